This design comes from an exercise in tuning for a short achievable clock period and few clock cycles per item on the open sky130 flow, not from production work. Where RTL was checked, it was by simulation tests only, not by an equivalence proof against the original. The runs stand in the order in which they began. Some may have run side by side, so a run need not build on the results above it, and the first need not be the original design. Not every run is shown, and edits may drop behaviour that the tests do not exercise. Function not checked in runs 2, 6 and 7: the RTL went through the layout flow alone. Power is estimated from default activity; no workload was simulated.

--- config.mk ---
export PLATFORM = sky130hd
export DESIGN_NAME = top_RISCV
export DESIGN_NICKNAME = top_RISCV
export VERILOG_FILES = /design/flow/design.v
export SDC_FILE = /design/flow/constraint.sdc
export NUM_CORES = 8
export LEC_CHECK = 0
export CAP_MARGIN = 20
export CORE_MARGIN = 2
export CORE_UTILIZATION = 40
export SETUP_SLACK_MARGIN = 5
export SLEW_MARGIN = 20
--- constraint.sdc ---
create_clock -name core_clock -period 10.0 [get_ports {clk}]
set_input_delay 2.0000 -clock core_clock [delete_from_list [all_inputs] [get_ports {clk}]]
set_output_delay 2.0000 -clock core_clock [all_outputs]
set_load 0.01 [all_outputs]
--- run.sh ---
#!/bin/bash
# synth_recipe.tcl (not shown) runs the flow's synth.tcl, then flattens the netlist and writes it again
# the make line also repeats each setting of config.mk as NAME=value (left out here)
make -C /OpenROAD-flow-scripts/flow DESIGN_CONFIG=/design/flow/config.mk WORK_HOME=/design/flow/orfs CLKGATE_MAP_FILE= SYNTH_SCRIPT=/design/flow/synth_recipe.tcl finish
--- design.v ---
module adder (
    input wire [31:0] in1,
    input wire [31:0] in2,
    output wire [31:0] out
);
assign out = in1 + in2;
endmodule
module mux2x1 #(parameter n = 32)(
    input wire sel,
    input wire [n-1:0] in0, in1,
    output reg [n-1:0] out
);
always @* begin
    out = (sel) ? in1 : in0;
end
endmodule
module mux3x1 #(parameter n = 32)(
    input wire [1:0] sel,
    input wire [n-1:0] in0, in1, in2,
    output reg [n-1:0] out
);
always @* begin
    case (sel)
        2'b10: out = in2;
        2'b01: out = in1;
        default: out = in0;
    endcase
end
endmodule
module flip_flop #(parameter n = 32) (
    input wire clk,
    input wire rst,
    input wire [n-1:0] d,
    output reg [n-1:0] q
);
always @(posedge clk or posedge rst) begin
    if (rst) begin
        q <= 'b0;
    end
    else begin
        q <= d; 
    end
end
endmodule
module Sign_ext (
    input wire [31:7] in,
    input wire [1:0] opcode,
    output reg [31:0] out
);
always @* begin
    case(opcode)
        2'b00: out = {{20{in[31]}}, in[31:20]};  
        2'b01: out = {{20{in[31]}}, in[31:25], in[11:7]};  
        2'b10: out = {{20{in[31]}}, in[7], in[30:25], in[11:8], 1'b0};  
        2'b11: out = {{12{in[31]}}, in[19:12], in[20], in[30:21], 1'b0};  
        default: out = 32'h00000000;  
    endcase
end
endmodule
module Reg_file (
    input wire clk,
    input wire rst,
    input wire [4:0] Addr1,
    input wire [4:0] Addr2,
    input wire [4:0] Addr3,
    input wire [31:0] wd3,
    input wire we3,
    output reg [31:0] rd1,
    output reg [31:0] rd2
);
reg [31:0] temp [0:31];
integer i;
always @(posedge clk or posedge rst) begin
    if (rst) begin
        for (i = 0; i < 32; i = i + 1) begin
            temp[i] <= 32'h0;
        end
    end
    else begin
        if (we3) begin
            temp[Addr3] <= wd3;
        end
    end
end
always @* begin
    rd1 = (Addr1 == 5'b0) ? 32'h0 : temp[Addr1];
    rd2 = (Addr2 == 5'b0) ? 32'h0 : temp[Addr2];
end
endmodule
module Alu (
    input wire [1:0] ALUctrl,
    input wire [31:0] A, B,
    output reg [31:0] ALUout,
    output wire zero
);
assign zero = (ALUout == 32'b0) ? 1'b1 : 1'b0;
always @(*)
begin
    case(ALUctrl)
        2'b00: ALUout = A + B;
        2'b01: ALUout = A - B;
        2'b10: ALUout = A & B;
        2'b11: ALUout = A | B;
        default: ALUout = 32'b0;
    endcase
end
endmodule
module Alu_decoder (
    input wire [1:0] ALUop,
    input wire [2:0] funct3,
    input wire        funct7_5,
    input wire        op_5,
    output reg [1:0] ALUctrl
);
always @(*)
begin
    case(ALUop)
        2'b00:  
            ALUctrl = 2'b00;
        2'b01:  
            ALUctrl = 2'b01;
        2'b10:  
            case(funct3)
                3'b000: 
                    if ({op_5, funct7_5} == 3'b11)
                        ALUctrl = 2'b01;  
                    else
                        ALUctrl = 2'b00;  
                3'b111: 
                    ALUctrl = 2'b10;  
                3'b110: 
                    ALUctrl = 2'b11;  
                default: 
                    ALUctrl = 2'b00;
            endcase
        default: 
            ALUctrl = 2'b00; 
    endcase
end
endmodule
module main_decoder (
    input wire [6:0] op,
    output reg jump,
    output reg jalr,
    output reg branch,
    output reg [1:0] immsrc,
    output reg ALUsrc,
    output reg [1:0] ALUop,
    output reg [1:0] resultsrc,
    output reg regwr,
    output reg memwr
);
reg [2:0] instr_type;
always @* begin
    instr_type[2] = (op[6] == 1'b1 && op[5:3] == 3'b000) ? 1 : 0;  
    instr_type[1] = (op == 7'b1100011) ? 1 : 0;  
    instr_type[0] = (op == 7'b1101111) ? 1 : 0;  
end
always@(*)
begin
  case(op)
    7'b0000011 :  
    begin
      regwr     = 1'b1  ;
      immsrc    = 2'b00 ;
      ALUsrc    = 1'b1  ;
      memwr     = 1'b0  ;
      resultsrc = 2'b01 ;
      branch    = 1'b0  ; 
      ALUop     = 2'b00 ;
      jump      = 1'b0  ;
      jalr      = 1'b0  ;
    end
    7'b0100011 :  
    begin
      regwr     = 1'b0  ;
      immsrc    = 2'b01 ;
      ALUsrc    = 1'b1  ;
      memwr     = 1'b1  ;
      resultsrc = 2'b00 ;
      branch    = 1'b0  ; 
      ALUop     = 2'b00 ;
      jump      = 1'b0  ;
      jalr      = 1'b0  ;
    end
    7'b0110011 :  
    begin
      regwr     = 1'b1  ;
      immsrc    = 2'b00 ;
      ALUsrc    = 1'b0  ;
      memwr     = 1'b0  ;
      resultsrc = 2'b00 ;
      branch    = 1'b0  ; 
      ALUop     = 2'b10 ;
      jump      = 1'b0  ;
      jalr      = 1'b0  ;
    end
    7'b1100011 :  
    begin
      regwr     = 1'b0  ;
      immsrc    = 2'b10 ;
      ALUsrc    = 1'b0  ;
      memwr     = 1'b0  ;
      resultsrc = 2'b00 ;
      branch    = 1'b1  ; 
      ALUop     = 2'b01 ;
      jump      = 1'b0  ;
      jalr      = 1'b0  ;
    end
    7'b0010011 :  
    begin
      regwr     = 1'b1  ;
      immsrc    = 2'b00 ;
      ALUsrc    = 1'b1  ;
      memwr     = 1'b0  ;
      resultsrc = 2'b00 ;
      branch    = 1'b0  ; 
      ALUop     = 2'b10 ;
      jump      = 1'b0  ;
      jalr      = 1'b0  ;
    end
    7'b1101111 :  
    begin
      regwr     = 1'b1  ;
      immsrc    = 2'b11 ;
      ALUsrc    = 1'b0  ;
      memwr     = 1'b0  ;
      resultsrc = 2'b10 ;
      branch    = 1'b0  ; 
      ALUop     = 2'b00 ;
      jump      = 1'b1  ;
      jalr      = 1'b0  ;
    end
    7'b1100111 :  
    begin
      regwr     = 1'b1  ;
      immsrc    = 2'b00 ;
      ALUsrc    = 1'b1  ;
      memwr     = 1'b0  ;
      resultsrc = 2'b10 ;
      branch    = 1'b0  ; 
      ALUop     = 2'b00 ;
      jump      = 1'b0  ;
      jalr      = 1'b1  ;
    end
    default : 
    begin
      regwr     = 1'b0  ;
      immsrc    = 2'b00 ;
      ALUsrc    = 1'b0  ;
      memwr     = 1'b0  ;
      resultsrc = 2'b00 ;
      branch    = 1'b0  ; 
      ALUop     = 2'b00 ;
      jump      = 1'b0  ;
      jalr      = 1'b0  ;
    end
  endcase
end
endmodule
module control_unit(
    input wire [6:0] op,
    input wire [2:0] funct3,
    input wire funct7_5,
    input wire zero,
    output wire [1:0] PCsrc,
    output wire [1:0] immsrc,
    output wire ALUsrc,
    output wire [1:0] ALUctrl,
    output wire [1:0] resultsrc,
    output wire regwr,
    output wire memwr
);
wire [1:0] ALUop;
wire jump;
wire jalr;
wire branch;
wire zero_new;
assign zero_new = (funct3[0] && op == 7'b1100011) ? !zero : zero;
assign PCsrc = {jalr, ((zero_new & branch) | jump)};
main_decoder u_md (
    .op(op),
    .jump(jump),
    .jalr(jalr),
    .branch(branch),
    .immsrc(immsrc),
    .ALUsrc(ALUsrc),
    .ALUop(ALUop), 
    .resultsrc(resultsrc),
    .regwr(regwr),
    .memwr(memwr)
);
Alu_decoder u_ad (
    .ALUop(ALUop),
    .funct3(funct3),
    .funct7_5(funct7_5),
    .op_5(op[5]),
    .ALUctrl(ALUctrl)
);
endmodule
module datapath (
    input wire clk,
    input wire rst,
    input wire [31:0] instr,
    input wire [31:0] read_data,
    input wire [1:0] PCsrc,
    input wire [1:0] immsrc,
    input wire ALUsrc,
    input wire [1:0] ALUctrl,
    input wire [1:0] resultsrc,
    input wire regwr,
    output wire [31:0] PC,
    output wire zero,
    output wire [31:0] ALUout,
    output wire [31:0] write_data
);
wire [31:0] PCnext, PCplus4, PCtarget;
wire [31:0] result;
wire [31:0] SrcA, SrcB;
wire [31:0] immext;
flip_flop #(32) u_ff(
    .clk(clk),
    .rst(rst),
    .d(PCnext), 
    .q(PC)
);
mux3x1 #(32) u_pcmux (
    .sel(PCsrc),
    .in0(PCplus4),
    .in1(PCtarget),
    .in2({ALUout[31:1], 1'b0}),
    .out(PCnext)
);
Reg_file u_regf (
    .clk(clk),
    .rst(rst),
    .Addr1(instr[19:15]),
    .Addr2(instr[24:20]),
    .Addr3(instr[11:7]),
    .wd3(result), 
    .we3(regwr),
    .rd1(SrcA), 
    .rd2(write_data)
);
Sign_ext u_signext(
    .in(instr[31:7]),
    .opcode(immsrc),
    .out(immext)
);
mux2x1 #(32) u_alumux (
    .sel(ALUsrc),
    .in0(write_data),
    .in1(immext),
    .out(SrcB)
);
adder u_adderplus4 (
    .in1(PC), 
    .in2(32'd4),
    .out(PCplus4)
);
adder u_addertarget (
    .in1(PC), 
    .in2(immext),
    .out(PCtarget)
);
Alu u_ALU (
    .ALUctrl(ALUctrl),
    .A(SrcA),
    .B(SrcB),
    .ALUout(ALUout),
    .zero(zero)
);
mux3x1 #(32) u_resultmux (
    .sel(resultsrc),
    .in0(ALUout),
    .in1(read_data),
    .in2(PCplus4),
    .out(result)
);
endmodule
module top_RISCV #(
    parameter n = 10,
    parameter m = 32
)(
    input wire clk,
    input wire rst,
    output wire [n-1:0] addr,
    output wire [m-1:0] write_data,
    output wire memwr,
    input wire [31:0] read_data,
    output wire [31:0] PC,
    input wire [31:0] instr
);
wire [1:0] PCsrc;
wire [1:0] immsrc;
wire ALUsrc;
wire [1:0] ALUctrl;
wire [1:0] resultsrc;
wire regwr;
wire zero;
wire [31:0] ALUout;
datapath u_dp (
    .clk(clk),
    .rst(rst),
    .instr(instr),
    .read_data(read_data),
    .PC(PC),
    .PCsrc(PCsrc),
    .immsrc(immsrc),
    .ALUsrc(ALUsrc),
    .ALUctrl(ALUctrl),
    .resultsrc(resultsrc),
    .regwr(regwr),
    .zero(zero),
    .ALUout(ALUout),
    .write_data(write_data)
);
control_unit u_cu (
    .op(instr[6:0]),
    .funct3(instr[14:12]),
    .funct7_5(instr[30]),
    .zero(zero),
    .PCsrc(PCsrc),
    .immsrc(immsrc),
    .ALUsrc(ALUsrc),
    .ALUctrl(ALUctrl),
    .resultsrc(resultsrc),
    .regwr(regwr),
    .memwr(memwr)
);
assign addr = ALUout[9:0];
endmodule
==> summary.md, run 1 <==
| Metric | Value |
|---|---|
| First-pass GRT wire length | 515000 um |
| Slowest stage delay, CP | 0.56 ns |
| Hold Crit Depth | 2 |
| Status | no timing/DRC/antenna violations |
| Post-synth EDFFs | 0 |
| NumNets Final | 7549 |
| Req. time, crit path | 10.69 ns |
| Post-synthesis sequential area ratio | 0.453 |
| Syn Inst Count | 6677 |
| Iteration-0 DRC Markers | 12900 |
| Ports | 141 |
| Setup CP Type | input port to flip-flop |
| Setup crit end kind | flip-flop |
| Routed Wire Length | 390000 um |
| Total of max-cap violations | 0 |
| Initial antenna violation count | 35 |
| Post-synthesis cell type count | 91 |
| Commonest cells after routing, fill and taps aside | nand2_1 (1168), dfrtp_1 (1024), buf_4 (566), a22oi_1 (510), o21ai_2 (452) |
| Skew-Pair Late Insertion Delay | 0.83 ns |
| Worst path arrival time | 9.23 ns |
| Slew Viols, Final | 0 |
| Avg Inst Size Synth | 8.48 um2 |
| # DRC | 0 |
| Share of cells above drive strength 1 | 0.316 |
| Worst R2R Path Depth | 31 |
| Top FF cell, synth | dfrtp_1 |
| Routed len/inst | 41.4 um |
| Vias in the first global route | 61200 |
| P per Cell Area | 178 mW/mm2 |
| Final period util | 0.854 |
| Post-route cell area | 0.0815 mm2 |
| Final setup vio count | 0 |
| Synth Area in Compound Gates | 0.248 |
| Die area | 0.145 mm2 |
| Commonest non-fill, non-tap cell in the layout | nand2_1 |
| Reg clk slew, reported paths | 0.06 ns |
| CTS H-tree lvls | 3 |
| Bufs on Longest Clock Path | 3 |
| IO buf count | 140 |
| Core ar. | 0.141 mm2 |
| Synth Area in Adders | 0.0200 |
| R2R setup slack | 2.55 ns |
| Grt ovf | 0 |
| Crit path time final | 8.54 ns |
| Main combinational cell family by area after synthesis | compound AO/OA/AOI/OAI gates |
| Die height | 380 um |
| Final core utilization | 0.578 |
| Vias | 67900 |
| Drt pass-1 iters | 14 |
| Clock Tree Root | clkbuf_16 |
| Leakage | 36.2 nW |
| RSZ-0062 raised after global routing | yes |
| Seq cells post-synth | 1024 |
| Mux contribution to synthesized area | 0.00676 |
| Worst setup SP type | input port |
| Die width | 380 um |
| Row cnt | 138 |
| Crit-path slowest cell | or4bb_4 |
| Placement Cell Area | 0.0635 mm2 |
| Initial Util | 0.401 |
| CTS tree | built |
| Total CTS buffers | 116 |
| Sink Count | 1024 |
| Post-DR vias/cell | 7.19 |
| FFs w/ async S/R, synth | 1.00 |
| Synth warn | 9 |
| Post-DP HPWL | 240000 um |
| Synth Cell Area | 0.0566 mm2 |
| Area grow syn2layout | 44.1% |
| Critical Path Sink | u_dp.u_ff.q[15] |
| Reg2reg end | u_dp.u_ff.q[15] |
| Highest clock rate | 0.117 GHz |
| Hold Vio Cnt, Final | 0 |
| Syn Nets | 6817 |
| Synth Area in XOR/XNOR | 0.0168 |
| Min-Delay Path Class | flip-flop to flip-flop |
| Post-layout power | 14.5 mW |
| Peak VDD IR | 0.204 mV |
| Largest net degree at the start of global routing | 167 |
| Slew HR | 0.116 |
| Final Wtd Congestion | 1.07 |
| Simple-gate share of the synthesized area | 0.209 |
| Measured slew at the worst slew-check pin | 1.33 ns |
| Reg2reg start | u_dp.u_regf.temp[23][5] |
| Worst setup startpoint | instr[20] |
| Critical path's most frequent cell | buf_6 |
| Post-Route Setup TNS | 0 ns |
| GRT Util Overall | 0.511 |
| Crit-path max FO | 20 |
| Clk_skew | 0.101 ns |
| Antenna Nets Post-Route | 0 |
-- logic make-up after synthesis --
group,count (synthesis)
simple gates,2513
compound gates,2225
flops,1024
buf+inv,678
xor+xnor,108
fa+ha+maj,93
mux,36
-- cell usage after synthesis, drive strengths merged, types with 9 or more instances --
cell type | number | area share
nand4 | 172 | 0.019
dfrtp | 1024 | 0.45
a22o | 33 | 0.0051
or2 | 10 | 0.0011
nand2 | 1218 | 0.081
a22oi | 526 | 0.070
nor2b | 23 | 0.0025
maj3 | 19 | 0.0034
nand3 | 376 | 0.033
and3b | 11 | 0.0017
nor3b | 14 | 0.0019
clkbuf | 547 | 0.036
o21a | 10 | 0.0013
a222oi | 30 | 0.0053
and2 | 24 | 0.0027
nor4 | 54 | 0.0062
a2111oi | 60 | 0.0093
mux2i | 18 | 0.0032
o21ai | 1089 | 0.098
a31oi | 22 | 0.0024
nor4bb | 9 | 0.0016
a21oi | 199 | 0.018
mux2 | 18 | 0.0036
and4 | 17 | 0.0026
a21boi | 9 | 0.0012
nand2b | 24 | 0.0027
nand4b | 13 | 0.0020
o211ai | 9 | 0.0013
ha | 72 | 0.016
and3 | 227 | 0.025
a221oi | 56 | 0.0087
a211oi | 16 | 0.0022
xor2 | 40 | 0.0063
xnor2 | 68 | 0.011
buf | 61 | 0.0058
nand3b | 14 | 0.0019
inv | 70 | 0.0046
nor2 | 215 | 0.014
o2111ai | 15 | 0.0023
a221o | 12 | 0.0021
nor3 | 60 | 0.0053
a21o | 51 | 0.0069
-- registers in the layout, summed over array words and instances, names as in the netlist --
signal and count:
u_dp.u_regf.temp 992, u_dp.u_ff.q 32
-- through the flow --
step / hold slack, ns / std cells / setup slack [ns]
floorplan: 0.455 / 6677 / -6.11
global placement: 0.482 / 8629 / -0.183
detailed placement: 0.486 / 8632 / 0.0459
CTS: 0.500 / 9212 / 1.85
global route: 0.524 / 9406 / 1.28
finish: 0.503 / 9433 / 1.46
-- area by class of cell --
type                       count  area [um2]
tap                         1890        2360
fill                       12400       59500
sequential                  1024       25600
clock inverter                54         823
timing repair buffer        1217       14800
multi-input combinational   4980       34100
inverter                      70         285
antenna                       34        85.1
clock buffer                 164        3410
-- critical path: cells and delay by family --
| family | cells | cell delay [ns] |
|---|---|---|
| buffers and inverters | 7 | 1.17 |
| AND/OR/NAND/NOR | 10 | 2.23 |
| XOR/XNOR | 2 | 0.36 |
| adder cells (fa/ha/maj) | 2 | 0.62 |
| AO/OA/AOI/OAI | 13 | 2.77 |
-- metal layers --
layer	track usage	wire length (um)
met1	0.628	137000
met5	0.00364	779
met2	0.680	149000
met3	0.246	63400
met4	0.398	40100
-- where the power goes --
group	switching, mW	leakage [nW]	internal (mW)	total [mW]
logic	2.82	20.0	2.21	5.02
clock network	2.02	2.05	2.77	4.79
registers	0.311	14.2	4.35	4.66
total	5.15	36.2	9.33	14.5
-- how the worst min path moves through the flow --
| stage | from | endpoint | slack, ns |
|---|---|---|---|
| after CTS | u_dp.u_regf.temp[30][19] | u_dp.u_regf.temp[30][19] | 0.50 |
| after global routing | u_dp.u_regf.temp[10][31] | u_dp.u_regf.temp[10][31] | 0.52 |
| after detailed placement | u_dp.u_regf.temp[25][20] | u_dp.u_regf.temp[25][20] | 0.49 |
| final | u_dp.u_regf.temp[10][21] | u_dp.u_regf.temp[10][21] | 0.50 |
| after global placement | u_dp.u_regf.temp[1][22] | u_dp.u_regf.temp[1][22] | 0.48 |
| after floorplan | u_dp.u_regf.temp[30][4] | u_dp.u_regf.temp[30][4] | 0.46 |
-- repair_timing --
| item | CTS | global route |
|---|---|---|
| pin swaps | 337 | 339 |
| setup endpoints to repair | 1067 | 1038 |
| endpoints found under the hold margin | 0 | 0 |
| resized for setup | 1415 | 1048 |
| buffers inserted | 294 | 148 |
| gates cloned | 68 | 38 |
| hold buffers | 0 | 0 |
Testbench counts, summed over its fixed seeds: cycles 21,394, instrs 21,298.
==> inputs of run 2 (changes only) <==
==> design.v (replaced) <==
module adder #(parameter N = 32) (
    input  wire [N-1:0] a,
    input  wire [N-1:0] b,
    input  wire         ci,
    output wire [N-1:0] s
);
localparam L = (N > 1) ? $clog2(N) : 1;
wire [N-1:0] p = a ^ b;
wire [N-1:0] g = {a[N-1:1] & b[N-1:1], (a[0] & b[0]) | (p[0] & ci)};
genvar k;
generate
    for (k = 0; k < L; k = k + 1) begin : g_lvl
        wire [N-1:0] gi, pi, go, po;
        if (k == 0) begin : g_first
            assign gi = g;
            assign pi = p;
        end else begin : g_next
            assign gi = g_lvl[k-1].go;
            assign pi = g_lvl[k-1].po;
        end
        assign go = gi | (pi & {gi[N-1-(1<<k):0], {(1<<k){1'b0}}});
        assign po = pi & {pi[N-1-(1<<k):0], {(1<<k){1'b0}}};
    end
endgenerate
wire [N-1:0] c = {g_lvl[L-1].go[N-2:0], ci};
assign s = p ^ c;
endmodule
module rfread (
    input  wire [4:0]       sel,
    input  wire [31*32-1:0] regs,
    output wire [31:0]      q
);
wire [32*32-1:0] all = {regs, 32'd0};
assign q = all[sel*32 +: 32];
endmodule
module eqcmp #(parameter N = 32) (
    input  wire [N-1:0] a,
    input  wire [N-1:0] b,
    output wire         eq
);
assign eq = ~|(a ^ b);
endmodule
module addz #(parameter N = 32) (
    input  wire [N-1:0] a,
    input  wire [N-1:0] b,
    output wire         z
);
assign z = ~|((a ^ b) ^ {a[N-2:0] | b[N-2:0], 1'b0});
endmodule
module top_RISCV #(
    parameter n = 10,
    parameter m = 32
)(
    input wire clk,
    input wire rst,
    output wire [n-1:0] addr,
    output wire [m-1:0] write_data,
    output wire memwr,
    input wire [31:0] read_data,
    output wire [31:0] PC,
    input wire [31:0] instr
);
localparam [6:0] OP_R = 7'b0110011, OP_I = 7'b0010011, OP_L = 7'b0000011,
                 OP_S = 7'b0100011, OP_B = 7'b1100011, OP_J = 7'b1101111,
                 OP_JR = 7'b1100111;
reg  [7:0]  fidx;            
reg  [7:0]  pc_o;            
reg  [31:0] pc_x;            
reg         v_e;
reg  [31:0] a_e, b_e, sd_e, imm_e;
reg         fa_e, fb_e, fs_e;        
reg         wa_e, wb_e, ws_e;        
reg  [4:0]  rd_e;
reg         wen_e, sub_e, and_e, or_e, br_e, bne_e, jal_e, jalr_e, lw_e, sw_e, link_e, alu_e, add_e;
reg  [7:0]  pred_e;
reg  [31:0] npc;             
reg  [31:0] res_m;
reg  [4:0]  rd_m;
reg         wen_m, ld_m;
reg  [31:0] wb_w;            
reg  [9:0]  addr_r;
reg  [31:0] wdata_r;
reg         memwr_r;
reg  [7:0]  ras;             
reg  [31:0] rf [1:31];
assign PC         = {pc_x[31:10], pc_o, pc_x[1:0]};
assign addr       = addr_r;
assign write_data = wdata_r;
assign memwr      = memwr_r;
wire [31:0] mval = ld_m ? read_data : res_m;
wire [31:0] A  = fa_e ? res_m : wa_e ? wb_w : a_e;
wire [31:0] B  = fb_e ? res_m : wb_e ? wb_w : b_e;
wire [31:0] SD = fs_e ? mval  : ws_e ? wb_w : sd_e;
wire [31:0] sum, tgt;
wire [29:0] link_hi;
adder #(32) u_sum  (.a(A), .b(sub_e ? ~B : B), .ci(sub_e), .s(sum));
adder #(32) u_tgt  (.a(npc), .b(imm_e), .ci(1'b0), .s(tgt));
adder #(30) u_link (.a(npc[31:2]), .b(30'd0), .ci(1'b1), .s(link_hi));
wire [31:0] link = {link_hi, npc[1:0]};
wire [31:0] alu = and_e ? (A & B) : or_e ? (A | B) : sum;
wire [31:0] res_e = link_e ? link : alu;
wire eq;
eqcmp #(32) u_eq (.a(A), .b(B), .eq(eq));
wire taken = br_e & (eq ^ bne_e);
wire okT, okN, okR;
eqcmp #(8) u_okt (.a(tgt[9:2]),  .b(pred_e), .eq(okT));
eqcmp #(8) u_okn (.a(link[9:2]), .b(pred_e), .eq(okN));
eqcmp #(8) u_okr (.a(sum[9:2]),  .b(pred_e), .eq(okR));
wire misT = ~okT;
wire misN = ~okN;
wire misR = ~okR;
wire e_mis = v_e & (jalr_e ? misR : (jal_e | taken) ? misT : misN);
wire [31:0] e_next = jalr_e ? {sum[31:1], 1'b0} : (jal_e | taken) ? tgt : link;
wire [7:0]  e_idx  = jalr_e ? sum[9:2] : (jal_e | taken) ? tgt[9:2] : link[9:2];
wire        e_mis_t = v_e & (jalr_e ? misR : misT);    
wire        e_mis_n = v_e & (jalr_e ? misR : misN);    
wire add_z;
addz #(32) u_addz (.a(A), .b(B), .z(add_z));
wire ezero = sub_e ? eq : and_e ? ~|(A & B) : or_e ? ~|(A | B) : add_z;
wire [6:0] op  = instr[6:0];
wire [2:0] f3  = instr[14:12];
wire [4:0] rs1 = instr[19:15];
wire [4:0] rs2 = instr[24:20];
wire [4:0] rd  = instr[11:7];
wire is_r    = (op == OP_R);
wire is_i    = (op == OP_I);
wire is_lw   = (op == OP_L);
wire is_sw   = (op == OP_S);
wire is_br   = (op == OP_B);
wire is_jal  = (op == OP_J);
wire is_jalr = (op == OP_JR);
wire wen_d    = (is_r | is_i | is_lw | is_jal | is_jalr) & (rd != 5'd0);
wire useimm_d = is_i | is_lw | is_sw | is_jalr;
wire use1_d   = is_r | is_i | is_lw | is_sw | is_br | is_jalr;
wire use2_d   = is_r | is_br;
wire [31:0] imm_i = {{20{instr[31]}}, instr[31:20]};
wire [31:0] imm_s = {{20{instr[31]}}, instr[31:25], instr[11:7]};
wire [31:0] imm_b = {{20{instr[31]}}, instr[7], instr[30:25], instr[11:8], 1'b0};
wire [31:0] imm_j = {{12{instr[31]}}, instr[19:12], instr[20], instr[30:21], 1'b0};
wire [31*32-1:0] rfv;
wire [31:0] rf1, rf2;
rfread u_rf1 (.sel(rs1), .regs(rfv), .q(rf1));
rfread u_rf2 (.sel(rs2), .regs(rfv), .q(rf2));
wire e1 = v_e & wen_e & (rd_e == rs1);
wire e2 = v_e & wen_e & (rd_e == rs2);
wire m1 = wen_m & (rd_m == rs1);
wire m2 = wen_m & (rd_m == rs2);
wire stall = lw_e & ((e1 & use1_d) | (e2 & use2_d));
wire [7:0] seq   = fidx + 8'd1;
wire       h_d   = f3[0] ^ (rs1 == rs2);
wire       e_alu = v_e & alu_e & wen_e;
wire       br_ex = e_alu & (((rs2 == 5'd0) & (rd_e == rs1)) | ((rs1 == 5'd0) & (rd_e == rs2)));
wire       br_pt = br_ex ? (ezero ^ f3[0]) : h_d;
wire [9:0] jr_e, jr_m;
adder #(10) u_jre (.a(sum[9:0]), .b(imm_i[9:0]), .ci(1'b0), .s(jr_e));
adder #(10) u_jrm (.a(res_m[9:0]), .b(imm_i[9:0]), .ci(1'b0), .s(jr_m));
wire [7:0] jr_pt = e1 ? ((e_alu & add_e) ? jr_e[9:2] : seq) :
                   m1 ? (ld_m ? seq : jr_m[9:2]) :
                   (rs1 == 5'd1) ? ras : seq;
wire [7:0] jal_t, br_t;
adder #(8) u_jal (.a(fidx), .b(imm_j[9:2]), .ci(1'b0), .s(jal_t));
adder #(8) u_br  (.a(fidx), .b(imm_b[9:2]), .ci(1'b0), .s(br_t));
wire [7:0] f_t = is_jal ? jal_t : is_br ? br_t : is_jalr ? jr_pt : seq;
wire [7:0] f_n = is_jal ? jal_t : is_jalr ? jr_pt : seq;
wire [7:0] f_next = br_pt ? f_t : f_n;
wire [7:0] e_side   = e_mis ? e_idx : fidx;
wire [7:0] idx_next = (e_mis | stall) ? e_side : f_next;
always @(posedge clk or posedge rst) begin
    if (rst)
        fidx <= 8'd0;
    else
        fidx <= idx_next;
end
always @(posedge clk) begin
    if (rst)
        pc_o <= 8'd0;
    else
        pc_o <= idx_next;
end
always @(posedge clk) begin
    if (rst)
        pc_x <= 32'd0;
    else if (v_e)
        pc_x <= e_next;
end
always @(posedge clk or posedge rst) begin
    if (rst)
        v_e <= 1'b0;
    else
        v_e <= ~e_mis & ~stall;
end
always @(posedge clk) begin
    a_e    <= rf1;
    fa_e   <= e1;
    wa_e   <= ~e1 & m1;
    b_e    <= useimm_d ? (is_sw ? imm_s : imm_i) : rf2;
    fb_e   <= ~useimm_d & e2;
    wb_e   <= ~useimm_d & ~e2 & m2;
    sd_e   <= rf2;
    fs_e   <= e2;
    ws_e   <= ~e2 & m2;
    imm_e  <= is_jal ? imm_j : imm_b;
    rd_e   <= rd;
    wen_e  <= wen_d;
    sub_e  <= is_r & (f3 == 3'b000) & instr[30];
    and_e  <= (is_r | is_i) & (f3 == 3'b111);
    or_e   <= (is_r | is_i) & (f3 == 3'b110);
    add_e  <= ~(is_r & instr[30]) & (f3 == 3'b000);
    br_e   <= is_br;
    bne_e  <= f3[0];
    jal_e  <= is_jal;
    jalr_e <= is_jalr;
    lw_e   <= is_lw;
    sw_e   <= is_sw;
    link_e <= is_jal | is_jalr;
    alu_e  <= is_r | is_i;
    pred_e <= f_next;
end
always @(posedge clk or posedge rst) begin
    if (rst) begin
        npc     <= 32'd0;
        wen_m   <= 1'b0;
        memwr_r <= 1'b0;
    end else begin
        if (v_e)
            npc <= e_next;
        wen_m   <= v_e & wen_e;
        memwr_r <= v_e & sw_e;
    end
end
always @(posedge clk) begin
    res_m   <= res_e;
    rd_m    <= rd_e;
    ld_m    <= lw_e;
    addr_r  <= sum[9:0];
    wdata_r <= SD;
    wb_w    <= mval;
end
always @(posedge clk or posedge rst) begin
    if (rst)
        ras <= 8'd0;
    else if (v_e & link_e & (rd_e == 5'd1))
        ras <= link[9:2];
end
genvar gi;
generate
    for (gi = 1; gi < 32; gi = gi + 1) begin : g_rf
        always @(posedge clk or posedge rst) begin
            if (rst)
                rf[gi] <= 32'd0;
            else if (wen_m && rd_m == gi)
                rf[gi] <= mval;
        end
        assign rfv[(gi-1)*32 +: 32] = rf[gi];
    end
endgenerate
endmodule
==> flow/run.sh (new file) <==
#!/bin/bash
# Layout flow: the standard ORFS flow (standard.sh) with three changes:
#  - synthesis maps the logic with abc using flow/abc_fast.script, which maps
#    every path for delay (the standard script recovers area on paths abc
#    thinks are short, which is most of the paths from the input ports);
#  - no full/half adder cells (ADDER_MAP_FILE empty): the adders, written as
#    prefix adders in the RTL, go to abc as plain logic;
#  - repair_timing aims at a tighter setup margin than the 5 ns that the
#    settings list allows, so it keeps working down to a ~3.5 ns period.
# Registers, constraints, floorplan, CTS and routing are standard.sh's.
# make's full output goes to flow_make.log here; ORFS keeps each step's log
# under orfs/logs/.
set -euo pipefail
WD=$(pwd)
MARGIN=${FLOW_SETUP_MARGIN:-6.5}
cat > flow_synth.tcl <<EOS
proc abc {args} {
  set i [lsearch -exact \$args -script]
  if {\$i >= 0} { lset args [expr {\$i + 1}] $WD/flow/abc_fast.script }
  yosys abc {*}\$args
}
source $WD/synth_recipe.tcl
EOS
grep -q 'SYNTH_SCRIPT=[^ ]*synth_recipe.tcl' standard.sh
grep -q '"${@:-finish}"' standard.sh
sed -e "s|SYNTH_SCRIPT=[^ ]*synth_recipe.tcl|SYNTH_SCRIPT=$WD/flow_synth.tcl|" \
    -e "s|\"\${@:-finish}\"|SETUP_SLACK_MARGIN=${MARGIN} ADDER_MAP_FILE= \"\${@:-finish}\"|" \
    standard.sh > flow_standard.sh
grep -q "SETUP_SLACK_MARGIN=${MARGIN} ADDER_MAP_FILE=" flow_standard.sh
grep -q "SYNTH_SCRIPT=$WD/flow_synth.tcl" flow_standard.sh
bash flow_standard.sh "$@" > flow_make.log 2>&1
==> flow/abc_fast.script (new file) <==
strash
dch -f
map -D 10
buffer -c
topo
stime -c
upsize -c
dnsize -c
==> standard.sh (new file) <==
#!/bin/bash
# synth_recipe.tcl (not shown) runs the flow's synth.tcl, then flattens the netlist and writes it again
# the make line also repeats each setting of config.mk as NAME=value (left out here)
make -C /OpenROAD-flow-scripts/flow DESIGN_CONFIG=/design/flow/config.mk WORK_HOME=/design/flow/orfs CLKGATE_MAP_FILE= SYNTH_SCRIPT=/design/flow/synth_recipe.tcl "${@:-finish}"
removed: run.sh
==> run 2 against run 1 <==
Net effect:
- still clean on timing, DRC and antenna
- sequential share of layout area rose by 4.4 points
- via count rose by 19%
- cell count rose by 29%
- sequential power rose by 41%
- worst setup slack improved by 4.6 ns
- register-to-register slack improved by 3.5 ns
- die area rose by 27%
- clock power rose by 21%
- non-clock buffer count fell by 532
- power rose by 23%
- global-route usage fell by 11 points
==> summary.md, run 2 <==
| Metric | Value |
|---|---|
| Status | no timing/DRC/antenna violations |
| Reg2reg start | wa_e |
| GRT Util Overall | 0.404 (-0.108) |
| Clk_skew | 0.0703 ns (-0.0310 ns) |
| Avg Inst Size Synth | 7.53 um2 (-11%) |
| Most flop-heavy register | rf |
| Psw | 6.91 mW (+34%) |
| Leakage | 40.6 nW (+12%) |
| Bufs on Longest Clock Path | 3 (unchanged) |
| Max reg flops | 992 (unchanged) |
| Post-synth EDFFs | 0 (unchanged) |
| Core ar. | 0.179 mm2 (+27%) |
| Req. time, crit path | 10.67 ns (-0.02 ns) |
| Slew Viols, Final | 0 (unchanged) |
| Clock network power share | 0.326 (-0.005) |
| Area grow syn2layout | 23.9% |
| DP Cell Count | 11500 (+33%) |
| Synth cell count leaders | o21ai_0 (2027), nand2_1 (1915), dfrtp_1 (1043) |
| Worst-path cell chain | bufbuf_16 > nand2_1 > nand3_1 > nand4_1 > nand2_1 > nand4_1 > nor4_4 > nand3_4 > a21boi_4 > o21ai_4 > and2_4 > clkinv_8 > o21ai_4 > a21oi_4 > nand2_4 > nand2_2 > o21bai_4 > a21oi_2 |
| Post-synthesis sequential area ratio | 0.444 (-0.00914) |
| Die width | 428 um (+13%) |
| Synth warn | 2 (-7) |
| Slew HR | 0.129 (+0.0125) |
| Worst hold slack | 0.350 ns (-0.152 ns) |
| Hold path startpoint | lw_e |
| RSZ-0062 raised after global routing | yes |
| Ports | 141 (unchanged) |
| IO buf count | 140 (unchanged) |
| Crit path time final | 3.94 ns (-4.60 ns) |
| Share of cells above drive strength 1 | 0.153 (-0.163) |
| Hold Vio Cnt, Final | 0 (unchanged) |
| Total CTS buffers | 152 (+31%) |
| Die area | 0.183 mm2 (+27%) |
| Antenna Nets Post-Route | 0 (unchanged) |
| Grt ovf | 0 (unchanged) |
| Post-DR vias/cell | 6.63 (-7.9%) |
| Clock Tree Root | clkbuf_16 |
| Post-synthesis cell type count | 84 (-7.7%) |
| CTS H-tree lvls | 4 (+1) |
| Crit-path slowest cell | nor4_4 |
| Final Wtd Congestion | 1.00 (-6.1%) |
| Post-synth top area share | 0.362 (-0.0903) |
| Sw Share | 0.390 (+0.0342) |
| Commonest cells after routing, fill and taps aside | o21ai_0 (1917), nand2_1 (1793), dfrtp_1 (1042), nor2_1 (657), a21oi_1 (547) |
| Routed Wire Length | 393000 um (+0.80%) |
| Non-Filler Instances | 12200 (+29%) |
| P per Cell Area | 199 mW/mm2 (+12%) |
| Setup crit end kind | flip-flop |
| NumNets Final | 9714 (+29%) |
| Drt pass-1 iters | 10 (-4) |
| Count leader, synth | o21ai_0 |
| CTS tree | built |
| Row cnt | 155 (+12%) |
| Sink Count | 1335 (+30%) |
| Post-DP HPWL | 214000 um (-11%) |
| Cell taking the most area after synthesis | dfrtp_1 |
| First-pass GRT wire length | 541000 um (+5.2%) |
| Vias in the first global route | 73400 (+20%) |
| Min-Delay Path Class | flip-flop to flip-flop |
| Reg clk slew, reported paths | 0.06 ns (about the same) |
| Top FF cell, synth | dfrtp_1 |
| Buffers & Inverters on Critical Path | 2 (-5) |
| P_int | 10.8 mW (+16%) |
| Flop pwr share | 0.369 (+0.047) |
| Syn Nets | 9636 (+41%) |
| Combinational share of power | 0.304 (-0.043) |
| Crit-path max FO | 14 (-30%) |
| Slowest stage delay, CP | 0.49 ns (-0.07 ns) |
| Commonest non-fill, non-tap cell in the layout | o21ai_0 |
| Seq cells post-synth | 1335 (+30%) |
| Initial Util | 0.403 (+0.00197) |
| Vias | 80600 (+19%) |
| Worst setup SP type | flip-flop |
| Syn Inst Count | 9570 (+43%) |
| Initial antenna violation count | 28 (-20%) |
| Routed len/inst | 32.4 um (-22%) |
| Worst path arrival time | 4.61 ns (-4.62 ns) |
| Total of max-cap violations | 0 (unchanged) |
| Skew-Pair Late Insertion Delay | 0.86 ns (+0.03 ns) |
| Iteration-0 DRC Markers | 14300 (+11%) |
| FFs w/ async S/R, synth | 0.781 (-0.219) |
| Die height | 428 um (+13%) |
| Measured slew at the worst slew-check pin | 1.29 ns (-0.0324 ns) |
| Synth Cell Area | 0.0720 mm2 (+27%) |
| Peak VDD IR | 0.118 mV (-42%) |
| Largest net degree at the start of global routing | 104 (-38%) |
| Highest clock rate | 0.254 GHz (+120%) |
| Final period util | 0.394 (-0.460) |
| Crit path max-delay family | simple AND/OR/NAND/NOR gates |
| Worst setup startpoint | wa_e |
| Setup CP Type | flip-flop to flip-flop |
| # DRC | 0 (unchanged) |
| Top cells by area, synth | dfrtp_1 (36%), o21ai_0 (14%), nand2_1 (10%) |
| Final setup vio count | 0 (unchanged) |
-- run 2: cell families after synthesis --
family                 share of synthesized area
AND/OR/NAND/NOR                            0.187
XOR/XNOR                                  0.0152
AO/OA/AOI/OAI                              0.282
buffers and inverters                     0.0728
flip-flops                                 0.444
-- run 2: timing repair --
action                      CTS  global route
pin swaps                   109           183
hold buffers                  0             0
setup endpoints to repair  1135           671
resized for setup           703           403
buffers inserted            167           130
cloned                       60            28
-- run 2: layout make-up --
| type | instances | area (um2) |
|---|---|---|
| fillers | 17000 | 89400 |
| multi-input cells | 6881 | 38200 |
| flip-flops and latches | 1335 | 32000 |
| repair buffers | 685 | 8500 |
| clock buffers | 238 | 4480 |
| well taps | 2355 | 2950 |
| inverters | 586 | 2440 |
| clock inverters | 45 | 583 |
| repair inverters | 7 | 67.6 |
| diodes | 21 | 52.6 |
-- run 2: metal layers --
metal | track usage | share of wire | up-vias
li1 | - | - | 33400
met1 | 0.521 | 0.37 | 38800
met2 | 0.569 | 0.41 | 6724
met3 | 0.141 | 0.15 | 1663
met4 | 0.267 | 0.078 | 14
met5 | 0 | 0.00059 | -
-- run 2: worst paths after layout --
path | end | slack, ns | cells after the start
setup / recovery | pc_o[4] | 6.06 | 18
hold / removal | ld_m | 0.35 | 0
setup reg to reg | pc_o[4] | 6.06 | 18
hold reg to reg | ld_m | 0.35 | 0
max in group asynchronous | rf[15][17] | 6.74 | 6
min in group asynchronous | ras[6] | 1.91 | 4
-- run 2: power by group through the flow --
stage                     Clock [mW]  Sequential [mW]  Combinational, mW
after floorplan                    0             6.36               2.71
after global placement             0             6.59               4.39
after detailed placement           0             6.59               4.39
after CTS                       5.79             6.50               4.80
after global routing            6.01             6.58               5.66
final                           5.79             6.56               5.40
-- run 2: stage by stage --
stage | setup slack, ns | TNS (ns) | utilization | instance area, um2 | power [mW]
floorplan | -6.66 | -6950.41 | - | 72000 | 9.06
global placement | 4.09 | 0 | 0.421 | 75200 | 11.0
detailed placement | 4.07 | 0 | 0.421 | 75300 | 11.0
CTS | 6.23 | 0 | 0.480 | 85800 | 17.1
global route | 6.03 | 0 | 0.499 | 89200 | 18.2
finish | 6.06 | 0 | 0.500 | 89200 | 17.7
==> inputs of run 3 (changes only) <==
--- a/design.v
+++ b/design.v
@@ -6,3 +6,3 @@
 );
-localparam L = (N > 1) ? $clog2(N) : 1;
+localparam L = (N > 32) ? 6 : (N > 16) ? 5 : (N > 8) ? 4 : (N > 4) ? 3 : (N > 2) ? 2 : 1;
 wire [N-1:0] p = a ^ b;
@@ -49,2 +49,26 @@
 endmodule
+module aluz (
+    input  wire [31:0] a,
+    input  wire [31:0] b,
+    input  wire        sub,
+    input  wire        andop,
+    input  wire        orop,
+    output wire        z
+);
+wire za, ze;
+addz  #(32) u_za (.a(a), .b(b), .z(za));
+eqcmp #(32) u_ze (.a(a), .b(b), .eq(ze));
+assign z = sub ? ze : andop ? ~|(a & b) : orop ? ~|(a | b) : za;
+endmodule
+module idxchk (
+    input  wire [9:0] a,
+    input  wire [9:0] b,
+    input  wire [7:0] k,
+    output wire       ok
+);
+wire [9:2] r  = a[9:2] ^ b[9:2] ^ k;
+wire       c2 = (a[1] & b[1]) | ((a[1] ^ b[1]) & a[0] & b[0]);
+wire [9:3] rk = ~(r[9:3] ^ ((a[8:2] & b[8:2]) | ((a[8:2] | b[8:2]) & r[8:2])));
+assign ok = (r[2] == c2) & (&rk);
+endmodule
 module top_RISCV #(
@@ -72,3 +96,5 @@
 reg         wa_e, wb_e, ws_e;        
+reg         q_ab, q_mb, q_wb, q_am, q_aw, q_mw, q_same;   
 reg  [4:0]  rd_e;
+reg         nbf_e;                   
 reg         wen_e, sub_e, and_e, or_e, br_e, bne_e, jal_e, jalr_e, lw_e, sw_e, link_e, alu_e, add_e;
@@ -101,4 +127,11 @@
 wire [31:0] res_e = link_e ? link : alu;
-wire eq;
-eqcmp #(32) u_eq (.a(A), .b(B), .eq(eq));
+wire eq_ab, eq_mb, eq_wb, eq_am, eq_aw, eq_mw;
+eqcmp #(32) u_eqab (.a(a_e),   .b(b_e),   .eq(eq_ab));
+eqcmp #(32) u_eqmb (.a(res_m), .b(b_e),   .eq(eq_mb));
+eqcmp #(32) u_eqwb (.a(wb_w),  .b(b_e),   .eq(eq_wb));
+eqcmp #(32) u_eqam (.a(a_e),   .b(res_m), .eq(eq_am));
+eqcmp #(32) u_eqaw (.a(a_e),   .b(wb_w),  .eq(eq_aw));
+eqcmp #(32) u_eqmw (.a(res_m), .b(wb_w),  .eq(eq_mw));
+wire eq = (q_ab & eq_ab) | (q_mb & eq_mb) | (q_wb & eq_wb) |
+          (q_am & eq_am) | (q_aw & eq_aw) | (q_mw & eq_mw) | q_same;
 wire taken = br_e & (eq ^ bne_e);
@@ -107,3 +140,7 @@
 eqcmp #(8) u_okn (.a(link[9:2]), .b(pred_e), .eq(okN));
-eqcmp #(8) u_okr (.a(sum[9:2]),  .b(pred_e), .eq(okR));
+wire okR_a, okR_m, okR_w;
+idxchk u_okra (.a(a_e[9:0]),   .b(b_e[9:0]), .k(pred_e), .ok(okR_a));
+idxchk u_okrm (.a(res_m[9:0]), .b(b_e[9:0]), .k(pred_e), .ok(okR_m));
+idxchk u_okrw (.a(wb_w[9:0]),  .b(b_e[9:0]), .k(pred_e), .ok(okR_w));
+assign okR = fa_e ? okR_m : wa_e ? okR_w : okR_a;
 wire misT = ~okT;
@@ -114,7 +151,7 @@
 wire [7:0]  e_idx  = jalr_e ? sum[9:2] : (jal_e | taken) ? tgt[9:2] : link[9:2];
-wire        e_mis_t = v_e & (jalr_e ? misR : misT);    
-wire        e_mis_n = v_e & (jalr_e ? misR : misN);    
-wire add_z;
-addz #(32) u_addz (.a(A), .b(B), .z(add_z));
-wire ezero = sub_e ? eq : and_e ? ~|(A & B) : or_e ? ~|(A | B) : add_z;
+wire z_a, z_m, z_w;
+aluz u_za (.a(a_e),   .b(b_e), .sub(sub_e), .andop(and_e), .orop(or_e), .z(z_a));
+aluz u_zm (.a(res_m), .b(b_e), .sub(sub_e), .andop(and_e), .orop(or_e), .z(z_m));
+aluz u_zw (.a(wb_w),  .b(b_e), .sub(sub_e), .andop(and_e), .orop(or_e), .z(z_w));
+wire ezero = fa_e ? z_m : wa_e ? z_w : z_a;
 wire [6:0] op  = instr[6:0];
@@ -124,9 +161,9 @@
 wire [4:0] rd  = instr[11:7];
-wire is_r    = (op == OP_R);
-wire is_i    = (op == OP_I);
-wire is_lw   = (op == OP_L);
-wire is_sw   = (op == OP_S);
-wire is_br   = (op == OP_B);
-wire is_jal  = (op == OP_J);
-wire is_jalr = (op == OP_JR);
+wire is_r    =  op[5] &  op[4];
+wire is_i    = ~op[5] &  op[4];
+wire is_lw   = ~op[5] & ~op[4];
+wire is_sw   = ~op[6] &  op[5] & ~op[4];
+wire is_br   =  op[6] & ~op[2];
+wire is_jal  =  op[3];
+wire is_jalr =  op[2] & ~op[3];
 wire wen_d    = (is_r | is_i | is_lw | is_jal | is_jalr) & (rd != 5'd0);
@@ -150,11 +187,14 @@
 wire       h_d   = f3[0] ^ (rs1 == rs2);
-wire       e_alu = v_e & alu_e & wen_e;
+wire       e_alu = v_e & alu_e & wen_e & nbf_e;
 wire       br_ex = e_alu & (((rs2 == 5'd0) & (rd_e == rs1)) | ((rs1 == 5'd0) & (rd_e == rs2)));
 wire       br_pt = br_ex ? (ezero ^ f3[0]) : h_d;
-wire [9:0] jr_e, jr_m;
-adder #(10) u_jre (.a(sum[9:0]), .b(imm_i[9:0]), .ci(1'b0), .s(jr_e));
+wire [9:0] jp_a, jp_m, jp_w, jr_a, jr_mm, jr_w, jr_e, jr_m;
+adder #(10) u_jpa (.a(a_e[9:0]),   .b(b_e[9:0]), .ci(1'b0), .s(jp_a));
+adder #(10) u_jpm (.a(res_m[9:0]), .b(b_e[9:0]), .ci(1'b0), .s(jp_m));
+adder #(10) u_jpw (.a(wb_w[9:0]),  .b(b_e[9:0]), .ci(1'b0), .s(jp_w));
+adder #(10) u_jra (.a(jp_a), .b(imm_i[9:0]), .ci(1'b0), .s(jr_a));
+adder #(10) u_jrx (.a(jp_m), .b(imm_i[9:0]), .ci(1'b0), .s(jr_mm));
+adder #(10) u_jrw (.a(jp_w), .b(imm_i[9:0]), .ci(1'b0), .s(jr_w));
+assign jr_e = fa_e ? jr_mm : wa_e ? jr_w : jr_a;
 adder #(10) u_jrm (.a(res_m[9:0]), .b(imm_i[9:0]), .ci(1'b0), .s(jr_m));
-wire [7:0] jr_pt = e1 ? ((e_alu & add_e) ? jr_e[9:2] : seq) :
-                   m1 ? (ld_m ? seq : jr_m[9:2]) :
-                   (rs1 == 5'd1) ? ras : seq;
 wire [7:0] jal_t, br_t;
@@ -162,7 +202,17 @@
 adder #(8) u_br  (.a(fidx), .b(imm_b[9:2]), .ci(1'b0), .s(br_t));
-wire [7:0] f_t = is_jal ? jal_t : is_br ? br_t : is_jalr ? jr_pt : seq;
-wire [7:0] f_n = is_jal ? jal_t : is_jalr ? jr_pt : seq;
-wire [7:0] f_next = br_pt ? f_t : f_n;
-wire [7:0] e_side   = e_mis ? e_idx : fidx;
-wire [7:0] idx_next = (e_mis | stall) ? e_side : f_next;
+wire nf    = ~e_mis & ~stall;            
+wire j_e   = e1 & e_alu & add_e;
+wire j_m   = ~e1 & m1 & ~ld_m;
+wire j_r   = ~e1 & ~m1 & (rs1 == 5'd1);
+wire s_jal = nf & is_jal;
+wire s_br  = nf & is_br & br_pt;
+wire s_jre = nf & is_jalr & j_e;
+wire s_jrm = nf & is_jalr & j_m;
+wire s_ras = nf & is_jalr & j_r;
+wire s_seq = nf & ~is_jal & ~(is_br & br_pt) & ~(is_jalr & (j_e | j_m | j_r));
+wire s_hld = ~e_mis & stall;
+wire [7:0] idx_next = ({8{e_mis}} & e_idx)     | ({8{s_hld}} & fidx) |
+                      ({8{s_jal}} & jal_t)     | ({8{s_br}}  & br_t) |
+                      ({8{s_jre}} & jr_e[9:2]) | ({8{s_jrm}} & jr_m[9:2]) |
+                      ({8{s_ras}} & ras)       | ({8{s_seq}} & seq);
 always @(posedge clk or posedge rst) begin
@@ -192,2 +242,9 @@
 always @(posedge clk) begin
+    q_ab   <= ~e1 & ~m1 & ~(~useimm_d & (e2 | m2));
+    q_mb   <=  e1 & ~(~useimm_d & (e2 | m2));
+    q_wb   <= ~e1 &  m1 & ~(~useimm_d & (e2 | m2));
+    q_am   <= ~e1 & ~m1 & ~useimm_d & e2;
+    q_aw   <= ~e1 & ~m1 & ~useimm_d & ~e2 & m2;
+    q_mw   <= (e1 & ~useimm_d & ~e2 & m2) | (~e1 & m1 & ~useimm_d & e2);
+    q_same <= (e1 & ~useimm_d & e2) | (~e1 & m1 & ~useimm_d & ~e2 & m2);
     a_e    <= rf1;
@@ -197,2 +254,3 @@
     fb_e   <= ~useimm_d & e2;
+    nbf_e  <= useimm_d | (~e2 & ~m2);
     wb_e   <= ~useimm_d & ~e2 & m2;
@@ -216,3 +274,3 @@
     alu_e  <= is_r | is_i;
-    pred_e <= f_next;
+    pred_e <= idx_next;
 end
==> flow/run.sh (replaced) <==
#!/bin/bash
# Layout flow: the standard ORFS flow (standard.sh) with these changes:
#  - synthesis maps the logic with abc using flow/abc_fast.script, which maps
#    every path for delay (the standard script recovers area on paths abc
#    thinks are short, which is most of the paths from the input ports),
#    without the slow 4-high-stack gates listed in flow/abc_dont_use.txt;
#  - no full/half adder cells (ADDER_MAP_FILE empty): the adders, written as
#    prefix adders in the RTL, go to abc as plain logic;
#  - repair_timing aims at a tighter setup margin than the 5 ns that the
#    settings list allows, so it keeps working down to a ~3.5 ns period;
#  - the port buffers are buf_4 cells (buffer_ports otherwise picks a
#    clock-delay buffer, which repair may only swap for other delay cells).
# Registers, constraints, floorplan, CTS and routing are standard.sh's.
# make's full output goes to flow_make.log here; ORFS keeps each step's log
# under orfs/logs/.
set -euo pipefail
WD=$(pwd)
MARGIN=${FLOW_SETUP_MARGIN:-6.5}
sed "s|@WD@|$WD|g" flow/synth_wrap.tcl > flow_synth.tcl
grep -q 'SYNTH_SCRIPT=[^ ]*synth_recipe.tcl' standard.sh
grep -q '"${@:-finish}"' standard.sh
sed -e "s|SYNTH_SCRIPT=[^ ]*synth_recipe.tcl|SYNTH_SCRIPT=$WD/flow_synth.tcl|" \
    -e "s|\"\${@:-finish}\"|SETUP_SLACK_MARGIN=${MARGIN} ADDER_MAP_FILE= BUFFER_PORTS_ARGS=\"-buffer_cell sky130_fd_sc_hd__buf_4\" \"\${@:-finish}\"|" \
    standard.sh > flow_standard.sh
grep -q "SETUP_SLACK_MARGIN=${MARGIN} ADDER_MAP_FILE=" flow_standard.sh
grep -q "SYNTH_SCRIPT=$WD/flow_synth.tcl" flow_standard.sh
bash flow_standard.sh "$@" > flow_make.log 2>&1
==> flow/abc_dont_use.txt (new file) <==
sky130_fd_sc_hd__a2111o_1
sky130_fd_sc_hd__a2111o_2
sky130_fd_sc_hd__a2111o_4
sky130_fd_sc_hd__a2111oi_0
sky130_fd_sc_hd__a2111oi_1
sky130_fd_sc_hd__a2111oi_2
sky130_fd_sc_hd__a2111oi_4
sky130_fd_sc_hd__a41o_1
sky130_fd_sc_hd__a41o_2
sky130_fd_sc_hd__a41o_4
sky130_fd_sc_hd__a41oi_1
sky130_fd_sc_hd__a41oi_2
sky130_fd_sc_hd__a41oi_4
sky130_fd_sc_hd__nor4_1
sky130_fd_sc_hd__nor4_2
sky130_fd_sc_hd__nor4_4
sky130_fd_sc_hd__nor4b_1
sky130_fd_sc_hd__nor4b_2
sky130_fd_sc_hd__nor4b_4
sky130_fd_sc_hd__nor4bb_1
sky130_fd_sc_hd__nor4bb_2
sky130_fd_sc_hd__nor4bb_4
sky130_fd_sc_hd__o2111a_1
sky130_fd_sc_hd__o2111a_2
sky130_fd_sc_hd__o2111a_4
sky130_fd_sc_hd__o2111ai_1
sky130_fd_sc_hd__o2111ai_2
sky130_fd_sc_hd__o2111ai_4
sky130_fd_sc_hd__o41a_1
sky130_fd_sc_hd__o41a_2
sky130_fd_sc_hd__o41a_4
sky130_fd_sc_hd__o41ai_1
sky130_fd_sc_hd__o41ai_2
sky130_fd_sc_hd__o41ai_4
sky130_fd_sc_hd__or4_1
sky130_fd_sc_hd__or4_2
sky130_fd_sc_hd__or4_4
sky130_fd_sc_hd__or4b_1
sky130_fd_sc_hd__or4b_2
sky130_fd_sc_hd__or4b_4
sky130_fd_sc_hd__or4bb_1
sky130_fd_sc_hd__or4bb_2
sky130_fd_sc_hd__or4bb_4
==> flow/synth_wrap.tcl (new file) <==
# Synthesis wrapper: synth_recipe.tcl (the standard synthesis) with its abc
# call given flow/abc_fast.script and the cells in flow/abc_dont_use.txt
# kept out of the mapping. @WD@ is replaced by the work folder.
proc abc {args} {
  set i [lsearch -exact $args -script]
  if {$i >= 0} { lset args [expr {$i + 1}] @WD@/flow/abc_fast.script }
  set f [open @WD@/flow/abc_dont_use.txt]
  foreach c [split [string trim [read $f]]] {
    if {$c ne ""} { lappend args -dont_use $c }
  }
  close $f
  yosys abc {*}$args
}
source @WD@/synth_recipe.tcl
==> run 3 against run 2 <==
Net effect:
- clock power grew 9.7%
- global-route usage grew 4.4 points
- hold slack gained 0.029 ns
- cell count grew 14%
- sequential share of layout area shrank 2.1 points
- utilization shrank 1.8 points
- register-to-register slack gained 0.18 ns
- via count grew 13%
- critical path depth shrank 3
- still clean on timing, DRC and antenna
- design area grew 7.6%
- non-clock buffer count shrank 78
- largest power group is now combinational logic
- critical endpoint is now fidx[3]
- worst setup slack gained 0.16 ns
==> summary.md, run 3 <==
| Metric | Value |
|---|---|
| Min-Delay Path Class | flip-flop to flip-flop |
| Die width | 452 um (+5.4%) |
| Syn Nets | 11200 (+17%) |
| Commonest non-fill, non-tap cell in the layout | nand2_1 |
| Post-synth top area share | 0.326 (-0.0367) |
| Commonest cells after routing, fill and taps aside | nand2_1 (2163), o21ai_0 (2019), dfrtp_1 (1041), nor2_1 (857), inv_1 (612) |
| Initial antenna violation count | 28 (unchanged) |
| Ports | 141 (unchanged) |
| Synth Cell Area | 0.0801 mm2 (+11%) |
| Slowest stage delay, CP | 0.33 ns (-0.16 ns) |
| GRT Max-Usage Layer | met2 |
| Top cells by area, synth | dfrtp_1 (33%), o21ai_0 (13%), nand2_1 (11%) |
| Leakage | 42.4 nW (+4.3%) |
| Total of max-cap violations | 0 (unchanged) |
| Final Wtd Congestion | 1.12 (+11%) |
| Worst R2R Path Depth | 16 (-2) |
| Slew Viols, Final | 0 (unchanged) |
| First-pass GRT wire length | 651000 um (+20%) |
| Post-synth EDFFs | 0 (unchanged) |
| Req. time, crit path | 10.72 ns (+0.05 ns) |
| Post-Route Setup TNS | 0 ns (unchanged) |
| Cell taking the most area after synthesis | dfrtp_1 |
| Crit-path max FO | 25 (+11) |
| Met1 usage | 0.527 (+0.00607) |
| Syn Inst Count | 11200 (+17%) |
| IO buf count | 138 (-1.4%) |
| Count leader, synth | nand2_1 |
| R2R setup slack | 6.24 ns (+0.18 ns) |
| Crit-path slowest cell | a21oi_4 |
| Routed len/inst | 34.3 um (+5.8%) |
| Hold path startpoint | lw_e |
| Reg clk slew, reported paths | 0.06 ns (about the same) |
| Initial Util | 0.402 (-0.00142) |
| NumNets Final | 11100 (+15%) |
| Final-layout fill cell count | 19800 (+17%) |
| Bufs on Longest Clock Path | 3 (unchanged) |
| CTS H-tree lvls | 4 (unchanged) |
| FFs w/ async S/R, synth | 0.777 (-0.00465) |
| Post-layout power | 29.1 mW (+64%) |
| Antenna Nets Post-Route | 0 (unchanged) |
| Worst setup startpoint | instr[20] |
| Measured slew at the worst slew-check pin | 1.27 ns (-0.0184 ns) |
| Clock Tree Root | clkbuf_16 |
| Post-DR vias/cell | 6.57 (-0.94%) |
| Stages on worst setup path | 15 (-3) |
| Reg2reg start | wb_w[30] |
| RSZ-0062 raised after global routing | yes |
| Seq cells post-synth | 1343 (+0.60%) |
| Post-synthesis sequential area ratio | 0.401 (-0.0429) |
| Worst setup SP type | input port |
| Iteration-0 DRC Markers | 13800 (-3.4%) |
| M2 GR Usage | 0.687 (+0.117) |
| Final setup vio count | 0 (unchanged) |
| Buffers & Inverters on Critical Path | 6 (+4) |
| Synth warn | 2 (unchanged) |
| Most flop-heavy register | rf |
| Synth cell count leaders | nand2_1 (2259), o21ai_0 (2089), dfrtp_1 (1043) |
| Hold Vio Cnt, Final | 0 (unchanged) |
| Setup CP Type | input port to flip-flop |
| Worst-path cell chain | buf_16 > buf_16 > nor2_4 > buf_12 > nand4_1 > a21oi_4 > buf_6 > buf_6 > nand2_4 > a31oi_4 > o21bai_4 > buf_12 > nand4_1 > nand4_1 > or2_1 |
| Critical path's most frequent cell | nand4_1 |
| Total CTS buffers | 160 (+5.3%) |
| Setup crit end kind | flip-flop |
| Skew-Pair Late Insertion Delay | 0.88 ns (+0.02 ns) |
| Hold Buf Count CTS | 0 (unchanged) |
| Crit path max-delay family | buffers and inverters |
| Post-DP HPWL | 293000 um (+37%) |
| Area grow syn2layout | 19.8% |
| Die area | 0.204 mm2 (+11%) |
| Clk_skew | 0.0608 ns (-0.00957 ns) |
| GR Layer Usage met3 | 0.113 (-0.0273) |
| Share of cells above drive strength 1 | 0.144 (-0.00910) |
| Critical Path Sink | fidx[3] |
| Max reg flops | 992 (unchanged) |
| Status | no timing/DRC/antenna violations |
| Post-route cell area | 0.0960 mm2 (+7.6%) |
| Core ar. | 0.199 mm2 (+12%) |
| Die height | 452 um (+5.4%) |
| Top FF cell, synth | dfrtp_1 |
| GRT Util Overall | 0.448 (+0.0440) |
| Row cnt | 164 (+5.8%) |
| CTS tree | built |
| Largest net degree at the start of global routing | 161 (+55%) |
| Peak VDD IR | 0.184 mV (+56%) |
| Drt pass-1 iters | 9 (-1) |
| Worst path arrival time | 4.50 ns (-0.11 ns) |
| Final period util | 0.378 (-0.0160) |
| Vias | 91100 (+13%) |
| Slew HR | 0.150 (+0.0214) |
| Grt ovf | 0 (unchanged) |
| Routed Wire Length | 475000 um (+21%) |
| Avg Inst Size Synth | 7.18 um2 (-4.6%) |
| # DRC | 0 (unchanged) |
| P per Cell Area | 303 mW/mm2 (+52%) |
| Sink Count | 1343 (+0.60%) |
| Vias in the first global route | 84600 (+15%) |
| Reg2reg end | pred_e[0] |
| Post-synthesis cell type count | 74 (-12%) |
| Placement Cell Area | 0.0833 mm2 (+11%) |
| Highest clock rate | 0.264 GHz (+4.2%) |
| Crit path time final | 3.78 ns (-0.160 ns) |
[run 3: final cells by class]
type                            count  area [um2]  area share
Tap cell                         2656        3320      0.0346
Antenna cell                       22        55.1    0.000573
Clock buffer                      229        4700      0.0489
Sequential cell                  1343       32400       0.337
Timing Repair inverter              2        17.5    0.000182
Inverter                          723        3110      0.0323
Timing Repair Buffer              607        6900      0.0719
Multi-Input combinational cell   8228       44600       0.465
Clock inverter                     66         952     0.00992
[run 3: worst min-delay path by stage]
stage	endpoint	slack [ns]	depth (start not counted)
6_report	ld_m	0.38	0
5_1_grt	ld_m	0.38	0
4_1_cts	ld_m	0.36	0
3_5_place_dp	ld_m	0.34	0
3_3_place_gp	ld_m	0.33	0
2_1_floorplan	ld_m	0.33	0
[run 3: logic make-up after synthesis]
kind of cell / synth area share
simple gates: 0.224
compound gates: 0.275
buf+inv: 0.0777
flops: 0.401
xor+xnor: 0.0229
mux: 0.000140
[run 3: routing by layer]
metal | share of wire | wire length, um
met5 | 0.00015 | 71
met4 | 0.10 | 49500
met3 | 0.11 | 52700
met2 | 0.43 | 205000
met1 | 0.35 | 168000
[run 3: repair_timing]
action	CTS	global route
endpoints found under the setup margin	290	142
pin swaps	87	63
gates cloned	39	10
setup buffers	150	83
gates resized for setup	661	285
[run 3: power by group]
group          internal [mW]  leakage, nW  total (mW)  switching [mW]
registers               7.95         14.3        10.3            2.37
clock network           3.71         2.76        6.35            2.64
logic                   4.08         25.4        12.4            8.32
total                   15.7         42.4        29.1            13.3
[run 3: worst reg2reg max path, cell delays in order (launching register included)]
cell     delay [ns]
dfxtp_2        0.46
nor2_4         0.38
nand4_1        0.57
nor2_1         0.29
nand3_1        0.14
o22ai_1        0.25
nand2_1        0.14
nand2_4        0.17
nand3_2        0.16
nand3_1        0.14
nand2_2        0.13
nand3_2        0.11
nand3_4        0.12
buf_4          0.18
nand4_1        0.06
nand3_1        0.10
or2_1          0.24
[run 3: stage by stage]
step                      std cells  worst slack [ns]   util  hold WS [ns]
final                         13900              6.22  0.481         0.379
after CTS                     13800              6.39  0.471         0.356
after floorplan               11200              5.42      -         0.331
after detailed placement      13300              4.06  0.417         0.335
after global routing          13900              6.14  0.481         0.381
after global placement        13300              4.10  0.417         0.332
Testbench counts for the RTL of run 3, summed over its fixed seeds: cycles 22,015, instrs 21,298.
==> inputs of run 4 (changes only) <==
--- a/design.v
+++ b/design.v
@@ -100,3 +100,2 @@
 reg         wen_e, sub_e, and_e, or_e, br_e, bne_e, jal_e, jalr_e, lw_e, sw_e, link_e, alu_e, add_e;
-reg  [7:0]  pred_e;
 reg  [31:0] npc;             
@@ -136,10 +135,14 @@
           (q_am & eq_am) | (q_aw & eq_aw) | (q_mw & eq_mw) | q_same;
+wire tk = jal_e | (br_e & ((q_ab & (eq_ab ^ bne_e)) | (q_mb & (eq_mb ^ bne_e)) |
+                           (q_wb & (eq_wb ^ bne_e)) | (q_am & (eq_am ^ bne_e)) |
+                           (q_aw & (eq_aw ^ bne_e)) | (q_mw & (eq_mw ^ bne_e)) |
+                           (q_same & ~bne_e)));
 wire taken = br_e & (eq ^ bne_e);
 wire okT, okN, okR;
-eqcmp #(8) u_okt (.a(tgt[9:2]),  .b(pred_e), .eq(okT));
-eqcmp #(8) u_okn (.a(link[9:2]), .b(pred_e), .eq(okN));
+idxchk u_okt (.a(npc[9:0]), .b(imm_e[9:0]), .k(fidx), .ok(okT));
+eqcmp #(8) u_okn (.a(link[9:2]), .b(fidx), .eq(okN));
 wire okR_a, okR_m, okR_w;
-idxchk u_okra (.a(a_e[9:0]),   .b(b_e[9:0]), .k(pred_e), .ok(okR_a));
-idxchk u_okrm (.a(res_m[9:0]), .b(b_e[9:0]), .k(pred_e), .ok(okR_m));
-idxchk u_okrw (.a(wb_w[9:0]),  .b(b_e[9:0]), .k(pred_e), .ok(okR_w));
+idxchk u_okra (.a(a_e[9:0]),   .b(b_e[9:0]), .k(fidx), .ok(okR_a));
+idxchk u_okrm (.a(res_m[9:0]), .b(b_e[9:0]), .k(fidx), .ok(okR_m));
+idxchk u_okrw (.a(wb_w[9:0]),  .b(b_e[9:0]), .k(fidx), .ok(okR_w));
 assign okR = fa_e ? okR_m : wa_e ? okR_w : okR_a;
@@ -148,5 +151,13 @@
 wire misR = ~okR;
-wire e_mis = v_e & (jalr_e ? misR : (jal_e | taken) ? misT : misN);
-wire [31:0] e_next = jalr_e ? {sum[31:1], 1'b0} : (jal_e | taken) ? tgt : link;
-wire [7:0]  e_idx  = jalr_e ? sum[9:2] : (jal_e | taken) ? tgt[9:2] : link[9:2];
+wire mT = v_e & ~jalr_e & misT;
+wire mN = v_e & ~jalr_e & misN;
+wire mR = v_e &  jalr_e & misR;
+wire e_mis = mR | (tk ? mT : mN);
+wire [31:0] e_next = jalr_e ? {sum[31:1], 1'b0} : tk ? tgt : link;
+wire [9:0] jp_a, jp_m, jp_w;
+adder #(10) u_jpa (.a(a_e[9:0]),   .b(b_e[9:0]), .ci(1'b0), .s(jp_a));
+adder #(10) u_jpm (.a(res_m[9:0]), .b(b_e[9:0]), .ci(1'b0), .s(jp_m));
+adder #(10) u_jpw (.a(wb_w[9:0]),  .b(b_e[9:0]), .ci(1'b0), .s(jp_w));
+wire [7:0]  jt_idx = fa_e ? jp_m[9:2] : wa_e ? jp_w[9:2] : jp_a[9:2];
+wire [7:0]  e_idx  = jalr_e ? jt_idx : tk ? tgt[9:2] : link[9:2];
 wire z_a, z_m, z_w;
@@ -170,3 +181,2 @@
 wire useimm_d = is_i | is_lw | is_sw | is_jalr;
-wire use1_d   = is_r | is_i | is_lw | is_sw | is_br | is_jalr;
 wire use2_d   = is_r | is_br;
@@ -184,3 +194,3 @@
 wire m2 = wen_m & (rd_m == rs2);
-wire stall = lw_e & ((e1 & use1_d) | (e2 & use2_d));
+wire stall = lw_e & ((e1 & ~is_jal) | (e2 & use2_d));
 wire [7:0] seq   = fidx + 8'd1;
@@ -190,6 +200,3 @@
 wire       br_pt = br_ex ? (ezero ^ f3[0]) : h_d;
-wire [9:0] jp_a, jp_m, jp_w, jr_a, jr_mm, jr_w, jr_e, jr_m;
-adder #(10) u_jpa (.a(a_e[9:0]),   .b(b_e[9:0]), .ci(1'b0), .s(jp_a));
-adder #(10) u_jpm (.a(res_m[9:0]), .b(b_e[9:0]), .ci(1'b0), .s(jp_m));
-adder #(10) u_jpw (.a(wb_w[9:0]),  .b(b_e[9:0]), .ci(1'b0), .s(jp_w));
+wire [9:0] jr_a, jr_mm, jr_w, jr_e;
 adder #(10) u_jra (.a(jp_a), .b(imm_i[9:0]), .ci(1'b0), .s(jr_a));
@@ -198,3 +205,2 @@
 assign jr_e = fa_e ? jr_mm : wa_e ? jr_w : jr_a;
-adder #(10) u_jrm (.a(res_m[9:0]), .b(imm_i[9:0]), .ci(1'b0), .s(jr_m));
 wire [7:0] jal_t, br_t;
@@ -202,17 +208,13 @@
 adder #(8) u_br  (.a(fidx), .b(imm_b[9:2]), .ci(1'b0), .s(br_t));
-wire nf    = ~e_mis & ~stall;            
 wire j_e   = e1 & e_alu & add_e;
-wire j_m   = ~e1 & m1 & ~ld_m;
-wire j_r   = ~e1 & ~m1 & (rs1 == 5'd1);
-wire s_jal = nf & is_jal;
-wire s_br  = nf & is_br & br_pt;
-wire s_jre = nf & is_jalr & j_e;
-wire s_jrm = nf & is_jalr & j_m;
-wire s_ras = nf & is_jalr & j_r;
-wire s_seq = nf & ~is_jal & ~(is_br & br_pt) & ~(is_jalr & (j_e | j_m | j_r));
-wire s_hld = ~e_mis & stall;
-wire [7:0] idx_next = ({8{e_mis}} & e_idx)     | ({8{s_hld}} & fidx) |
-                      ({8{s_jal}} & jal_t)     | ({8{s_br}}  & br_t) |
-                      ({8{s_jre}} & jr_e[9:2]) | ({8{s_jrm}} & jr_m[9:2]) |
-                      ({8{s_ras}} & ras)       | ({8{s_seq}} & seq);
+wire j_r   = ~j_e & (rs1 == 5'd1);
+wire s_jal = is_jal;
+wire s_br  = is_br & br_pt;
+wire s_jre = is_jalr & j_e;
+wire s_ras = is_jalr & j_r;
+wire s_seq = ~(s_jal | s_br | s_jre | s_ras);
+wire [7:0] g_idx    = ({8{s_jal}} & jal_t)     | ({8{s_br}}  & br_t) |
+                      ({8{s_jre}} & jr_e[9:2]) | ({8{s_ras}} & ras)  |
+                      ({8{s_seq}} & seq);
+wire [7:0] idx_next = e_mis ? e_idx : stall ? fidx : g_idx;
 always @(posedge clk or posedge rst) begin
@@ -274,3 +276,2 @@
     alu_e  <= is_r | is_i;
-    pred_e <= idx_next;
 end
--- a/flow/run.sh
+++ b/flow/run.sh
@@ -17,3 +17,3 @@
 WD=$(pwd)
-MARGIN=${FLOW_SETUP_MARGIN:-6.5}
+MARGIN=${FLOW_SETUP_MARGIN:-6.8}
 sed "s|@WD@|$WD|g" flow/synth_wrap.tcl > flow_synth.tcl
--- a/config.mk
+++ b/config.mk
@@ -9,3 +9,3 @@
 export CORE_MARGIN = 2
-export CORE_UTILIZATION = 40
+export CORE_UTILIZATION = 65
 export SETUP_SLACK_MARGIN = 5
==> run 4 against run 3 <==
Net effect:
- the flow now stops in global routing
- synthesized area rose by 0.11%
- synthesized cell count increased by 1.1%
==> summary.md, run 4 <==
| Metric | Value |
|---|---|
| Status | aborted with a tool error |
| Last stage reached | global routing |
| Halt Reason | [ERROR GRT-0232] Routing congestion too high. Check the congestion heatmap in the GUI. |
| Seq cells post-synth | 1335 (-0.60%) |
| Clock Tree Root | clkbuf_16 |
| DP Cell Count | 12300 (-7.5%) |
| Synth warn | 2 (unchanged) |
| Syn Inst Count | 11300 (+1.1%) |
| CTS H-tree lvls | 4 (unchanged) |
| Total CTS buffers | 143 (-11%) |
| Synth Cell Area | 0.0802 mm2 (+0.11%) |
| Bufs on Longest Clock Path | 3 (unchanged) |
| Pre-CTS setup slack | 4.36 ns (+0.296 ns) |
| Avg Inst Size Synth | 7.11 um2 (-0.96%) |
| Count leader, synth | nand2_1 |
| Syn Nets | 11300 (+1.1%) |
| Top FF cell, synth | dfrtp_1 |
| Final Wtd Congestion | 1.12 (-0.13%) |
| Synth cell count leaders | nand2_1 (2312), o21ai_0 (2216), nor2_1 (1339) |
| GRT Util Overall | 0.732 |
| Ports | 141 (unchanged) |
| Largest net degree at the start of global routing | 200 |
| Post-DP HPWL | 225000 um (-23%) |
| Top cells by area, synth | dfrtp_1 (33%), o21ai_0 (14%), nand2_1 (11%) |
| Sink Count | 1335 (-0.60%) |
| Cell taking the most area after synthesis | dfrtp_1 |
| Post-synthesis sequential area ratio | 0.398 (-0.00242) |
| Die width | 355 um (-21%) |
| Row cnt | 128 (-22%) |
| Initial Util | 0.657 (+0.255) |
| Die height | 355 um (-21%) |
| IO buf count | 138 (unchanged) |
| Grt ovf | 2 |
| Hold Buf Count CTS | 0 (unchanged) |
| Post-synthesis cell type count | 76 (+2.7%) |
| FFs w/ async S/R, synth | 0.781 (+0.00465) |
| Post-synth EDFFs | 0 (unchanged) |
| Post-synth top area share | 0.325 (-0.000345) |
[run 4: changes by cell type after synthesis, moves of 21 or more]
cell,change
a22oi_1,-81
buf_1,-21
clkbuf_1,+41
a21oi_1,-212
o211ai_1,+115
o22ai_1,+117
nand4_1,-88
o21ai_0,+127
nand2_1,+53
inv_1,-131
nor2_1,+408
nand3_1,-193
a221oi_1,-107
xor2_1,+70
[run 4: worst max-delay path by stage]
stage                          from      end  slack (ns)  cells after the start
after floorplan                 rst  fidx[0]       -6.66                      3
after detailed placement  instr[15]   a_e[2]        4.36                      9
after global placement    instr[15]   a_e[2]        4.36                      9
after CTS                 instr[21]  pc_o[6]        6.43                     16
[run 4: routing by layer]
metal	GRT overflow	GRT usage
met1	0	0.757
met2	1	0.897
met3	0	0.557
met4	1	0.692
met5	0	0.344
[run 4: kinds of logic after synthesis]
kind of cell | synth area share
simple gates | 0.228
flops | 0.398
compound gates | 0.274
buf+inv | 0.0739
xor+xnor | 0.0265
[run 4: per-stage QoR]
stage               hold slack, ns  cell area, um2  power, mW  setup TNS, ns
floorplan                    0.331           80200       16.2       -6950.41
global placement             0.333           81300       19.4              0
detailed placement           0.335           81300       19.9              0
CTS                          0.361           91900       26.2              0
[run 4: power by group through the flow]
stage | Clock [mW] | Sequential, mW | Combinational [mW]
floorplan | 0 | 9.30 | 6.92
global placement | 0 | 9.95 | 9.40
detailed placement | 0 | 10.1 | 9.75
CTS | 5.54 | 10.2 | 10.5
[run 4: repair_timing]
item                                    4_1_cts
gates cloned                                 68
setup buffers                               125
endpoints found under the setup margin      919
pin swaps                                    83
resized for setup                           805
Testbench counts for the RTL of run 4, summed over its fixed seeds: cycles 22,015, instrs 21,298.
==> inputs of run 5 (changes only) <==
--- a/flow/run.sh
+++ b/flow/run.sh
@@ -17,3 +17,3 @@
 WD=$(pwd)
-MARGIN=${FLOW_SETUP_MARGIN:-6.8}
+MARGIN=${FLOW_SETUP_MARGIN:-6.5}
 sed "s|@WD@|$WD|g" flow/synth_wrap.tcl > flow_synth.tcl
--- a/config.mk
+++ b/config.mk
@@ -9,3 +9,3 @@
 export CORE_MARGIN = 2
-export CORE_UTILIZATION = 65
+export CORE_UTILIZATION = 40
 export SETUP_SLACK_MARGIN = 5
==> run 5 against run 4 <==
Net effect:
- now clean on timing, DRC and antenna
- synthesized area unchanged
- synthesized cell count stayed put
==> summary.md, run 5 <==
| Metric | Value |
|---|---|
| Seq cells post-synth | 1335 (unchanged) |
| Reg clk slew, reported paths | 0.06 ns |
| Synth warn | 2 (unchanged) |
| R2R setup slack | 6.47 ns |
| Slowest stage delay, CP | 0.28 ns |
| Skew-Pair Late Insertion Delay | 0.86 ns |
| Req. time, crit path | 10.71 ns |
| Grt ovf | 0 |
| P per Cell Area | 290 mW/mm2 |
| Stages on worst setup path | 16 |
| Bufs on Longest Clock Path | 3 (unchanged) |
| Routed len/inst | 29.9 um |
| Commonest non-fill, non-tap cell in the layout | nand2_1 |
| Clock Tree Root | clkbuf_16 |
| Measured slew at the worst slew-check pin | 1.26 ns |
| Synth Area in Adders | 0 (unchanged) |
| Combinational share of power | 0.394 |
| Most flop-heavy register | rf |
| Top cells by area, synth | dfrtp_1 (33%), o21ai_0 (14%), nand2_1 (11%) |
| Reg2reg start | res_m[5] |
| Synth Area in Compound Gates | 0.274 (unchanged) |
| Min-Delay Path Class | flip-flop to flip-flop |
| FFs w/ async S/R, synth | 0.781 (unchanged) |
| Drt pass-1 iters | 9 |
| Synth Cell Area | 0.0802 mm2 (unchanged) |
| Final setup vio count | 0 |
| Psw | 11.9 mW |
| Commonest cells after routing, fill and taps aside | nand2_1 (2261), o21ai_0 (2156), nor2_1 (1303), dfrtp_1 (1040), inv_1 (537) |
| Mux contribution to synthesized area | 0 (unchanged) |
| Hold Vio Cnt, Final | 0 |
| Setup crit end kind | flip-flop |
| Final-layout fill cell count | 19900 |
| Worst path arrival time | 4.38 ns |
| Count leader, synth | nand2_1 |
| Final core utilization | 0.465 |
| Worst R2R Path Depth | 16 |
| Slew HR | 0.163 |
| CTS tree | built |
| Worst setup startpoint | instr[20] |
| Critical Path Sink | pc_o[3] |
| First-pass GRT wire length | 584000 um |
| Syn Nets | 11300 (unchanged) |
| Die height | 452 um (+27%) |
| Sink Count | 1335 (unchanged) |
| Crit path time final | 3.67 ns |
| RSZ-0062 raised after global routing | yes |
| Post-synth top area share | 0.325 (unchanged) |
| Status | no timing/DRC/antenna violations |
| Share of cells above drive strength 1 | 0.114 |
| Main combinational cell family by area after synthesis | compound AO/OA/AOI/OAI gates |
| Worst-path cell chain | buf_16 > clkinv_16 > buf_16 > nor3_4 > o21a_1 > nand4_1 > a31oi_4 > a21oi_2 > o21ai_2 > o311ai_4 > nand3_2 > nand2_1 > a31oi_1 > nand2_1 > nand2_2 > a21oi_1 |
| Antenna Nets Post-Route | 0 |
| CTS H-tree lvls | 4 (unchanged) |
| Die area | 0.204 mm2 |
| Initial antenna violation count | 17 |
| Crit path max-delay family | compound AO/OA/AOI/OAI gates |
| IO buf count | 138 (unchanged) |
| Total CTS buffers | 155 (+8.4%) |
| Die width | 452 um (+27%) |
| Buffers & Inverters on Critical Path | 3 |
| Leakage | 41.0 nW |
| Row cnt | 164 (+28%) |
| Core ar. | 0.199 mm2 |
| Initial Util | 0.402 (-0.254) |
| Area grow syn2layout | 15.5% |
| Ports | 141 (unchanged) |
| Post-synthesis sequential area ratio | 0.398 (unchanged) |
| Sw Share | 0.445 |
| Post-synthesis cell type count | 76 (unchanged) |
| Clock network power share | 0.223 |
| Vias | 88900 |
| Iteration-0 DRC Markers | 13400 |
| Total of max-cap violations | 0 |
| Crit-path slowest cell | nor3_4 |
| Post-layout power | 26.8 mW |
| P_int | 14.9 mW |
| Worst setup SP type | input port |
| Post-route cell area | 0.0927 mm2 |
| Post-synth EDFFs | 0 (unchanged) |
| Crit-path max FO | 8 |
| Avg Inst Size Synth | 7.11 um2 (unchanged) |
| Largest net degree at the start of global routing | 170 |
| Post-DR vias/cell | 6.44 |
| Synth Area in XOR/XNOR | 0.0265 (unchanged) |
| Routed Wire Length | 413000 um |
| # DRC | 0 |
| Simple-gate share of the synthesized area | 0.228 (unchanged) |
| Vias in the first global route | 81800 |
| Top FF cell, synth | dfrtp_1 |
| Clk_skew | 0.0490 ns |
| Final period util | 0.367 |
| Reg2reg end | pc_o[6] |
| Synth cell count leaders | nand2_1 (2312), o21ai_0 (2216), nor2_1 (1339) |
| Syn Inst Count | 11300 (unchanged) |
| Flop pwr share | 0.383 |
| Cell taking the most area after synthesis | dfrtp_1 |
| Post-DP HPWL | 249000 um (+11%) |
| Highest clock rate | 0.273 GHz |
| Slew Viols, Final | 0 |
| GRT Util Overall | 0.388 |
| NumNets Final | 11100 |
| Setup CP Type | input port to flip-flop |
| Max reg flops | 992 |
| Placement Cell Area | 0.0829 mm2 (+2.0%) |
| Peak VDD IR | 0.193 mV |
| Final Wtd Congestion | 1.03 (-7.6%) |
[run 5: cell counts after synthesis]
Identical to the previous run, type by type.
[run 5: power by group through the flow]
stage	Sequential [mW]	Combinational (mW)	Clock, mW
2_1_floorplan	9.30	6.92	0
3_3_place_gp	10.1	9.65	0
3_5_place_dp	10.1	9.80	0
4_1_cts	10.1	10.1	6.03
5_1_grt	10.5	11.6	6.25
6_report	10.3	10.6	5.99
[run 5: timing repair]
action                                  4_1_cts  5_1_grt
gates cloned                                 41       10
endpoints found under the setup margin      216      500
hold buffers                                  0        0
resized for setup                           393      221
pin swaps                                    46       64
setup buffers                                58       49
[run 5: metal layers]
metal / share of wire / track usage / up-vias
li1: - / - / 38400
met1: 0.38 / 0.497 / 42900
met2: 0.43 / 0.575 / 6215
met3: 0.12 / 0.0935 / 1394
met4: 0.079 / 0.272 / 8
met5: 0.00011 / 0 / -
[run 5: worst min-delay path by stage]
| stage | from | to | slack (ns) | cells past startpoint |
|---|---|---|---|---|
| detailed placement | lw_e | ld_m | 0.34 | 0 |
| global route | lw_e | ld_m | 0.39 | 0 |
| floorplan | lw_e | ld_m | 0.33 | 0 |
| finish | lw_e | ld_m | 0.38 | 0 |
| CTS | lw_e | ld_m | 0.36 | 0 |
| global placement | lw_e | ld_m | 0.33 | 0 |
[run 5: final cells by class]
cell class	count	area (um2)	share of cell area
diodes	16	40.0	0.000432
clock buffers	239	4670	0.0504
clock inverters	46	602	0.00649
inverters	604	2450	0.0264
multi-input cells	8461	44200	0.477
flip-flops and latches	1335	32100	0.346
well taps	2656	3320	0.0358
repair buffers	449	5240	0.0565
repair inverters	9	81.3	0.000877
[run 5: cell families (layout without fill, tap and decap cells)]
group | after synthesis | in the layout
flops | 1335 | 1335
simple gates | 4454 | 4459
buf+inv | 1491 | 1347
compound gates | 3785 | 3785
xor+xnor | 217 | 217
other cells | 0 | 16
[run 5: through the flow]
step	hold slack, ns	cells	TNS [ns]	worst slack (ns)
after global routing	0.386	13800	0	6.31
after detailed placement	0.340	13400	0	4.00
after CTS	0.359	13700	0	6.43
after floorplan	0.331	11300	-6950.41	-6.66
after global placement	0.332	13400	0	4.04
final	0.380	13800	0	6.33
==> inputs of run 6 (changes only) <==
--- a/design.v
+++ b/design.v
@@ -90,4 +90,2 @@
 reg  [7:0]  fidx;            
-reg  [7:0]  pc_o;            
-reg  [31:0] pc_x;            
 reg         v_e;
@@ -110,3 +108,3 @@
 reg  [31:0] rf [1:31];
-assign PC         = {pc_x[31:10], pc_o, pc_x[1:0]};
+assign PC         = {npc[31:10], fidx, npc[1:0]};
 assign addr       = addr_r;
@@ -225,14 +223,2 @@
 end
-always @(posedge clk) begin
-    if (rst)
-        pc_o <= 8'd0;
-    else
-        pc_o <= idx_next;
-end
-always @(posedge clk) begin
-    if (rst)
-        pc_x <= 32'd0;
-    else if (v_e)
-        pc_x <= e_next;
-end
 always @(posedge clk or posedge rst) begin
==> run 6 against run 5 <==
Net effect:
- still clean on timing, DRC and antenna
- hold slack improved by 0.0015 ns
- critical path depth is the same
- count of clock-buffer cells in the layout fell by 3
- first-iteration DRC count is 12% lower
- register-to-register slack worse by 0.30 ns
- power decreased by 3.3%
- clock skew down 0.0086 ns
- utilization is 0.44 points lower
- die area shrank 0.77%
- routed wire length shrank 3.0%
- design area is 1.8% lower
==> summary.md, run 6 <==
| Metric | Value |
|---|---|
| Status | no timing/DRC/antenna violations |
| Syn Nets | 11300 (-0.70%) |
| CTS H-tree lvls | 4 (unchanged) |
| Commonest non-fill, non-tap cell in the layout | nand2_1 |
| Synth Area in Compound Gates | 0.273 (-0.000589) |
| Slew Viols, Final | 0 (unchanged) |
| IO buf count | 137 (-0.72%) |
| Highest clock rate | 0.261 GHz (-4.4%) |
| Commonest cells after routing, fill and taps aside | nand2_1 (2265), o21ai_0 (2192), nor2_1 (1270), dfrtp_1 (1017), inv_1 (511) |
| Max reg flops | 992 (unchanged) |
| Synth cell count leaders | nand2_1 (2308), o21ai_0 (2248), nor2_1 (1289) |
| Routed Wire Length | 400000 um (-3.0%) |
| Worst hold slack | 0.382 ns (+0.00148 ns) |
| Synth Area in Adders | 0.000126 (+0.000126) |
| Routed len/inst | 29.3 um (-1.8%) |
| Initial antenna violation count | 27 (+10) |
| Vias | 86200 (-3.0%) |
| Simple-gate share of the synthesized area | 0.233 (+0.00498) |
| P per Cell Area | 285 mW/mm2 (-1.5%) |
| Post-synthesis sequential area ratio | 0.393 (-0.00524) |
| Bufs on Longest Clock Path | 3 (unchanged) |
| Slew HR | 0.0952 (-0.0678) |
| Sink Count | 1302 (-2.5%) |
| Die height | 450 um (-0.39%) |
| Post-synth top area share | 0.328 (+0.00224) |
| Largest net degree at the start of global routing | 167 (-1.8%) |
| R2R setup slack | 6.17 ns (-0.30 ns) |
| Post-synth EDFFs | 0 (unchanged) |
| Slowest stage delay, CP | 0.55 ns (+0.27 ns) |
| Skew-Pair Late Insertion Delay | 0.85 ns (about the same) |
| Leakage | 40.1 nW (-2.1%) |
| RSZ-0062 raised after global routing | yes |
| Clk_skew | 0.0404 ns (-0.00859 ns) |
| Vias in the first global route | 80700 (-1.3%) |
| Crit path time final | 3.83 ns (+0.168 ns) |
| Grt ovf | 0 (unchanged) |
| Critical path's most frequent cell | nand2_1 |
| First-pass GRT wire length | 568000 um (-2.6%) |
| Final Wtd Congestion | 1.04 (+0.58%) |
| Syn Inst Count | 11200 (-0.70%) |
| Synth Cell Area | 0.0796 mm2 (-0.78%) |
| Setup crit end kind | flip-flop |
| Cell taking the most area after synthesis | dfrtp_1 |
| Reg clk slew, reported paths | 0.06 ns (about the same) |
| Buffers & Inverters on Critical Path | 2 (-1) |
| Measured slew at the worst slew-check pin | 1.35 ns (+0.0926 ns) |
| CTS tree | built |
| Area grow syn2layout | 14.3% |
| Post-DP HPWL | 249000 um (-0.11%) |
| Clock Tree Root | clkbuf_16 |
| Synth warn | 2 (unchanged) |
| Crit-path slowest cell | dfxtp_1 |
| Main combinational cell family by area after synthesis | compound AO/OA/AOI/OAI gates |
| Die area | 0.203 mm2 (-0.77%) |
| FFs w/ async S/R, synth | 0.800 (+0.0190) |
| Final-layout fill cell count | 19800 (-0.77%) |
| Top cells by area, synth | dfrtp_1 (33%), o21ai_0 (14%), nand2_1 (11%) |
| GRT Util Overall | 0.378 (-0.0102) |
| Hold Vio Cnt, Final | 0 (unchanged) |
| Worst path arrival time | 4.56 ns (+0.18 ns) |
| Most flop-heavy register | rf |
| Total CTS buffers | 152 (-1.9%) |
| Initial Util | 0.403 (+0.000562) |
| Die width | 450 um (-0.39%) |
| Drt pass-1 iters | 10 (+1) |
| Post-layout power | 26.0 mW (-3.3%) |
| Worst-path cell chain | inv_1 > nand2_1 > nand2_1 > nand2_1 > nand4_1 > nor2_1 > nand4_1 > o21ai_0 > a31oi_1 > o221ai_2 > nand2_2 > a31oi_4 > buf_6 > a211oi_2 > o21ai_1 > nand2_1 |
| NumNets Final | 10900 (-1.5%) |
| Final setup vio count | 0 (unchanged) |
| Setup CP Type | flip-flop to flip-flop |
| Synth Area in XOR/XNOR | 0.0241 (-0.00237) |
| Worst setup SP type | flip-flop |
| Final period util | 0.383 (+0.0168) |
| Row cnt | 163 (-0.61%) |
| Iteration-0 DRC Markers | 11800 (-12%) |
| Post-synthesis cell type count | 90 (+18%) |
| Antenna Nets Post-Route | 0 (unchanged) |
| Count leader, synth | nand2_1 |
| Total of max-cap violations | 0 (unchanged) |
| Core ar. | 0.198 mm2 (-0.92%) |
| Post-DR vias/cell | 6.32 (-1.8%) |
| Min-Delay Path Class | flip-flop to flip-flop |
| # DRC | 0 (unchanged) |
| Avg Inst Size Synth | 7.11 um2 (about the same) |
| Seq cells post-synth | 1302 (-2.5%) |
| Crit-path max FO | 7 (-1) |
| Req. time, crit path | 10.73 ns (+0.02 ns) |
| Ports | 141 (unchanged) |
| Peak VDD IR | 0.214 mV (+11%) |
| Share of cells above drive strength 1 | 0.114 (-0.000351) |
| Crit path max-delay family | compound AO/OA/AOI/OAI gates |
| Mux contribution to synthesized area | 0.000424 (+0.000424) |
| Top FF cell, synth | dfrtp_1 |
[run 6: what timing repair did]
action,4_1_cts,5_1_grt
cloned,17,14
resized for setup,370,212
setup endpoints to repair,213,694
hold buffers,0,0
setup buffers,58,29
pin swaps,40,43
[run 6: worst paths after layout]
path	depth (start not counted)	to	from
max in group asynchronous	4	rf[14][0]	rst
max	16	fidx[4]	b_e[30]
min in group asynchronous	2	rf[26][28]	rst
min reg2reg	0	ld_m	lw_e
max reg2reg	16	fidx[4]	b_e[30]
min	0	ld_m	lw_e
[run 6: routing by layer]
| metal | wire [um] | up-vias | GRT usage |
|---|---|---|---|
| li1 | - | 38000 | - |
| met1 | 147000 | 41300 | 0.460 |
| met2 | 178000 | 5526 | 0.590 |
| met3 | 40100 | 1437 | 0.0788 |
| met4 | 34900 | 14 | 0.281 |
| met5 | 86 | - | 0 |
[run 6: logic make-up after synthesis]
group | count (synthesis)
buffers and inverters | 1523
muxes | 3
xor gates and xnor gates | 197
DFF | 1302
AOI/OAI and AO/OA | 3731
and+or+nand+nor | 4445
other | 1
adders and majority gates | 1
[run 6: worst register-to-register path, stage by stage, from the launching register on]
cell,delay (ns)
dfxtp_1,0.55
inv_1,0.22
nand2_1,0.22
nand2_1,0.24
nand2_1,0.12
nand4_1,0.09
nor2_1,0.19
nand4_1,0.29
o21ai_0,0.28
a31oi_1,0.18
o221ai_2,0.43
nand2_2,0.14
a31oi_4,0.28
buf_6,0.18
a211oi_2,0.06
o21ai_1,0.19
nand2_1,0.07
[run 6: metrics by stage]
step           std cells  utilization  setup slack (ns)  instance area, um2  TNS (ns)
2_1_floorplan      11200            -             -6.37               79800  -6633.07
3_3_place_gp       13200        0.415              3.99               82100         0
3_5_place_dp       13200        0.415              3.97               82100         0
4_1_cts            13600        0.453              6.33               89600         0
5_1_grt            13600        0.460              6.16               91000         0
6_report           13600        0.460              6.17               91000         0
[run 6: area by class of cell]
class	instances	area [um2]	area share
inverter	610	2420	0.0266
clock inverter	42	447	0.00491
antenna	33	82.6	0.000908
clock buffer	236	4560	0.0502
sequential	1302	31500	0.346
multi-input combinational	8379	44000	0.483
timing repair buffer	403	4710	0.0517
tap	2640	3300	0.0363
timing repair inverter	3	25.0	0.000275
[run 6: power by group]
group / switching (mW) / total (mW) / leakage [nW] / internal, mW
Combinational: 6.79 / 10.3 / 23.6 / 3.51
Sequential: 2.28 / 9.95 / 14.0 / 7.68
Clock: 2.47 / 5.71 / 2.46 / 3.24
Total: 11.5 / 26.0 / 40.1 / 14.4
==> inputs of run 7 (changes only) <==
--- a/design.v
+++ b/design.v
@@ -90,2 +90,4 @@
 reg  [7:0]  fidx;            
+reg  [7:0]  pc_o;            
+reg  [31:0] pc_x;            
 reg         v_e;
@@ -108,3 +110,3 @@
 reg  [31:0] rf [1:31];
-assign PC         = {npc[31:10], fidx, npc[1:0]};
+assign PC         = {pc_x[31:10], pc_o, pc_x[1:0]};
 assign addr       = addr_r;
@@ -196,3 +198,3 @@
 wire       e_alu = v_e & alu_e & wen_e & nbf_e;
-wire       br_ex = e_alu & (((rs2 == 5'd0) & (rd_e == rs1)) | ((rs1 == 5'd0) & (rd_e == rs2)));
+wire       br_ex = e_alu & (rs2 == 5'd0) & (rd_e == rs1);
 wire       br_pt = br_ex ? (ezero ^ f3[0]) : h_d;
@@ -223,2 +225,14 @@
 end
+always @(posedge clk) begin
+    if (rst)
+        pc_o <= 8'd0;
+    else
+        pc_o <= idx_next;
+end
+always @(posedge clk) begin
+    if (rst)
+        pc_x <= 32'd0;
+    else if (v_e)
+        pc_x <= e_next;
+end
 always @(posedge clk or posedge rst) begin
==> run 7 against run 6 <==
Net effect:
- first-iteration DRC count increased by 14%
- register-to-register slack gained 0.05 ns
- global-route usage up 1.1 points
- hold slack hardly changed
- largest cell class unchanged
- highest routed layer unchanged
==> summary.md, run 7 <==
| Metric | Value |
|---|---|
| Top cells by area, synth | dfrtp_1 (32%), o21ai_0 (14%), nand2_1 (10%) |
| Count leader, synth | o21ai_0 |
| RSZ-0062 raised after global routing | yes |
| Peak VDD IR | 0.189 mV (-12%) |
| NumNets Final | 11200 (+2.9%) |
| Final setup vio count | 0 (unchanged) |
| Post-synth EDFFs | 0 (unchanged) |
| Iteration-0 DRC Markers | 13400 (+14%) |
| Simple-gate share of the synthesized area | 0.222 (-0.0107) |
| Highest clock rate | 0.264 GHz (+1.3%) |
| Post-DP HPWL | 259000 um (+4.2%) |
| P per Cell Area | 294 mW/mm2 (+3.1%) |
| Vias | 89700 (+4.0%) |
| Crit path time final | 3.79 ns (-0.0474 ns) |
| Setup CP Type | flip-flop to flip-flop |
| Mux contribution to synthesized area | 0 (-0.000424) |
| Routed Wire Length | 418000 um (+4.4%) |
| Placement Cell Area | 0.0837 mm2 (+1.9%) |
| R2R setup slack | 6.21 ns (+0.05 ns) |
| Post-synthesis cell type count | 86 (-4.4%) |
| Die area | 0.206 mm2 (+1.7%) |
| Synth warn | 2 (unchanged) |
| Req. time, crit path | 10.76 ns (+0.03 ns) |
| Top FF cell, synth | dfrtp_1 |
| Worst setup SP type | flip-flop |
| Drt pass-1 iters | 9 (-1) |
| Antenna Nets Post-Route | 0 (unchanged) |
| Largest net degree at the start of global routing | 187 (+12%) |
| Clk_skew | 0.0635 ns (+0.0231 ns) |
| CTS tree | built |
| Post-synth top area share | 0.322 (-0.00525) |
| Grt ovf | 0 (unchanged) |
| Total of max-cap violations | 0 (unchanged) |
| Synth Area in Adders | 0 (-0.000126) |
| Reg2reg end | pc_o[5] |
| Reg clk slew, reported paths | 0.06 ns (about the same) |
| Synth cell count leaders | o21ai_0 (2338), nand2_1 (2257), nor2_1 (1463) |
| Reg2reg start | res_m[17] |
| Cell taking the most area after synthesis | dfrtp_1 |
| Final Wtd Congestion | 1.05 (+1.8%) |
| Commonest cells after routing, fill and taps aside | o21ai_0 (2267), nand2_1 (2204), nor2_1 (1410), dfrtp_1 (1042), inv_1 (578) |
| Initial Util | 0.401 (-0.00132) |
| Syn Nets | 11600 (+2.6%) |
| Bufs on Longest Clock Path | 3 (unchanged) |
| Worst R2R Path Depth | 18 (+2) |
| Die height | 454 um (+0.85%) |
| Crit-path max FO | 8 (+1) |
| Hold Vio Cnt, Final | 0 (unchanged) |
| Worst hold slack | 0.382 ns (+0.000144 ns) |
| Row cnt | 165 (+1.2%) |
| Synth Cell Area | 0.0810 mm2 (+1.7%) |
| Slew Viols, Final | 0 (unchanged) |
| Total CTS buffers | 158 (+3.9%) |
| Ports | 141 (unchanged) |
| Hold Crit Depth | 0 (unchanged) |
| Hold Buf Count CTS | 0 (unchanged) |
| Worst path arrival time | 4.54 ns (-0.02 ns) |
| Slew HR | 0.152 (+0.0569) |
| First-pass GRT wire length | 587000 um (+3.2%) |
| IO buf count | 138 (+0.73%) |
| Routed len/inst | 29.9 um (+1.9%) |
| Post-synthesis sequential area ratio | 0.394 (+0.00155) |
| Post-DR vias/cell | 6.41 (+1.5%) |
| Initial antenna violation count | 18 (-33%) |
| # DRC | 0 (unchanged) |
| Hold EP | ld_m |
| Post-route cell area | 0.0935 mm2 (+2.7%) |
| Main combinational cell family by area after synthesis | compound AO/OA/AOI/OAI gates |
| Share of cells above drive strength 1 | 0.116 (+0.00194) |
| Final period util | 0.379 (-0.00474) |
| FFs w/ async S/R, synth | 0.781 (-0.0190) |
| Setup crit end kind | flip-flop |
| Vias in the first global route | 82400 (+2.1%) |
| Status | no timing/DRC/antenna violations |
| Synth Area in XOR/XNOR | 0.0252 (+0.00112) |
| Area grow syn2layout | 15.4% |
| Syn Inst Count | 11500 (+2.6%) |
| Commonest non-fill, non-tap cell in the layout | o21ai_0 |
| Hold path startpoint | lw_e |
| Skew-Pair Late Insertion Delay | 0.86 ns (about the same) |
| CTS H-tree lvls | 4 (unchanged) |
| Measured slew at the worst slew-check pin | 1.26 ns (-0.0896 ns) |
| Clock Tree Root | clkbuf_16 |
| Sink Count | 1335 (+2.5%) |
| Avg Inst Size Synth | 7.04 um2 (-0.89%) |
| Synth Area in Compound Gates | 0.283 (+0.0100) |
| Most flop-heavy register | rf |
| Leakage | 41.1 nW (+2.5%) |
| Seq cells post-synth | 1335 (+2.5%) |
| Core ar. | 0.202 mm2 (+2.1%) |
| Max reg flops | 992 (unchanged) |
| GRT Util Overall | 0.389 (+0.0110) |
| Min-Delay Path Class | flip-flop to flip-flop |
| Die width | 454 um (+0.85%) |
run 7: changes by cell type after synthesis, sizes merged, moves of 38 or more:
cell / previous run / this run
a221oi: 105 / 42
buf: 188 / 140
nand3: 405 / 283
o22ai: 118 / 246
clkbuf: 725 / 773
a21oi: 366 / 473
nor2: 1326 / 1487
nand2: 2342 / 2288
o21ai: 2339 / 2442
a22oi: 114 / 64
o211ai: 219 / 257
run 7: cell type report:
cell class / instances / area (um2)
flip-flops and latches: 1335 / 32100
repair buffers: 414 / 4860
multi-input cells: 8618 / 45200
inverters: 639 / 2540
fillers: 20200 / 108000
clock buffers: 234 / 4660
repair inverters: 6 / 75.1
diodes: 10 / 25.0
clock inverters: 55 / 687
well taps: 2672 / 3340
run 7: worst max-delay path by stage:
stage | slack [ns] | from | cells after the start | to
CTS | 6.46 | instr[20] | 13 | pc_o[2]
detailed placement | 4.43 | instr[23] | 17 | pc_o[5]
finish | 6.21 | res_m[17] | 18 | pc_o[5]
global route | 6.26 | b_e[28] | 16 | pc_o[0]
global placement | 4.42 | instr[23] | 17 | pc_o[5]
floorplan | -6.63 | rst | 3 | fidx[0]
run 7: what timing repair did:
item,4_1_cts,5_1_grt
pin swaps,44,77
setup endpoints to repair,476,414
gates resized for setup,358,328
setup buffers,50,29
gates cloned,35,11
run 7: stage by stage:
step	std cells	worst slack, ns	util	power [mW]	setup TNS [ns]
after floorplan	11500	-6.63	-	16.4	-6915.17
after global placement	13600	4.42	0.415	20.1	0
after detailed placement	13600	4.43	0.415	20.4	0
after CTS	13900	6.46	0.455	26.8	0
after global routing	14000	6.26	0.463	29.0	0
final	14000	6.21	0.464	27.5	0
run 7: report_power, final:
part	switching (mW)	internal (mW)	total (mW)
combinational	7.54	3.77	11.3
sequential	2.31	7.85	10.2
clock	2.52	3.52	6.04
total	12.4	15.1	27.5
run 7: cell families after synthesis:
family,count (synthesis)
buffers and inverters,1552
DFF,1335
AOI/OAI and AO/OA,3992
xor gates and xnor gates,208
and+or+nand+nor,4412
run 7: per-layer routing:
metal  share of wire  GRT usage  up-vias
li1                -          -    38900
met3            0.11     0.0772     1278
met1            0.40      0.521    43300
met2            0.43      0.583     6078
met5         0.00041          0        -
met4           0.067      0.224       12
run 7: critical path: stages, from the launching register on:
cell,delay [ns]
dfxtp_4,0.36
clkinvlp_4,0.20
nand2_2,0.10
nand4_1,0.17
nor3_4,0.31
nand4_1,0.44
nor2_4,0.37
a21boi_1,0.10
o21ai_1,0.10
nand4_1,0.16
o21ai_4,0.19
buf_12,0.15
buf_4,0.13
nand2_4,0.14
nand2_2,0.13
nand2_1,0.10
a21oi_4,0.21
o21ai_1,0.11
a21oi_1,0.20
==> inputs of run 8 (changes only) <==
--- a/design.v
+++ b/design.v
@@ -91,3 +91,3 @@
 reg  [7:0]  pc_o;            
-reg  [31:0] pc_x;            
+reg  [31:0] pc_xn;           
 reg         v_e;
@@ -110,3 +110,3 @@
 reg  [31:0] rf [1:31];
-assign PC         = {pc_x[31:10], pc_o, pc_x[1:0]};
+assign PC         = {~pc_xn[31:10], pc_o, ~pc_xn[1:0]};
 assign addr       = addr_r;
@@ -231,7 +231,7 @@
 end
-always @(posedge clk) begin
+always @(posedge clk or posedge rst) begin
     if (rst)
-        pc_x <= 32'd0;
+        pc_xn <= 32'hffffffff;
     else if (v_e)
-        pc_x <= e_next;
+        pc_xn <= ~e_next;
 end
==> run 8 against run 7 <==
Net effect:
- sequential power about the same
- via count decreased by 1.0%
- still clean
- register-to-register slack improved by 0.25 ns
- design area about the same
- clock power decreased by 1%
- hold slack improved by 0.020 ns
- synthesized cell count decreased by 0.34%
==> summary.md, run 8 <==
| Metric | Value |
|---|---|
| Status | no timing/DRC/antenna violations |
| Syn Inst Count | 11500 (-0.34%) |
| Largest net degree at the start of global routing | 184 (-1.6%) |
| Worst setup SP type | input port |
| Routed Wire Length | 410000 um (-2.0%) |
| Die area | 0.206 mm2 (about the same) |
| Vias | 88700 (-1.0%) |
| Seq cells post-synth | 1335 (unchanged) |
| Setup crit end kind | flip-flop |
| Final period util | 0.363 (-0.0160) |
| P per Cell Area | 287 mW/mm2 (-2.5%) |
| Cell taking the most area after synthesis | dfrtp_1 |
| Final Wtd Congestion | 1.02 (-3.5%) |
| Max reg flops | 992 (unchanged) |
| CTS H-tree lvls | 4 (unchanged) |
| Post-route cell area | 0.0934 mm2 (about the same) |
| Commonest cells after routing, fill and taps aside | o21ai_0 (2322), nand2_1 (2123), nor2_1 (1447), dfrtp_1 (1042), inv_1 (567) |
| Vias in the first global route | 81400 (-1.2%) |
| Antenna Nets Post-Route | 0 (unchanged) |
| Clock Tree Root | clkbuf_16 |
| Most flop-heavy register | rf |
| Die height | 454 um (about the same) |
| Top cells by area, synth | dfrtp_1 (32%), o21ai_0 (15%), nand2_1 (10%) |
| NumNets Final | 11300 (+0.15%) |
| Worst path arrival time | 4.38 ns (-0.16 ns) |
| Reg clk slew, reported paths | 0.07 ns (about the same) |
| RSZ-0062 raised after global routing | yes |
| DP Cell Count | 13500 (-0.13%) |
| CTS tree | built |
| Sw Share | 0.442 (-0.00736) |
| Psw | 11.9 mW (-4.1%) |
| Core ar. | 0.202 mm2 (unchanged) |
| Final-layout fill cell count | 20200 (-0.17%) |
| Sink Count | 1335 (unchanged) |
| Share of cells above drive strength 1 | 0.124 (+0.00826) |
| Hold Crit Depth | 0 (unchanged) |
| Min-Delay Path Class | flip-flop to flip-flop |
| Post-synth EDFFs | 0 (unchanged) |
| Non-Filler Instances | 14000 (+0.26%) |
| Peak VDD IR | 0.189 mV (+0.18%) |
| Routed len/inst | 29.2 um (-2.2%) |
| Area grow syn2layout | 15.4% (about the same) |
| Post-synthesis sequential area ratio | 0.396 (+0.00185) |
| Post-DR vias/cell | 6.33 (-1.3%) |
| Die width | 454 um (about the same) |
| Slew HR | 0.187 (+0.0347) |
| GRT Util Overall | 0.378 (-0.0114) |
| Post-synthesis cell type count | 83 (-3.5%) |
| Row cnt | 165 (unchanged) |
| Measured slew at the worst slew-check pin | 1.22 ns (-0.0387 ns) |
| Combinational share of power | 0.396 (-0.015) |
| Grt ovf | 0 (unchanged) |
| Total CTS buffers | 157 (-0.63%) |
| # DRC | 0 (unchanged) |
| Initial Util | 0.401 (about the same) |
| Flop pwr share | 0.381 (+0.012) |
| Clk_skew | 0.0444 ns (-0.0190 ns) |
| Drt pass-1 iters | 7 (-2) |
| Total of max-cap violations | 0 (unchanged) |
| P_int | 15.0 mW (-1.2%) |
| First-pass GRT wire length | 573000 um (-2.4%) |
| Bufs on Longest Clock Path | 3 (unchanged) |
| Syn Nets | 11500 (-0.34%) |
| Post-synth top area share | 0.322 (about the same) |
| Iteration-0 DRC Markers | 13400 (+0.38%) |
| Highest clock rate | 0.276 GHz (+4.4%) |
| Slew Viols, Final | 0 (unchanged) |
| Skew-Pair Late Insertion Delay | 0.86 ns (about the same) |
| Synth warn | 2 (unchanged) |
| Placement Cell Area | 0.0837 mm2 (about the same) |
| Leakage | 41.4 nW (+0.83%) |
| Hold Vio Cnt, Final | 0 (unchanged) |
| Post-DP HPWL | 252000 um (-2.9%) |
| Synth cell count leaders | o21ai_0 (2381), nand2_1 (2180), nor2_1 (1485) |
| Worst R2R Path Depth | 13 (-5) |
| Initial antenna violation count | 22 (+4) |
| Setup CP Type | input port to flip-flop |
| Avg Inst Size Synth | 7.07 um2 (+0.34%) |
| Clock network power share | 0.223 (+0.003) |
| Req. time, crit path | 10.75 ns (about the same) |
| Top FF cell, synth | dfrtp_1 |
| FFs w/ async S/R, synth | 0.799 (+0.0180) |
| Crit-path max FO | 61 (+53) |
| Final core utilization | 0.463 (about the same) |
| Commonest non-fill, non-tap cell in the layout | o21ai_0 |
| Ports | 141 (unchanged) |
| Count leader, synth | o21ai_0 |
| Final setup vio count | 0 (unchanged) |
| Synth Cell Area | 0.0810 mm2 (about the same) |
| Crit path time final | 3.63 ns (-0.160 ns) |
| IO buf count | 138 (unchanged) |
## run 8: cell types whose count changed in the layout (fill, tap and decap cells not counted), moves of 27 or more
cell | previous run | this run
dfxtp_1 | 196 | 167
nand2_1 | 2204 | 2123
nor2_1 | 1410 | 1447
a21oi_1 | 404 | 377
a32oi_1 | 62 | 30
nand3_1 | 258 | 293
o21ai_0 | 2267 | 2322
## run 8: critical path: stages
cell and delay [ns]:
buf_16 0.16, inv_16 0.19, buf_16 0.31, buf_8 0.30
o21ai_0 0.12, o22ai_1 0.14, nor2_1 0.06, o21ai_0 0.35
nor2_1 0.12, a31oi_2 0.29, nand2_1 0.10, nand2_1 0.08
## run 8: path summary, 6_finish.rpt
path	from	endpoint	slack [ns]
worst max-delay path	instr[20]	b_e[21]	6.37
worst min-delay path	lw_e	ld_m	0.40
worst max register to register	res_m[8]	pc_o[5]	6.46
worst min register to register	lw_e	ld_m	0.40
max in group asynchronous	rst	rf[14][19]	6.70
min in group asynchronous	rst	fidx[1]	1.26
## run 8: logic make-up after synthesis
family	share of synthesized area
and+or+nand+nor	0.226
AOI/OAI and AO/OA	0.277
buffers and inverters	0.0756
DFF	0.396
xor gates and xnor gates	0.0244
adders and majority gates	0.000139
## run 8: final cells by class
cell class | instances | area [um2] | share of cell area
flip-flops and latches | 1335 | 32300 | 0.346
clock buffers | 237 | 4730 | 0.0507
clock inverters | 55 | 606 | 0.00648
repair inverters | 6 | 52.6 | 0.000562
multi-input cells | 8582 | 44400 | 0.476
repair buffers | 452 | 5290 | 0.0566
inverters | 655 | 2630 | 0.0281
well taps | 2672 | 3340 | 0.0358
diodes | 25 | 62.6 | 0.000669
## run 8: timing repair
item                       CTS  global route
pin swaps                   35            58
setup buffers               69            44
setup endpoints to repair  237           355
hold buffers                 0             0
gates resized for setup    381           249
gates cloned                30            15
## run 8: through the flow
step	power [mW]	hold WS [ns]	setup TNS [ns]	setup WS [ns]
floorplan	16.2	0.331	-7205.14	-6.85
global placement	19.7	0.362	0	4.14
detailed placement	19.9	0.358	0	4.13
CTS	26.3	0.402	0	6.40
global route	28.4	0.410	0	6.36
finish	26.8	0.402	0	6.37
## run 8: power groups by stage
stage          Clock (mW)  Sequential (mW)  Combinational, mW
2_1_floorplan           0             9.30               6.89
3_3_place_gp            0             10.0               9.73
3_5_place_dp            0             10.1               9.86
4_1_cts              6.02             10.1               10.2
5_1_grt              6.24             10.5               11.7
6_report             5.97             10.2               10.6
## run 8: per-layer routing
layer | share of wire | GRT usage | up-vias | routed length (um)
met3 | 0.11 | 0.0685 | 1212 | 44600
met1 | 0.39 | 0.507 | 42800 | 161000
met5 | 0.00026 | 0 | - | 106
met2 | 0.43 | 0.567 | 5933 | 177000
li1 | - | - | 38800 | -
met4 | 0.066 | 0.224 | 16 | 27200
Testbench counts for the RTL of run 8, summed over its fixed seeds: cycles 22,016, instrs 21,298.
==> inputs of run 9 (changes only) <==
--- a/flow/run.sh
+++ b/flow/run.sh
@@ -17,3 +17,3 @@
 WD=$(pwd)
-MARGIN=${FLOW_SETUP_MARGIN:-6.5}
+MARGIN=${FLOW_SETUP_MARGIN:-6.8}
 sed "s|@WD@|$WD|g" flow/synth_wrap.tcl > flow_synth.tcl
==> run 9 against run 8 <==
Net effect:
- routed wire length grew 8.2%
- largest power group unchanged
- global-route usage is 2.3 points higher
- critical endpoint is now PC[13]
- first-iteration DRC count rose by 8.0%
- still clean
- critical path type is now flip-flop to output port
==> summary.md, run 9 <==
| Metric | Value |
|---|---|
| Status | no timing/DRC/antenna violations |
| Largest net degree at the start of global routing | 184 (unchanged) |
| Total of max-cap violations | 0 (unchanged) |
| Post-synth EDFFs | 0 (unchanged) |
| Worst hold slack | 0.403 ns (+0.00109 ns) |
| Routed len/inst | 31.0 um (+6.2%) |
| Post-synth top area share | 0.322 (unchanged) |
| Leakage | 44.2 nW (+6.6%) |
| Register Area | 0.0324 mm2 (+0.48%) |
| Cell taking the most area after synthesis | dfrtp_1 |
| Clock Tree Root | clkbuf_16 |
| Clk_skew | 0.0848 ns (+0.0404 ns) |
| Crit-path max FO | 2 (-97%) |
| RSZ-0062 raised after global routing | yes |
| Avg Inst Size Synth | 7.07 um2 (unchanged) |
| Routed Wire Length | 444000 um (+8.2%) |
| Post-synthesis cell type count | 83 (unchanged) |
| Initial Util | 0.401 (unchanged) |
| R2R setup slack | 6.48 ns (+0.02 ns) |
| Slew HR | 0.166 (-0.0210) |
| Synth Cell Area | 0.0810 mm2 (unchanged) |
| Setup crit end kind | output port |
| Crit path time final | 3.54 ns (-0.0818 ns) |
| P per Cell Area | 278 mW/mm2 (-3.1%) |
| Hold Crit Depth | 0 (unchanged) |
| Post-DP HPWL | 252000 um (unchanged) |
| Skew-Pair Late Insertion Delay | 0.89 ns (+0.03 ns) |
| Commonest cells after routing, fill and taps aside | o21ai_0 (2239), nand2_1 (2044), nor2_1 (1383), dfrtp_1 (1041), inv_1 (550) |
| NumNets Final | 11500 (+2.3%) |
| CTS tree | built |
| First-pass GRT wire length | 602000 um (+5.1%) |
| Area of the multi-input gates | 0.0468 mm2 (+5.3%) |
| Synth warn | 2 (unchanged) |
| Req. time, crit path | 8.00 ns (-2.75 ns) |
| Reg2reg start | wb_w[19] |
| Worst setup SP type | flip-flop |
| Bufs on Longest Clock Path | 3 (unchanged) |
| GRT Util Overall | 0.400 (+0.0229) |
| Antenna Nets Post-Route | 0 (unchanged) |
| Commonest non-fill, non-tap cell in the layout | o21ai_0 |
| Final setup vio count | 0 (unchanged) |
| Most flop-heavy register | rf |
| CTS H-tree lvls | 4 (unchanged) |
| Crit path max-delay family | flip-flops |
| Core ar. | 0.202 mm2 (unchanged) |
| Count leader, synth | o21ai_0 |
| Die area | 0.206 mm2 (unchanged) |
| FFs w/ async S/R, synth | 0.799 (unchanged) |
| Seq cells post-synth | 1335 (unchanged) |
| Highest clock rate | 0.282 GHz (+2.3%) |
| Syn Nets | 11500 (unchanged) |
| Post-synthesis sequential area ratio | 0.396 (unchanged) |
| Min-Delay Path Class | flip-flop to flip-flop |
| Post-DR vias/cell | 6.44 (+1.7%) |
| Iteration-0 DRC Markers | 14500 (+8.0%) |
| Worst-path cell chain | inv_2 > buf_6 |
| Sink Count | 1335 (unchanged) |
| Slowest stage delay, CP | 0.52 ns (+0.17 ns) |
| Peak VDD IR | 0.190 mV (+0.67%) |
| Hold Buf Count CTS | 0 (unchanged) |
| Worst path arrival time | 1.54 ns (-2.84 ns) |
| Syn Inst Count | 11500 (unchanged) |
| Buffers & Inverters on Critical Path | 2 (-2) |
| Final-layout fill cell count | 19500 (-3.3%) |
| Total CTS buffers | 157 (unchanged) |
| Initial antenna violation count | 28 (+27%) |
| Synth cell count leaders | o21ai_0 (2381), nand2_1 (2180), nor2_1 (1485) |
| Measured slew at the worst slew-check pin | 1.24 ns (+0.0184 ns) |
| Area grow syn2layout | 24.0% |
| Ports | 141 (unchanged) |
| Setup CP Type | flip-flop to output port |
| Vias in the first global route | 83800 (+3.0%) |
| Vias | 92000 (+3.7%) |
| Final Wtd Congestion | 1.02 (unchanged) |
| Hold path startpoint | lw_e |
| Max reg flops | 992 (unchanged) |
| Top cells by area, synth | dfrtp_1 (32%), o21ai_0 (15%), nand2_1 (10%) |
| Crit-path slowest cell | dfstp_2 |
| # DRC | 0 (unchanged) |
| Die height | 454 um (unchanged) |
| Final core utilization | 0.498 (+0.0344) |
| Die width | 454 um (unchanged) |
| Reg clk slew, reported paths | 0.07 ns (about the same) |
| Grt ovf | 0 (unchanged) |
| Drt pass-1 iters | 11 (+4) |
| Share of cells above drive strength 1 | 0.182 (+0.0582) |
| Top FF cell, synth | dfrtp_1 |
| IO buf count | 138 (unchanged) |
| Reg2reg end | npc[21] |
| Hold Vio Cnt, Final | 0 (unchanged) |
| Worst R2R Path Depth | 18 (+5) |
| Final period util | 0.354 (-0.00818) |
| Hold EP | ld_m |
| Row cnt | 165 (unchanged) |
| Slew Viols, Final | 0 (unchanged) |
[run 9: area by class of cell]
| cell class | count | area share |
|---|---|---|
| antenna | 35 | 0.000872 |
| inverter | 655 | 0.0266 |
| multi-input combinational | 8587 | 0.466 |
| clock inverter | 55 | 0.00603 |
| timing repair buffer | 705 | 0.0952 |
| sequential | 1335 | 0.323 |
| clock buffer | 237 | 0.0471 |
| tap | 2672 | 0.0333 |
| timing repair inverter | 11 | 0.00126 |
[run 9: worst reg2reg max path: stages (launching register included)]
cell,delay (ns)
dfxtp_4,0.38
buf_6,0.13
nand2_2,0.04
nand4_1,0.16
nor3_4,0.26
nand4_1,0.45
nor2_4,0.32
a21boi_2,0.08
o21ai_1,0.09
nand3_1,0.13
o21ai_4,0.27
buf_6,0.14
buf_6,0.09
buf_8,0.12
nand2_8,0.12
nand3b_1,0.22
o211ai_1,0.14
nand2_1,0.14
o21ai_1,0.07
[run 9: layer usage]
layer	track usage	share of wire	wire, um
met3	0.0890	0.12	54900
met4	0.261	0.078	34400
met2	0.595	0.42	187000
met5	0.000933	0.00028	124
met1	0.523	0.38	168000
[run 9: worst max path at each step]
| stage | startpoint | cells past startpoint | end |
|---|---|---|---|
| 2_1_floorplan | rst | 2 | fidx[0] |
| 3_3_place_gp | instr[15] | 14 | pc_o[7] |
| 3_5_place_dp | instr[15] | 13 | pc_o[0] |
| 4_1_cts | pc_xn[13] | 2 | PC[13] |
| 5_1_grt | instr[21] | 15 | pc_o[7] |
| 6_report | pc_xn[13] | 2 | PC[13] |
[run 9: repair_timing]
action	4_1_cts	5_1_grt
pin swaps	119	252
resized for setup	963	588
setup endpoints to repair	689	522
buffers inserted	168	127
gates cloned	70	57
[run 9: cell families after synthesis]
kind of cell / Yosys count / synth area share
adder cells (fa/ha/maj): 1 / 0.000139
buffers and inverters: 1545 / 0.0756
AO/OA/AOI/OAI: 3917 / 0.277
AND/OR/NAND/NOR: 4458 / 0.226
flip-flops: 1335 / 0.396
XOR/XNOR: 204 / 0.0244
[run 9: power breakdown]
| part | switching (mW) | leakage, nW | internal (mW) |
|---|---|---|---|
| Sequential | 2.38 | 14.4 | 7.93 |
| Combinational | 7.50 | 27.1 | 4.12 |
| Clock | 2.59 | 2.63 | 3.42 |
| Total | 12.5 | 44.2 | 15.5 |
[run 9: stage by stage]
stage	cells	total power, mW	area, um2	setup slack, ns	setup TNS (ns)
2_1_floorplan	11500	16.2	81000	-6.85	-7205.14
3_3_place_gp	13500	19.7	83700	4.14	0
3_5_place_dp	13500	19.9	83700	4.13	0
4_1_cts	14100	26.8	95600	6.41	0
5_1_grt	14300	29.4	100000	6.40	0
6_report	14300	27.9	100000	6.46	0
==> inputs of run 10 (changes only) <==
--- a/flow/run.sh
+++ b/flow/run.sh
@@ -17,3 +17,3 @@
 WD=$(pwd)
-MARGIN=${FLOW_SETUP_MARGIN:-6.8}
+MARGIN=${FLOW_SETUP_MARGIN:-7.0}
 sed "s|@WD@|$WD|g" flow/synth_wrap.tcl > flow_synth.tcl
==> run 10 against run 9 <==
Net effect:
- register-to-register slack worse by 0.05 ns
- largest cell class unchanged
- non-clock buffer count is 395 higher
- routed wire length is 9.4% higher
- still clean on timing, DRC and antenna
- largest power group unchanged
- synthesized cell count stayed put
==> summary.md, run 10 <==
| Metric | Value |
|---|---|
| Status | no timing/DRC/antenna violations |
| Seq cells post-synth | 1335 (unchanged) |
| Final setup vio count | 0 (unchanged) |
| Slew HR | 0.144 (-0.0218) |
| Hold EP | ld_m |
| Top FF cell, synth | dfrtp_1 |
| CTS tree | built |
| Max reg flops | 992 (unchanged) |
| Crit path time final | 3.57 ns (+0.0276 ns) |
| Skew-Pair Late Insertion Delay | 0.89 ns (about the same) |
| Commonest non-fill, non-tap cell in the layout | o21ai_0 |
| Synth Area in XOR/XNOR | 0.0244 (unchanged) |
| Total of max-cap violations | 0 (unchanged) |
| Initial antenna violation count | 35 (+25%) |
| Worst setup SP type | flip-flop |
| Reg2reg end | fidx[3] |
| Worst-path cell chain | inv_2 > buf_6 |
| Crit-path slowest cell | dfstp_2 |
| Routed len/inst | 33.0 um (+6.3%) |
| Buffers & Inverters on Critical Path | 2 (unchanged) |
| Final core utilization | 0.541 (+0.0436) |
| Grt ovf | 0 (unchanged) |
| Post-DP HPWL | 252000 um (unchanged) |
| Vias in the first global route | 87800 (+4.7%) |
| Synth cell count leaders | o21ai_0 (2381), nand2_1 (2180), nor2_1 (1485) |
| Non-Filler Instances | 14700 (+2.9%) |
| Most flop-heavy register | rf |
| Slowest stage delay, CP | 0.53 ns (about the same) |
| # DRC | 0 (unchanged) |
| FFs w/ async S/R, synth | 0.799 (unchanged) |
| Share of cells above drive strength 1 | 0.241 (+0.0593) |
| Worst path arrival time | 1.57 ns (+0.03 ns) |
| Routed Wire Length | 485000 um (+9.4%) |
| Min-Delay Path Class | flip-flop to flip-flop |
| Synth Area in Compound Gates | 0.277 (unchanged) |
| Initial Util | 0.401 (unchanged) |
| Clock Tree Root | clkbuf_16 |
| Syn Inst Count | 11500 (unchanged) |
| GRT Util Overall | 0.433 (+0.0326) |
| Setup crit end kind | output port |
| Core ar. | 0.202 mm2 (unchanged) |
| Post-DR vias/cell | 6.62 (+2.8%) |
| DP Cell Count | 13500 (unchanged) |
| Reg2reg start | a_e[16] |
| Final period util | 0.357 (+0.00276) |
| Leakage | 47.8 nW (+8.3%) |
| Total CTS buffers | 157 (unchanged) |
| Slew Viols, Final | 0 (unchanged) |
| Count leader, synth | o21ai_0 |
| Largest net degree at the start of global routing | 152 (-17%) |
| Hold Vio Cnt, Final | 0 (unchanged) |
| Peak VDD IR | 0.200 mV (+5.1%) |
| Final Wtd Congestion | 1.02 (unchanged) |
| NumNets Final | 11900 (+3.4%) |
| Row cnt | 165 (unchanged) |
| Syn Nets | 11500 (unchanged) |
| Clk_skew | 0.0557 ns (-0.0291 ns) |
| Die width | 454 um (unchanged) |
| Post-route cell area | 0.109 mm2 (+8.8%) |
| Vias | 97300 (+5.8%) |
| Reg clk slew, reported paths | 0.07 ns (about the same) |
| Cell taking the most area after synthesis | dfrtp_1 |
| Top cells by area, synth | dfrtp_1 (32%), o21ai_0 (15%), nand2_1 (10%) |
| Post-synthesis sequential area ratio | 0.396 (unchanged) |
| Pre-CTS setup slack | 4.13 ns (unchanged) |
| Simple-gate share of the synthesized area | 0.226 (unchanged) |
| Bufs on Longest Clock Path | 3 (unchanged) |
| Worst setup margin | 6.43 ns (-0.0276 ns) |
| Mux contribution to synthesized area | 0 (unchanged) |
| Crit-path max FO | 2 (unchanged) |
| Req. time, crit path | 8.00 ns (about the same) |
| IO buf count | 138 (unchanged) |
| First-pass GRT wire length | 645000 um (+7.1%) |
| Sink Count | 1335 (unchanged) |
| Main combinational cell family by area after synthesis | compound AO/OA/AOI/OAI gates |
| Post-synth EDFFs | 0 (unchanged) |
| R2R setup slack | 6.43 ns (-0.05 ns) |
| Hold path startpoint | lw_e |
| RSZ-0062 raised after global routing | yes |
| Worst R2R Path Depth | 15 (-3) |
| Synth warn | 2 (unchanged) |
| Post-synthesis cell type count | 83 (unchanged) |
| Antenna Nets Post-Route | 0 (unchanged) |
| Drt pass-1 iters | 17 (+6) |
| Highest clock rate | 0.280 GHz (-0.77%) |
| Hold Buf Count CTS | 0 (unchanged) |
| Worst hold slack | 0.399 ns (-0.00431 ns) |
| Avg Inst Size Synth | 7.07 um2 (unchanged) |
| Ports | 141 (unchanged) |
| Iteration-0 DRC Markers | 16600 (+14%) |
| Die area | 0.206 mm2 (unchanged) |
| Synth Cell Area | 0.0810 mm2 (unchanged) |
| Setup CP Type | flip-flop to output port |
| Measured slew at the worst slew-check pin | 1.28 ns (+0.0373 ns) |
| Commonest cells after routing, fill and taps aside | o21ai_0 (2027), nand2_1 (1993), nor2_1 (1305), dfrtp_1 (1041), inv_1 (532) |
| Area grow syn2layout | 34.8% |
| P per Cell Area | 268 mW/mm2 (-3.6%) |
| CTS H-tree lvls | 4 (unchanged) |
| Crit path max-delay family | flip-flops |
| Hold Crit Depth | 0 (unchanged) |
| Die height | 454 um (unchanged) |
| Placement Cell Area | 0.0837 mm2 (unchanged) |
| Synth Area in Adders | 0.000139 (unchanged) |
| Post-synth top area share | 0.322 (unchanged) |
-- run 10: cell counts after synthesis --
Identical to the previous run, type by type.
-- run 10: repair_timing --
item	in CTS	in global routing
setup endpoints to repair	912	885
buffers inserted	393	207
pin swaps	428	492
cloned	152	69
gates resized for setup	1733	902
-- run 10: power breakdown --
part / switching (mW) / internal (mW)
clock: 2.62 / 3.42
sequential: 2.49 / 7.93
combinational: 8.11 / 4.71
-- run 10: per-stage QoR --
step	total power [mW]	setup TNS, ns
after global placement	19.7	0
after global routing	30.6	0
final	29.3	0
after floorplan	16.2	-7205.14
after detailed placement	19.9	0
after CTS	27.6	0
-- run 10: worst max-delay path by stage --
stage / cells past startpoint / startpoint / end
final: 2 / pc_xn[15] / PC[15]
after global routing: 2 / pc_xn[12] / PC[12]
after CTS: 2 / pc_xn[13] / PC[13]
after detailed placement: 13 / instr[15] / pc_o[0]
after global placement: 14 / instr[15] / pc_o[7]
after floorplan: 2 / rst / fidx[0]
-- run 10: cell type report --
cell class,count,area (um2)
inverter,655,2690
tap,2672,3340
clock inverter,55,606
multi-input combinational,8589,49500
fill,18400,92500
antenna,52,130
clock buffer,237,4730
timing repair inverter,11,158
timing repair buffer,1100,15600
sequential,1335,32500
-- run 10: logic make-up after synthesis --
group,after synthesis
AO/OA/AOI/OAI,3917
buffers and inverters,1545
AND/OR/NAND/NOR,4458
XOR/XNOR,204
adder cells (fa/ha/maj),1
flip-flops,1335
-- run 10: layer usage --
metal  part of all wire  vias to the layer above  GRT usage
met4              0.097                       39      0.314
li1                   -                    40300          -
met2               0.40                     8025      0.623
met5             0.0015                        -          0
met3               0.14                     2498      0.133
met1               0.36                    46400      0.547
==> inputs of run 11 (changes only) <==
--- a/flow/run.sh
+++ b/flow/run.sh
@@ -10,3 +10,3 @@
 #    settings list allows, so it keeps working down to a ~3.5 ns period;
-#  - the port buffers are buf_4 cells (buffer_ports otherwise picks a
+#  - the port buffers are buf_8 cells (buffer_ports otherwise picks a
 #    clock-delay buffer, which repair may only swap for other delay cells).
@@ -17,3 +17,3 @@
 WD=$(pwd)
-MARGIN=${FLOW_SETUP_MARGIN:-7.0}
+MARGIN=${FLOW_SETUP_MARGIN:-6.8}
 sed "s|@WD@|$WD|g" flow/synth_wrap.tcl > flow_synth.tcl
@@ -22,3 +22,3 @@
 sed -e "s|SYNTH_SCRIPT=[^ ]*synth_recipe.tcl|SYNTH_SCRIPT=$WD/flow_synth.tcl|" \
-    -e "s|\"\${@:-finish}\"|SETUP_SLACK_MARGIN=${MARGIN} ADDER_MAP_FILE= BUFFER_PORTS_ARGS=\"-buffer_cell sky130_fd_sc_hd__buf_4\" \"\${@:-finish}\"|" \
+    -e "s|\"\${@:-finish}\"|SETUP_SLACK_MARGIN=${MARGIN} ADDER_MAP_FILE= BUFFER_PORTS_ARGS=\"-buffer_cell sky130_fd_sc_hd__buf_8\" \"\${@:-finish}\"|" \
     standard.sh > flow_standard.sh
==> run 11 against run 10 <==
Net effect:
- still clean on timing, DRC and antenna
- design area is 6.9% lower
- sequential share of layout area is 2.1 points higher
- register-to-register slack better by 0.02 ns
- fmax hardly changed
- largest cell class unchanged
- die area stayed put
- clock skew is 0.0085 ns lower
- highest routed layer unchanged
- hold slack worse by 0.024 ns
- cell count is 2.5% lower
- utilization is 3.7 points lower
- clock power is 1% lower
- global-route usage is 3.4 points lower
- sequential power hardly changed
==> summary.md, run 11 <==
| Metric | Value |
|---|---|
| Syn Inst Count | 11500 (unchanged) |
| Synth Area in XOR/XNOR | 0.0244 (unchanged) |
| Antenna Nets Post-Route | 0 (unchanged) |
| Synth cell count leaders | o21ai_0 (2381), nand2_1 (2180), nor2_1 (1485) |
| FFs w/ async S/R, synth | 0.799 (unchanged) |
| Leakage | 44.6 nW (-6.7%) |
| Clk_skew | 0.0473 ns (-0.00846 ns) |
| Iteration-0 DRC Markers | 15300 (-8.1%) |
| Area grow syn2layout | 25.5% |
| Row cnt | 165 (unchanged) |
| Post-synth EDFFs | 0 (unchanged) |
| Post-synthesis sequential area ratio | 0.396 (unchanged) |
| Cell taking the most area after synthesis | dfrtp_1 |
| Mux contribution to synthesized area | 0 (unchanged) |
| Final period util | 0.357 (about the same) |
| Crit path time final | 3.57 ns (-0.00356 ns) |
| Buffers & Inverters on Critical Path | 2 (unchanged) |
| Vias | 92700 (-4.8%) |
| Synth Area in Adders | 0.000139 (unchanged) |
| Die height | 454 um (unchanged) |
| Post-layout power | 28.1 mW (-4.0%) |
| Clock network power share | 0.212 (+0.006) |
| Vias in the first global route | 83000 (-5.5%) |
| Post-synth top area share | 0.322 (unchanged) |
| NumNets Final | 11600 (-3.0%) |
| Crit-path slowest cell | dfstp_2 |
| Slew HR | 0.128 (-0.0160) |
| Grt ovf | 0 (unchanged) |
| Post-DR vias/cell | 6.46 (-2.3%) |
| Largest net degree at the start of global routing | 151 (-0.66%) |
| Measured slew at the worst slew-check pin | 1.30 ns (+0.0238 ns) |
| Post-DP HPWL | 255000 um (+1.2%) |
| Worst-path cell chain | inv_4 > buf_8 |
| Total CTS buffers | 156 (-0.64%) |
| Top FF cell, synth | dfrtp_1 |
| Initial antenna violation count | 40 (+14%) |
| Die width | 454 um (unchanged) |
| DP Cell Count | 13500 (+0.030%) |
| Setup crit end kind | output port |
| Setup CP Type | flip-flop to output port |
| CTS tree | built |
| Crit-path max FO | 2 (unchanged) |
| IO buf count | 138 (unchanged) |
| # DRC | 0 (unchanged) |
| Ports | 141 (unchanged) |
| Flop pwr share | 0.368 (+0.012) |
| First-pass GRT wire length | 600000 um (-6.9%) |
| Count leader, synth | o21ai_0 |
| Synth warn | 2 (unchanged) |
| Post-synthesis cell type count | 83 (unchanged) |
| P_int | 15.6 mW (-2.8%) |
| P per Cell Area | 277 mW/mm2 (+3.1%) |
| Highest clock rate | 0.280 GHz (about the same) |
| Slowest stage delay, CP | 0.55 ns (+0.02 ns) |
| Psw | 12.5 mW (-5.4%) |
| CTS H-tree lvls | 4 (unchanged) |
| Hold Vio Cnt, Final | 0 (unchanged) |
| Non-Filler Instances | 14300 (-2.5%) |
| Combinational share of power | 0.420 (-0.018) |
| Simple-gate share of the synthesized area | 0.226 (unchanged) |
| Min-Delay Path Class | flip-flop to flip-flop |
| Commonest cells after routing, fill and taps aside | o21ai_0 (2132), nand2_1 (2065), nor2_1 (1375), dfrtp_1 (1040), inv_1 (556) |
| GRT Util Overall | 0.399 (-0.0337) |
| Bufs on Longest Clock Path | 3 (unchanged) |
| Pre-CTS setup slack | 4.37 ns (+0.236 ns) |
| Avg Inst Size Synth | 7.07 um2 (unchanged) |
| Sink Count | 1335 (unchanged) |
| Status | no timing/DRC/antenna violations |
| Clock Tree Root | clkbuf_16 |
| Share of cells above drive strength 1 | 0.184 (-0.0573) |
| Synth Area in Compound Gates | 0.277 (unchanged) |
| Final setup vio count | 0 (unchanged) |
| Die area | 0.206 mm2 (unchanged) |
| Syn Nets | 11500 (unchanged) |
| Worst setup SP type | flip-flop |
| Peak VDD IR | 0.210 mV (+5.0%) |
| Crit path max-delay family | flip-flops |
| Worst hold slack | 0.374 ns (-0.0244 ns) |
| RSZ-0062 raised after global routing | yes |
| Skew-Pair Late Insertion Delay | 0.86 ns (-0.03 ns) |
| Total of max-cap violations | 0 (unchanged) |
| Top cells by area, synth | dfrtp_1 (32%), o21ai_0 (15%), nand2_1 (10%) |
| Req. time, crit path | 8.00 ns (about the same) |
| Reg clk slew, reported paths | 0.06 ns (about the same) |
| Seq cells post-synth | 1335 (unchanged) |
| Most flop-heavy register | rf |
| Worst setup margin | 6.43 ns (+0.00356 ns) |
| Worst path arrival time | 1.57 ns (about the same) |
| Final Wtd Congestion | 1.03 (+1.2%) |
| Drt pass-1 iters | 10 (-7) |
| Initial Util | 0.401 (unchanged) |
| Core ar. | 0.202 mm2 (unchanged) |
| Hold Buf Count CTS | 0 (unchanged) |
| Routed Wire Length | 450000 um (-7.4%) |
| Synth Cell Area | 0.0810 mm2 (unchanged) |
| Main combinational cell family by area after synthesis | compound AO/OA/AOI/OAI gates |
| Routed len/inst | 31.4 um (-5.0%) |
| Slew Viols, Final | 0 (unchanged) |
| Max reg flops | 992 (unchanged) |
| Commonest non-fill, non-tap cell in the layout | o21ai_0 |
| Sw Share | 0.445 (-0.00663) |
==> run 11: path summary, 6_finish.rpt <==
check / start / endpoint / slack, ns / cells past startpoint
setup / recovery: pc_xn[18] / PC[18] / 6.43 / 2
hold / removal: lw_e / ld_m / 0.37 / 0
setup reg to reg: wb_w[22] / pc_o[3] / 6.45 / 18
hold reg to reg: lw_e / ld_m / 0.37 / 0
max in group asynchronous: rst / rf[6][9] / 6.97 / 4
min in group asynchronous: rst / rf[17][0] / 1.26 / 2
==> run 11: per-layer routing <==
| layer | vias up | track usage | share of wire |
|---|---|---|---|
| met5 | - | 0 | 0.00056 |
| met4 | 24 | 0.261 | 0.080 |
| met3 | 1725 | 0.0926 | 0.13 |
| met2 | 6996 | 0.590 | 0.42 |
| met1 | 44400 | 0.522 | 0.37 |
| li1 | 39500 | - | - |
==> run 11: worst register-to-register path, stage by stage, from the launching register on <==
cell and delay [ns]:
dfxtp_2 0.45, inv_1 0.14, nand2_1 0.08, nand4_1 0.11, nor3_2 0.20, nand4_1 0.43, nor2_4 0.26, buf_12 0.15
a21boi_2 0.05, o21ai_1 0.08, nand3_1 0.14, o21ai_4 0.28, buf_6 0.18, nand2_8 0.09, buf_12 0.20, o211ai_1 0.32
nand2_1 0.16, nand2_2 0.10, a21oi_2 0.05
==> run 11: final cells by class <==
| class | count | area [um2] |
|---|---|---|
| Fill cell | 19300 | 100000 |
| Multi-Input combinational cell | 8584 | 46900 |
| Sequential cell | 1335 | 32400 |
| Timing Repair Buffer | 752 | 11000 |
| Clock buffer | 231 | 4530 |
| Tap cell | 2672 | 3340 |
| Inverter | 655 | 2660 |
| Clock inverter | 56 | 677 |
| Antenna cell | 42 | 105 |
| Timing Repair inverter | 9 | 81.3 |
==> run 11: logic make-up (layout without fill, tap and decap cells) <==
logic type,count (synthesis),in the layout
other,0,42
AOI/OAI and AO/OA,3917,3917
DFF,1335,1335
and+or+nand+nor,4458,4462
xor gates and xnor gates,204,204
adders and majority gates,1,1
buffers and inverters,1545,1703
==> run 11: metrics by stage <==
stage | utilization | instance area (um2) | setup TNS [ns]
floorplan | - | 81000 | -7205.14
global placement | 0.420 | 84700 | 0
detailed placement | 0.420 | 84700 | 0
CTS | 0.475 | 95900 | 0
global route | 0.504 | 102000 | 0
finish | 0.504 | 102000 | 0
==> run 11: repair_timing <==
action,4_1_cts,5_1_grt
endpoints found under the setup margin,510,705
gates resized for setup,839,753
gates cloned,62,76
buffers inserted,148,173
pin swaps,146,305
==> run 11: power by group through the flow <==
stage               clock (mW)  sequential (mW)  combinational, mW
floorplan                    0             9.30               6.89
global placement             0             10.0               9.86
detailed placement           0             10.1               10.0
CTS                       5.98             10.1               10.8
global route              6.19             10.6               12.8
finish                    5.95             10.4               11.8
==> inputs of run 12 (changes only) <==
--- a/flow/run.sh
+++ b/flow/run.sh
@@ -10,3 +10,3 @@
 #    settings list allows, so it keeps working down to a ~3.5 ns period;
-#  - the port buffers are buf_8 cells (buffer_ports otherwise picks a
+#  - the port buffers are buf_4 cells (buffer_ports otherwise picks a
 #    clock-delay buffer, which repair may only swap for other delay cells).
@@ -22,3 +22,3 @@
 sed -e "s|SYNTH_SCRIPT=[^ ]*synth_recipe.tcl|SYNTH_SCRIPT=$WD/flow_synth.tcl|" \
-    -e "s|\"\${@:-finish}\"|SETUP_SLACK_MARGIN=${MARGIN} ADDER_MAP_FILE= BUFFER_PORTS_ARGS=\"-buffer_cell sky130_fd_sc_hd__buf_8\" \"\${@:-finish}\"|" \
+    -e "s|\"\${@:-finish}\"|SETUP_SLACK_MARGIN=${MARGIN} ADDER_MAP_FILE= BUFFER_PORTS_ARGS=\"-buffer_cell sky130_fd_sc_hd__buf_4\" \"\${@:-finish}\"|" \
     standard.sh > flow_standard.sh
--- a/config.mk
+++ b/config.mk
@@ -9,3 +9,3 @@
 export CORE_MARGIN = 2
-export CORE_UTILIZATION = 40
+export CORE_UTILIZATION = 45
 export SETUP_SLACK_MARGIN = 5
==> run 12 against run 11 <==
Net effect:
- first-iteration DRC count fell by 4.3%
- global-route usage is 3.9 points higher
- critical path type is now flip-flop to flip-flop
- count of clock-buffer cells in the layout is 9 higher
- cell count fell by 3.2%
- clock skew decreased by 0.0023 ns
- sequential share of layout area increased by 1.1 points
==> summary.md, run 12 <==
| Metric | Value |
|---|---|
| Row cnt | 155 (-6.1%) |
| Skew-Pair Late Insertion Delay | 0.87 ns (about the same) |
| First-pass GRT wire length | 592000 um (-1.4%) |
| Area grow syn2layout | 21.1% |
| Vias in the first global route | 82700 (-0.33%) |
| # DRC | 0 (unchanged) |
| Synth warn | 2 (unchanged) |
| Avg Inst Size Synth | 7.07 um2 (unchanged) |
| Seq cells post-synth | 1335 (unchanged) |
| Slew Viols, Final | 0 (unchanged) |
| Worst setup SP type | flip-flop |
| Commonest non-fill, non-tap cell in the layout | o21ai_0 |
| Drt pass-1 iters | 10 (unchanged) |
| Largest net degree at the start of global routing | 154 (+2.0%) |
| Final setup vio count | 0 (unchanged) |
| Synth Cell Area | 0.0810 mm2 (unchanged) |
| Setup crit end kind | flip-flop |
| Flop pwr share | 0.373 (+0.005) |
| Peak VDD IR | 0.197 mV (-5.9%) |
| Syn Nets | 11500 (unchanged) |
| P per Cell Area | 281 mW/mm2 (+1.7%) |
| Hold Vio Cnt, Final | 0 (unchanged) |
| Cell taking the most area after synthesis | dfrtp_1 |
| Post-synthesis sequential area ratio | 0.396 (unchanged) |
| Antenna Nets Post-Route | 0 (unchanged) |
| Sink Count | 1335 (unchanged) |
| Final Wtd Congestion | 1.03 (+0.41%) |
| Worst setup margin | 6.14 ns (-0.295 ns) |
| Crit-path max FO | 6 (+4) |
| Post-DR vias/cell | 6.58 (+1.9%) |
| Post-layout power | 27.6 mW (-1.9%) |
| Worst-path cell chain | xor2_1 > nor3_4 > nand4_1 > nor2_2 > a21boi_1 > o21ai_1 > nand4_1 > o21ai_4 > buf_12 > nand2_8 > o211ai_4 > nand2_4 > buf_12 > buf_8 > nand2_4 > a21oi_1 |
| Post-DP HPWL | 257000 um (+0.95%) |
| Iteration-0 DRC Markers | 14600 (-4.3%) |
| Crit path time final | 3.86 ns (+0.295 ns) |
| Top FF cell, synth | dfrtp_1 |
| Core ar. | 0.179 mm2 (-11%) |
| Bufs on Longest Clock Path | 3 (unchanged) |
| Setup CP Type | flip-flop to flip-flop |
| Count leader, synth | o21ai_0 |
| Die height | 428 um (-5.7%) |
| P_int | 15.3 mW (-1.6%) |
| NumNets Final | 11400 (-1.1%) |
| Status | no timing/DRC/antenna violations |
| Clock Tree Root | clkbuf_16 |
| Measured slew at the worst slew-check pin | 1.31 ns (+0.0145 ns) |
| Clk_skew | 0.0450 ns (-0.00226 ns) |
| FFs w/ async S/R, synth | 0.799 (unchanged) |
| Min-Delay Path Class | flip-flop to flip-flop |
| Total CTS buffers | 155 (-0.64%) |
| Vias | 91400 (-1.4%) |
| Post-Route Setup TNS | 0 ns (unchanged) |
| Post-synth top area share | 0.322 (unchanged) |
| Worst path arrival time | 4.58 ns (+3.01 ns) |
| Commonest cells after routing, fill and taps aside | o21ai_0 (2267), nand2_1 (2073), nor2_1 (1414), dfrtp_1 (1042), inv_1 (557) |
| Crit-path slowest cell | dfxtp_2 |
| Non-Filler Instances | 13900 (-3.2%) |
| Highest clock rate | 0.259 GHz (-7.6%) |
| Slew HR | 0.124 (-0.00385) |
| DP Cell Count | 13200 (-2.3%) |
| Die area | 0.183 mm2 (-11%) |
| Pre-CTS setup slack | 4.11 ns (-0.254 ns) |
| Most flop-heavy register | rf |
| Combinational share of power | 0.411 (-0.009) |
| Routed Wire Length | 433000 um (-3.7%) |
| Share of cells above drive strength 1 | 0.159 (-0.0252) |
| Initial antenna violation count | 32 (-20%) |
| CTS H-tree lvls | 4 (unchanged) |
| Req. time, crit path | 10.71 ns (+2.71 ns) |
| Reg clk slew, reported paths | 0.06 ns (about the same) |
| Routed len/inst | 31.2 um (-0.52%) |
| Ports | 141 (unchanged) |
| Die width | 428 um (-5.7%) |
| IO buf count | 138 (unchanged) |
| Clock network power share | 0.216 (+0.004) |
| Total of max-cap violations | 0 (unchanged) |
| Psw | 12.2 mW (-2.3%) |
| Hold Buf Count CTS | 0 (unchanged) |
| Slowest stage delay, CP | 0.54 ns (about the same) |
| Syn Inst Count | 11500 (unchanged) |
| Post-synthesis cell type count | 83 (unchanged) |
| Initial Util | 0.453 (+0.0519) |
| Final-layout fill cell count | 16800 (-13%) |
| Final period util | 0.386 (+0.0295) |
| Post-synth EDFFs | 0 (unchanged) |
| CTS tree | built |
| Sw Share | 0.443 (-0.00179) |
| Grt ovf | 0 (unchanged) |
| Synth cell count leaders | o21ai_0 (2381), nand2_1 (2180), nor2_1 (1485) |
| GRT Util Overall | 0.438 (+0.0389) |
| Leakage | 43.5 nW (-2.6%) |
| Top cells by area, synth | dfrtp_1 (32%), o21ai_0 (15%), nand2_1 (10%) |
| Max reg flops | 992 (unchanged) |
| RSZ-0062 raised after global routing | yes |
==> run 12: critical path: cells and delay by family, from the launching register on <==
| kind | cells | cell delay [ns] |
|---|---|---|
| AO/OA/AOI/OAI | 5 | 0.82 |
| XOR/XNOR | 1 | 0.17 |
| buffers and inverters | 3 | 0.43 |
| flip-flops | 1 | 0.54 |
| AND/OR/NAND/NOR | 7 | 1.72 |
==> run 12: metrics by stage <==
step / utilization / hold slack [ns] / cell area, um2
3_3_place_gp: 0.466 / 0.342 / 83200
4_1_cts: 0.529 / 0.366 / 94400
3_5_place_dp: 0.466 / 0.346 / 83300
6_report: 0.549 / 0.367 / 98000
2_1_floorplan: - / 0.331 / 81000
5_1_grt: 0.549 / 0.374 / 98000
==> run 12: cells by family (layout without fill, tap and decap cells) <==
| family | after synthesis | after routing | synth area share |
|---|---|---|---|
| fa+ha+maj | 1 | 1 | 0.000139 |
| simple gates | 4458 | 4461 | 0.226 |
| xor+xnor | 204 | 204 | 0.0244 |
| flops | 1335 | 1335 | 0.396 |
| compound gates | 3917 | 3917 | 0.277 |
| other cells | 0 | 21 | 0 |
| buf+inv | 1545 | 1582 | 0.0756 |
==> run 12: worst paths after layout <==
kind | startpoint | slack [ns] | end | depth (start not counted)
max | a_e[17] | 6.14 | pc_o[3] | 16
min | lw_e | 0.37 | ld_m | 0
max reg2reg | a_e[17] | 6.14 | pc_o[3] | 16
min reg2reg | lw_e | 0.37 | ld_m | 0
max in group asynchronous | rst | 6.95 | rf[1][10] | 4
min in group asynchronous | rst | 1.29 | rf[14][26] | 2
==> run 12: layout make-up <==
cell class | count | area (um2) | share of cell area
Multi-Input combinational cell | 8583 | 46000 | 0.470
Sequential cell | 1335 | 32400 | 0.330
Timing Repair Buffer | 628 | 8590 | 0.0877
Clock buffer | 240 | 4650 | 0.0474
Tap cell | 2355 | 2950 | 0.0301
Inverter | 655 | 2670 | 0.0272
Clock inverter | 51 | 649 | 0.00662
Timing Repair inverter | 8 | 80.1 | 0.000817
Antenna cell | 21 | 52.6 | 0.000536
==> run 12: power groups by stage <==
stage / sequential [mW] / combinational [mW] / clock, mW
global route: 10.5 / 12.4 / 6.20
floorplan: 9.30 / 6.89 / 0
global placement: 10.0 / 9.61 / 0
finish: 10.3 / 11.3 / 5.96
CTS: 10.1 / 10.6 / 5.98
detailed placement: 10.1 / 9.76 / 0
==> run 12: timing repair <==
item                                    in CTS  in global routing
cloned                                      56                 46
endpoints found under the hold margin        0                  0
gates resized for setup                    893                384
pin swaps                                  144                153
buffers inserted                           125                111
endpoints found under the setup margin     517                761
==> run 12: per-layer routing <==
metal / GRT usage / share of wire / vias to the layer above
li1: - / - / 39200
met1: 0.574 / 0.38 / 43700
met2: 0.647 / 0.42 / 6853
met3: 0.100 / 0.13 / 1588
met4: 0.293 / 0.077 / 16
met5: 0 / 0.00023 / -
==> inputs of run 13 (changes only) <==
--- a/config.mk
+++ b/config.mk
@@ -9,3 +9,4 @@
 export CORE_MARGIN = 2
-export CORE_UTILIZATION = 45
+export CORE_UTILIZATION = 40
+export GPL_ROUTABILITY_DRIVEN = 0
 export SETUP_SLACK_MARGIN = 5
==> run 13 against run 12 <==
Net effect:
- worst setup slack improved by 0.23 ns
- routed wire length decreased by 5.1%
- synthesized cell count did not move
- clock power rose by 3%
==> summary.md, run 13 <==
| Metric | Value |
|---|---|
| Status | no timing/DRC/antenna violations |
| Sink Count | 1335 (unchanged) |
| Critical path's most frequent cell | nand2_4 |
| IO buf count | 138 (unchanged) |
| Skew-Pair Late Insertion Delay | 0.87 ns (about the same) |
| Buffers & Inverters on Critical Path | 4 (+1) |
| Min-Delay Path Class | flip-flop to flip-flop |
| Synth Cell Area | 0.0810 mm2 (unchanged) |
| Share of cells above drive strength 1 | 0.170 (+0.0109) |
| Total of max-cap violations | 0 (unchanged) |
| Commonest non-fill, non-tap cell in the layout | o21ai_0 |
| Hold Buf Count CTS | 0 (unchanged) |
| Post-DR vias/cell | 6.50 (-1.2%) |
| Die width | 454 um (+6.0%) |
| Total CTS buffers | 153 (-1.3%) |
| Syn Inst Count | 11500 (unchanged) |
| Slowest stage delay, CP | 0.42 ns (-0.12 ns) |
| Grt ovf | 0 (unchanged) |
| Crit-path slowest cell | nand4_1 |
| Count leader, synth | o21ai_0 |
| Post-synth EDFFs | 0 (unchanged) |
| CTS H-tree lvls | 4 (unchanged) |
| Crit-path max FO | 10 (+4) |
| Cell taking the most area after synthesis | dfrtp_1 |
| Worst setup SP type | flip-flop |
| Setup CP Type | flip-flop to flip-flop |
| First-pass GRT wire length | 563000 um (-4.8%) |
| Iteration-0 DRC Markers | 16700 (+14%) |
| Area grow syn2layout | 23.0% |
| Area of the multi-input gates | 0.0464 mm2 (+0.79%) |
| GRT Util Overall | 0.367 (-0.0714) |
| Final setup vio count | 0 (unchanged) |
| Register Area | 0.0324 mm2 (+0.15%) |
| Slew Viols, Final | 0 (unchanged) |
| Worst setup margin | 6.37 ns (+0.229 ns) |
| Vias | 92500 (+1.2%) |
| Row cnt | 165 (+6.5%) |
| Final period util | 0.363 (-0.0229) |
| Peak VDD IR | 0.218 mV (+10%) |
| CTS tree | built |
| Hold EP | ld_m |
| R2R setup slack | 6.37 ns (+0.23 ns) |
| Reg clk slew, reported paths | 0.06 ns (about the same) |
| Post-Route Setup TNS | 0 ns (unchanged) |
| Core ar. | 0.202 mm2 (+13%) |
| Worst path arrival time | 4.34 ns (-0.24 ns) |
| Drt pass-1 iters | 13 (+3) |
| RSZ-0062 raised after global routing | yes |
| Initial antenna violation count | 27 (-16%) |
| Pre-CTS setup slack | 4.22 ns (+0.105 ns) |
| Top FF cell, synth | dfrtp_1 |
| Synth warn | 2 (unchanged) |
| Die area | 0.206 mm2 (+12%) |
| Post-synthesis cell type count | 83 (unchanged) |
| Post-DP HPWL | 225000 um (-12%) |
| Clk_skew | 0.0660 ns (+0.0210 ns) |
| Highest clock rate | 0.275 GHz (+6.3%) |
| Reg2reg end | pc_o[7] |
| Die height | 454 um (+6.0%) |
| Hold Vio Cnt, Final | 0 (unchanged) |
| Avg Inst Size Synth | 7.07 um2 (unchanged) |
| Final-layout fill cell count | 19100 (+14%) |
| Post-synth top area share | 0.322 (unchanged) |
| Post-synthesis sequential area ratio | 0.396 (unchanged) |
| Worst hold slack | 0.383 ns (+0.0159 ns) |
| Slew HR | 0.114 (-0.0101) |
| Worst R2R Path Depth | 18 (+2) |
| Seq cells post-synth | 1335 (unchanged) |
| Hold path startpoint | lw_e |
| Top cells by area, synth | dfrtp_1 (32%), o21ai_0 (15%), nand2_1 (10%) |
| Routed len/inst | 28.9 um (-7.4%) |
| P per Cell Area | 278 mW/mm2 (-1.1%) |
| Syn Nets | 11500 (unchanged) |
| FFs w/ async S/R, synth | 0.799 (unchanged) |
| NumNets Final | 11500 (+0.22%) |
| Leakage | 43.8 nW (+0.75%) |
| Req. time, crit path | 10.71 ns (about the same) |
| Largest net degree at the start of global routing | 149 (-3.2%) |
| Routed Wire Length | 411000 um (-5.1%) |
| Antenna Nets Post-Route | 0 (unchanged) |
| Vias in the first global route | 83500 (+1.0%) |
| Max reg flops | 992 (unchanged) |
| Clock Tree Root | clkbuf_16 |
| Measured slew at the worst slew-check pin | 1.32 ns (+0.00627 ns) |
| Initial Util | 0.401 (-0.0519) |
| Setup crit end kind | flip-flop |
| Worst-path cell chain | inv_2 > nand2_2 > nand2_4 > nand4_1 > nor2_1 > nand4_1 > buf_4 > xor2_1 > nand2_1 > nand3_2 > o21ai_4 > buf_6 > nand2_8 > o211ai_4 > nand2_4 > buf_12 > nand2_4 > a21oi_2 |
| Reg2reg start | b_e[6] |
| Hold Crit Depth | 0 (unchanged) |
| Synth cell count leaders | o21ai_0 (2381), nand2_1 (2180), nor2_1 (1485) |
| Bufs on Longest Clock Path | 3 (unchanged) |
| Crit path max-delay family | simple AND/OR/NAND/NOR gates |
| Most flop-heavy register | rf |
| Ports | 141 (unchanged) |
| Crit path time final | 3.63 ns (-0.229 ns) |
| # DRC | 0 (unchanged) |
| Worst setup startpoint | b_e[6] |
| Commonest cells after routing, fill and taps aside | o21ai_0 (2146), nand2_1 (2092), nor2_1 (1380), dfrtp_1 (1041), inv_1 (557) |
[run 13: cell counts after synthesis]
Identical to the previous run, type by type.
[run 13: final cells by class]
type,count,share of cell area
Antenna cell,31,0.000779
Inverter,655,0.0268
Tap cell,2672,0.0336
Clock inverter,50,0.00777
Timing Repair Buffer,650,0.0923
Timing Repair inverter,11,0.00136
Sequential cell,1335,0.325
Multi-Input combinational cell,8585,0.466
Clock buffer,234,0.0465
[run 13: where the power goes]
part | internal (mW) | switching, mW | total (mW)
clock network | 3.59 | 2.51 | 6.11
registers | 7.92 | 2.40 | 10.3
logic | 4.06 | 7.22 | 11.3
total | 15.6 | 12.1 | 27.7
[run 13: how the worst max path moves through the flow]
| stage | endpoint | slack (ns) | cells past startpoint |
|---|---|---|---|
| 5_1_grt | pc_o[1] | 6.38 | 18 |
| 3_5_place_dp | b_e[26] | 4.22 | 10 |
| 2_1_floorplan | fidx[0] | -6.85 | 2 |
| 6_report | pc_o[7] | 6.37 | 18 |
| 3_3_place_gp | pc_o[3] | 4.18 | 17 |
| 4_1_cts | PC[0] | 6.40 | 2 |
[run 13: kinds of logic after synthesis]
| group | count (synthesis) | synth area share |
|---|---|---|
| AND/OR/NAND/NOR | 4458 | 0.226 |
| AO/OA/AOI/OAI | 3917 | 0.277 |
| buffers and inverters | 1545 | 0.0756 |
| flip-flops | 1335 | 0.396 |
| XOR/XNOR | 204 | 0.0244 |
| adder cells (fa/ha/maj) | 1 | 0.000139 |
[run 13: per-stage QoR]
stage	instance area [um2]	instances	utilization	power (mW)
3_3_place_gp	83500	13500	0.414	19.3
3_5_place_dp	83500	13500	0.414	19.5
5_1_grt	99600	14200	0.494	29.1
2_1_floorplan	81000	11500	-	16.2
6_report	99600	14200	0.494	27.7
4_1_cts	94800	14000	0.470	26.4
[run 13: timing repair]
action                     in CTS  in global routing
setup buffers                 142                111
cloned                         70                 60
setup endpoints to repair    1032                680
pin swaps                     117                276
gates resized for setup       815                717
[run 13: worst register-to-register path, delay by kind of cell, from the launching register on]
| family | cells | cell delay (ns) |
|---|---|---|
| XOR/XNOR | 1 | 0.15 |
| AND/OR/NAND/NOR | 10 | 1.58 |
| AO/OA/AOI/OAI | 3 | 0.64 |
| buffers and inverters | 4 | 0.72 |
| flip-flops | 1 | 0.40 |
[run 13: layer usage]
metal  up-vias  share of wire  GRT usage
li1      39300              -          -
met1     43600           0.35      0.457
met2      7623           0.41      0.534
met3      2018           0.15      0.114
met4        20          0.090      0.266
met5         -        0.00035    0.00163
==> inputs of run 14 (changes only) <==
--- a/flow/run.sh
+++ b/flow/run.sh
@@ -5,3 +5,4 @@
 #    thinks are short, which is most of the paths from the input ports),
-#    without the slow 4-high-stack gates listed in flow/abc_dont_use.txt;
+#    without the slow 4-high-stack gates and the weakest (_0, _1) sizes
+#    listed in flow/abc_dont_use.txt;
 #  - no full/half adder cells (ADDER_MAP_FILE empty): the adders, written as
--- a/flow/abc_dont_use.txt
+++ b/flow/abc_dont_use.txt
@@ -7,2 +7,22 @@
 sky130_fd_sc_hd__a2111oi_4
+sky130_fd_sc_hd__a211o_1
+sky130_fd_sc_hd__a211oi_1
+sky130_fd_sc_hd__a21bo_1
+sky130_fd_sc_hd__a21boi_0
+sky130_fd_sc_hd__a21boi_1
+sky130_fd_sc_hd__a21o_1
+sky130_fd_sc_hd__a21oi_1
+sky130_fd_sc_hd__a221o_1
+sky130_fd_sc_hd__a221oi_1
+sky130_fd_sc_hd__a222oi_1
+sky130_fd_sc_hd__a22o_1
+sky130_fd_sc_hd__a22oi_1
+sky130_fd_sc_hd__a2bb2o_1
+sky130_fd_sc_hd__a2bb2oi_1
+sky130_fd_sc_hd__a311o_1
+sky130_fd_sc_hd__a311oi_1
+sky130_fd_sc_hd__a31o_1
+sky130_fd_sc_hd__a31oi_1
+sky130_fd_sc_hd__a32o_1
+sky130_fd_sc_hd__a32oi_1
 sky130_fd_sc_hd__a41o_1
@@ -13,2 +33,31 @@
 sky130_fd_sc_hd__a41oi_4
+sky130_fd_sc_hd__and2_0
+sky130_fd_sc_hd__and2_1
+sky130_fd_sc_hd__and2b_1
+sky130_fd_sc_hd__and3_1
+sky130_fd_sc_hd__and3b_1
+sky130_fd_sc_hd__and4_1
+sky130_fd_sc_hd__and4b_1
+sky130_fd_sc_hd__and4bb_1
+sky130_fd_sc_hd__fa_1
+sky130_fd_sc_hd__fah_1
+sky130_fd_sc_hd__fahcin_1
+sky130_fd_sc_hd__fahcon_1
+sky130_fd_sc_hd__ha_1
+sky130_fd_sc_hd__inv_1
+sky130_fd_sc_hd__maj3_1
+sky130_fd_sc_hd__mux2_1
+sky130_fd_sc_hd__mux2i_1
+sky130_fd_sc_hd__mux4_1
+sky130_fd_sc_hd__nand2_1
+sky130_fd_sc_hd__nand2b_1
+sky130_fd_sc_hd__nand3_1
+sky130_fd_sc_hd__nand3b_1
+sky130_fd_sc_hd__nand4_1
+sky130_fd_sc_hd__nand4b_1
+sky130_fd_sc_hd__nand4bb_1
+sky130_fd_sc_hd__nor2_1
+sky130_fd_sc_hd__nor2b_1
+sky130_fd_sc_hd__nor3_1
+sky130_fd_sc_hd__nor3b_1
 sky130_fd_sc_hd__nor4_1
@@ -28,2 +77,22 @@
 sky130_fd_sc_hd__o2111ai_4
+sky130_fd_sc_hd__o211a_1
+sky130_fd_sc_hd__o211ai_1
+sky130_fd_sc_hd__o21a_1
+sky130_fd_sc_hd__o21ai_0
+sky130_fd_sc_hd__o21ai_1
+sky130_fd_sc_hd__o21ba_1
+sky130_fd_sc_hd__o21bai_1
+sky130_fd_sc_hd__o221a_1
+sky130_fd_sc_hd__o221ai_1
+sky130_fd_sc_hd__o22a_1
+sky130_fd_sc_hd__o22ai_1
+sky130_fd_sc_hd__o2bb2a_1
+sky130_fd_sc_hd__o2bb2ai_1
+sky130_fd_sc_hd__o311a_1
+sky130_fd_sc_hd__o311ai_0
+sky130_fd_sc_hd__o311ai_1
+sky130_fd_sc_hd__o31a_1
+sky130_fd_sc_hd__o31ai_1
+sky130_fd_sc_hd__o32a_1
+sky130_fd_sc_hd__o32ai_1
 sky130_fd_sc_hd__o41a_1
@@ -34,2 +103,7 @@
 sky130_fd_sc_hd__o41ai_4
+sky130_fd_sc_hd__or2_0
+sky130_fd_sc_hd__or2_1
+sky130_fd_sc_hd__or2b_1
+sky130_fd_sc_hd__or3_1
+sky130_fd_sc_hd__or3b_1
 sky130_fd_sc_hd__or4_1
@@ -43 +117,6 @@
 sky130_fd_sc_hd__or4bb_4
+sky130_fd_sc_hd__sdlclkp_1
+sky130_fd_sc_hd__xnor2_1
+sky130_fd_sc_hd__xnor3_1
+sky130_fd_sc_hd__xor2_1
+sky130_fd_sc_hd__xor3_1
--- a/config.mk
+++ b/config.mk
@@ -10,3 +10,2 @@
 export CORE_UTILIZATION = 40
-export GPL_ROUTABILITY_DRIVEN = 0
 export SETUP_SLACK_MARGIN = 5
==> run 14 against run 13 <==
Net effect:
- combinational power rose by 44%
- utilization fell by 0.30 points
- global-route usage fell by 2.3 points
- critical path depth fell by 1
- clock skew rose by 0.0074 ns
- sequential power barely moved
- synthesized area rose by 24%
- non-clock buffer count rose by 153
- routed wire length rose by 12%
- worst setup slack got worse by 0.034 ns
- first-iteration DRC count fell by 46%
- largest cell class unchanged
==> summary.md, run 14 <==
| Metric | Value |
|---|---|
| Status | no timing/DRC/antenna violations |
| Top FF cell, synth | dfrtp_1 |
| Worst hold slack | 0.414 ns (+0.0316 ns) |
| Commonest non-fill, non-tap cell in the layout | mux2_2 |
| Drt pass-1 iters | 5 (-8) |
| Reg2reg start | b_e[4] |
| Simple-gate share of the synthesized area | 0.185 (-0.0412) |
| Setup CP Type | input port to flip-flop |
| Final Wtd Congestion | 0.996 |
| Post-layout power | 33.1 mW (+19%) |
| RSZ-0062 raised after global routing | yes |
| Post-Route Setup TNS | 0 ns (unchanged) |
| Die width | 505 um (+11%) |
| Seq cells post-synth | 1335 (unchanged) |
| Clock Tree Root | clkbuf_16 |
| Skew-Pair Late Insertion Delay | 0.89 ns (+0.02 ns) |
| Post-synth top area share | 0.260 (-0.0622) |
| Commonest cells after routing, fill and taps aside | mux2_2 (2053), dfrtp_1 (1037), nand2_2 (876), nor2_2 (420), buf_4 (373) |
| Crit-path max FO | 7 (-3) |
| Total of max-cap violations | 0 (unchanged) |
| Reg clk slew, reported paths | 0.06 ns (about the same) |
| Final period util | 0.367 (+0.00341) |
| Core ar. | 0.249 mm2 (+24%) |
| Row cnt | 183 (+11%) |
| Final setup vio count | 0 (unchanged) |
| Mux contribution to synthesized area | 0.242 (+0.242) |
| Cell taking the most area after synthesis | dfrtp_1 |
| Initial antenna violation count | 45 (+67%) |
| Post-synth EDFFs | 0 (unchanged) |
| Max reg flops | 992 (unchanged) |
| Routed len/inst | 35.9 um (+24%) |
| Die height | 505 um (+11%) |
| Hold path startpoint | rd_e[3] |
| Vias in the first global route | 80900 (-3.1%) |
| Iteration-0 DRC Markers | 8951 (-46%) |
| Most flop-heavy register | rf |
| Worst setup startpoint | instr[20] |
| Clk_skew | 0.0734 ns (+0.00741 ns) |
| Syn Inst Count | 9080 (-21%) |
| Slew HR | 0.196 (+0.0822) |
| FFs w/ async S/R, synth | 0.799 (unchanged) |
| Leakage | 51.7 nW (+18%) |
| Peak VDD IR | 0.204 mV (-6.3%) |
| Synth warn | 2 (unchanged) |
| GRT Util Overall | 0.344 (-0.0225) |
| Setup crit end kind | flip-flop |
| CTS H-tree lvls | 4 (unchanged) |
| Measured slew at the worst slew-check pin | 1.21 ns (-0.114 ns) |
| Sink Count | 1335 (unchanged) |
| Slew Viols, Final | 0 (unchanged) |
| CTS tree | built |
| Syn Nets | 9146 (-21%) |
| Vias | 82300 (-11%) |
| Die area | 0.255 mm2 (+24%) |
| Worst setup SP type | input port |
| Ports | 141 (unchanged) |
| Avg Inst Size Synth | 11.1 um2 (+56%) |
| First-pass GRT wire length | 632000 um (+12%) |
| Area grow syn2layout | 21.9% |
| Total CTS buffers | 160 (+4.6%) |
| Hold Vio Cnt, Final | 0 (unchanged) |
| P per Cell Area | 270 mW/mm2 (-2.8%) |
| Post-synthesis sequential area ratio | 0.320 (-0.0765) |
| Top cells by area, synth | dfrtp_1 (26%), mux2_2 (24%), nand2_2 (5.8%) |
| Grt ovf | 0 (unchanged) |
| # DRC | 0 (unchanged) |
| Count leader, synth | mux2_2 |
| Synth Area in Adders | 0.000337 (+0.000198) |
| Req. time, crit path | 10.70 ns (about the same) |
| Routed Wire Length | 459000 um (+12%) |
| Post-DP HPWL | 262000 um (+16%) |
| Min-Delay Path Class | flip-flop to flip-flop |
| Antenna Nets Post-Route | 0 (unchanged) |
| Synth Area in Compound Gates | 0.183 (-0.0941) |
| Post-DR vias/cell | 6.44 (-0.93%) |
| NumNets Final | 9342 (-18%) |
| Initial Util | 0.403 (+0.00128) |
| Placement Cell Area | 0.104 mm2 (+24%) |
| IO buf count | 138 (unchanged) |
| Share of cells above drive strength 1 | 0.865 (+0.695) |
| Synth Area in XOR/XNOR | 0.0213 (-0.00312) |
| Synth Cell Area | 0.100 mm2 (+24%) |
| Largest net degree at the start of global routing | 139 (-6.7%) |
| Main combinational cell family by area after synthesis | multiplexers |
| Synth cell count leaders | mux2_2 (2150), dfrtp_1 (1043), nand2_2 (936) |
| Highest clock rate | 0.273 GHz (-0.93%) |
| Bufs on Longest Clock Path | 3 (unchanged) |
| Post-route cell area | 0.122 mm2 (+23%) |
| Crit path time final | 3.67 ns (+0.0341 ns) |
| Worst path arrival time | 4.36 ns (+0.02 ns) |
| Post-synthesis cell type count | 93 (+12%) |
[run 14: cell types whose count changed in the layout (fill, tap and decap cells not counted), sizes merged, moves of 217 or more]
cell,before,now
mux2,0,2151
o211ai,251,34
o21a,14,305
or2,13,329
inv,648,260
nor2,1533,498
o22ai,254,4
a21oi,433,128
a221o,0,292
nand2,2229,943
o21ai,2461,184
[run 14: metal layers]
metal / routed length, um / part of all wire / vias to the layer above / GRT usage
met5: 166 / 0.00036 / - / 0
met4: 32100 / 0.070 / 24 / 0.198
met3: 50100 / 0.11 / 1432 / 0.0943
met2: 191000 / 0.42 / 4930 / 0.503
met1: 185000 / 0.40 / 42300 / 0.455
li1: - / - / 33600 / -
[run 14: layout make-up]
type	instances	area, um2
Timing Repair Buffer	803	11600
Timing Repair inverter	9	111
Antenna cell	27	67.6
Multi-Input combinational cell	6591	66200
Clock buffer	228	4610
Clock inverter	72	1190
Fill cell	22000	127000
Tap cell	3330	4170
Inverter	376	1790
Sequential cell	1335	32500
[run 14: critical path: stages]
cell and delay, ns:
buf_16 0.11, buf_12 0.16, buf_12 0.13, clkinv_16 0.08, or2_4 0.23, o211a_4 0.14
o211a_4 0.14, nand3_4 0.07, inv_4 0.05, a22o_4 0.26, nand2_8 0.09, clkinv_8 0.07
a311o_2 0.36, a21oi_2 0.13, nand2_2 0.09, o21bai_4 0.16, a21oi_2 0.07
[run 14: cell families (layout without fill, tap and decap cells)]
group                    count (synthesis)  count (layout)
adder cells (fa/ha/maj)                  3               3
XOR/XNOR                               120             120
flip-flops                            1335            1335
other                                    0              27
buffers and inverters                 1156            1488
AO/OA/AOI/OAI                         1806            1806
AND/OR/NAND/NOR                       2503            2505
multiplexers                          2157            2157
[run 14: repair_timing]
item	in CTS	in global routing
pin swaps	117	174
setup endpoints to repair	785	889
hold endpoints to repair	0	0
cloned	128	21
buffers inserted	276	124
hold buffers	0	0
gates resized for setup	991	289
[run 14: stage by stage]
stage,cells,setup WS [ns],utilization
floorplan,9080,4.83,-
global placement,11900,3.78,0.416
detailed placement,11900,3.81,0.416
CTS,12600,6.34,0.478
global route,12800,6.29,0.491
finish,12800,6.33,0.491
[run 14: report_power, final]
part	internal, mW	leakage (nW)	switching (mW)
Sequential	7.80	16.0	2.51
Combinational	7.83	33.0	8.46
Clock	3.80	2.82	2.68
Total	19.4	51.7	13.6
[run 14: final timing paths]
| path | slack [ns] | cells after the start | end |
|---|---|---|---|
| max in group asynchronous | 6.92 | 4 | rf[23][17] |
| max reg2reg | 6.67 | 18 | pc_o[3] |
| min | 0.41 | 0 | rd_m[3] |
| min reg2reg | 0.41 | 0 | rd_m[3] |
| min in group asynchronous | 1.14 | 2 | npc[6] |
| max | 6.33 | 17 | pc_o[5] |
==> inputs of run 15 (changes only) <==
--- a/flow/run.sh
+++ b/flow/run.sh
@@ -5,4 +5,3 @@
 #    thinks are short, which is most of the paths from the input ports),
-#    without the slow 4-high-stack gates and the weakest (_0, _1) sizes
-#    listed in flow/abc_dont_use.txt;
+#    without the slow 4-high-stack gates listed in flow/abc_dont_use.txt;
 #  - no full/half adder cells (ADDER_MAP_FILE empty): the adders, written as
@@ -18,3 +17,3 @@
 WD=$(pwd)
-MARGIN=${FLOW_SETUP_MARGIN:-6.8}
+MARGIN=${FLOW_SETUP_MARGIN:-6.7}
 sed "s|@WD@|$WD|g" flow/synth_wrap.tcl > flow_synth.tcl
==> flow/abc_dont_use.txt (replaced) <==
sky130_fd_sc_hd__a2111o_1
sky130_fd_sc_hd__a2111o_2
sky130_fd_sc_hd__a2111o_4
sky130_fd_sc_hd__a2111oi_0
sky130_fd_sc_hd__a2111oi_1
sky130_fd_sc_hd__a2111oi_2
sky130_fd_sc_hd__a2111oi_4
sky130_fd_sc_hd__a41o_1
sky130_fd_sc_hd__a41o_2
sky130_fd_sc_hd__a41o_4
sky130_fd_sc_hd__a41oi_1
sky130_fd_sc_hd__a41oi_2
sky130_fd_sc_hd__a41oi_4
sky130_fd_sc_hd__nor4_1
sky130_fd_sc_hd__nor4_2
sky130_fd_sc_hd__nor4_4
sky130_fd_sc_hd__nor4b_1
sky130_fd_sc_hd__nor4b_2
sky130_fd_sc_hd__nor4b_4
sky130_fd_sc_hd__nor4bb_1
sky130_fd_sc_hd__nor4bb_2
sky130_fd_sc_hd__nor4bb_4
sky130_fd_sc_hd__o2111a_1
sky130_fd_sc_hd__o2111a_2
sky130_fd_sc_hd__o2111a_4
sky130_fd_sc_hd__o2111ai_1
sky130_fd_sc_hd__o2111ai_2
sky130_fd_sc_hd__o2111ai_4
sky130_fd_sc_hd__o41a_1
sky130_fd_sc_hd__o41a_2
sky130_fd_sc_hd__o41a_4
sky130_fd_sc_hd__o41ai_1
sky130_fd_sc_hd__o41ai_2
sky130_fd_sc_hd__o41ai_4
sky130_fd_sc_hd__or4_1
sky130_fd_sc_hd__or4_2
sky130_fd_sc_hd__or4_4
sky130_fd_sc_hd__or4b_1
sky130_fd_sc_hd__or4b_2
sky130_fd_sc_hd__or4b_4
sky130_fd_sc_hd__or4bb_1
sky130_fd_sc_hd__or4bb_2
sky130_fd_sc_hd__or4bb_4
==> run 15 against run 14 <==
Net effect:
- first-iteration DRC count rose by 52%
- count of clock-buffer cells in the layout rose by 9
- still clean on timing, DRC and antenna
- die area fell by 19%
- highest routed layer unchanged
- critical path depth did not move
==> summary.md, run 15 <==
| Metric | Value |
|---|---|
| Clock Tree Root | clkbuf_16 |
| # DRC | 0 (unchanged) |
| Die width | 454 um (-10%) |
| Status | no timing/DRC/antenna violations |
| Drt pass-1 iters | 9 (+4) |
| Share of cells above drive strength 1 | 0.160 (-0.705) |
| Bufs on Longest Clock Path | 3 (unchanged) |
| Commonest cells after routing, fill and taps aside | o21ai_0 (2289), nand2_1 (2055), nor2_1 (1403), dfrtp_1 (1041), inv_1 (559) |
| Syn Nets | 11500 (+26%) |
| Highest clock rate | 0.280 GHz (+2.6%) |
| Slew HR | 0.149 (-0.0468) |
| Worst R2R Path Depth | 17 (-1) |
| Min-Delay Path Class | flip-flop to flip-flop |
| FFs w/ async S/R, synth | 0.799 (unchanged) |
| Crit path time final | 3.58 ns (-0.0919 ns) |
| Req. time, crit path | 10.71 ns (about the same) |
| Post-synthesis cell type count | 83 (-11%) |
| Vias | 90300 (+9.7%) |
| Routed Wire Length | 429000 um (-6.5%) |
| Post-Route Setup TNS | 0 ns (unchanged) |
| Final setup vio count | 0 (unchanged) |
| Seq cells post-synth | 1335 (unchanged) |
| Commonest non-fill, non-tap cell in the layout | o21ai_0 |
| Synth Cell Area | 0.0810 mm2 (-19%) |
| Reg clk slew, reported paths | 0.07 ns (about the same) |
| Syn Inst Count | 11500 (+26%) |
| Final period util | 0.358 (-0.00920) |
| Final-layout fill cell count | 19800 (-10%) |
| P_int | 15.3 mW (-21%) |
| Top FF cell, synth | dfrtp_1 |
| Vias in the first global route | 82700 (+2.3%) |
| Post-synthesis sequential area ratio | 0.396 (+0.0765) |
| Largest net degree at the start of global routing | 184 (+32%) |
| Routed len/inst | 30.3 um (-16%) |
| Critical Path Sink | fidx[3] |
| Psw | 12.2 mW (-10%) |
| Register Area | 0.0324 mm2 (-0.36%) |
| Antenna Nets Post-Route | 0 (unchanged) |
| Avg Inst Size Synth | 7.07 um2 (-36%) |
| Crit-path max FO | 8 (+1) |
| Post-DR vias/cell | 6.38 (-0.99%) |
| Initial antenna violation count | 18 (-60%) |
| Grt ovf | 0 (unchanged) |
| Worst setup SP type | flip-flop |
| GRT Util Overall | 0.390 (+0.0461) |
| Sink Count | 1335 (unchanged) |
| RSZ-0062 raised after global routing | yes |
| Top cells by area, synth | dfrtp_1 (32%), o21ai_0 (15%), nand2_1 (10%) |
| Initial Util | 0.401 (-0.00128) |
| Setup CP Type | flip-flop to flip-flop |
| Peak VDD IR | 0.192 mV (-5.9%) |
| Reg2reg start | wb_w[18] |
| Total of max-cap violations | 0 (unchanged) |
| Clk_skew | 0.0467 ns (-0.0267 ns) |
| Setup crit end kind | flip-flop |
| Worst path arrival time | 4.29 ns (-0.07 ns) |
| P per Cell Area | 282 mW/mm2 (+4.3%) |
| Area of the multi-input gates | 0.0460 mm2 (-31%) |
| Worst setup startpoint | wb_w[18] |
| Row cnt | 165 (-9.8%) |
| Clock network power share | 0.218 (+0.022) |
| Sw Share | 0.445 (+0.0322) |
| Count leader, synth | o21ai_0 |
| Post-DP HPWL | 252000 um (-4.1%) |
| CTS tree | built |
| Cell taking the most area after synthesis | dfrtp_1 |
| Leakage | 42.9 nW (-17%) |
| First-pass GRT wire length | 589000 um (-6.7%) |
| Final core utilization | 0.483 (-0.00790) |
| Area grow syn2layout | 20.3% |
| Synth warn | 2 (unchanged) |
| CTS H-tree lvls | 4 (unchanged) |
| Post-synth top area share | 0.322 (+0.0622) |
| Reg2reg end | fidx[3] |
| Core ar. | 0.202 mm2 (-19%) |
| Die height | 454 um (-10%) |
| NumNets Final | 11400 (+22%) |
| Die area | 0.206 mm2 (-19%) |
| IO buf count | 138 (unchanged) |
| Final Wtd Congestion | 1.02 (+2.2%) |
| Iteration-0 DRC Markers | 13600 (+52%) |
| Post-synth EDFFs | 0 (unchanged) |
| Ports | 141 (unchanged) |
| Hold Buf Count CTS | 0 (unchanged) |
| Synth cell count leaders | o21ai_0 (2381), nand2_1 (2180), nor2_1 (1485) |
| Max reg flops | 992 (unchanged) |
| Combinational share of power | 0.408 (-0.085) |
| Hold Vio Cnt, Final | 0 (unchanged) |
| Skew-Pair Late Insertion Delay | 0.87 ns (-0.02 ns) |
| R2R setup slack | 6.42 ns (-0.25 ns) |
| Measured slew at the worst slew-check pin | 1.28 ns (+0.0702 ns) |
| Total CTS buffers | 157 (-1.9%) |
| Most flop-heavy register | rf |
| Slew Viols, Final | 0 (unchanged) |
| Flop pwr share | 0.374 (+0.062) |
-- run 15: changes by cell type after synthesis, moves of 314 or more --
cell      before   now
nor2_2       487    42
nand2_1        0  2180
nand3_1        0   329
nand2_2      936    44
a21oi_1        0   418
clkbuf_1     444   758
o21ai_0        0  2381
inv_1          0   612
nor2_1         0  1485
mux2_2      2150     0
-- run 15: cells by family (layout without fill, tap and decap cells) --
family | after synthesis | count (layout) | share of synthesized area
adder cells (fa/ha/maj) | 1 | 1 | 0.000139
AO/OA/AOI/OAI | 3917 | 3917 | 0.277
flip-flops | 1335 | 1335 | 0.396
XOR/XNOR | 204 | 204 | 0.0244
other | 0 | 31 | 0
AND/OR/NAND/NOR | 4458 | 4463 | 0.226
buffers and inverters | 1545 | 1528 | 0.0756
-- run 15: worst min-delay path by stage --
| stage | from | to | slack (ns) | cells past startpoint |
|---|---|---|---|---|
| 2_1_floorplan | lw_e | ld_m | 0.33 | 0 |
| 3_3_place_gp | lw_e | ld_m | 0.36 | 0 |
| 3_5_place_dp | lw_e | ld_m | 0.36 | 0 |
| 4_1_cts | lw_e | ld_m | 0.40 | 0 |
| 5_1_grt | lw_e | ld_m | 0.42 | 0 |
| 6_report | lw_e | ld_m | 0.40 | 0 |
-- run 15: worst max-delay path, cell delays in order, from the launching register on --
cell and delay, ns:
dfxtp_4 0.37, buf_4 0.14, nand2_1 0.07, nand4_1 0.14, nor3_4 0.27, nand4_1 0.47
nor2_4 0.32, a21boi_2 0.07, o21ai_1 0.08, nand3_1 0.13, o21ai_4 0.27, buf_6 0.15
buf_6 0.11, nand2_8 0.09, o211ai_1 0.39, nand2_1 0.15, nand2_1 0.13, nand2_1 0.07
-- run 15: layout make-up --
type                            instances  share of cell area
Timing Repair Buffer                  572              0.0771
Antenna cell                           31            0.000796
Timing Repair inverter                  9            0.000938
Tap cell                             2672              0.0343
Sequential cell                      1335               0.333
Clock buffer                          237              0.0486
Inverter                              655              0.0273
Clock inverter                         55             0.00622
Multi-Input combinational cell       8585               0.472
-- run 15: repair_timing --
action                                  4_1_cts  5_1_grt
setup buffers                               112       85
endpoints found under the setup margin      362      462
pin swaps                                    80      142
gates resized for setup                     717      535
gates cloned                                 52       35
-- run 15: stage by stage --
| stage | total power, mW | worst slack, ns | std cells | area [um2] | hold slack, ns |
|---|---|---|---|---|---|
| 2_1_floorplan | 16.2 | -6.85 | 11500 | 81000 | 0.331 |
| 3_3_place_gp | 19.7 | 4.14 | 13500 | 83700 | 0.362 |
| 3_5_place_dp | 19.9 | 4.13 | 13500 | 83700 | 0.358 |
| 4_1_cts | 26.6 | 6.41 | 14000 | 93800 | 0.404 |
| 5_1_grt | 29.0 | 6.41 | 14100 | 97400 | 0.415 |
| 6_report | 27.5 | 6.42 | 14200 | 97400 | 0.399 |
-- run 15: power by group through the flow --
| stage | combinational, mW | clock (mW) | sequential [mW] |
|---|---|---|---|
| floorplan | 6.89 | 0 | 9.30 |
| global placement | 9.73 | 0 | 10.0 |
| detailed placement | 9.86 | 0 | 10.1 |
| CTS | 10.4 | 6.02 | 10.1 |
| global route | 12.2 | 6.24 | 10.5 |
| finish | 11.2 | 6.00 | 10.3 |
-- run 15: layer usage --
layer	global-route usage	vias up	part of all wire
li1	-	39100	-
met1	0.516	43600	0.39
met2	0.583	6157	0.43
met3	0.0799	1391	0.11
met4	0.244	6	0.072
met5	0	-	0.000072
==> inputs of run 16 (changes only) <==
--- a/flow/run.sh
+++ b/flow/run.sh
@@ -17,3 +17,3 @@
 WD=$(pwd)
-MARGIN=${FLOW_SETUP_MARGIN:-6.7}
+MARGIN=${FLOW_SETUP_MARGIN:-6.8}
 sed "s|@WD@|$WD|g" flow/synth_wrap.tcl > flow_synth.tcl
==> flow/abc_fast.script (replaced) <==
strash
dch
map -D 10
buffer -c
topo
stime -c
upsize -c
dnsize -c
==> run 16 against run 15 <==
Net effect:
- via count rose by 1.3%
- global-route usage rose by 0.82 points
- hold slack got worse by 0.041 ns
==> summary.md, run 16 <==
| Metric | Value |
|---|---|
| Status | no timing/DRC/antenna violations |
| Synth warn | 2 (unchanged) |
| Final Wtd Congestion | 0.990 (-2.7%) |
| Commonest cells after routing, fill and taps aside | nand2_1 (2323), o21ai_0 (2069), nor2_1 (1182), dfrtp_1 (1042), a21oi_1 (573) |
| FFs w/ async S/R, synth | 0.799 (unchanged) |
| Grt ovf | 0 (unchanged) |
| Slew Viols, Final | 0 (unchanged) |
| Post-DP HPWL | 253000 um (+0.47%) |
| Hold Buf Count CTS | 0 (unchanged) |
| Post-layout power | 27.6 mW (+0.32%) |
| Max reg flops | 992 (unchanged) |
| Final setup vio count | 0 (unchanged) |
| Slew HR | 0.173 (+0.0235) |
| Top FF cell, synth | dfrtp_1 |
| Post-synth EDFFs | 0 (unchanged) |
| Cell taking the most area after synthesis | dfrtp_1 |
| Initial antenna violation count | 25 (+7) |
| First-pass GRT wire length | 597000 um (+1.3%) |
| Die area | 0.205 mm2 (-0.65%) |
| Reg clk slew, reported paths | 0.06 ns (about the same) |
| Hold Vio Cnt, Final | 0 (unchanged) |
| Post-synthesis sequential area ratio | 0.399 (+0.00261) |
| Clock Tree Root | clkbuf_16 |
| Total of max-cap violations | 0 (unchanged) |
| Setup CP Type | flip-flop to output port |
| Synth cell count leaders | nand2_1 (2443), o21ai_0 (2210), nor2_1 (1259) |
| Met1 wire length | 164000 um (-1.4%) |
| Worst path arrival time | 1.58 ns (-2.71 ns) |
| Clk_skew | 0.0824 ns (+0.0357 ns) |
| Post-DR vias/cell | 6.43 (+0.83%) |
| Buffers & Inverters on Critical Path | 2 (-1) |
| GRT Util Overall | 0.399 (+0.00819) |
| Crit-path slowest cell | dfstp_2 |
| Max layer used | met5 |
| Avg Inst Size Synth | 7.04 um2 (-0.38%) |
| Top cells by area, synth | dfrtp_1 (32%), o21ai_0 (14%), nand2_1 (11%) |
| Vias | 91400 (+1.3%) |
| Largest net degree at the start of global routing | 139 (-24%) |
| Worst setup SP type | flip-flop |
| Crit-path max FO | 2 (-6) |
| Met2 routed WL | 184000 um (+0.37%) |
| Row cnt | 164 (-0.61%) |
| Area grow syn2layout | 23.5% |
| Highest clock rate | 0.279 GHz (-0.13%) |
| Final period util | 0.358 (+0.000460) |
| Worst hold slack | 0.358 ns (-0.0415 ns) |
| NumNets Final | 11500 (+0.81%) |
| DP Cell Count | 13500 (-0.30%) |
| Die height | 452 um (-0.32%) |
| IO buf count | 138 (unchanged) |
| Final-layout fill cell count | 19500 (-1.5%) |
| Post-synth top area share | 0.324 (+0.00212) |
| Final core utilization | 0.497 (+0.0140) |
| Skew-Pair Late Insertion Delay | 0.90 ns (+0.03 ns) |
| Syn Nets | 11500 (-0.28%) |
| Commonest non-fill, non-tap cell in the layout | nand2_1 |
| P per Cell Area | 278 mW/mm2 (-1.6%) |
| Slowest stage delay, CP | 0.58 ns (+0.11 ns) |
| CTS H-tree lvls | 4 (unchanged) |
| Routed len/inst | 30.8 um (+1.7%) |
| Worst-path cell chain | inv_2 > buf_6 |
| Bufs on Longest Clock Path | 3 (unchanged) |
| Antenna Nets Post-Route | 0 (unchanged) |
| Crit path time final | 3.58 ns (+0.00460 ns) |
| RSZ-0062 raised after global routing | yes |
| Setup crit end kind | output port |
| Req. time, crit path | 8.00 ns (-2.71 ns) |
| Sink Count | 1335 (unchanged) |
| Ports | 141 (unchanged) |
| Most flop-heavy register | rf |
| Crit path max-delay family | flip-flops |
| Count leader, synth | nand2_1 |
| Die width | 452 um (-0.32%) |
| Post-synthesis cell type count | 80 (-3.6%) |
| Seq cells post-synth | 1335 (unchanged) |
| Core ar. | 0.200 mm2 (-0.91%) |
| Iteration-0 DRC Markers | 14400 (+5.7%) |
| CTS tree | built |
| Vias in the first global route | 83200 (+0.55%) |
| Leakage | 44.1 nW (+2.8%) |
| Total CTS buffers | 155 (-1.3%) |
| Syn Inst Count | 11400 (-0.28%) |
| Min-Delay Path Class | flip-flop to flip-flop |
| Detail Route met3 WL | 55900 um (+15%) |
| Routed Wire Length | 438000 um (+2.1%) |
| Synth Cell Area | 0.0805 mm2 (-0.65%) |
| Initial Util | 0.403 (+0.00104) |
| # DRC | 0 (unchanged) |
| Measured slew at the worst slew-check pin | 1.24 ns (-0.0352 ns) |
| Peak VDD IR | 0.196 mV (+1.8%) |
| Non-Filler Instances | 14200 (+0.42%) |
| Drt pass-1 iters | 10 (+1) |
| Share of cells above drive strength 1 | 0.170 (+0.0102) |
run 16: cell types whose count changed in the layout (fill, tap and decap cells not counted), moves of 34 or more:
cell / before / now
o22ai_1: 251 / 175
nand3_1: 271 / 320
nand2_1: 2055 / 2323
buf_4: 302 / 371
o221ai_1: 173 / 139
o21ai_2: 86 / 125
o211ai_1: 233 / 76
nor2_1: 1403 / 1182
o21ai_0: 2289 / 2069
a21oi_1: 353 / 573
a22oi_1: 40 / 116
run 16: cells by family (layout without fill, tap and decap cells):
family | count (synthesis) | count (layout) | share of synthesized area
DFF | 1335 | 1335 | 0.399
other | 0 | 14 | 0
xor gates and xnor gates | 196 | 196 | 0.0238
AOI/OAI and AO/OA | 3902 | 3903 | 0.276
buffers and inverters | 1520 | 1627 | 0.0745
and+or+nand+nor | 4475 | 4480 | 0.227
run 16: final timing paths:
path	slack [ns]	cells after the start	to	start
worst max-delay path	6.42	2	PC[1]	pc_xn[1]
min in group asynchronous	1.33	2	rf[27][5]	rst
worst min-delay path	0.36	0	ld_m	lw_e
worst min register to register	0.36	0	ld_m	lw_e
max in group asynchronous	7.25	4	rf[6][23]	rst
worst max register to register	6.51	18	npc[28]	wb_w[31]
run 16: layout make-up:
| type | count | area, um2 | area share |
|---|---|---|---|
| well taps | 2656 | 3320 | 0.0335 |
| repair buffers | 704 | 9340 | 0.0941 |
| clock buffers | 238 | 4600 | 0.0463 |
| multi-input cells | 8579 | 46000 | 0.463 |
| flip-flops and latches | 1335 | 32400 | 0.326 |
| inverters | 623 | 2570 | 0.0258 |
| diodes | 14 | 35.0 | 0.000353 |
| repair inverters | 9 | 76.3 | 0.000768 |
| clock inverters | 53 | 937 | 0.00943 |
run 16: metrics by stage:
stage	setup WS, ns	TNS [ns]	area [um2]
floorplan	-6.88	-7237.95	80500
global placement	4.17	0	83200
detailed placement	4.18	0	83200
CTS	6.38	0	94900
global route	6.39	0	99300
finish	6.42	0	99300
run 16: power breakdown:
part / switching, mW / internal, mW / total [mW]
Combinational: 7.12 / 3.97 / 11.1
Clock: 2.63 / 3.56 / 6.20
Sequential: 2.42 / 7.87 / 10.3
Total: 12.2 / 15.4 / 27.6
run 16: what timing repair did:
item                                    CTS  global route
setup buffers                           157           144
endpoints found under the setup margin  985           733
cloned                                   61            45
gates resized for setup                 943           559
pin swaps                               114           160
run 16: per-layer routing:
layer  up-vias  GRT usage
met3      1550      0.105
met4        14      0.257
met1     43900      0.513
li1      39200          -
met5         -          0
met2      6704      0.591
==> inputs of run 17 (changes only) <==
--- a/design.v
+++ b/design.v
@@ -200,7 +200,5 @@
 wire       br_pt = br_ex ? (ezero ^ f3[0]) : h_d;
-wire [9:0] jr_a, jr_mm, jr_w, jr_e;
-adder #(10) u_jra (.a(jp_a), .b(imm_i[9:0]), .ci(1'b0), .s(jr_a));
-adder #(10) u_jrx (.a(jp_m), .b(imm_i[9:0]), .ci(1'b0), .s(jr_mm));
-adder #(10) u_jrw (.a(jp_w), .b(imm_i[9:0]), .ci(1'b0), .s(jr_w));
-assign jr_e = fa_e ? jr_mm : wa_e ? jr_w : jr_a;
+wire [9:0] jp_s = fa_e ? jp_m : wa_e ? jp_w : jp_a;
+wire [9:0] jr_e;
+adder #(10) u_jre (.a(jp_s), .b(imm_i[9:0]), .ci(1'b0), .s(jr_e));
 wire [7:0] jal_t, br_t;
==> flow/abc_fast.script (replaced) <==
strash
dch -f
map -D 10
buffer -c
topo
stime -c
upsize -c
dnsize -c
==> run 17 against run 16 <==
Net effect:
- critical path type unchanged
- clock power decreased by 3.5%
- count of clock-buffer cells in the layout rose by 3
- clock skew is 0.039 ns lower
- register-to-register slack hardly changed
- global-route usage down 2.2 points
- highest routed layer unchanged
- flip-flop and latch count unchanged
- non-clock buffer count decreased by 112
- critical endpoint is now PC[0]
- via count down 4.1%
- still clean on timing, DRC and antenna
- worst setup slack better by 0.018 ns
- hold slack worse by 0.016 ns
==> summary.md, run 17 <==
| Metric | Value |
|---|---|
| Status | no timing/DRC/antenna violations |
| Min-Delay Path Class | flip-flop to flip-flop |
| Ports | 141 (unchanged) |
| Critical Path Sink | PC[0] |
| Setup crit end kind | output port |
| Commonest non-fill, non-tap cell in the layout | nand2_1 |
| CTS tree | built |
| Worst path arrival time | 1.56 ns (-0.02 ns) |
| Final core utilization | 0.491 (-0.00605) |
| Post-synthesis sequential area ratio | 0.410 (+0.0109) |
| CTS H-tree lvls | 4 (unchanged) |
| Worst setup startpoint | pc_xn[0] |
| Cell taking the most area after synthesis | dfrtp_1 |
| Leakage | 41.8 nW (-5.3%) |
| NumNets Final | 10900 (-5.0%) |
| Die width | 446 um (-1.3%) |
| Worst setup SP type | flip-flop |
| Die area | 0.199 mm2 (-2.6%) |
| Antenna Nets Post-Route | 0 (unchanged) |
| Routed len/inst | 29.8 um (-3.5%) |
| Slowest stage delay, CP | 0.53 ns (-0.05 ns) |
| Clk_skew | 0.0429 ns (-0.0394 ns) |
| GRT Util Overall | 0.377 (-0.0218) |
| Placement Cell Area | 0.0808 mm2 (-2.9%) |
| Most flop-heavy register | rf |
| Final setup vio count | 0 (unchanged) |
| Initial Util | 0.402 (-0.000515) |
| Core ar. | 0.195 mm2 (-2.5%) |
| Avg Inst Size Synth | 7.18 um2 (+2.0%) |
| Highest clock rate | 0.281 GHz (+0.50%) |
| Top FF cell, synth | dfrtp_1 |
| Syn Inst Count | 10900 (-4.6%) |
| Slew HR | 0.189 (+0.0160) |
| Post-synth top area share | 0.333 (+0.00887) |
| FFs w/ async S/R, synth | 0.799 (unchanged) |
| Die height | 446 um (-1.3%) |
| Slew Viols, Final | 0 (unchanged) |
| Top cells by area, synth | dfrtp_1 (33%), o21ai_0 (14%), nand2_1 (11%) |
| Syn Nets | 11000 (-4.5%) |
| Clock Tree Root | clkbuf_16 |
| Post-synth EDFFs | 0 (unchanged) |
| # DRC | 0 (unchanged) |
| Crit-path max FO | 2 (unchanged) |
| Post-Route Setup TNS | 0 ns (unchanged) |
| Area grow syn2layout | 22.1% |
| Grt ovf | 0 (unchanged) |
| Reg2reg start | a_e[17] |
| Synth warn | 2 (unchanged) |
| Reg2reg end | pc_o[6] |
| R2R setup slack | 6.51 ns (about the same) |
| Peak VDD IR | 0.179 mV (-8.6%) |
| Iteration-0 DRC Markers | 15200 (+5.2%) |
| Reg clk slew, reported paths | 0.06 ns (about the same) |
| Final period util | 0.356 (-0.00177) |
| Routed Wire Length | 405000 um (-7.6%) |
| Total CTS buffers | 155 (unchanged) |
| Share of cells above drive strength 1 | 0.162 (-0.00810) |
| Worst R2R Path Depth | 18 (unchanged) |
| Sink Count | 1335 (unchanged) |
| Total of max-cap violations | 0 (unchanged) |
| Bufs on Longest Clock Path | 3 (unchanged) |
| Hold Vio Cnt, Final | 0 (unchanged) |
| Post-route cell area | 0.0956 mm2 (-3.7%) |
| First-pass GRT wire length | 553000 um (-7.3%) |
| Final Wtd Congestion | 1.08 (+8.7%) |
| Max reg flops | 992 (unchanged) |
| Setup CP Type | flip-flop to output port |
| Post-DP HPWL | 233000 um (-7.8%) |
| P per Cell Area | 281 mW/mm2 (+1.1%) |
| Synth Cell Area | 0.0783 mm2 (-2.7%) |
| Worst-path cell chain | inv_2 > buf_6 |
| Post-DR vias/cell | 6.44 (+0.21%) |
| Hold Buf Count CTS | 0 (unchanged) |
| Non-Filler Instances | 13600 (-4.3%) |
| Post-synthesis cell type count | 77 (-3.8%) |
| Commonest cells after routing, fill and taps aside | nand2_1 (2154), o21ai_0 (2097), nor2_1 (1158), dfrtp_1 (1039), inv_1 (520) |
| Largest net degree at the start of global routing | 165 (+19%) |
| DP Cell Count | 13000 (-3.9%) |
| Row cnt | 162 (-1.2%) |
| Crit path time final | 3.56 ns (-0.0177 ns) |
| RSZ-0062 raised after global routing | yes |
| IO buf count | 138 (unchanged) |
| Vias | 87700 (-4.1%) |
| Vias in the first global route | 80100 (-3.7%) |
| Synth cell count leaders | nand2_1 (2239), o21ai_0 (2187), nor2_1 (1231) |
| Drt pass-1 iters | 11 (+1) |
| Seq cells post-synth | 1335 (unchanged) |
| Crit-path slowest cell | dfstp_2 |
| Initial antenna violation count | 24 (-4.0%) |
| Measured slew at the worst slew-check pin | 1.22 ns (-0.0240 ns) |
| Count leader, synth | nand2_1 |
| Skew-Pair Late Insertion Delay | 0.86 ns (-0.04 ns) |
| Req. time, crit path | 8.00 ns (about the same) |
==> run 17: cell types whose count changed after synthesis, moves of 23 or more <==
cell / before / now
a21oi_1: 641 / 432
a221oi_1: 34 / 77
a22oi_1: 152 / 121
a32oi_1: 30 / 89
buf_2: 84 / 32
nand2_1: 2443 / 2239
nand3_1: 362 / 307
nand4_1: 204 / 167
nor2_1: 1259 / 1231
o211ai_1: 76 / 226
o21ai_0: 2210 / 2187
o311ai_0: 55 / 3
==> run 17: cell families (layout without fill, tap and decap cells) <==
group	count (synthesis)	count (layout)	share of synthesized area
buffers and inverters	1465	1514	0.0735
AND/OR/NAND/NOR	4175	4184	0.218
flip-flops	1335	1335	0.410
AO/OA/AOI/OAI	3752	3752	0.278
other	0	17	0
XOR/XNOR	179	179	0.0203
==> run 17: per-stage QoR <==
stage                     power [mW]  worst slack, ns  hold WS (ns)
final                           26.8             6.44         0.342
after global routing            28.3             6.42         0.353
after CTS                       25.6             6.42         0.340
after detailed placement        19.0             4.23         0.332
after global placement          18.7             4.24         0.331
after floorplan                 15.7            -6.85         0.325
==> run 17: area by class of cell <==
cell class	instances	area, um2
Fill cell	18700	99200
Timing Repair Buffer	592	8100
Timing Repair inverter	9	71.3
Antenna cell	17	42.5
Clock inverter	46	646
Inverter	626	2550
Sequential cell	1335	32400
Tap cell	2624	3280
Clock buffer	241	4650
Multi-Input combinational cell	8115	43800
==> run 17: worst min path at each step <==
stage	startpoint	to	slack [ns]	cells past startpoint
after floorplan	lw_e	ld_m	0.32	0
after global placement	lw_e	ld_m	0.33	0
after detailed placement	lw_e	ld_m	0.33	0
after CTS	lw_e	ld_m	0.34	0
after global routing	lw_e	ld_m	0.35	0
final	lw_e	ld_m	0.34	0
==> run 17: routing by layer <==
layer / vias to the layer above / part of all wire / GRT usage
met5: - / 0.00033 / 0
met4: 6 / 0.081 / 0.269
met3: 1578 / 0.13 / 0.0915
met2: 6682 / 0.42 / 0.558
met1: 41900 / 0.37 / 0.480
li1: 37500 / - / -
==> run 17: timing repair <==
item / CTS / global route
setup endpoints to repair: 671 / 767
gates cloned: 46 / 47
gates resized for setup: 780 / 573
pin swaps: 68 / 216
buffers inserted: 113 / 117
hold endpoints to repair: 0 / 0
==> run 17: critical path: cells and delay by family, from the launching register on <==
| family | cells | cell delay (ns) |
|---|---|---|
| DFF | 1 | 0.53 |
| buffers and inverters | 2 | 0.18 |
==> run 17: power breakdown <==
group	internal [mW]	switching, mW
registers	7.94	2.32
logic	3.76	6.84
clock network	3.49	2.49
total	15.2	11.6
Testbench counts for the RTL of run 17, summed over its fixed seeds: cycles 22,016, instrs 21,298.
==> inputs of run 18 (changes only) <==
--- a/flow/run.sh
+++ b/flow/run.sh
@@ -17,3 +17,3 @@
 WD=$(pwd)
-MARGIN=${FLOW_SETUP_MARGIN:-6.8}
+MARGIN=${FLOW_SETUP_MARGIN:-6.7}
 sed "s|@WD@|$WD|g" flow/synth_wrap.tcl > flow_synth.tcl
==> run 18 against run 17 <==
Net effect:
- still clean
- fmax up 0.90%
- flip-flop and latch count did not move
- sequential power barely moved
- first-iteration DRC count is 11% lower
- critical path type unchanged
==> summary.md, run 18 <==
| Metric | Value |
|---|---|
| Core ar. | 0.195 mm2 (unchanged) |
| Post-layout power | 26.4 mW (-1.6%) |
| Post-route cell area | 0.0931 mm2 (-2.6%) |
| Worst path arrival time | 1.53 ns (-0.03 ns) |
| CTS H-tree lvls | 4 (unchanged) |
| Die width | 446 um (unchanged) |
| Reg2reg start | a_e[11] |
| Crit path time final | 3.53 ns (-0.0317 ns) |
| R2R setup slack | 6.49 ns (-0.02 ns) |
| Vias in the first global route | 79200 (-1.1%) |
| P per Cell Area | 284 mW/mm2 (+1.1%) |
| CTS tree | built |
| GRT Util Overall | 0.370 (-0.00704) |
| Post-synth EDFFs | 0 (unchanged) |
| IO buf count | 138 (unchanged) |
| Vias | 86200 (-1.7%) |
| Hold path startpoint | lw_e |
| Worst R2R Path Depth | 18 (unchanged) |
| Crit-path max FO | 2 (unchanged) |
| Die area | 0.199 mm2 (unchanged) |
| Synth warn | 2 (unchanged) |
| FFs w/ async S/R, synth | 0.799 (unchanged) |
| Ports | 141 (unchanged) |
| Most flop-heavy register | rf |
| RSZ-0062 raised after global routing | yes |
| Antenna Nets Post-Route | 0 (unchanged) |
| Setup crit end kind | output port |
| Total CTS buffers | 155 (unchanged) |
| Reg clk slew, reported paths | 0.06 ns (about the same) |
| Top FF cell, synth | dfrtp_1 |
| Initial antenna violation count | 12 (-50%) |
| Initial Util | 0.402 (unchanged) |
| Synth Cell Area | 0.0783 mm2 (unchanged) |
| Crit path max-delay family | flip-flops |
| Routed Wire Length | 392000 um (-3.2%) |
| Hold Crit Depth | 0 (unchanged) |
| Hold Vio Cnt, Final | 0 (unchanged) |
| # DRC | 0 (unchanged) |
| Worst hold slack | 0.340 ns (-0.00131 ns) |
| Bufs on Longest Clock Path | 3 (unchanged) |
| Setup CP Type | flip-flop to output port |
| Share of cells above drive strength 1 | 0.142 (-0.0202) |
| Highest clock rate | 0.283 GHz (+0.90%) |
| Final setup vio count | 0 (unchanged) |
| Status | no timing/DRC/antenna violations |
| Top cells by area, synth | dfrtp_1 (33%), o21ai_0 (14%), nand2_1 (11%) |
| Non-Filler Instances | 13500 (-0.72%) |
| Post-synthesis cell type count | 77 (unchanged) |
| Max reg flops | 992 (unchanged) |
| Area of the multi-input gates | 0.0429 mm2 (-2.1%) |
| Grt ovf | 0 (unchanged) |
| Slowest stage delay, CP | 0.52 ns (about the same) |
| Final-layout fill cell count | 19000 (+1.5%) |
| Area grow syn2layout | 18.9% |
| First-pass GRT wire length | 544000 um (-1.7%) |
| Iteration-0 DRC Markers | 13500 (-11%) |
| Row cnt | 162 (unchanged) |
| Clock Tree Root | clkbuf_16 |
| Skew-Pair Late Insertion Delay | 0.85 ns (about the same) |
| Worst setup margin | 6.47 ns (+0.0317 ns) |
| Final Wtd Congestion | 1.08 (unchanged) |
| Worst-path cell chain | inv_2 > buf_6 |
| Commonest non-fill, non-tap cell in the layout | nand2_1 |
| Post-Route Setup TNS | 0 ns (unchanged) |
| Routed len/inst | 29.0 um (-2.5%) |
| Post-synthesis sequential area ratio | 0.410 (unchanged) |
| Drt pass-1 iters | 8 (-3) |
| Buffers & Inverters on Critical Path | 2 (unchanged) |
| Pre-CTS setup slack | 4.23 ns (unchanged) |
| Post-DP HPWL | 233000 um (unchanged) |
| Measured slew at the worst slew-check pin | 1.27 ns (+0.0580 ns) |
| Post-DR vias/cell | 6.38 (-0.95%) |
| Reg2reg end | npc[30] |
| Placement Cell Area | 0.0808 mm2 (unchanged) |
| Synth cell count leaders | nand2_1 (2239), o21ai_0 (2187), nor2_1 (1231) |
| Sink Count | 1335 (unchanged) |
| Hold EP | ld_m |
| Peak VDD IR | 0.174 mV (-2.5%) |
| NumNets Final | 10800 (-0.84%) |
| Avg Inst Size Synth | 7.18 um2 (unchanged) |
| Syn Nets | 11000 (unchanged) |
| Cell taking the most area after synthesis | dfrtp_1 |
| Total of max-cap violations | 0 (unchanged) |
| Worst setup SP type | flip-flop |
| Largest net degree at the start of global routing | 165 (unchanged) |
| Post-synth top area share | 0.333 (unchanged) |
| Count leader, synth | nand2_1 |
| Syn Inst Count | 10900 (unchanged) |
| Slew Viols, Final | 0 (unchanged) |
| Req. time, crit path | 8.00 ns (about the same) |
| Clk_skew | 0.0434 ns (+0.000518 ns) |
| DP Cell Count | 13000 (unchanged) |
| Seq cells post-synth | 1335 (unchanged) |
| Min-Delay Path Class | flip-flop to flip-flop |
| Leakage | 40.8 nW (-2.3%) |
| Die height | 446 um (unchanged) |
| Register Area | 0.0324 mm2 (about the same) |
| Crit-path slowest cell | dfstp_2 |
| Final period util | 0.353 (-0.00317) |
| Commonest cells after routing, fill and taps aside | nand2_1 (2181), o21ai_0 (2129), nor2_1 (1172), dfrtp_1 (1039), inv_1 (532) |
| Slew HR | 0.150 (-0.0387) |
| Final core utilization | 0.478 (-0.0129) |
-- run 18: layer usage --
layer / GRT usage / up-vias / wire [um]
li1: - / 37300 / -
met5: 0 / - / 238
met1: 0.471 / 41300 / 146000
met4: 0.257 / 14 / 31700
met3: 0.0892 / 1480 / 46400
met2: 0.552 / 6132 / 167000
-- run 18: worst max-delay path by stage --
stage                         start      end  depth (start not counted)
after floorplan                 rst  fidx[0]                          2
after global placement    instr[20]  b_e[25]                         13
after detailed placement  instr[20]  b_e[25]                         13
after CTS                  pc_xn[0]    PC[0]                          2
after global routing      pc_xn[18]   PC[18]                          2
final                      pc_xn[0]    PC[0]                          2
-- run 18: cell type report --
type,instances,share of cell area
antenna,11,0.000296
timing repair inverter,6,0.000564
clock inverter,46,0.00693
timing repair buffer,503,0.0705
sequential,1335,0.348
clock buffer,241,0.0499
multi-input combinational,8115,0.461
inverter,626,0.0272
tap,2624,0.0353
-- run 18: what timing repair did --
item | in CTS | in global routing
buffers inserted | 87 | 84
cloned | 34 | 26
pin swaps | 49 | 123
endpoints found under the setup margin | 431 | 579
hold buffers | 0 | 0
gates resized for setup | 632 | 423
-- run 18: kinds of logic (layout without fill, tap and decap cells) --
family	count (synthesis)	in the layout	synth area share
other	0	11	0
xor gates and xnor gates	179	179	0.0203
DFF	1335	1335	0.410
and+or+nand+nor	4175	4184	0.218
buffers and inverters	1465	1422	0.0735
AOI/OAI and AO/OA	3752	3752	0.278
-- run 18: power by group --
| group | switching [mW] | total (mW) | internal [mW] |
|---|---|---|---|
| combinational | 6.61 | 10.2 | 3.61 |
| clock | 2.47 | 5.97 | 3.49 |
| sequential | 2.30 | 10.2 | 7.93 |
==> inputs of run 19 (changes only) <==
--- a/flow/run.sh
+++ b/flow/run.sh
@@ -17,3 +17,3 @@
 WD=$(pwd)
-MARGIN=${FLOW_SETUP_MARGIN:-6.7}
+MARGIN=${FLOW_SETUP_MARGIN:-6.8}
 sed "s|@WD@|$WD|g" flow/synth_wrap.tcl > flow_synth.tcl
--- a/config.mk
+++ b/config.mk
@@ -9,3 +9,3 @@
 export CORE_MARGIN = 2
-export CORE_UTILIZATION = 40
+export CORE_UTILIZATION = 35
 export SETUP_SLACK_MARGIN = 5
==> run 19 against run 18 <==
Net effect:
- via count is 2.1% higher
- register-to-register slack improved by 0.03 ns
- flip-flop and latch count stayed put
- hold slack gained 0.011 ns
- power is 1.8% higher
- combinational power up 6%
- routed wire length rose by 8.4%
- cell count rose by 3.3%
- design area is 3.6% higher
- die area increased by 14%
==> summary.md, run 19 <==
| Metric | Value |
|---|---|
| Largest net degree at the start of global routing | 178 (+7.9%) |
| Die width | 477 um (+6.8%) |
| Post-synthesis sequential area ratio | 0.410 (unchanged) |
| Synth Area in Adders | 0 (unchanged) |
| Max reg flops | 992 (unchanged) |
| Cell taking the most area after synthesis | dfrtp_1 |
| Clock Tree Root | clkbuf_16 |
| Seq cells post-synth | 1335 (unchanged) |
| CTS H-tree lvls | 4 (unchanged) |
| Syn Inst Count | 10900 (unchanged) |
| Req. time, crit path | 8.00 ns (about the same) |
| Slew HR | 0.142 (-0.00809) |
| Clk_skew | 0.0646 ns (+0.0211 ns) |
| Most flop-heavy register | rf |
| Measured slew at the worst slew-check pin | 1.29 ns (+0.0121 ns) |
| Post-synth top area share | 0.333 (unchanged) |
| Peak VDD IR | 0.207 mV (+19%) |
| Vias in the first global route | 81300 (+2.6%) |
| GRT Util Overall | 0.342 (-0.0281) |
| Pre-CTS setup slack | 3.87 ns (-0.363 ns) |
| Reg2reg end | npc[25] |
| Setup crit end kind | output port |
| Post-DR vias/cell | 6.31 (-1.1%) |
| P per Cell Area | 279 mW/mm2 (-1.8%) |
| Final setup vio count | 0 (unchanged) |
| Post-synth EDFFs | 0 (unchanged) |
| FFs w/ async S/R, synth | 0.799 (unchanged) |
| Commonest non-fill, non-tap cell in the layout | nand2_1 |
| Final-layout fill cell count | 22200 (+16%) |
| CTS tree | built |
| First-pass GRT wire length | 576000 um (+5.8%) |
| Drt pass-1 iters | 9 (+1) |
| Setup CP Type | flip-flop to output port |
| Mux contribution to synthesized area | 0 (unchanged) |
| Iteration-0 DRC Markers | 12900 (-4.8%) |
| Synth Cell Area | 0.0783 mm2 (unchanged) |
| R2R setup slack | 6.52 ns (+0.03 ns) |
| Routed len/inst | 30.4 um (+4.9%) |
| NumNets Final | 10900 (+0.91%) |
| Routed Wire Length | 425000 um (+8.4%) |
| Core ar. | 0.222 mm2 (+14%) |
| Worst R2R Path Depth | 19 (+1) |
| Min-Delay Path Class | flip-flop to flip-flop |
| IO buf count | 138 (unchanged) |
| Bufs on Longest Clock Path | 3 (unchanged) |
| Die area | 0.228 mm2 (+14%) |
| Post-DP HPWL | 242000 um (+3.8%) |
| Simple-gate share of the synthesized area | 0.218 (unchanged) |
| Critical Path Sink | PC[0] |
| Final core utilization | 0.434 (-0.0442) |
| Worst path arrival time | 1.55 ns (+0.02 ns) |
| Synth warn | 2 (unchanged) |
| Synth cell count leaders | nand2_1 (2239), o21ai_0 (2187), nor2_1 (1231) |
| Syn Nets | 11000 (unchanged) |
| Count leader, synth | nand2_1 |
| Total of max-cap violations | 0 (unchanged) |
| Slew Viols, Final | 0 (unchanged) |
| Synth Area in XOR/XNOR | 0.0203 (unchanged) |
| Avg Inst Size Synth | 7.18 um2 (unchanged) |
| Main combinational cell family by area after synthesis | compound AO/OA/AOI/OAI gates |
| Area grow syn2layout | 23.2% |
| Die height | 477 um (+6.8%) |
| Synth Area in Compound Gates | 0.278 (unchanged) |
| Hold Vio Cnt, Final | 0 (unchanged) |
| Post-synthesis cell type count | 77 (unchanged) |
| M2 GR Usage | 0.511 (-0.0409) |
| # DRC | 0 (unchanged) |
| Crit-path max FO | 2 (unchanged) |
| Antenna Nets Post-Route | 0 (unchanged) |
| GR Layer Usage met3 | 0.0844 (-0.00481) |
| Crit path time final | 3.55 ns (+0.0220 ns) |
| GRT Max-Usage Layer | met2 |
| Worst hold slack | 0.351 ns (+0.0111 ns) |
| Initial Util | 0.352 (-0.0498) |
| Row cnt | 173 (+6.8%) |
| Status | no timing/DRC/antenna violations |
| Final Wtd Congestion | 1.00 (-7.1%) |
| Initial antenna violation count | 16 (+4) |
| Commonest cells after routing, fill and taps aside | nand2_1 (2150), o21ai_0 (2052), nor2_1 (1164), dfrtp_1 (1038), inv_1 (529) |
| Worst setup SP type | flip-flop |
| Post-layout power | 26.9 mW (+1.8%) |
| Highest clock rate | 0.281 GHz (-0.62%) |
| Top cells by area, synth | dfrtp_1 (33%), o21ai_0 (14%), nand2_1 (11%) |
| Reg clk slew, reported paths | 0.06 ns (about the same) |
| Vias | 88100 (+2.1%) |
| Top FF cell, synth | dfrtp_1 |
| Worst setup margin | 6.45 ns (-0.0220 ns) |
| RSZ-0062 raised after global routing | yes |
| Met1 usage | 0.430 (-0.0411) |
| Total CTS buffers | 153 (-1.3%) |
| Grt ovf | 0 (unchanged) |
| Final period util | 0.355 (+0.00220) |
| Ports | 141 (unchanged) |
| Reg2reg start | wb_w[25] |
| Share of cells above drive strength 1 | 0.166 (+0.0242) |
| Worst setup startpoint | pc_xn[0] |
| Sink Count | 1335 (unchanged) |
| Skew-Pair Late Insertion Delay | 0.89 ns (+0.04 ns) |
| Leakage | 41.8 nW (+2.4%) |
==> run 19: cell counts after synthesis <==
Identical to the previous run, type by type.
==> run 19: routing by layer <==
metal | routed length (um) | vias up | part of all wire
met3 | 51000 | 1655 | 0.12
met2 | 179000 | 6591 | 0.42
met4 | 36700 | 8 | 0.086
li1 | - | 37500 | -
met1 | 157000 | 42300 | 0.37
met5 | 52 | - | 0.00012
==> run 19: cell families after synthesis <==
logic type,after synthesis
buf+inv,1465
simple gates,4175
flops,1335
xor+xnor,179
compound gates,3752
==> run 19: what timing repair did <==
action                                  CTS  global route
setup buffers                           140            88
resized for setup                       861           577
pin swaps                               115           186
hold buffers                              0             0
cloned                                   56            59
endpoints found under the hold margin     0             0
endpoints found under the setup margin  334           909
==> run 19: stage by stage <==
stage	TNS (ns)	cells	instance area (um2)
final	0	14000	96400
after global routing	0	13900	96400
after CTS	0	13800	92000
after detailed placement	0	13300	81300
after global placement	0	13300	81200
after floorplan	-7205.14	10900	78300
==> run 19: power breakdown <==
group | switching, mW | internal (mW)
clock | 2.54 | 3.28
combinational | 7.02 | 3.78
sequential | 2.35 | 7.92
total | 11.9 | 15.0
==> run 19: area by class of cell <==
cell class	count	area, um2	share of cell area
repair buffers	595	8370	0.0867
flip-flops and latches	1335	32400	0.336
multi-input cells	8117	44200	0.458
inverters	626	2560	0.0266
clock inverters	43	477	0.00494
repair inverters	12	103	0.00106
diodes	16	40.0	0.000415
clock buffers	236	4590	0.0475
well taps	2975	3720	0.0386
==> run 19: worst min-delay path by stage <==
stage                     startpoint  endpoint  slack [ns]  cells after the start
after global placement          lw_e      ld_m        0.34                      0
after floorplan                 lw_e      ld_m        0.32                      0
final                           lw_e      ld_m        0.35                      0
after CTS                       lw_e      ld_m        0.35                      0
after detailed placement        lw_e      ld_m        0.34                      0
after global routing            lw_e      ld_m        0.35                      0
==> run 19: worst max-delay path, stage by stage (launching register included) <==
cell,delay [ns]
dfstp_2,0.54
inv_4,0.05
buf_6,0.11

re-timing with driven ports:
Ports are ideal in the flow. The routed layouts listed here were re-timed in OpenROAD.
Step 1 sets driving cells, clkbuf_16 on the clock port and buf_2 on the other inputs (assumed; they add their load-dependent delay and slew).
Step 2 also shifts input and output timing later by t, the mid clock arrival at the registers, as if the neighbouring blocks saw the same clock.
Slacks: no drivers / after step 1 / after step 2; pairs: no drivers / after step 1.
run | t (ns) | slack for setup (ns) | clock arrival spread, ns | pins driven straight from the clock port
run 1 | 0.879 | 1.460 / 1.288 / 0.430 | 0.101 / 0.101 | 1
run 2 | 0.915 | 6.058 / 5.927 / 5.011 | 0.071 / 0.071 | 1
run 3 | 0.944 | 6.219 / 5.964 / 5.020 | 0.064 / 0.064 | 1
run 5 | 0.927 | 6.334 / 6.088 / 5.161 | 0.050 / 0.050 | 1
run 6 | 0.917 | 6.167 / 6.074 / 5.157 | 0.045 / 0.044 | 1
run 7 | 0.918 | 6.214 / 6.008 / 5.090 | 0.063 / 0.064 | 1
run 8 | 0.921 | 6.375 / 6.095 / 5.174 | 0.047 / 0.046 | 1
run 9 | 0.934 | 6.456 / 6.170 / 5.235 | 0.086 / 0.087 | 1
run 10 | 0.952 | 6.429 / 6.136 / 5.184 | 0.057 / 0.058 | 1
run 11 | 0.932 | 6.432 / 6.233 / 5.301 | 0.048 / 0.048 | 1
run 12 | 0.934 | 6.138 / 6.138 / 5.220 | 0.047 / 0.047 | 1
run 13 | 0.931 | 6.367 / 6.227 / 5.296 | 0.066 / 0.066 | 1
run 14 | 0.953 | 6.332 / 6.158 / 5.206 | 0.079 / 0.079 | 1
run 15 | 0.932 | 6.424 / 6.159 / 5.227 | 0.048 / 0.047 | 1
run 16 | 0.946 | 6.420 / 6.218 / 5.272 | 0.082 / 0.082 | 1
run 17 | 0.934 | 6.437 / 6.340 / 5.521 | 0.043 / 0.044 | 1
run 18 | 0.918 | 6.469 / 6.378 / 5.490 | 0.045 / 0.044 | 1
run 19 | 0.950 | 6.447 / 6.217 / 5.267 | 0.065 / 0.066 | 1
After both steps setup and hold are still met in every run listed. The setup slack of run 10, which loses most, moves by -0.293 ns with the drivers and by -1.245 ns with both steps.
